From an optimization exercise on the open Yosys and OpenROAD flow, aimed at small area and a short achievable clock period; shortcuts taken in it are not production practice. Where RTL was checked, it was by simulation tests only, not by an equivalence proof against the original. The runs stand in the order in which they began. Some may have run side by side, so a run need not build on the results above it, and the first need not be the original design. The series may have gaps, and a smaller design here may also do less where the tests do not look. The RTL of run 1 was laid out without a check of its function.

==> design/flow/design.v <==
`timescale 1ns / 1ps
module mips(
	input clk,                     
    input reset,                   
    input interrupt,               
    output [31:0] macroscopic_pc,  
    output [31:0] i_inst_addr,     
    input  [31:0] i_inst_rdata,    
    output [31:0] m_data_addr,     
    input  [31:0] m_data_rdata,    
    output [31:0] m_data_wdata,    
    output [3 :0] m_data_byteen,   
    output [31:0] m_int_addr,      
    output [3 :0] m_int_byteen,    
    output [31:0] m_inst_addr,     
    output w_grf_we,               
    output [4 :0] w_grf_addr,      
    output [31:0] w_grf_wdata,     
    output [31:0] w_inst_addr      
    );
wire IRQ0, IRQ1, DM_Wr, Timer0_Wr, Timer1_Wr;
wire [5:0] HWInt = {{3{1'b0}},interrupt,IRQ1,IRQ0};
wire [31:0] DIV_RD,DIV_WD, timer1_RD, timer0_RD, CPU_WD;
wire [3:0] DIV_Byteen, CPU_Byteen;
assign m_data_wdata = CPU_WD;
assign m_int_addr = m_data_addr;
assign m_int_byteen = CPU_Byteen;
CPU cpu(
	.clk (clk),
	.reset (reset),
    .i_inst_rdata (i_inst_rdata),
    .m_data_rdata (m_data_rdata),
	.HWInt (HWInt),
    .i_inst_addr (i_inst_addr),
    .m_data_addr (m_data_addr),
    .m_data_wdata (CPU_WD),
    .m_data_byteen (CPU_Byteen),
    .m_inst_addr (m_inst_addr),
    .w_grf_we (w_grf_we),
    .w_grf_addr (w_grf_addr),
    .w_grf_wdata (w_grf_wdata),
    .w_inst_addr (w_inst_addr),
	.macroscopic_pc (macroscopic_pc)
	);
wire DIV_Wr = |CPU_Byteen;
BRIDGE bridge(
	.DM_RD (m_data_rdata),
	.timer0_RD (timer0_RD),
	.timer1_RD (timer1_RD),
	.CPU_WD (CPU_WD),
	.DIV_Wr (DIV_Wr),
	.addr (m_data_addr),
	.CPU_Byteen (CPU_Byteen),
	.DM_Wr (DM_Wr),
	.DM_Byteen (m_data_byteen),
	.Timer0_Wr (Timer0_Wr),
	.Timer1_Wr (Timer1_Wr),
	.DIV_RD (DIV_RD),
	.DIV_WD (DIV_WD)
	);
TC timer0(
	.clk(clk), 
    .reset(reset), 
    .Addr(m_data_addr[31:2]), 
    .WE(Timer0_Wr), 
    .Din(DIV_WD), 
    .Dout(timer0_RD), 
    .IRQ(IRQ0)
	);
TC timer1(
	.clk(clk), 
    .reset(reset), 
    .Addr(m_data_addr[31:2]), 
    .WE(Timer1_Wr), 
    .Din(DIV_WD), 
    .Dout(timer1_RD), 
    .IRQ(IRQ1)
	);
endmodule
`timescale 1ns / 1ps
 `timescale 1ns / 1ps
module CPU(
    input clk,
    input reset,
	input [5:0] HWInt,
    input [31:0] i_inst_rdata,
    input [31:0] m_data_rdata,
    output [31:0] i_inst_addr,
    output [31:0] m_data_addr,
    output [31:0] m_data_wdata,
    output [3 :0] m_data_byteen,
    output [31:0] m_inst_addr,
    output w_grf_we,
    output [4:0] w_grf_addr,
    output [31:0] w_grf_wdata,
    output [31:0] w_inst_addr,
	output [31:0] macroscopic_pc  
    );
assign i_inst_addr = PC ; 
assign m_data_addr = AO_M;
assign m_data_wdata = DM_WD;
assign m_inst_addr = PC_M;
assign w_grf_we = RF_Wr;
assign w_grf_addr = A3_W;
assign w_grf_wdata = (A3_W == 0) 		   ? 0:
					 (RF_WD_Sel == 0) ? AO_W :
					 (RF_WD_Sel == 1) ? DR_W :
					 (RF_WD_Sel == 2) ? RA_W :
					 (RF_WD_Sel == 3) ? MD_W : 
					 (RF_WD_Sel == 4) ? CP0_W : AO_W;
assign w_inst_addr = PC_W;
assign macroscopic_pc = PC_M;
wire EXT_Sel,DM_Wr,RF_Wr,Stall;
wire [31:0] Instr,PC,RA,RD1,RD2,EXT_Ext,DM_D,ALU_C,HI,LO,Dout,Din;
wire [31:0] RA_D, PC_D,
			V1_E, V2_E, EXT_E, RA_E, PC_E,
			V2_M, AO_M, RA_M, PC_M, MD_M,DM_WD,
			DR_W, AO_W, RA_W, PC_W, MD_W,
			CP0_M, CP0_W, epc;
wire [4:0] RS_D,RT_D,RD_D,A3_E,A3_M,A3_W,RD,RD_E,RD_M;
wire [4:0] excCode_D,excCode_toD,excCode_E,excCode_toE,excCode_M,excCode_toM,excCode_toCP0;
wire [1:0] RF_A3_Sel,storeType,loadType,bType,detectType;
wire [2:0] RF_WD_Sel,ALU_Op,NPC_Op;
wire [3:0] MD_Op,CPU_Byteen;
wire [25:0] IMM_D; 
wire AO_M_For_ALU_A,AO_M_For_ALU_B,DR_W_For_ALU_A,DR_W_For_ALU_B,AO_M_For_V2_M,
	 AO_M_For_rs,AO_M_For_rt,DR_W_For_rs,DR_W_For_rt,AO_W_For_rs,AO_W_For_rt;
wire [5:0] opCode_D;
wire ALU_B_Sel, CP0_W_For_ALU_A, CP0_W_For_ALU_B, CP0_W_For_DM_WD, CP0_W_For_V2_M, CP0_W_For_rs, CP0_W_For_rt, CP0_Wr, DR_W_For_DM_WD, DR_W_For_V2_M, DStall, DisExc, EisExc, MD_M_For_ALU_A, MD_M_For_ALU_B, MD_M_For_V2_M, MD_M_For_rs, MD_M_For_rt, MD_W_For_rs, MD_W_For_rt, MisExc, RA_E_For_rs, RA_E_For_rt, RA_M_For_rs, RA_M_For_rt, RA_W_For_rs, RA_W_For_rt, busy, isBD, isERET, isExc_toCP0, isExc_toD, isExc_toE, isExc_toM, isJump, isOverflow_M, isOverflow_toM, req;
assign Instr = i_inst_rdata;
NPC npc(
	.clk (clk),  
	.reset (reset),
	.En (!DStall),
	.req (req),
	.PC (PC),
	.RF_RD1 ((RA_E_For_rs == 1) ? RA_E :
			 (AO_M_For_rs == 1) ? AO_M :
			 (MD_M_For_rs == 1) ? MD_M :
			 (RA_M_For_rs == 1) ? RA_M :
			 (DR_W_For_rs == 1) ? DR_W :
			 (CP0_W_For_rs == 1) ? CP0_W :
			 (AO_W_For_rs == 1) ? AO_W :
			 (MD_W_For_rs == 1) ? MD_W :
			 (RA_W_For_rs == 1) ? RA_W : RD1),
	.EPC (epc),
	.isJump (isJump),
	.Imm (IMM_D),
	.NPC_Op (NPC_Op),
	.NPC (PC),
	.RA (RA)
	);
IF_ExcDetect IF_Exc(
	.PC (PC),
	.isExc (isExc_toD),
	.excCode (excCode_toD)
	);
CONTROLLER controller(
	.clk (clk),
	.reset (reset),
	.instr (NPC_Op == 5 ? 0 : Instr),
	.flush (req),
	.busy (busy),
	.AO_M_For_ALU_A (AO_M_For_ALU_A),
	.AO_M_For_ALU_B (AO_M_For_ALU_B),
	.AO_M_For_V2_M (AO_M_For_V2_M),
	.AO_M_For_rs (AO_M_For_rs),
	.AO_M_For_rt (AO_M_For_rt),
	.MD_M_For_ALU_A (MD_M_For_ALU_A),
	.MD_M_For_ALU_B (MD_M_For_ALU_B),
	.MD_M_For_V2_M (MD_M_For_V2_M),
	.MD_M_For_rs (MD_M_For_rs),
	.MD_M_For_rt (MD_M_For_rt),
	.DR_W_For_rs (DR_W_For_rs),
	.DR_W_For_rt (DR_W_For_rt),
	.CP0_W_For_rs (CP0_W_For_rs),
	.CP0_W_For_rt (CP0_W_For_rt),
	.AO_W_For_rs (AO_W_For_rs), 
	.AO_W_For_rt (AO_W_For_rt),
	.MD_W_For_rs (MD_W_For_rs), 
	.MD_W_For_rt (MD_W_For_rt),
	.DR_W_For_ALU_A (DR_W_For_ALU_A),
	.DR_W_For_ALU_B (DR_W_For_ALU_B),
	.DR_W_For_DM_WD (DR_W_For_DM_WD),
	.DR_W_For_V2_M  (DR_W_For_V2_M),
	.CP0_W_For_ALU_A (CP0_W_For_ALU_A),
	.CP0_W_For_ALU_B (CP0_W_For_ALU_B),
	.CP0_W_For_DM_WD (CP0_W_For_DM_WD),
	.CP0_W_For_V2_M  (CP0_W_For_V2_M),
	.RA_E_For_rs (RA_E_For_rs),
	.RA_E_For_rt (RA_E_For_rt),
	.RA_M_For_rs (RA_M_For_rs),
	.RA_M_For_rt (RA_M_For_rt),
	.RA_W_For_rs (RA_W_For_rs),
	.RA_W_For_rt (RA_W_For_rt),
	.Dstop (DStall),
	.RF_A3_Sel (RF_A3_Sel),
	.RF_WD_Sel (RF_WD_Sel),
	.ALU_B_Sel (ALU_B_Sel),
	.EXT_Sel (EXT_Sel),
	.DM_Wr (DM_Wr),
	.CP0_Wr (CP0_Wr),
	.NPC_Op (NPC_Op),
	.RF_Wr (RF_Wr),
	.ALU_Op (ALU_Op),
	.MD_Op (MD_Op),
	.loadType (loadType),
	.storeType (storeType),
	.bType (bType),
	.detectType (detectType),
	.isBD (isBD),
	.isERET (isERET)
	);
regD D(
	.clk (clk),
	.reset (reset || req),
	.En (!DStall),
	.PC_Start (PC),
	.IM25_21 (Instr[25:21]),
	.IM20_16 (Instr[20:16]),
	.IM15_11 (Instr[15:11]),
	.IM25_0 (Instr[25:0]),
	.opCode (Instr[31:26]),
	.ADD4 (PC+8),
	.IFisExc (isExc_toD),
	.excCode_IF (excCode_toD),
	.rs (RS_D),
	.rt (RT_D),
	.rd (RD_D),
	.imm (IMM_D),
	.RA (RA_D),
	.PC (PC_D),
	.isExc (DisExc),
	.excCode (excCode_D),
	.opCode_D (opCode_D)
	);
D_ExcDetect D_Exc(
	.isD_Exc (DisExc),
	.D_ExcCode (excCode_D),
	.opCode (opCode_D),
	.isExc (isExc_toE),
	.excCode (excCode_toE)
	);
CMP cmp(
	.A ((RA_E_For_rs == 1) ? RA_E :
		(AO_M_For_rs == 1) ? AO_M :
		(MD_M_For_rs == 1) ? MD_M :
		(RA_M_For_rs == 1) ? RA_M :
		(DR_W_For_rs == 1) ? DR_W :
		(CP0_W_For_rs == 1) ? CP0_W :
		(AO_W_For_rs == 1) ? AO_W :
		(MD_W_For_rs == 1) ? MD_W :
		(RA_W_For_rs == 1) ? RA_W : RD1),
	.B ((RA_E_For_rt == 1) ? RA_E :
		(MD_M_For_rt == 1) ? MD_M :
		(RA_M_For_rt == 1) ? RA_M :
		(AO_M_For_rt == 1) ? AO_M :
		(DR_W_For_rt == 1) ? DR_W :
		(CP0_W_For_rt == 1) ? CP0_W :
		(AO_W_For_rt == 1) ? AO_W :
		(MD_W_For_rt == 1) ? MD_W :
		(RA_W_For_rt == 1) ? RA_W :RD2),
	.bType (bType),
	.isJump (isJump)
	);
GRF grf(
	.clk (clk),
	.reset (reset),
	.WE (RF_Wr),
	.WD ((A3_W == 0) ? 0 :
		 (RF_WD_Sel == 0) ? AO_W :
		 (RF_WD_Sel == 1) ? DR_W :
		 (RF_WD_Sel == 2) ? RA_W :
		 (RF_WD_Sel == 3) ? MD_W :
		 (RF_WD_Sel == 4) ? CP0_W : AO_W),		 
	.A1 (RS_D),
	.A2 (RT_D),
	.A3 (A3_W),
	.WPC (PC_W),
	.RD1 (RD1),
	.RD2 (RD2)	
	);
EXT ext(
	.IM_D (IMM_D[15:0]),
	.EXT_Sel (EXT_Sel),
	.EXT_Ext (EXT_Ext)
	);
regE E(
	.clk (clk),
	.En (!DStall),
	.reset (reset),
	.clear (DStall || req),
	.RD1 ((RA_E_For_rs == 1) ? RA_E :
		  (AO_M_For_rs == 1) ? AO_M :
		  (MD_M_For_rs == 1) ? MD_M :
		  (RA_M_For_rs == 1) ? RA_M :
		  (DR_W_For_rs == 1) ? DR_W :
		  (AO_W_For_rs == 1) ? AO_W :
		  (MD_W_For_rs == 1) ? MD_W :
		  (RA_W_For_rs == 1) ? RA_W : RD1),
	.RD2 ((RA_E_For_rt == 1) ? RA_E :
		  (MD_M_For_rt == 1) ? MD_M :
		  (RA_M_For_rt == 1) ? RA_M :
		  (AO_M_For_rt == 1) ? AO_M :
		  (DR_W_For_rt == 1) ? DR_W :
		  (AO_W_For_rt == 1) ? AO_W :
		  (MD_W_For_rt == 1) ? MD_W :
		  (RA_W_For_rt == 1) ? RA_W :RD2),
	.A3_D ((RF_A3_Sel == 0) ? RT_D:
		   (RF_A3_Sel == 1) ? RD_D:
		   (RF_A3_Sel == 2   ) ? 5'b11111 : RD_D), 
	.RD_D (RD_D),
	.EXT (EXT_Ext),
	.RA_D (RA_D),
	.PC_D (PC_D), 
	.DisExc (isExc_toE),
	.DExcCode (excCode_toE),
	.V1 (V1_E),
	.V2 (V2_E),
	.A3 (A3_E),
	.RD (RD_E),
	.ext (EXT_E),
	.RA (RA_E),
	.PC (PC_E),
	.EisExc (EisExc),
	.EExcCode (excCode_E)
	);	
ALU alu(
	.ALU_A ((AO_M_For_ALU_A == 1) ? AO_M : 
			(MD_M_For_ALU_A == 1) ? MD_M :
			(DR_W_For_ALU_A == 1) ? DR_W :
			(CP0_W_For_ALU_A == 1) ? CP0_W: V1_E),
	.ALU_B ((ALU_B_Sel == 0) ? EXT_E : 
			(AO_M_For_ALU_B == 1) ? AO_M :
			(MD_M_For_ALU_B == 1) ? MD_M :
			(DR_W_For_ALU_B == 1) ? DR_W :
			(CP0_W_For_ALU_B == 1) ? CP0_W : V2_E),
	.ALUOp (ALU_Op),
	.ALU_C (ALU_C)
	);
MULTDIV md(
	.clk (clk),
	.reset (reset),
	.A ((AO_M_For_ALU_A == 1) ? AO_M : 
		(MD_M_For_ALU_A == 1) ? MD_M :
		(DR_W_For_ALU_A == 1) ? DR_W :
		(CP0_W_For_ALU_A == 1) ? CP0_W: V1_E),
	.B ((ALU_B_Sel == 0) ? EXT_E : 
		(AO_M_For_ALU_B == 1) ? AO_M :
		(MD_M_For_ALU_B == 1) ? MD_M :
		(DR_W_For_ALU_B == 1) ? DR_W :
		(CP0_W_For_ALU_B == 1) ? CP0_W : V2_E),
	.MD_Op (MD_Op),
	.busy (busy),
	.HI (HI),
	.LO (LO)
	);
E_ExcDetect E_Exc(
	.isE_Exc (EisExc),
	.E_ExcCode (excCode_E),
	.ALU_A ((AO_M_For_ALU_A == 1) ? AO_M : 
			(MD_M_For_ALU_A == 1) ? MD_M :
			(DR_W_For_ALU_A == 1) ? DR_W :
			(CP0_W_For_ALU_A == 1) ? CP0_W :V1_E),
	.ALU_B ((ALU_B_Sel == 0) ? EXT_E : 
			(AO_M_For_ALU_B == 1) ? AO_M :
			(MD_M_For_ALU_B == 1) ? MD_M :
			(DR_W_For_ALU_B == 1) ? DR_W :
			(CP0_W_For_ALU_B == 1) ? CP0_W :V2_E),
	.detectType (detectType),
	.isOverflow (isOverflow_toM),
	.isExc (isExc_toM),
	.excCode (excCode_toM)
);	
regM M(
	.clk (clk),
	.reset (reset || req),
	.V2_E ((AO_M_For_V2_M == 1) ? AO_M :
		   (MD_M_For_V2_M == 1) ? MD_M :
		   (DR_W_For_V2_M == 1) ? DR_W :
		   (CP0_W_For_V2_M == 1) ? CP0_W : V2_E),
	.ALU_C (ALU_C),
	.A3_E (A3_E),
	.RD_E (RD_E),
	.RA_E (RA_E),
	.PC_E (PC_E),
	.MD ((MD_Op == 6) ? HI :
		 (MD_Op == 7) ? LO : 0),
	.EisExc (isExc_toM),
	.excCode_E (excCode_toM),
	.isOverflow_E (isOverflow_toM),
	.V2 (V2_M),
	.AO (AO_M),
	.A3 (A3_M),
	.RD (RD_M),
	.RA (RA_M),
	.PC (PC_M), 
	.MD_O (MD_M),
	.isExc (MisExc),
	.excCode (excCode_M),
	.isOverflow (isOverflow_M)
	);
M_ExcDetect M_Exc(
	.isOverflow (isOverflow_M),
	.isE_Exc (MisExc),
	.AO_M (AO_M),
	.E_ExcCode (excCode_M),
    .loadType (loadType),
    .storeType (storeType),
	.isExc (isExc_toCP0),
	.excCode (excCode_toCP0)
	);
CP0 cp0(
	.clk (clk),
	.reset (reset),
	.CP0_Wr (CP0_Wr),
	.readReg (RD_M),  
	.writeReg (RD_M),  
	.V2_M (V2_M),  
	.PC (PC_M),  
	.isBD (isBD),  
	.isExc (isExc_toCP0), 
	.excCode (excCode_toCP0),
	.HWInt (HWInt),  
	.EXLclear (isERET),
	.epc (epc),
	.req (req), 
	.CP0out (CP0_M)  
	);
assign m_data_byteen = (req) ? 0 : CPU_Byteen;	
DATA_BYTE data_byte(
	.sType (storeType),
	.DM_RD (m_data_rdata),
	.tempWD ((DR_W_For_DM_WD) ? DR_W : V2_M),
	.lowAddr (AO_M[1:0]),
    .m_data_byteen (CPU_Byteen),
	.DM_WD (DM_WD)
	);
DATA_EXTEND data_extend(
	.A (AO_M[1:0]),
	.Din (m_data_rdata),
	.loadType (loadType),
	.Dout (Dout)
	);
regW W(
	.clk (clk),
	.reset (reset || req),
	.D (Dout),
	.AO_M (AO_M),
	.A3_M (A3_M),
	.RA_M (RA_M),
	.PC_M (PC_M),
	.MD_M (MD_M),
	.CP0_M (CP0_M),
	.DR (DR_W),
	.AO (AO_W),
	.A3 (A3_W),
	.RA (RA_W),
	.PC (PC_W),
	.MD (MD_W),
	.CP0 (CP0_W)
	);
endmodule
`timescale 1ns / 1ps
module BRIDGE(
	input [31:0] DM_RD,
	input [31:0] timer0_RD,
	input [31:0] timer1_RD,
	input [31:0] CPU_WD,
	input DIV_Wr,
	input [31:0] addr,
	input [3:0] CPU_Byteen,
	output DM_Wr,
	output [3:0] DM_Byteen,
	output Timer0_Wr,
	output Timer1_Wr,
	output [31:0] DIV_RD,
	output [31:0] DIV_WD
    );
wire hitDM = (32'h0 <= addr && addr <= 32'h0000_2fff) ? 1 : 0;
wire hitTimer0 = (32'h0000_7f00 <= addr && addr <= 32'h0000_7f0b) ? 1 : 0;
wire hitTimer1 = (32'h0000_7f01 <= addr && addr <= 32'h0000_7f1b) ? 1 : 0;
assign DM_Wr = DIV_Wr && hitDM;
assign Timer0_Wr = DIV_Wr && hitTimer0;
assign Timer1_Wr = DIV_Wr && hitTimer1;
assign DM_Byteen = (DM_Wr) ? CPU_Byteen : 4'b0;
assign DIV_RD = (hitDM) ? DM_RD :
				(hitTimer0) ? timer0_RD :
				(hitTimer1) ? timer1_RD : 0 ;
assign DIV_WD = CPU_WD;
endmodule
`timescale 1ns / 1ps
module TC(
    input clk,
    input reset,
    input [31:2] Addr,
    input WE,
    input [31:0] Din,
    output [31:0] Dout,
    output IRQ
    );
	reg [1:0] state;
	reg [31:0] mem [2:0];
	reg _IRQ;
	assign IRQ = mem[0][3] & _IRQ;
	assign Dout = mem[Addr[3:2]];
	wire [31:0] load = Addr[3:2] == 0 ? {28'h0, Din[3:0]} : Din;
	integer i;
	always @(posedge clk) begin
		if(reset) begin
			state <= 0; 
			for(i = 0; i < 3; i = i+1) mem[i] <= 0;
			_IRQ <= 0;
		end
		else if(WE) begin
			mem[Addr[3:2]] <= load;
		end
		else begin
			case(state)
				2'b00 : if(mem[0][0]) begin
					state <= 2'b01;
					_IRQ <= 1'b0;
				end
				2'b01 : begin
					mem[2] <= mem[1];
					state <= 2'b10;
				end
				2'b10  : 
					if(mem[0][0]) begin
						if(mem[2] > 1) mem[2] <= mem[2]-1;
						else begin
							mem[2] <= 0;
							state <= 2'b11;
							_IRQ <= 1'b1;
						end
					end
					else state <= 2'b00;
				default : begin
					if(mem[0][2:1] == 2'b00) mem[0][0] <= 1'b0;
					else _IRQ <= 1'b0;
					state <= 2'b00;
				end
			endcase
		end
	end
endmodule
`timescale 1ns / 1ps
 `timescale 1ns / 1ps
module CONTROLLER(
	input clk,
	input reset,
	input flush,
    input [31:0] instr,
	input busy,
	output AO_M_For_ALU_A,
	output AO_M_For_ALU_B,
	output AO_M_For_V2_M,
	output MD_M_For_ALU_A,
	output MD_M_For_ALU_B,
	output MD_M_For_V2_M,
	output reg AO_M_For_rs,
	output reg AO_M_For_rt,
	output reg MD_M_For_rs,
	output reg MD_M_For_rt, 
	output reg DR_W_For_rs, 
	output reg DR_W_For_rt,
	output reg CP0_W_For_rs,
	output reg CP0_W_For_rt,
	output reg AO_W_For_rs, 
	output reg AO_W_For_rt,
	output reg MD_W_For_rs,
	output reg MD_W_For_rt,
	output reg DR_W_For_ALU_A, 
	output reg DR_W_For_ALU_B,
	output reg DR_W_For_DM_WD,
	output reg DR_W_For_V2_M,
	output reg CP0_W_For_ALU_A, 
	output reg CP0_W_For_ALU_B,
	output reg CP0_W_For_DM_WD,
	output reg CP0_W_For_V2_M,
	output reg RA_E_For_rs,
	output reg RA_E_For_rt,
	output reg RA_M_For_rs,
	output reg RA_M_For_rt,
	output reg RA_W_For_rs,
	output reg RA_W_For_rt,
	output reg Dstop,
	output [1:0] RF_A3_Sel,  
    output [2:0] RF_WD_Sel,  
    output ALU_B_Sel,  
    output EXT_Sel,  
    output DM_Wr,
	output CP0_Wr,
    output [2:0] NPC_Op,  
	output [1:0] bType,
    output RF_Wr,
	output [2:0] ALU_Op,
	output [3:0] MD_Op,
	output [1:0] loadType,
	output [1:0] storeType,
	output [1:0] detectType,
	output isBD,
	output isERET
    );
reg [31:0] Dinstr, Einstr, Minstr, Winstr;
reg [2:0] Dread,Dwrite,Eread,Ewrite,Mread,Mwrite,Wread,Wwrite;
reg [4:0] Drs, Drt, Drd, Ers, Ert, Erd, Mrs, Mrt, Mrd, Wrs, Wrt, Wrd;
reg DisLW,EisLW,MisLW,WisLW,DisJ,EisJ,MisJ,WisJ,
	DisCP0,EisCP0,MisCP0,WisCP0,DisMTC0,WisMTC0,DisERET,EisERET,MisERET,WisERET,
	DisPreBD,DisBD,EisBD,MisBD;
reg [1:0] DrsUse,DrtUse,Dnew,Enew,Mnew;
wire EisMTC0 = 1'b0;
wire MisMTC0 = 1'b0;
reg rsStopByE,rtStopByE,rsStopByM,rtStopByM,eretStopByMTC0;
reg [1:0] DRF_A3_Sel,
		  DdetectType,EdetectType,
		  DloadType,EloadType,MloadType,
		  DstoreType,EstoreType,MstoreType;
reg [2:0] DNPC_Op,
		  DRF_WD_Sel,ERF_WD_Sel,MRF_WD_Sel,WRF_WD_Sel,
		  DALU_Op,EALU_Op;
reg [3:0]		  DMD_Op,EMD_Op,MMD_Op,WMD_Op;
reg DRF_Wr,ERF_Wr,MRF_Wr,WRF_Wr,
	DALU_B_Sel,EALU_B_Sel,
	DEXT_Sel,
	DbType,
	DDM_Wr,EDM_Wr,MDM_Wr,WDM_Wr,
	DCP0_Wr,ECP0_Wr,MCP0_Wr,WCP0_Wr,
	DAO_M_For_ALU_A,DAO_M_For_ALU_B,EAO_M_For_ALU_A,EAO_M_For_ALU_B,
	DMD_M_For_ALU_A,DMD_M_For_ALU_B,EMD_M_For_ALU_A,EMD_M_For_ALU_B,
	DAO_M_For_V2_M,EAO_M_For_V2_M,
	DMD_M_For_V2_M,EMD_M_For_V2_M;
assign RF_A3_Sel = DRF_A3_Sel;
assign RF_WD_Sel = WRF_WD_Sel;
assign ALU_B_Sel = EALU_B_Sel;
assign EXT_Sel = DEXT_Sel;
assign DM_Wr = MDM_Wr;
assign CP0_Wr = MCP0_Wr;
assign NPC_Op = DNPC_Op;
assign bType = DbType;
assign RF_Wr = WRF_Wr;
assign ALU_Op = EALU_Op;
assign MD_Op = EMD_Op;
assign loadType = MloadType;
assign storeType = MstoreType;
assign detectType = EdetectType;
assign isBD = MisBD;
assign isERET = MisERET;
assign AO_M_For_ALU_A = EAO_M_For_ALU_A;
assign AO_M_For_ALU_B = EAO_M_For_ALU_B;
assign AO_M_For_V2_M = EAO_M_For_V2_M;
assign MD_M_For_ALU_A = EMD_M_For_ALU_A;
assign MD_M_For_ALU_B = EMD_M_For_ALU_B;
assign MD_M_For_V2_M = EMD_M_For_V2_M;
always @(posedge clk) begin
	if (reset) begin
		Dinstr <= 0;
		Einstr <= 0;
		Minstr <= 0;
		Winstr <= 0;
		Ewrite <= 5;
		Mwrite <= 5;
		Wwrite <= 5;
		Eread <= 5;
		Mread <= 5;
		Wread <= 5;
		DisBD <= 0; EisBD <= 0; MisBD <= 0;
		Ers <= 0; Ert <= 0; Erd <= 0;
		Mrs <= 0; Mrt <= 0; Mrd <= 0;
		Wrs <= 0; Wrt <= 0; Wrd <= 0;
		EisLW <= 0; MisLW <= 0; WisLW <= 0;
		EisCP0 <= 0; MisCP0 <= 0; WisCP0 <= 0;
		EisERET <= 0; MisERET <= 0; WisERET <= 0;
		EisJ <= 0; MisJ <= 0; WisJ <= 0;
		Enew <= 0; Mnew <= 0;
		ERF_WD_Sel <= 0; MRF_WD_Sel <= 0; WRF_WD_Sel <= 0;
		EALU_B_Sel <= 0;
		EDM_Wr <= 0; MDM_Wr <= 0;
		ECP0_Wr <= 0; MCP0_Wr <= 0;
		ERF_Wr <= 0; MRF_Wr <= 0; WRF_Wr <= 0;
		EMD_Op <= 8; MMD_Op <= 8; WMD_Op <= 8;
		EALU_Op <= 0;
		EloadType <= 3; MloadType <= 3;
		EstoreType <= 3; MstoreType <= 3;
		EdetectType <= 2;
		EAO_M_For_ALU_A <= 0;
		EAO_M_For_ALU_B <= 0;
		EAO_M_For_V2_M <= 0;
		EMD_M_For_ALU_A <= 0;
		EMD_M_For_ALU_B <= 0;
		EMD_M_For_V2_M <= 0;
		end
	else if (flush) begin
		Dinstr <= 0;
		Einstr <= 0;
		Minstr <= 0;
		Winstr <= 0;
		Ewrite <= 5;
		Mwrite <= 5;
		Wwrite <= 5;
		Eread <= 5;
		Mread <= 5;
		Wread <= 5;
		EDM_Wr <= 0;
		MDM_Wr <= 0;
		ECP0_Wr <= 0;
		MCP0_Wr <= 0;
		ERF_Wr <= 0;
		MRF_Wr <= 0;
		WRF_Wr <= 0;
		EloadType <= 3;
		EstoreType <= 3;
		MloadType <= 3;
		MstoreType <= 3;
	end
	else begin 
		if (Dstop == 0) begin
			Dinstr <= instr;
			DisBD <= (DisPreBD) ? 1 : 0;
			Einstr <= Dinstr;
			Ers <= Drs;
			Ert <= Drt;
			Erd <= Drd;
			Eread <= Dread;
			Ewrite <= Dwrite;
			EisLW <= DisLW;
			EisCP0 <= DisCP0;
			EisBD <= DisBD;
			EisERET <= DisERET;
			EisJ <= DisJ;
			Enew <= (Dnew == 0) ? 0 : Dnew - 1;
			ERF_WD_Sel <= DRF_WD_Sel;
			EALU_B_Sel <= DALU_B_Sel;
			EDM_Wr <= DDM_Wr;
			ECP0_Wr <= DCP0_Wr;
			ERF_Wr <= DRF_Wr;
			EMD_Op <= DMD_Op;
			EALU_Op <= DALU_Op;
			EstoreType <= DstoreType;
			EloadType <= DloadType;
			EdetectType <= DdetectType;
			EAO_M_For_ALU_A <= DAO_M_For_ALU_A;
			EAO_M_For_ALU_B <= DAO_M_For_ALU_B;
			EAO_M_For_V2_M  <= DAO_M_For_V2_M;
			EMD_M_For_ALU_A <= DMD_M_For_ALU_A;
			EMD_M_For_ALU_B <= DMD_M_For_ALU_B;
			EMD_M_For_V2_M  <= DMD_M_For_V2_M;
			end
		else if (Dstop == 1) begin
			Dinstr <= Dinstr;
			Einstr <= 0;
			Ers <= 0;
			Ert <= 0;
			Eread <= 5;
			Ewrite <= 5;
			EisLW <= 0;
			EisJ <= 0;
			EisCP0 <= 0;
			EisBD <= 0;
			EisERET <= 0;
			Enew <= 0;
			EALU_B_Sel <= 0;
			EDM_Wr <= 0;
			ECP0_Wr <= 0;
			ERF_Wr <= 0;
			EMD_Op <= 8;
			EALU_Op <= 0;
			EloadType <= 3;
			EstoreType <= 3;
			EdetectType <= 2;
			EAO_M_For_ALU_A <= 0;
			EAO_M_For_ALU_B <= 0;
			EAO_M_For_V2_M <= 0;
			EMD_M_For_ALU_A <= 0;
			EMD_M_For_ALU_B <= 0;
			EMD_M_For_V2_M <= 0;
			end
		Mread <= Eread;
		Minstr <= Einstr;
		Mrs <= Ers;
		Mrt <= Ert;	
		Mrd <= Erd;						
		Mwrite <= Ewrite;		
		MisLW <= EisLW;		
		MisJ <= EisJ;
		MisBD <= EisBD;
		MisERET <= EisERET;
		MisCP0 <= EisCP0;
		MMD_Op <= EMD_Op;			
		Mnew <= (Enew == 0) ? 0 : Enew - 1;
		MRF_WD_Sel <= ERF_WD_Sel;							
		MDM_Wr <= EDM_Wr;	
		MCP0_Wr <= ECP0_Wr;
		MRF_Wr <= ERF_Wr;					
		MloadType <= EloadType;
		MstoreType <= EstoreType;
		Wread <= Mread;
		Winstr <= Minstr;
		Wrs <= Mrs;
		Wrt <= Mrt;
		Wrd <= Mrd;
		Wwrite <= Mwrite;
		WisLW <= MisLW;
		WisJ <= MisJ;
		WisCP0 <= MisCP0;
		WisERET <= MisERET;
		WMD_Op <= MMD_Op;
		WRF_WD_Sel <= MRF_WD_Sel;
		WRF_Wr <= MRF_Wr;
end
end
always @(*) begin
	decode(Dinstr, Drs, Drt, Drd, Dread, Dwrite, DisLW, DisJ, DisCP0, DisMTC0, DisERET, DrsUse, DrtUse, Dnew,
		   DRF_A3_Sel, DRF_WD_Sel, DALU_B_Sel, DEXT_Sel, DDM_Wr,DCP0_Wr, DNPC_Op, DRF_Wr, 
		   DALU_Op, DMD_Op, DloadType, DstoreType, DbType, DdetectType, DisPreBD);
	DAO_M_For_ALU_A = (!EisJ) && (EMD_Op == 8) && ((DrsUse == Enew) && (Enew == 1))
				  && (Dread == 2 || Dread == 0)
				  && ((Ewrite == 3 && Erd == Drs && Erd != 0) || (Ewrite == 1 && Ert == Drs && Ert!= 0));
	DAO_M_For_ALU_B = (!EisJ) && (EMD_Op == 8) && ((DrtUse == Enew) && (Enew == 1))
				  && ((Dread == 2) || (Dread == 1))
				  && ((Ewrite == 3 && Erd == Drt && Erd != 0) || (Ewrite == 1 && Ert == Drt && Ert != 0));
	DMD_M_For_ALU_A = (EMD_Op == 6 || EMD_Op == 7)
				  && (Dread == 2 || Dread == 0)
				  && (Ewrite == 3 && Erd == Drs && Erd != 0);
	DMD_M_For_ALU_B = (EMD_Op == 6 || EMD_Op == 7)
				  && ((Dread == 2) || (Dread == 1))
				  && (Ewrite == 3 && Erd == Drt && Erd != 0);
	RA_E_For_rs = (EisJ)
				  && (Dread == 2 || Dread == 0)
				  && (Ewrite == 1 && Ert == Drs);
	RA_E_For_rt = (EisJ)
				  && ((Dread == 2) || (Dread == 1))
				  && (Ewrite == 1 && Ert == Drt);
	RA_M_For_rs = (MisJ)
				  && (Dread == 2 || Dread == 0)
				  && (Mwrite == 1 && Mrt == Drs)
				  && ((Ewrite == 3 && Erd != Drs) || (Ewrite == 1 && Ert != Drs) || (Ewrite == 5) || (Ewrite == 4) ||(Ewrite == 6) || (Mwrite == 7));
	RA_M_For_rt = (MisJ)
				  && ((Dread == 2) || (Dread == 1))
				  && (Mwrite == 1 && Mrt == Drt)
				  && ((Ewrite == 3 && Erd != Drt) || (Ewrite == 1 && Ert != Drt) || (Ewrite == 5) ||(Ewrite == 4)||(Ewrite == 6)  || (Mwrite == 7));
	RA_W_For_rs = (WisJ)
				  && (Dread == 2 || Dread == 0)
				  && (Wwrite == 1 && Wrt == Drs);
	RA_W_For_rt = (WisJ)
				  && ((Dread == 2) || (Dread == 1))
				  && (Wwrite == 1 && Wrt == Drt);
	DR_W_For_ALU_A = (WisLW)
				  && (Eread == 2 || Eread == 0)
				  && (Wrt == Ers && Wrt != 0)
				  && (((Mwrite == 3) && (Mrd != Ers)) || ((Mwrite == 1) && (Mrt != Ers)) || Mwrite == 5 || Mwrite == 4 || Mwrite == 6 || Mwrite == 7);
	DR_W_For_ALU_B = (WisLW)
				  && ((Eread == 2) || (Eread == 1)) 
				  && (Wrt == Ert && Wrt != 0)
				  && (((Mwrite == 3) && (Mrd != Ert)) || ((Mwrite == 1) && (Mrt != Ert)) || Mwrite == 5 || Mwrite == 4 || Mwrite == 6 || Mwrite == 7);
	DR_W_For_V2_M = (WisLW)
				  && ((Eread == 2) || (Eread == 1))
				  && (Wrt == Ert && Wrt != 0)
				  && (((Mwrite == 3) && (Mrd != Ert)) || ((Mwrite == 1) && (Mrt != Ert)) || Mwrite == 5 || Mwrite == 4 || Mwrite == 6 || Mwrite == 7);
	DR_W_For_DM_WD = (WisLW)
				  && ((Mread ==2) || (Mread == 1))
				  && (Wrt == Mrt  && Wrt != 0);
	CP0_W_For_ALU_A = (WisCP0)
				  && (Eread == 2 || Eread == 0)
				  && (Wrt == Ers && Wrt != 0)
				  && (((Mwrite == 3) && (Mrd != Ers)) || ((Mwrite == 1) && (Mrt != Ers)) || Mwrite == 5 || Mwrite == 4 || Mwrite == 6 || Mwrite == 7);
	CP0_W_For_ALU_B = (WisCP0)
				  && ((Eread == 2) || (Eread == 1))
				  && (Wrt == Ert && Wrt != 0)
				  && (((Mwrite == 3) && (Mrd != Ert)) || ((Mwrite == 1) && (Mrt != Ert)) || Mwrite == 5 || Mwrite == 4 || Mwrite == 6 || Mwrite == 7);
	CP0_W_For_V2_M = (WisCP0)
				  && ((Eread == 2) || (Eread == 1))
				  && (Wrt == Ert && Wrt != 0)
				  && (((Mwrite == 3) && (Mrd != Ert)) || ((Mwrite == 1) && (Mrt != Ert)) || Mwrite == 5 || Mwrite == 4 || Mwrite == 6 || Mwrite == 7);
	CP0_W_For_DM_WD = (WisCP0)
				  && ((Mread ==2) || (Mread == 1))
				  && (Wrt == Mrt  && Wrt != 0);
	DAO_M_For_V2_M =  (!EisJ) && (!EisLW) && (EMD_Op == 8)
				  && (DrtUse >= Enew)
				  && ((Dread == 2) || (Dread == 1))
				  && ((Ewrite == 3 && Erd == Drt && Erd != 0) || (Ewrite == 1 && Ert == Drt && Ert != 0));
	DMD_M_For_V2_M = (EMD_Op == 6 || EMD_Op == 7)
				  && (DrtUse >= Enew)
				  && (Dread == 2 || Dread == 1)
				  && (Ewrite == 3 && Erd == Drt && Erd != 0);
	AO_M_For_rs = (!MisJ) && (Mnew == 0) && (MMD_Op == 8)
	           && (Dread == 2 || Dread == 0)
			   && ((Mwrite == 3 && Mrd == Drs && Mrd != 0) || (Mwrite == 1 && Mrt == Drs && Mrt != 0))			
			   && ((Ewrite == 3 && Erd != Drs) || (Ewrite == 1 && Ert != Drs) || Ewrite == 5 || Ewrite == 4 || Ewrite == 6);
	MD_M_For_rs = (MMD_Op == 6 || MMD_Op == 7)
			   && (Dread == 2 || Dread == 0)
			   && (Mwrite == 3 && Mrd == Drs && Mrd != 0)			
			   && ((Ewrite == 3 && Erd != Drs) || (Ewrite == 1 && Ert != Drs) || Ewrite == 5 || Ewrite == 4 || Ewrite == 6);
	AO_M_For_rt = (!MisJ) && (Mnew == 0) && (MMD_Op == 8) && (!MisLW)
			   && ((Dread == 2) || (Dread == 1))
			   && ((Mwrite == 3 && Mrd == Drt && Mrd != 0) || (Mwrite == 1 && Mrt == Drt && Mrt != 0))
			   && ((Ewrite == 3 && Erd != Drt) || (Ewrite == 1 && Ert != Drt) || Ewrite == 5 || Ewrite == 4 || Ewrite == 6);
	MD_M_For_rt = (MMD_Op == 6 || MMD_Op == 7)
			   && ((Dread == 2) || (Dread == 1))
			   && (Mwrite == 3 && Mrd == Drt && Mrd != 0)		
			   && ((Ewrite == 3 && Erd != Drt) || (Ewrite == 1 && Ert != Drt) || Ewrite == 5 || Ewrite == 4 || Ewrite == 6);
	DR_W_For_rs = (WisLW)
			   && (Dread == 2 || Dread == 0)
			   && (Wrt == Drs && Wrt != 0);
	DR_W_For_rt = (WisLW)
			   && ((Dread == 2) || (Dread == 1))
			   && (Wrt == Drt && Wrt != 0);
	CP0_W_For_rs = (WisCP0)
			   && (Dread == 2 || Dread == 0)
			   && (Wrt == Drs && Wrt != 0);
	CP0_W_For_rt = (WisCP0)
			   && ((Dread == 2) || (Dread == 1))
			   && (Wrt == Drt && Wrt != 0);
	AO_W_For_rs = (!WisLW && !WisJ && WMD_Op == 8)
			   && (Dread == 2 || Dread == 0)
			   && ((Wwrite == 3 && Wrd == Drs && Wrd !=0 ) || (Wwrite == 1 && Wrt == Drs && Wrt != 0));
	MD_W_For_rs = (WMD_Op == 6 || WMD_Op == 7)
			   && (Dread == 2 || Dread == 0)
			   && (Wwrite == 3 && Wrd == Drs && Wrd !=0 );
	AO_W_For_rt = (!WisLW && !WisJ && WMD_Op == 8)
			   && ((Dread == 2) || (Dread == 1))
			   && ((Wwrite == 3 && Wrd == Drt && Wrd != 0) || (Wwrite == 1 && Wrt == Drt && Wrt != 0));
	MD_W_For_rt = (WMD_Op == 6 || WMD_Op == 7)
			   && ((Dread == 2) || (Dread == 1))
			   && (Wwrite == 3 && Wrd == Drt && Wrd !=0 );
	rsStopByE = (Dread == 2 || Dread == 0) 
			 && (Enew > DrsUse) 
			 && ((Ewrite == 3 && Erd == Drs && Erd != 0 ) || (Ewrite == 1 && Ert == Drs && Ert != 0));
	rsStopByM = (Dread == 2 || Dread == 0) 
			 && (Mnew > DrsUse)
			 && ((Mwrite == 3 && Mrd == Drs && Mrd != 0 ) || (Mwrite == 1 && Mrt == Drs && Mrt != 0));
	rtStopByE = (Dread == 2)
			 && (Enew > DrtUse)
			 && ((Ewrite == 3 && Erd == Drt && Erd != 0) || (Ewrite == 1 && Ert == Drt && Ert != 0));
	rtStopByM = (Dread == 2)
			 && (Mnew > DrtUse)
			 && ((Mwrite == 3 && Mrd == Drt && Mrd != 0) || (Mwrite == 1 && Mrt == Drt & Mrt != 0));
	eretStopByMTC0 = (DisERET) 
			 && ((EisMTC0 && Erd == 14) || (MisMTC0 && Mrd == 14));
	Dstop = (rsStopByE || rsStopByM || rtStopByE || rtStopByM)
		  ||(busy && (DMD_Op == 6 || DMD_Op == 7 || DMD_Op == 4 || DMD_Op == 5))
		  ||((EMD_Op == 0 || EMD_Op == 2 || EMD_Op == 1 || EMD_Op == 3) && (DMD_Op == 6 || DMD_Op == 7 || DMD_Op == 4 || DMD_Op == 5))
		  || eretStopByMTC0;
end
task decode;
	input [31:0] Instr;
	output [4:0] rs;
	output [4:0] rt;
	output [4:0] rd;
	output [2:0] read;
	output [2:0] write;
	output isLW;
	output isJ;
	output isCP0;
	output isMTC0;
	output isERET;
	output [1:0] rsUse;
	output [1:0] rtUse;
	output [1:0] new_c;
	output [1:0] RF_A3_Sel;  
    output [2:0] RF_WD_Sel;  
    output ALU_B_Sel;  
    output EXT_Sel;  
    output DM_Wr;
	output CP0_Wr;
    output [2:0] NPC_Op;  
    output RF_Wr;
	output [2:0] ALU_Op;
	output [3:0] MD_Op;
	output [1:0] loadType;
	output [1:0] storeType;
	output [1:0] bType;
	output [1:0] detectType;
	output isPreBD;
reg add, sub, And, Or, slt, sltu, lui, addi, andi, ori, addu, subu,
	lb, lh, lw, sb, sh, sw,
	mult, multu, div, divu, mfhi, mflo, mthi, mtlo,
	beq, bne, jal, jr,j,nop,
	mtc0, mfc0, eret, syscall;
reg [5:0] op,func;
reg [4:0] CP0;
begin
	rsUse = 0;
	rtUse = 0;
	new_c = 0;	
	op = Instr[31:26];
	func = Instr[5:0];
	CP0 = Instr[25:21];
	add = (op == 6'b000000) && (func == 6'b100000);
	addu = (op == 6'b000000) && (func == 6'b100001);
	addi = (op == 6'b001000);
	And = (op == 6'b000000) && (func == 6'b100100);
	andi = (op == 6'b001100);
	sub = (op == 6'b000000) && (func == 6'b100010);
	subu = (op == 6'b000000) && (func == 6'b100011);
	Or = (op == 6'b000000) && (func == 6'b100101);
	ori = (op == 6'b001101);
	lui = (op == 6'b001111);
	slt = (op == 6'b000000) && (func == 6'b101010);
	sltu = (op == 6'b000000) && (func == 6'b101011);
	mult = (op == 6'b000000) && (func == 6'b011000);
	multu = (op == 6'b000000) && (func == 6'b011001);
	div = (op == 6'b000000) && (func == 6'b011010);
	divu = (op == 6'b000000) && (func == 6'b011011);
	mfhi = (op == 6'b000000) && (func == 6'b010000);
	mflo = (op == 6'b000000) && (func == 6'b010010);
	mthi = (op == 6'b000000) && (func == 6'b010001);
	mtlo = (op == 6'b000000) && (func == 6'b010011);
	beq = (op == 6'b 000100);
	bne = (op == 6'b 000101);
	lb = (op == 6'b100000);
	lh = (op == 6'b100001);
	lw = (op == 6'b100011);
	sb = (op == 6'b101000);
	sh = (op == 6'b101001);
	sw = (op == 6'b101011);
	jal = (op == 6'b000011);
	jr = (op == 6'b000000) && (func == 6'b001000);
	j = (op == 6'b000010);
	nop = (Instr == 0);
	mtc0 = (op == 6'b010000) && (CP0 == 5'b00100);
	mfc0 = (op == 6'b010000) && (CP0 == 5'b00000);
	eret = (op == 6'b010000) && (func == 6'b011000);
	syscall = (op == 6'b000000) && (func == 6'b001100);
	rs = Instr[25:21];
	rt = (jal) ? 31 : Instr[20:16];
	rd = Instr[15:11];
	isLW = lw || lh || lb;
	isJ = jal || j;
	isPreBD = beq || bne ;
	RF_A3_Sel =    					  (ori || lui || lw || addi || andi || mfc0) ? 0 :
				(add || addu || sub || subu	|| And || Or || slt || sltu || mfhi || mflo) ? 1 :
																		(jal) ? 2 : 0;
	RF_WD_Sel = (add || addu || sub || subu || ori || lui || addi || And || andi || Or || slt || sltu) ? 0 :
																					  (lw || lh || lb) ? 1 :
																								 (jal) ? 2 : 
																						(mfhi || mflo) ? 3 : 
																								(mfc0) ? 4 : 0;
	ALU_B_Sel = (add || sub || addu || subu || beq || Or || And || slt || sltu || mult || multu || div || divu) ? 1 : 0;
	EXT_Sel = (lw || lh || lb || sw || sh || sb || addi) ? 1 : 0;
	DM_Wr = sw || sh || sb; 
	NPC_Op = (beq || bne) ? 1 :
			 (jal) ? 2 :
			 (jr)  ? 3  :
			 (j)   ? 4 : 
			 (eret)? 5 : 0;
	bType = (beq) ? 0 : 
			(bne) ? 1 : 2;
	RF_Wr = add ||addi || And || andi || slt || sltu || sub || addu|| subu || Or || ori 
			|| lw || lb || lh || lui || jal || addi || mfhi || mflo || mfc0;
	MD_Op = (mult ) ? 0 :
			(div )  ? 1  : 
			(multu) ? 2 :
			(divu) 	? 3 :
			(mthi)	? 4		:
			(mtlo)	? 5		: 
			(mfhi)	? 6		:
			(mflo)	? 7		: 8;
	isCP0 = mfc0;
	isMTC0 = mtc0;
	isERET = eret;
	CP0_Wr = mtc0;
	ALU_Op = (add || addu || lw ||lh || lb || sw || sh || sb || addi) ? 0 :
						  (sub || subu || beq) ? 1 :
								   (ori || Or) ? 2 : 
										 (lui) ? 3 : 
								 (And || andi) ? 4:
										  (slt)? 5: 
										 (sltu)? 6 :0;
	storeType = (sw) ? 0:
				(sh) ? 1:
				(sb) ? 2: 3;
	loadType = (lw) ? 0:
			   (lh) ? 1:
			   (lb) ? 2 : 3;
	detectType = (add || addi) ? 0 :
				 (sub)		   ? 1 : 2;
	if (add || sub || addu || subu || Or || And || slt || sltu) begin
		read = 2;
		write = 3;
		rsUse = 1;
		rtUse = 1;
		new_c = 2;
		end
	else if (ori || addi || andi) begin
		read = 0;
		write = 1;
		rsUse = 1;
		new_c = 2;
		end
	else if (lw || lh || lb) begin
		read = 0;
		write = 1;
		rsUse = 1;
		new_c = 3;
		end
	else if (sw || sh || sb) begin
		read = 2;
		write = 4;
		rsUse = 1;
		rtUse = 2;
		end
	else if (beq || bne) begin
		read = 2;
		write = 5;
		rsUse = 0;
		rtUse = 0;
		end
	else if (lui) begin
		read = 5;
		write = 1;
		rsUse = 1;
		new_c = 2;
		end
	else if (jal) begin
		read = 5;
		write = 1;
		new_c = 0;
		end
	else if (jr) begin
		read = 0;
		write = 5;
		rsUse = 0;
		end
	else if (mthi || mtlo) begin
		read = 0;
		write = 6;
		rsUse = 1;
		end
	else if (mult || multu || div || divu) begin
		read = 2;
		write = 6;
		rsUse = 1;
		rtUse = 1;
		end
	else if (mfhi || mflo) begin
		read = 6;
		write = 3;
		new_c = 2;
		end
	else if (mtc0) begin
		read = 1;
		write = 7;
		rtUse = 3;
		new_c = 3;
	end
	else if (mfc0) begin
		read = 7;
		write = 1;
		new_c = 3;
	end 
	else if (eret) begin
		read = 7;
		write = 5;
	end
	else begin
		read = 5;
		write = 5;
	end	
	end
endtask
endmodule 
`timescale 1ns / 1ps
 `timescale 1ns / 1ps
module NPC(
	input clk,
	input reset,
	input req,
	input En,
    input [31:0] PC,
	input [31:0] RF_RD1,
	input [31:0] EPC,
    input isJump,
	input [25:0] Imm,  
    input [2:0] NPC_Op,
    output reg [31:0] NPC,
	output reg [31:0] RA
    );
wire [2:0] option = NPC_Op;
wire [31:0] branch = {{14{Imm[15]}} , {Imm[15:0] , {2{1'b0}}}};  
wire [31:0] jal = {PC[31:28] , Imm , {2{1'b0}}};  
wire [31:0] j = {PC[31:28] , Imm , {2{1'b0}}};
always @(posedge clk) begin 
	if (reset) begin
		NPC <= 32'h00003000;
		RA <= 0;
	end
	else begin
		if (req) begin
			NPC <= 32'h0000_4180;
		end
	else if (En) begin
			case (NPC_Op)
				0 : NPC <= PC + 4;
				1 : if(isJump) NPC <= PC + branch  ;
					   else NPC <= PC + 4;
				2: begin
					NPC <= jal;
					RA <= PC + 4;
					end
				3 : NPC <= RF_RD1;
				4 : NPC <= j;
				5: NPC <= EPC;
				default : NPC <= PC + 4;
				endcase
				end
	end
end	
endmodule
`timescale 1ns / 1ps
module GRF(
	input clk,
	input reset,
	input WE,
	input [31:0] WD,
	input [4:0] A1,
	input [4:0] A2,
	input [4:0] A3,
	input [31:0] WPC,
	output [31:0] RD1,
	output [31:0] RD2
    );
reg [31:0] register [31:0];
assign RD1 = register[A1];
assign RD2 = register[A2];
integer i;
wire zero = 0;
always @(posedge clk) begin
	if (reset) begin
		for (i = 0; i < 32; i = i + 1) begin
		register[i] = 0;
		end
	end
	else begin 
		if(WE) begin
				register[A3] <= WD;
		end
	end
end
endmodule
`timescale 1ns / 1ps
 `timescale 1ns / 1ps
module CMP(
    input [31:0] A,
    input [31:0] B,
	input [1:0] bType,
	output reg isJump
    );
always @(*) begin
	case (bType)
		0 : isJump = (A == B) ? 1 : 0;
		1 : isJump = (A != B) ? 1 : 0;
		default : isJump = 0;
		endcase
end
endmodule
`timescale 1ns / 1ps
 `timescale 1ns / 1ps
module EXT(
    input [15:0] IM_D,
    input EXT_Sel,
    output [31:0] EXT_Ext
    );
assign EXT_Ext = (EXT_Sel == 0) ? {{16{2'b0}},IM_D} : {{16{IM_D[15]}},IM_D};
endmodule
`timescale 1ns / 1ps
 `timescale 1ns / 1ps
module ALU(
	input [31:0] ALU_A,
	input [31:0] ALU_B,
	input [2:0] ALUOp,
	output reg [31:0] ALU_C
    );
reg [32:0] temp;
always @(*) begin
	ALU_C = ALU_A + ALU_B;
	case (ALUOp)
		0:
			ALU_C = ALU_A + ALU_B;
		1:
			ALU_C = ALU_A - ALU_B;
		2:
			ALU_C = ALU_A | ALU_B;
		3:
			ALU_C = ALU_B << 16;
		4:
			ALU_C = ALU_A & ALU_B;
		5: begin
			ALU_C = (((ALU_A[31] == 1'd1) && (ALU_B[31] == 1'd0)) ||((ALU_A[31] == ALU_B[31]) &&(ALU_A[30:0] < ALU_B[30:0]))) ? 32'd1 : 32'd0;
			end
		6:
			ALU_C = ({1'b0,ALU_A} < {1'b0,ALU_B}) ? 1 : 0;
		endcase
end
function [31:0] opposite;
	input [31:0] temp;
	integer i;
	begin
		for (i = 0; i < 32; i = i + 1) begin
			opposite[i] = !temp[i];
		end
		opposite = opposite + 1'b1; 
	end
endfunction
endmodule
`timescale 1ns / 1ps
 `timescale 1ns / 1ps
module CP0(
	input clk,
	input reset,
	input CP0_Wr,
	input [4:0] readReg,  
	input [4:0] writeReg,  
	input [31:0] V2_M,  
	input [31:0] PC,  
	input isBD,  
	input isExc,
	input [4:0] excCode,
	input [5:0] HWInt,  
	input EXLclear,
	output [31:0] epc,
	output req, 
	output [31:0] CP0out  
    );
reg [31:0]SR, Cause, EPC, Prid;
reg[5:0] IM,IP;
reg [4:0] Cau_excCode;
reg IE, EXL;
wire CPU_Exc;
wire Int_Req;
wire [31:0] returnPC = (isBD) ? PC - 4 : PC;
assign Int_Req = |(HWInt[5:0] & IM[5:0]) & IE & !EXL ;
assign CPU_Exc = (isExc) && (excCode != 0) && (!EXL);
assign req = Int_Req || CPU_Exc;	
assign epc = EPC;
assign CP0out = (readReg == 12) ? SR :
				(readReg == 13) ? Cause :
				(readReg == 14) ? EPC :
				(readReg == 15) ? Prid : 0;
always @(*) begin
	IM = SR[15:10];
	EXL = SR[1];
	IE = SR[0];
	IP = Cause[15:10];
	Cau_excCode = Cause[6:2];
end
always @(posedge clk) begin
	if (reset) begin
		SR <= 0;
		Cause <= 0;
		EPC <= 0;
		Prid <= 0;
	end
	else begin
		Cause[15:10] <= HWInt;
		if (EXLclear) begin
			SR[1] <= 0;
		end
		else begin
			if (req) begin
				Cause[6:2] <= (Int_Req) ? 0 : excCode;
				SR[1] <= 1;
				EPC <= PC;
				Cause[31] <= isBD;
			end
			else if (CP0_Wr) begin
				if (writeReg == 12) SR <= V2_M;
				else if (writeReg == 14) EPC <= V2_M;
			end
		end
	end
end	
endmodule
`timescale 1ns / 1ps
 `timescale 1ns / 1ps
module MULTDIV(
    input clk,
    input reset,
	input [3:0] MD_Op,
    input [31:0] A,
    input [31:0] B,
	output reg busy,
    output reg [31:0] HI,
    output reg [31:0] LO
    );
reg [63:0] temp;
reg [3:0] cnt;
reg [31:0] hi,lo,tempA,tempB;
reg [31:0] res_hi,res_lo;
always @(posedge clk) begin
	if (reset) begin
		hi <= 0;
		lo <= 0;
	end
	else if (MD_Op == 0 || MD_Op == 2 || MD_Op == 1 || MD_Op == 3) begin
		hi <= res_hi;
		lo <= res_lo;
	end
end
always @(posedge clk) begin
	if (reset) begin
		busy <= 0;
		cnt <= 0;
		HI <= 0;
		LO <= 0;
	end
	else if (cnt == 0) begin
		case (MD_Op) 
			0: begin
				busy <= 1;
				cnt <= 5;
				end
			2: begin
				busy <= 1;
				cnt <= 5;
				end	
			1: begin
				busy <= 1;
				cnt <= 10;
				end
			3: begin
				busy <= 1;
				cnt <= 10;
				end
			4: HI <= A;
			5: LO <= A;
			default: begin
				busy <= 0;
				cnt <= 0;
			end
		endcase
	end
	else begin  
		case (MD_Op) 
			0: begin
				busy <= 1;
				cnt <= 5;
				end	
			2: begin
				busy <= 1;
				cnt <= 5;
				end	
			1: begin
				busy <= 1;
				cnt <= 5;
				end
			3: begin
				busy <= 1;
				cnt <= 5;
				end
			default:begin
				if (cnt == 1) begin
					busy <= 0;
					cnt <= 0;
					HI <= hi;
					LO <= lo;
					end
				else begin
					cnt <= (cnt == 0) ? 0 : cnt - 1;
					end
				end
		endcase
	end
end
always @(*) begin
	tempA = 0;
	tempB = 0;
	temp = 0;
	res_hi = hi;
	res_lo = lo;
	case (MD_Op)
		0: begin
			tempA = (A[31] == 1) ? opposite(A) : A;
			tempB = (B[31] == 1) ? opposite(B) : B;
			temp = tempA * tempB;
			temp = (A[31] == B[31]) ? temp : ~temp + 1;
			res_hi = temp[63:32];
			res_lo = temp[31:0];
			end
		2: begin
			temp = {{1'b0},A} * {{1'b0},B};
			res_hi = temp[63:32];
			res_lo = temp[31:0];
			end
		1: begin
			res_hi = $signed(A) % $signed(B);
			res_lo = $signed(A) / $signed(B);
			if (A == 32'h80000000 && B == 32'hffffffff) begin
				res_hi = 0;
				res_lo = 32'h80000000;
				end
			if (B == 0) begin
				res_hi = 0;
				res_lo = 0;
				end
			end
		3: begin
			res_hi = {{1'b0},A} % {{1'b0},B};
			res_lo = {{1'b0},A} / {{1'b0},B};
			if (B == 0) begin
				res_hi = 0;
				res_lo = 0;
				end
			end
		default: ;
	endcase
end
function [31:0] opposite;
	input [31:0] temp;
	begin
		opposite = ~temp + 1;
	end
endfunction
endmodule
`timescale 1ns / 1ps
 `timescale 1ns / 1ps
module regD(
	input clk,
	input reset,
	input En,
	input [31:0] PC_Start,
	input [5:0] opCode,
	input [4:0] IM25_21,
	input [4:0] IM20_16,
	input [4:0] IM15_11,
	input [25:0] IM25_0,
	input [31:0] ADD4,
	input IFisExc,
	input [4:0] excCode_IF,
	output reg isExc,
	output reg [4:0] rs,
	output reg [4:0] rt,
	output reg [4:0] rd,
	output reg [25:0] imm,
	output reg [31:0] RA,
	output reg [31:0] PC,
	output reg [5:0] opCode_D,
	output reg [4:0] excCode
    );
always @(posedge clk) begin
	if (reset) begin
		rs <= 0;
		rt <= 0;
		rd <= 0;
		imm <= 0;
		RA <= 0;
		PC <= 0;
		isExc <= 0;
		excCode <= 0;
		opCode_D <= 0;
	end
	else if (En) begin
		rs <= IM25_21;
		rt <= IM20_16;
		rd <= IM15_11;
		imm <= IM25_0;
		RA <= ADD4;
		PC <= PC_Start;
		isExc <= IFisExc;
		excCode <= 10;
		opCode_D <= opCode;
	end
end
endmodule
`timescale 1ns / 1ps
module regE(
	input clk,
	input reset,
	input clear,
	input En,
	input [31:0] PC_D,
	input [31:0] RD1,
	input [31:0] RD2,
	input [4:0] A3_D,
	input [31:0] EXT,
	input [31:0] RA_D,
	input [4:0] RD_D,
	input DisExc,
	input [4:0] DExcCode,
	output reg [31:0] V1,
	output reg [31:0] V2,
	output reg [4:0] A3,
	output reg [4:0] RD,
	output reg [31:0] ext,
	output reg [31:0] RA,
	output reg [31:0] PC,
	output reg EisExc,
	output reg [4:0] EExcCode
    );
always @(posedge clk) begin
	if (reset) begin
		V1 <= 0;
		V2 <= 0;
		A3 <= 0;
		ext <= 0;
		RA <= 0;
		PC <= 32'h00003000;
		EisExc <= 0;
		RD <= 0;
		EExcCode <= 0;
		end
	else begin
		if(clear) begin
			V1 <= 0;
			V2 <= 0;
			A3 <= 0;
			ext <= 0;
			RA <= 0;
			PC <= 32'h00003000;
			EisExc <= 0;
			RD <= 0;
		end
		else begin
			V1 <= RD1;
			V2 <= RD2;
			A3 <= A3_D;
			RD <= RD_D;
			ext <= EXT;
			RA <= RA_D;
			PC <= PC_D;
			EisExc <= DisExc;
			EExcCode <= DExcCode;
		end
	end
end
endmodule
`timescale 1ns / 1ps
 `timescale 1ns / 1ps
module regM(
	input clk,
	input reset,
	input [31:0] PC_E,
    input [31:0] V2_E,
    input [31:0] ALU_C,
    input [4:0] A3_E,
	input [4:0] RD_E,
    input [31:0] RA_E,
	input [31:0] MD,
	input EisExc,
	input [4:0] excCode_E,
	input isOverflow_E,
    output reg [31:0] V2,
    output reg [31:0] AO,
    output reg [4:0] A3,
	output reg [4:0] RD,
    output reg [31:0] RA,
	output reg [31:0] PC,
	output reg [31:0] MD_O,
	output reg isExc,
	output reg [4:0] excCode,
	output reg isOverflow
    );
always @(posedge clk) begin
	if (reset) begin
		V2 <= 0;
		AO <= 0;
		A3 <= 0;
		RA <= 0;
		PC <= 32'h00003000;
		MD_O <= 0;
		RD <= 0;
		isExc <= 0;
		isOverflow <= 0;
		excCode <= 0;
	end
	else begin
			V2 <= V2_E;
			AO <= ALU_C;
			A3 <= A3_E;
			RA <= RA_E;
			PC <= PC_E;
			MD_O <= MD;
			RD <= RD_E;
			isExc <= EisExc;
			excCode <= excCode_E;
			isOverflow <= isOverflow_E;
	end
end
endmodule
`timescale 1ns / 1ps
module regW(
	input clk,
	input reset,
	input [31:0] PC_M,
    input [31:0] D,
    input [31:0] AO_M,
    input [4:0] A3_M,
    input [31:0] RA_M,
	input [31:0] MD_M,
	input [31:0] CP0_M,
    output reg [31:0] DR,
    output reg [31:0] AO,
    output reg [4:0] A3,
    output reg [31:0] RA,
	output reg [31:0] PC,
	output reg [31:0] MD,
	output reg [31:0] CP0
    );
always @(posedge clk) begin
	if (reset) begin
		DR <= 0;
		AO <= 0;
		A3 <= 0;
		RA <= 0;
		PC <= 32'h3000;
		MD <= 0;
		CP0 <= 0;
	end
	else begin
		DR <= D;
		AO <= AO_M;
		A3 <= A3_M;
		RA <= RA_M;
		PC <= PC_M;
		MD <= MD_M;
		CP0 <= CP0_M;
	end
end
endmodule
`timescale 1ns / 1ps
module IF_ExcDetect(
	input [31:0] PC,
	output reg isExc,
	output reg [4:0] excCode
    );
always @(*) begin
	excCode = 4;
	if ((32'h00003000 > PC || PC > 32'h00006ffc) || (PC[1:0] != 0)) begin
		isExc = 1;
		excCode = 4;
	end
	else begin
		isExc = 0;
	end
end
endmodule
`timescale 1ns / 1ps
 `timescale 1ns / 1ps
module D_ExcDetect(
	input isD_Exc,
	input [4:0] D_ExcCode,
	input [5:0] opCode,
	output reg isExc,
	output reg [4:0] excCode
    );
wire legal = (opCode == 6'b000000 
		   || opCode == 6'b001000 
		   || opCode == 6'b001100
		   || opCode == 6'b 000100
		   || opCode == 6'b 000101
		   || opCode == 6'b000010
		   || opCode == 6'b000011
		   || opCode == 6'b100000
		   || opCode == 6'b100001
		   || opCode == 6'b100011
		   || opCode == 6'b001111
		   || opCode == 6'b001101
		   || opCode == 6'b010000
		   || opCode == 6'b010010
		   || opCode == 6'b010001
		   || opCode == 6'b010011
		   || opCode == 6'b101000
		   || opCode == 6'b101001
		   || opCode == 6'b101011);
always @(*) begin
	excCode = D_ExcCode;
	if (isD_Exc) begin
		isExc = 1;
		excCode = D_ExcCode;
	end
	else begin
		if (!legal) begin
			isExc = 1;
			excCode = 10;
		end	
		else begin
			isExc = 0;
		end
	end
end
endmodule
`timescale 1ns / 1ps
 `timescale 1ns / 1ps
module E_ExcDetect(
	input isE_Exc,
	input [4:0] E_ExcCode,
    input [31:0] ALU_A,
    input [31:0] ALU_B,
    input [1:0] detectType,
	output reg isOverflow,
	output reg isExc,
	output reg [4:0] excCode
    );
wire [32:0] temp_add = {ALU_A[31],ALU_A} + {ALU_B[31],ALU_B};
wire [32:0] temp_sub = {ALU_A[31],ALU_A} - {ALU_B[31],ALU_B};
always @(*) begin
	isOverflow = 0;
	isExc = 0;
	excCode = E_ExcCode;
	if (isE_Exc) begin
		isExc = 1;
		excCode = E_ExcCode;
	end
	else begin
		case (detectType)
			0: begin
				if (temp_add[32] != temp_add[31]) begin
					isOverflow = 1;
					isExc = 1;
					excCode = 12;
					end
				end
			1: begin
				if (temp_sub[32] != temp_sub[31]) begin
					isOverflow = 0;
					isExc = 1;
					excCode = 12;
					end
				end
			default : ;
		endcase
	end
end
endmodule
`timescale 1ns / 1ps
 `timescale 1ns / 1ps
module M_ExcDetect(
    input isOverflow,
	input isE_Exc,
	input [31:0] AO_M,
	input [4:0] E_ExcCode,
    input [1:0] loadType,
    input [1:0] storeType,
	output reg isExc,
	output reg [4:0] excCode
    );
wire isBeyond = !((32'h0000_7f20 <= AO_M && AO_M <= 32'h0000_7f23) 
			  ||(32'h0000_7f10 <= AO_M && AO_M <= 32'h0000_7f1b)
			  ||(32'h0000_7f00 <= AO_M && AO_M <= 32'h0000_7f0b)
			  ||(32'h0000_0000 <= AO_M && AO_M <= 32'h0000_2fff));
wire getTimer = (32'h0000_7f10 <= AO_M && AO_M <= 32'h0000_7f1b)
			  ||(32'h0000_7f00 <= AO_M && AO_M <= 32'h0000_7f0b);
always @(*) begin
	isExc = 0;
	excCode = E_ExcCode;
	if (isE_Exc) begin
		isExc = isE_Exc;
		excCode = E_ExcCode;
		end
	else if (loadType == 3 || storeType == 3) begin
		isExc = 0;
		end
	else begin
		case(loadType) 
			0 : begin
				if (AO_M[1:0] != 0 || isOverflow || isBeyond) begin
					isExc = 1;
					excCode = 4;
					end
				else begin
					isExc = 0;
					end
				end
			1 : begin
				if (AO_M[0] != 0 || isOverflow || isBeyond || getTimer) begin
					isExc = 1;
					excCode = 4;
				end
				else begin
					isExc = 0;
					end
				end
			2 : begin
				if (isOverflow || isBeyond || getTimer) begin
					isExc = 1;
					excCode = 4;
				end
				else begin
					isExc = 0;
					end
				end
		endcase
		case (storeType) 
			0 : begin
				if ((AO_M[1:0] != 0 || isOverflow || isBeyond || getTimer) && AO_M[3:2] == 2'd2) begin
					isExc = 1;
					excCode = 4;
					end
				else begin
					isExc = 0;
					end
				end
			1 : begin
				if (AO_M[0] != 0 || isOverflow || isBeyond || getTimer) begin
					isExc = 1;
					excCode = 4;
					end
				else begin
					isExc = 0;
					end
				end
			2 : begin
				if (isOverflow || isBeyond || getTimer) begin
					isExc = 1;
					excCode = 4;
				end
				else begin
					isExc = 0;
					end	
				end
		endcase
	end
end
endmodule
`timescale 1ns / 1ps
 `timescale 1ns / 1ps
module DATA_BYTE(
	input [1:0] sType,
	input [31:0] DM_RD,
	input [31:0] tempWD, 
	input [1:0] lowAddr,
    output reg [3:0] m_data_byteen,
	output reg [31:0] DM_WD
    );
always @(*) begin
	DM_WD = DM_RD;
	case (sType)
		0 : begin
				m_data_byteen = 4'b1111;
				DM_WD = tempWD;
				end
		1 : begin
			   if (lowAddr[1] == 0) begin
				m_data_byteen = 4'b0011;
				DM_WD[15:0] = tempWD[15:0];
				end
			   else begin
				m_data_byteen = 4'b1100;
				DM_WD[31:16] = tempWD[15:0];
				end
			    end
		2 : begin
			case(lowAddr)
				0 : begin
					m_data_byteen = 4'b0001;
					DM_WD[7:0] = tempWD[7:0];
					end
				1 : begin
					m_data_byteen = 4'b0010;
					DM_WD[15:8] = tempWD[7:0];
					end
				2 : begin
					m_data_byteen = 4'b0100;
					DM_WD[23:16] = tempWD[7:0];
					end
				3 : begin
					m_data_byteen = 4'b1000;
					DM_WD[31:24] = tempWD[7:0];
					end
			endcase
			end
		default : m_data_byteen = 0;
	endcase
end
endmodule
`timescale 1ns / 1ps
 `timescale 1ns / 1ps
module DATA_EXTEND(
    input [1:0] A,
    input [31:0] Din, 
    input [1:0] loadType,
    output reg [31:0] Dout
    );
wire byteLh = A[1];
wire [1:0] byteLb = A;
always @(*) begin
	case (loadType)
		0 : Dout = Din;
		1 : if (byteLh == 1) Dout = {{16{Din[31]}},Din[31:16]};
			  else Dout = {{16{Din[15]}}, Din[15:0]};
		2 : begin
			case(byteLb)
				0: Dout = {{24{Din[7]}},Din[7:0]};
				1: Dout = {{24{Din[15]}},Din[15:8]};
				2: Dout = {{24{Din[23]}},Din[23:16]};
				3: Dout = {{24{Din[31]}},Din[31:24]};
				endcase
			end
		default: Dout = Din;
		endcase
end
endmodule
`timescale 1ns / 1ps
==> design/flow/run.sh <==
#!/bin/bash
# synth_recipe.tcl (not shown) runs the flow's synth.tcl, then flattens the netlist and writes it again
# the make line also repeats each setting of config.mk as NAME=value (left out here)
make -C /OpenROAD-flow-scripts/flow DESIGN_CONFIG=/design/flow/config.mk WORK_HOME=/design/flow/orfs CLKGATE_MAP_FILE= SYNTH_SCRIPT=/design/flow/synth_recipe.tcl finish
==> design/flow/config.mk <==
export PLATFORM = sky130hd
export DESIGN_NAME = mips
export DESIGN_NICKNAME = mips
export VERILOG_FILES = /design/flow/design.v
export SDC_FILE = /design/flow/constraint.sdc
export NUM_CORES = 4
export LEC_CHECK = 0
export CAP_MARGIN = 40
export CELL_PAD_IN_SITES_DETAIL_PLACEMENT = 1
export CELL_PAD_IN_SITES_GLOBAL_PLACEMENT = 2
export CORE_MARGIN = 2
export CORE_UTILIZATION = 30
export PLACE_DENSITY = 0.5
export SLEW_MARGIN = 40
==> design/flow/constraint.sdc <==
create_clock -name core_clock -period 125.0 [get_ports {clk}]
set_input_delay 25.0000 -clock core_clock [delete_from_list [all_inputs] [get_ports {clk}]]
set_output_delay 25.0000 -clock core_clock [all_outputs]
set_load 0.01 [all_outputs]
==> results of run 1 <==
==> synth_stat cells, drive strengths merged, types with 333 or more instances <==
cell	n	area, um2
xor2	414	3630
ha	1801	22500
o21ai	1437	7210
mux4	673	15200
a21oi	1552	7770
buf	441	2120
nand2	3665	13800
nand3	404	2020
a21o	333	2500
clkbuf	1388	5210
o21a	427	3210
fa	1797	36000
xnor2	752	6600
inv	2475	9290
dfxtp	1003	20100
mux2i	555	5560
nor2	3463	13000
edfxtp	1160	34800
nor3	660	3370
==> layout by cell type (no fill, tap or decap), types with 335 or more instances in the layout <==
cell	count
inv_1	2424
nand3_1	399
o21a_1	425
xor2_1	406
xnor2_1	678
ha_1	1798
nor3_1	621
buf_4	2269
fa_1	1797
mux2i_1	524
nor2_1	3422
edfxtp_1	1160
a21oi_1	1525
o21ai_0	1311
nand2_1	3586
mux4_2	673
clkdlybuf4s50_1	335
dfxtp_1	958
==> kinds of logic (layout without fill, tap and decap cells) <==
kind of cell | after synthesis | count (layout) | share of synthesized area, %
adders and majority gates | 3598 | 3598 | 24.0
and+or+nand+nor | 9849 | 9849 | 17.6
AOI/OAI and AO/OA | 5848 | 5848 | 15.5
xor gates and xnor gates | 1166 | 1166 | 4.20
muxes | 1383 | 1383 | 9.22
buffers and inverters | 4345 | 5704 | 6.89
DFF | 2163 | 2163 | 22.6
other | 1 | 135 | 0.00154
==> worst min-delay path by stage <==
stage / slack, ns / to / cells after the start
after detailed placement: 0.40 / cpu.M.PC[12] / 1
after global placement: 0.39 / cpu.M.PC[12] / 1
after floorplan: 0.39 / cpu.M.PC[12] / 1
==> layout make-up <==
cell class	count	share of cell area, %
multi-input combinational	21900	61.7
sequential	2163	19.3
timing repair buffer	2702	7.76
tap	10800	4.74
inverter	2516	3.33
clock buffer	350	2.57
clock inverter	136	0.504
antenna	103	0.0905
==> per-stage QoR <==
stage | hold slack, ns | instance area (um2) | util, % | worst slack, ns
finish | 0.407 | 285000 | 35.2 | 6.30
floorplan | 0.393 | 244000 | - | 22.43
detailed placement | 0.404 | 275000 | 34.1 | 5.96
CTS | 0.412 | 284000 | 35.2 | 5.37
global placement | 0.395 | 274000 | 33.9 | 3.63
global route | 0.419 | 285000 | 35.2 | 0.00189
==> repair_timing <==
item,4_1_cts,5_1_grt
endpoints found under the setup margin,0,59
resized for setup,0,32
setup buffers,0,1
==> layer usage <==
layer	vias up	GRT usage [%]	part of all wire (%)
met4	96	14.6	4.9
met5	-	0.133	0.047
li1	100000	-	-
met3	2025	7.05	7.9
met1	124000	50.9	44
met2	9837	55.2	43
==> flow_metrics.tcl, run 1 <==
set metrics [dict create \
    crit_path_frequent_cell "o21a_1" \
    synthArstFlopShare_pct 0 \
    ctsHoldBuffers 0 \
    die_w_um 905 \
    tightest_slew_ns 1.01 \
    cts_made_buffers 270 \
    largest_reg_flops 1024 \
    hold_viol_final 0 \
    grt_pass1_vias 238000 \
    synth_area_um2 243000 \
    skew_ns 0.132 \
    finalWirelength_um 1540000 \
    slew_violations 0 \
    reg2regPathDepth 510 \
    slowest_delay_ns 0.76 \
    rsz0062_at_grt "no" \
    cp.depth 510 \
    yosysSeqAreaShare_pct 22.6 \
    relSlewSlack_pct 32.0 \
    drt_iter0_drc 25300 \
    layout.nets 33200 \
    crit_buf_inv 73 \
    avgRoutedWirePerCell_um 37.9 \
    cts.sinks 2163 \
    ys_ff_latch 2163 \
    fill_cells 93800 \
    io_buffers 336 \
    finalSetupViolations 0 \
    grt_pass1_wl_um 2080000 \
    place_inst 40000 \
    cts.htree.levels 5 \
    status "no timing/DRC/antenna violations" \
    drv_cap 0 \
    synth_edf_count 1160 \
    initial_core_util_pct 30.1 \
    cp.required_ns 125.82 \
    critPathSlowestCell "or4b_2" \
    hold_path_class "flip-flop to flip-flop" \
    synthFlopType "edfxtp_1" \
    drive_gt1_share_pct 15.0 \
    clockRootBuffer "clkbuf_16" \
    io_pins 337 \
    r2r_start "cpu.controller.Ert[1]" \
    cts_tree "yes" \
    holdPathStages 1 \
    multi_input_area_um2 176000 \
    cts_buffer_depth 4 \
    ant_nets 0 \
    fin_crit_ns 118.70 \
    fin_crit_sh_pct 95.0 \
    dr.pass1.iters 9 \
    viasPerCell 5.83 \
    drc 0 \
    synth_cell_types 122 \
    crit_family "compound AO/OA/AOI/OAI gates" \
    rows 330 \
    dp_hpwl_um 1170000 \
    core_area_um2 808000 \
    grt_max_degree 142 \
    min_from "cpu.E.PC[12]" \
    max_freq_mhz 8.42 \
    endpoint "cpu.md.lo[25]" \
    fin_cells 40600 \
    grt_usage_pct 36.4 \
    largest-register "cpu.grf.register" \
    antenna_found_initial 231 \
    globalplace.congestion 0.978 \
    path_class "flip-flop to flip-flop" \
    avgSynthCellArea_um2 8.59 \
    top_regs "cpu.grf.register x1024, timer0.mem x68, timer1.mem x68" \
    rrSetupSlack_ns 6.30 \
    fin_tns_setup_ns 0 \
    die_area_um2 819000 \
    via_count 237000 \
    syn-instance-count 28400 \
    arrival_ns 119.52 \
    yosys_warnings 18 \
    crit_path_start "cpu.controller.Ert[1]" \
    crit_fanout 30 \
    clkLatencyLatePin_ns 1.03 \
    startpoint_type "flip-flop" \
    regArea_um2 55000 \
    synthToLayoutAreaGrowth_pct 17.0 \
    grt_overflow 0 \
    worstReg2RegEnd "cpu.md.lo[25]" \
    cts.clk_slew.worst_paths_ns 0.06 \
    dieHeight_um 905 \
    worstSetupEndpointType "flip-flop" \
    hold_path_end "cpu.M.PC[12]" \
]
Power of run 1 is not shown: the default activity estimate is doubtful for this run.
==> inputs of run 2 (changes only) <==
--- a/design/flow/design.v
+++ b/design/flow/design.v
@@ -1383,18 +1383,62 @@
     output reg [31:0] HI,
     output reg [31:0] LO
     );
-reg [63:0] temp;
 reg [3:0] cnt;
-reg [31:0] hi,lo,tempA,tempB;
-reg [31:0] res_hi,res_lo;
-always @(posedge clk) begin
-	if (reset) begin
-		hi <= 0;
-		lo <= 0;
+wire isMult = (MD_Op == 0) || (MD_Op == 2);
+wire isDiv = (MD_Op == 1) || (MD_Op == 3);
+wire isSigned = (MD_Op == 0) || (MD_Op == 1);
+wire issue = isMult || isDiv;
+reg mode_div;           
+reg neg_q, neg_r, dz;   
+reg [32:0] ph;          
+reg [34:0] pl;          
+reg [32:0] md;          
+wire aNeg = isSigned & A[31];
+wire bNeg = isSigned & B[31];
+wire negA = isDiv ? aNeg : bNeg;
+wire [32:0] A33 = {aNeg, A};
+wire [32:0] nA = negA ? (~A33 + 33'd1) : A33;
+wire [31:0] absB = bNeg ? (~B + 32'd1) : B;
+reg [32:0] h;
+reg [34:0] l;
+reg [32:0] t;
+reg [33:0] s;
+integer k;
+always @(*) begin
+	h = ph;
+	l = pl;
+	for (k = 0; k < 7; k = k + 1) begin
+		if (mode_div) begin
+			t = {h[31:0], l[34]};
+			s = {1'b0, t} - {1'b0, md};
+			l = {l[33:0], ~s[33]};
+			h = s[33] ? t : s[32:0];
+		end
+		else begin
+			s = {h[32], h} + (l[0] ? {md[32], md} : 34'd0);
+			h = s[33:1];
+			l = {s[0], l[34:1]};
+		end
 	end
-	else if (MD_Op == 0 || MD_Op == 2 || MD_Op == 1 || MD_Op == 3) begin
-		hi <= res_hi;
-		lo <= res_lo;
+end
+wire [31:0] q = l[31:0];
+wire [31:0] r = h[31:0];
+wire [31:0] resLo = mode_div ? (dz ? 32'd0 : (neg_q ? (~q + 32'd1) : q)) : l[31:0];
+wire [31:0] resHi = mode_div ? (dz ? 32'd0 : (neg_r ? (~r + 32'd1) : r)) : {h[28:0], l[34:32]};
+wire iterate = (cnt != 0) && (cnt <= 5);
+always @(posedge clk) begin
+	if (issue) begin
+		mode_div <= isDiv;
+		neg_q <= aNeg ^ bNeg;
+		neg_r <= aNeg;
+		dz <= (B == 0);
+		ph <= 0;
+		pl <= {3'b000, isDiv ? nA[31:0] : absB};
+		md <= isDiv ? {1'b0, absB} : nA;
+	end
+	else if (iterate) begin
+		ph <= h;
+		pl <= l;
 	end
 end
 always @(posedge clk) begin
@@ -1406,19 +1450,11 @@
 	end
 	else if (cnt == 0) begin
 		case (MD_Op) 
-			0: begin
+			0, 2: begin
 				busy <= 1;
 				cnt <= 5;
 				end
-			2: begin
-				busy <= 1;
-				cnt <= 5;
-				end	
-			1: begin
-				busy <= 1;
-				cnt <= 10;
-				end
-			3: begin
+			1, 3: begin
 				busy <= 1;
 				cnt <= 10;
 				end
@@ -1431,86 +1467,21 @@
 		endcase
 	end
 	else begin  
-		case (MD_Op) 
-			0: begin
-				busy <= 1;
-				cnt <= 5;
-				end	
-			2: begin
-				busy <= 1;
-				cnt <= 5;
-				end	
-			1: begin
-				busy <= 1;
-				cnt <= 5;
-				end
-			3: begin
-				busy <= 1;
-				cnt <= 5;
-				end
-			default:begin
-				if (cnt == 1) begin
-					busy <= 0;
-					cnt <= 0;
-					HI <= hi;
-					LO <= lo;
-					end
-				else begin
-					cnt <= (cnt == 0) ? 0 : cnt - 1;
-					end
-				end
-		endcase
+		if (issue) begin
+			busy <= 1;
+			cnt <= 5;
+		end
+		else if (cnt == 1) begin
+			busy <= 0;
+			cnt <= 0;
+			HI <= resHi;
+			LO <= resLo;
+		end
+		else begin
+			cnt <= cnt - 1;
+		end
 	end
 end
-always @(*) begin
-	tempA = 0;
-	tempB = 0;
-	temp = 0;
-	res_hi = hi;
-	res_lo = lo;
-	case (MD_Op)
-		0: begin
-			tempA = (A[31] == 1) ? opposite(A) : A;
-			tempB = (B[31] == 1) ? opposite(B) : B;
-			temp = tempA * tempB;
-			temp = (A[31] == B[31]) ? temp : ~temp + 1;
-			res_hi = temp[63:32];
-			res_lo = temp[31:0];
-			end
-		2: begin
-			temp = {{1'b0},A} * {{1'b0},B};
-			res_hi = temp[63:32];
-			res_lo = temp[31:0];
-			end
-		1: begin
-			res_hi = $signed(A) % $signed(B);
-			res_lo = $signed(A) / $signed(B);
-			if (A == 32'h80000000 && B == 32'hffffffff) begin
-				res_hi = 0;
-				res_lo = 32'h80000000;
-				end
-			if (B == 0) begin
-				res_hi = 0;
-				res_lo = 0;
-				end
-			end
-		3: begin
-			res_hi = {{1'b0},A} % {{1'b0},B};
-			res_lo = {{1'b0},A} / {{1'b0},B};
-			if (B == 0) begin
-				res_hi = 0;
-				res_lo = 0;
-				end
-			end
-		default: ;
-	endcase
-end
-function [31:0] opposite;
-	input [31:0] temp;
-	begin
-		opposite = ~temp + 1;
-	end
-endfunction
 endmodule
 `timescale 1ns / 1ps
  `timescale 1ns / 1ps
@@ -1923,7 +1894,7 @@
 	output reg [31:0] DM_WD
     );
 always @(*) begin
-	DM_WD = DM_RD;
+	DM_WD = tempWD;
 	case (sType)
 		0 : begin
 				m_data_byteen = 4'b1111;
@@ -1932,30 +1903,30 @@
 		1 : begin
 			   if (lowAddr[1] == 0) begin
 				m_data_byteen = 4'b0011;
-				DM_WD[15:0] = tempWD[15:0];
+				DM_WD = {2{tempWD[15:0]}};
 				end
 			   else begin
 				m_data_byteen = 4'b1100;
-				DM_WD[31:16] = tempWD[15:0];
+				DM_WD = {2{tempWD[15:0]}};
 				end
 			    end
 		2 : begin
 			case(lowAddr)
 				0 : begin
 					m_data_byteen = 4'b0001;
-					DM_WD[7:0] = tempWD[7:0];
+					DM_WD = {4{tempWD[7:0]}};
 					end
 				1 : begin
 					m_data_byteen = 4'b0010;
-					DM_WD[15:8] = tempWD[7:0];
+					DM_WD = {4{tempWD[7:0]}};
 					end
 				2 : begin
 					m_data_byteen = 4'b0100;
-					DM_WD[23:16] = tempWD[7:0];
+					DM_WD = {4{tempWD[7:0]}};
 					end
 				3 : begin
 					m_data_byteen = 4'b1000;
-					DM_WD[31:24] = tempWD[7:0];
+					DM_WD = {4{tempWD[7:0]}};
 					end
 			endcase
 			end
==> design/flow/config.mk (replaced) <==
export PLATFORM = sky130hd
export DESIGN_NAME = mips
export DESIGN_NICKNAME = mips
export VERILOG_FILES = /design/flow/design.v
export SDC_FILE = /design/flow/constraint.sdc
export NUM_CORES = 4
export LEC_CHECK = 0
export ABC_AREA = 1
export ABC_CLOCK_PERIOD_IN_PS = 50000
export CAP_MARGIN = 40
export CELL_PAD_IN_SITES_DETAIL_PLACEMENT = 1
export CELL_PAD_IN_SITES_GLOBAL_PLACEMENT = 2
export CORE_MARGIN = 2
export CORE_UTILIZATION = 50
export PLACE_DENSITY = 0.65
export SLEW_MARGIN = 40
==> run 2 against run 1 <==
Compared with the run above:
- the run now fails in global placement without I/O (3_1_place_gp_skip_io)
- area after synthesis down 36%
- synthesized cell count down 18%
==> flow_metrics.tcl, run 2 <==
set metrics [dict create \
    synth-compound-area-share_pct 17.8 \
    synthXorXnorAreaFrac_pct 2.80 \
    synth.area.top_cells "edfxtp_1, nand2_1, dfxtp_1" \
    post-synth-top-area-fraction_pct 23.5 \
    post-synth-top-count-cell "nand2_1" \
    yosysTopAreaCell "edfxtp_1" \
    die_w_um 564 \
    synthFlopType "edfxtp_1" \
    yosys_warnings 18 \
    dieHeight_um 564 \
    avgSynthCellArea_um2 6.78 \
    syn-instance-count 23200 \
    rows 205 \
    synth_common_cells "nand2_1, nor2_1, inv_1" \
    ys_ff_latch 2204 \
    initial_core_util_pct 50.3 \
    synth-simple-area-share_pct 28.5 \
    synth_area_um2 157000 \
    synth_edf_count 1229 \
    yosysSeqAreaShare_pct 35.9 \
    synth_fa_ha_area_share_pct 5.36 \
    stop_stage "global placement without I/O (3_1_place_gp_skip_io)" \
    synth_cell_types 75 \
    synthArstFlopShare_pct 0 \
    synth_top_family_by_area "simple AND/OR/NAND/NOR gates" \
    status "aborted with a tool error" \
    firstError "[ERROR GPL-0301] Utilization 102.045 % exceeds 100%." \
    muxShareOfSynthArea_pct 0.0510 \
]
[run 2: cell families after synthesis]
family | Yosys count
multiplexers | 8
XOR/XNOR | 502
other | 1
adder cells (fa/ha/maj) | 662
AND/OR/NAND/NOR | 10900
buffers and inverters | 3839
AO/OA/AOI/OAI | 5021
flip-flops | 2204
==> inputs of run 3 (changes only) <==
==> design/flow/config.mk (replaced) <==
export PLATFORM = sky130hd
export DESIGN_NAME = mips
export DESIGN_NICKNAME = mips
export VERILOG_FILES = /design/flow/design.v
export SDC_FILE = /design/flow/constraint.sdc
export NUM_CORES = 4
export LEC_CHECK = 0
export ABC_AREA = 1
export ABC_CLOCK_PERIOD_IN_PS = 50000
export CAP_MARGIN = 40
export CELL_PAD_IN_SITES_DETAIL_PLACEMENT = 0
export CELL_PAD_IN_SITES_GLOBAL_PLACEMENT = 1
export CORE_MARGIN = 2
export CORE_UTILIZATION = 40
export PLACE_DENSITY = 0.6
export SLEW_MARGIN = 40
==> run 3 against run 2 <==
Compared with the run above:
- the run now finishes clean
- area after synthesis unchanged
- synthesized cell count unchanged
==> flow_metrics.tcl, run 3 <==
set metrics [dict create \
    cts.sinks 2204 \
    tightest_slew_ns 1.04 \
    dr.pass1.iters 7 \
    cts_buffer_depth 4 \
    cts_tree "yes" \
    drc 0 \
    grt_max_degree 135 \
    fin_tns_setup_ns 0 \
    avgRoutedWirePerCell_um 28.7 \
    die_w_um 630 \
    ctsResizeCount 0 \
    reg2regPathDepth 124 \
    io_pins 337 \
    r2r_start "cpu.md.pl[0]" \
    ctsHoldBuffers 0 \
    regArea_um2 56500 \
    synthXorXnorAreaFrac_pct 2.80 \
    hold_path_class "flip-flop to flip-flop" \
    drive_gt1_share_pct 5.15 \
    rrSetupSlack_ns 97.74 \
    core_area_um2 392000 \
    rows 230 \
    crit_fanout 7 \
    die_area_um2 397000 \
    drv_cap 0 \
    startpoint_type "primary input" \
    skew_ns 0.0642 \
    yosysTopAreaCell "edfxtp_1" \
    cts_made_buffers 278 \
    synth_area_um2 157000 \
    yosys_warnings 18 \
    largest-register "cpu.grf.register" \
    fin_crit_ns 52.28 \
    fin_crit_sh_pct 41.8 \
    crit_path_start "interrupt" \
    cp.required_ns 100.00 \
    grt_usage_pct 39.2 \
    relSlewSlack_pct 30.2 \
    endpoint "m_data_byteen[3]" \
    synth.area.top_cells "edfxtp_1, nand2_1, dfxtp_1" \
    rsz0062_at_grt "no" \
    finalSetupViolations 0 \
    yosysSeqAreaShare_pct 35.9 \
    via_count 164000 \
    status "no timing/DRC/antenna violations" \
    fill_cells 41200 \
    cts.htree.levels 5 \
    synth_fa_ha_area_share_pct 5.36 \
    clockRootBuffer "clkbuf_16" \
    final_common_cell "nand2_1" \
    ys_ff_latch 2204 \
    ant_nets 0 \
    worstSetupEndpointType "output port" \
    finalWirelength_um 810000 \
    muxShareOfSynthArea_pct 0.0510 \
    synth_edf_count 1229 \
    antenna_found_initial 35 \
    synth_common_cells "nand2_1, nor2_1, inv_1" \
    layout.nets 23500 \
    arrival_ns 27.28 \
    worstReg2RegEnd "cpu.md.LO[30]" \
    globalplace.congestion 1.00 \
    post-synth-top-count-cell "nand2_1" \
    top_regs "cpu.grf.register x1024, timer0.mem x68, timer1.mem x68" \
    synthToLayoutAreaGrowth_pct 11.3 \
    grt_overflow 0 \
    dp_hpwl_um 570000 \
    io_buffers 336 \
    synth-simple-area-share_pct 28.5 \
    synth_top_family_by_area "simple AND/OR/NAND/NOR gates" \
    slew_violations 0 \
    dieHeight_um 630 \
    multi_input_area_um2 86500 \
    postCtsSetupBuffers 0 \
    synthArstFlopShare_pct 0 \
    path_class "primary input to output port" \
    avgSynthCellArea_um2 6.78 \
    syn-instance-count 23200 \
    cts.clk_slew.worst_paths_ns 0.06 \
    initial_core_util_pct 40.1 \
    grt_pass1_wl_um 1130000 \
    synth_cell_types 75 \
    synthFlopType "edfxtp_1" \
    hold_viol_final 0 \
    mostFrequentLayoutCells "nand2_1, nor2_1, inv_1" \
    max_freq_mhz 19.1 \
    largest_reg_flops 1024 \
    synth-compound-area-share_pct 17.8 \
    viasPerCell 5.82 \
    grt_pass1_vias 151000 \
    post-synth-top-area-fraction_pct 23.5 \
    clkLatencyLatePin_ns 0.97 \
    drt_iter0_drc 19900 \
]
-- run 3: cell counts after synthesis --
No cell type changed its count.
-- run 3: logic make-up (layout without fill, tap and decap cells) --
family	Yosys count	count (layout)
buf+inv	3839	3646
fa+ha+maj	662	662
simple gates	10900	10900
xor+xnor	502	502
other cells	1	53
compound gates	5021	5021
mux	8	8
flops	2204	2204
-- run 3: cell type report --
type                    count  area share (%)
multi-input cells       17100            49.5
flip-flops and latches   2204            32.3
inverters                2389            5.18
clock buffers             368            4.44
repair buffers            775            3.97
well taps                5220            3.74
clock inverters           114           0.762
diodes                     21          0.0301
-- run 3: stage by stage --
step | instances | utilization [%] | setup WS, ns | hold slack (ns) | cell area [um2]
floorplan | 23200 | - | 74.00 | 0.393 | 157000
global placement | 27700 | 42.1 | 72.68 | 0.395 | 165000
detailed placement | 27700 | 42.2 | 72.78 | 0.397 | 165000
CTS | 28200 | 44.5 | 72.76 | 0.409 | 174000
global route | 28200 | 44.6 | 72.61 | 0.423 | 175000
finish | 28200 | 44.6 | 72.72 | 0.403 | 175000
-- run 3: worst min-delay path by stage --
stage | cells after the start | endpoint | start
after floorplan | 1 | cpu.M.PC[12] | cpu.E.PC[12]
after global placement | 2 | cpu.M.A3[3] | cpu.E.A3[3]
after detailed placement | 2 | cpu.M.PC[4] | cpu.E.PC[4]
after CTS | 2 | cpu.M.PC[29] | cpu.E.PC[29]
after global routing | 2 | cpu.M.PC[29] | cpu.E.PC[29]
final | 2 | cpu.M.PC[29] | cpu.E.PC[29]
-- run 3: worst max-delay path: stages --
cell and delay, ns:
clkdlybuf4s50_1 0.39, inv_1 0.11, o211ai_1 0.09, nand2_1 0.17
nand2_4 0.10, inv_2 0.14, o21ai_0 0.15, nand2_2 0.18
nand4_1 0.20, nor2_1 0.17, clkdlybuf4s50_1 0.56
-- run 3: metal layers --
layer	GRT usage [%]	vias to the layer above	routed length (um)	part of all wire, %
li1	-	76300	-	-
met1	52.7	78100	338000	42
met2	59.1	8298	343000	42
met3	6.58	1647	72000	8.9
met4	23.2	20	55900	6.9
met5	0	-	134	0.017
Power of run 3 is not shown: default switching activity piles up to over one toggle a cycle in this logic, so the estimate is an artifact.
==> run 4: too many edits to list; what changed since run 3 <==
design/flow/design.v: 1964 -> 1872 lines; modules unchanged: 6
  mips: edited, 78 -> 78 lines
  CPU: edited, 382 -> 323 lines
  TC: edited, 54 -> 71 lines
  CONTROLLER: edited, 614 -> 619 lines
  NPC: edited, 45 -> 46 lines
  GRF: edited, 30 -> 31 lines
  ALU: edited, 38 -> 39 lines
  CP0: edited, 66 -> 66 lines
  MULTDIV: edited, 110 -> 166 lines
  cneg: new, 17 lines
  regD: edited, 48 -> 27 lines
  regE: edited, 61 -> 58 lines
  regM: edited, 51 -> 39 lines
  regW: edited, 39 -> 27 lines
  E_ExcDetect: edited, 41 -> 38 lines
  M_ExcDetect: edited, 88 -> 9 lines
  DATA_BYTE: edited, 49 -> 48 lines
==> module mips, changes in run 4 <==
@@ -1,7 +1,7 @@
 module mips(
-	input clk,                     
-    input reset,                   
-    input interrupt,               
+	input clk,                    
+    input reset,                  
+    input interrupt,              
     output [31:0] macroscopic_pc,  
     output [31:0] i_inst_addr,     
     input  [31:0] i_inst_rdata,    
@@ -9,8 +9,8 @@
     input  [31:0] m_data_rdata,    
     output [31:0] m_data_wdata,    
     output [3 :0] m_data_byteen,   
-    output [31:0] m_int_addr,      
-    output [3 :0] m_int_byteen,    
+    output [31:0] m_int_addr,     
+    output [3 :0] m_int_byteen,   
     output [31:0] m_inst_addr,     
     output w_grf_we,               
     output [4 :0] w_grf_addr,      
==> module CPU as of run 4 <==
module CPU(
    input clk,
    input reset,
	input [5:0] HWInt,
    input [31:0] i_inst_rdata,
    input [31:0] m_data_rdata,
    output [31:0] i_inst_addr,
    output [31:0] m_data_addr,
    output [31:0] m_data_wdata,
    output [3 :0] m_data_byteen,
    output [31:0] m_inst_addr,
    output w_grf_we,
    output [4:0] w_grf_addr,
    output [31:0] w_grf_wdata,
    output [31:0] w_inst_addr,
	output [31:0] macroscopic_pc  
    );
assign i_inst_addr = PC ; 
assign m_data_addr = AO_M;
assign m_data_wdata = DM_WD;
assign m_inst_addr = PC_M;
assign w_grf_we = RF_Wr;
assign w_grf_addr = A3_W;
assign w_inst_addr = PC_W;
assign macroscopic_pc = PC_M;
wire EXT_Sel,DM_Wr,RF_Wr,Stall;
wire alu_ovf;
wire [31:0] Instr,PC,RD1,RD2,EXT_Ext,Dout,instr_D;
wire [31:0] PC_D,
			V1_E, V2_E, EXT_E, PC_E,
			V2_M, AO_M, PC_M, DM_WD,
			AO_W, PC_W,
			CP0_M, CP0_W, epc, HI, LO, ALU_C;
wire [4:0] A3_E,A3_M,A3_W,RD_E,RD_M;
wire [4:0] excCode_D,excCode_toD,excCode_E,excCode_toE,excCode_M,excCode_toM,excCode_toCP0;
wire [1:0] RF_A3_Sel,storeType,loadType,bType,detectType;
wire [2:0] RF_WD_Sel,ALU_Op,NPC_Op;
wire [3:0] MD_Op,CPU_Byteen;
wire AO_M_For_ALU_A,AO_M_For_ALU_B,DR_W_For_ALU_A,DR_W_For_ALU_B,AO_M_For_V2_M,
	 AO_M_For_rs,AO_M_For_rt,DR_W_For_rs,DR_W_For_rt,AO_W_For_rs,AO_W_For_rt;
wire ALU_B_Sel, CP0_W_For_ALU_A, CP0_W_For_ALU_B, CP0_W_For_DM_WD, CP0_W_For_V2_M, CP0_W_For_rs, CP0_W_For_rt, CP0_Wr, DR_W_For_DM_WD, DR_W_For_V2_M, DStall, DisExc, EisExc, MD_M_For_ALU_A, MD_M_For_ALU_B, MD_M_For_V2_M, MD_M_For_rs, MD_M_For_rt, MD_W_For_rs, MD_W_For_rt, MisExc, RA_E_For_rs, RA_E_For_rt, RA_M_For_rs, RA_M_For_rt, RA_W_For_rs, RA_W_For_rt, busy, isBD, isERET, isExc_toCP0, isExc_toD, isExc_toE, isExc_toM, isJump, req, isJ_E, isLW_M;
assign Instr = i_inst_rdata;
wire [4:0] RS_D = instr_D[25:21];
wire [4:0] RT_D = instr_D[20:16];
wire [4:0] RD_D = instr_D[15:11];
wire [25:0] IMM_D = instr_D[25:0];
wire [5:0] opCode_D = instr_D[31:26];
reg [31:0] RA_E;
reg rc;
integer ri;
always @(*) begin
	rc = 1'b1;
	RA_E[2:0] = PC_E[2:0];
	for (ri = 3; ri < 32; ri = ri + 1) begin
		RA_E[ri] = PC_E[ri] ^ rc;
		rc = PC_E[ri] & rc;
	end
end
wire M_rs = AO_M_For_rs | MD_M_For_rs | RA_M_For_rs;
wire M_rt = AO_M_For_rt | MD_M_For_rt | RA_M_For_rt;
wire W_rs = AO_W_For_rs | MD_W_For_rs | RA_W_For_rs;
wire W_rt = AO_W_For_rt | MD_W_For_rt | RA_W_For_rt;
wire [31:0] fwdE_rs = RA_E_For_rs ? RA_E :
					  M_rs ? AO_M :
					  (DR_W_For_rs | W_rs) ? AO_W : RD1;
wire [31:0] fwdE_rt = RA_E_For_rt ? RA_E :
					  M_rt ? AO_M :
					  (DR_W_For_rt | W_rt) ? AO_W : RD2;
wire cp0_rs = !RA_E_For_rs && !M_rs && !DR_W_For_rs && CP0_W_For_rs;
wire cp0_rt = !RA_E_For_rt && !M_rt && !DR_W_For_rt && CP0_W_For_rt;
wire [31:0] fwdD_rs = cp0_rs ? CP0_W : fwdE_rs;
wire [31:0] fwdD_rt = cp0_rt ? CP0_W : fwdE_rt;
NPC npc(
	.clk (clk),  
	.reset (reset),
	.En (!DStall),
	.req (req),
	.PC (PC),
	.RF_RD1 (fwdD_rs),
	.EPC (epc),
	.isJump (isJump),
	.Imm (IMM_D),
	.NPC_Op (NPC_Op),
	.NPC (PC)
	);
IF_ExcDetect IF_Exc(
	.PC (PC),
	.isExc (isExc_toD),
	.excCode (excCode_toD)
	);
CONTROLLER controller(
	.clk (clk),
	.reset (reset),
	.instr (instr_D),
	.flush (req),
	.busy (busy),
	.AO_M_For_ALU_A (AO_M_For_ALU_A),
	.AO_M_For_ALU_B (AO_M_For_ALU_B),
	.AO_M_For_V2_M (AO_M_For_V2_M),
	.AO_M_For_rs (AO_M_For_rs),
	.AO_M_For_rt (AO_M_For_rt),
	.MD_M_For_ALU_A (MD_M_For_ALU_A),
	.MD_M_For_ALU_B (MD_M_For_ALU_B),
	.MD_M_For_V2_M (MD_M_For_V2_M),
	.MD_M_For_rs (MD_M_For_rs),
	.MD_M_For_rt (MD_M_For_rt),
	.DR_W_For_rs (DR_W_For_rs),
	.DR_W_For_rt (DR_W_For_rt),
	.CP0_W_For_rs (CP0_W_For_rs),
	.CP0_W_For_rt (CP0_W_For_rt),
	.AO_W_For_rs (AO_W_For_rs), 
	.AO_W_For_rt (AO_W_For_rt),
	.MD_W_For_rs (MD_W_For_rs), 
	.MD_W_For_rt (MD_W_For_rt),
	.DR_W_For_ALU_A (DR_W_For_ALU_A),
	.DR_W_For_ALU_B (DR_W_For_ALU_B),
	.DR_W_For_DM_WD (DR_W_For_DM_WD),
	.DR_W_For_V2_M  (DR_W_For_V2_M),
	.CP0_W_For_ALU_A (CP0_W_For_ALU_A),
	.CP0_W_For_ALU_B (CP0_W_For_ALU_B),
	.CP0_W_For_DM_WD (CP0_W_For_DM_WD),
	.CP0_W_For_V2_M  (CP0_W_For_V2_M),
	.RA_E_For_rs (RA_E_For_rs),
	.RA_E_For_rt (RA_E_For_rt),
	.RA_M_For_rs (RA_M_For_rs),
	.RA_M_For_rt (RA_M_For_rt),
	.RA_W_For_rs (RA_W_For_rs),
	.RA_W_For_rt (RA_W_For_rt),
	.Dstop (DStall),
	.RF_A3_Sel (RF_A3_Sel),
	.RF_WD_Sel (RF_WD_Sel),
	.ALU_B_Sel (ALU_B_Sel),
	.EXT_Sel (EXT_Sel),
	.DM_Wr (DM_Wr),
	.CP0_Wr (CP0_Wr),
	.NPC_Op (NPC_Op),
	.RF_Wr (RF_Wr),
	.ALU_Op (ALU_Op),
	.MD_Op (MD_Op),
	.loadType (loadType),
	.storeType (storeType),
	.bType (bType),
	.detectType (detectType),
	.isBD (isBD),
	.isERET (isERET),
	.isJ_E (isJ_E),
	.isLW_M (isLW_M)
	);
regD D(
	.clk (clk),
	.reset (reset || req),
	.En (!DStall),
	.PC_Start (PC),
	.Instr (Instr),
	.IFisExc (isExc_toD),
	.isExc (DisExc),
	.instr (instr_D),
	.PC (PC_D),
	.excCode (excCode_D)
	);
D_ExcDetect D_Exc(
	.isD_Exc (DisExc),
	.D_ExcCode (excCode_D),
	.opCode (opCode_D),
	.isExc (isExc_toE),
	.excCode (excCode_toE)
	);
CMP cmp(
	.A (fwdD_rs),
	.B (fwdD_rt),
	.bType (bType),
	.isJump (isJump)
	);
wire [31:0] WD_W = (A3_W == 0) ? 32'd0 :
				   (RF_WD_Sel == 4) ? CP0_W : AO_W;
assign w_grf_wdata = WD_W;
GRF grf(
	.clk (clk),
	.reset (reset),
	.WE (RF_Wr),
	.WD (WD_W),
	.A1 (RS_D),
	.A2 (RT_D),
	.A3 (A3_W),
	.WPC (PC_W),
	.RD1 (RD1),
	.RD2 (RD2)	
	);
EXT ext(
	.IM_D (IMM_D[15:0]),
	.EXT_Sel (EXT_Sel),
	.EXT_Ext (EXT_Ext)
	);
regE E(
	.clk (clk),
	.En (!DStall),
	.reset (reset),
	.clear (DStall || req),
	.RD1 (fwdE_rs),
	.RD2 (fwdE_rt),
	.A3_D ((RF_A3_Sel == 0) ? RT_D:
		   (RF_A3_Sel == 1) ? RD_D:
		   (RF_A3_Sel == 2   ) ? 5'b11111 : RD_D),
	.RD_D (RD_D),
	.EXT (EXT_Ext),
	.PC_D (PC_D), 
	.DisExc (isExc_toE),
	.DExcCode (excCode_toE),
	.V1 (V1_E),
	.V2 (V2_E),
	.A3 (A3_E),
	.RD (RD_E),
	.ext (EXT_E),
	.PC (PC_E),
	.EisExc (EisExc),
	.EExcCode (excCode_E)
	);	
wire [31:0] opA = (AO_M_For_ALU_A | MD_M_For_ALU_A) ? AO_M :
				  DR_W_For_ALU_A ? AO_W :
				  CP0_W_For_ALU_A ? CP0_W : V1_E;
wire [31:0] opB = (ALU_B_Sel == 0) ? EXT_E :
				  (AO_M_For_ALU_B | MD_M_For_ALU_B) ? AO_M :
				  DR_W_For_ALU_B ? AO_W :
				  CP0_W_For_ALU_B ? CP0_W : V2_E;
ALU alu(
	.ALU_A (opA),
	.ALU_B (opB),
	.ALUOp (ALU_Op),
	.ALU_C (ALU_C),
	.ovf (alu_ovf)
	);
MULTDIV md(
	.clk (clk),
	.reset (reset),
	.A (opA),
	.B (opB),
	.MD_Op (MD_Op),
	.busy (busy),
	.HI (HI),
	.LO (LO)
	);
E_ExcDetect E_Exc(
	.isE_Exc (EisExc),
	.E_ExcCode (excCode_E),
	.ovf (alu_ovf),
	.detectType (detectType),
	.isOverflow (),
	.isExc (isExc_toM),
	.excCode (excCode_toM)
);	
wire [31:0] AO_E = isJ_E ? RA_E :
				   (MD_Op == 6) ? HI :
				   (MD_Op == 7) ? LO : ALU_C;
regM M(
	.clk (clk),
	.reset (reset || req),
	.V2_E ((AO_M_For_V2_M | MD_M_For_V2_M) ? AO_M :
		   DR_W_For_V2_M ? AO_W :
		   CP0_W_For_V2_M ? CP0_W : V2_E),
	.AO_E (AO_E),
	.A3_E (A3_E),
	.RD_E (RD_E),
	.PC_E (PC_E),
	.EisExc (isExc_toM),
	.excCode_E (excCode_toM),
	.V2 (V2_M),
	.AO (AO_M),
	.A3 (A3_M),
	.RD (RD_M),
	.PC (PC_M), 
	.isExc (MisExc),
	.excCode (excCode_M)
	);
M_ExcDetect M_Exc(
	.isE_Exc (MisExc),
	.E_ExcCode (excCode_M),
	.isExc (isExc_toCP0),
	.excCode (excCode_toCP0)
	);
CP0 cp0(
	.clk (clk),
	.reset (reset),
	.CP0_Wr (CP0_Wr),
	.readReg (RD_M),  
	.writeReg (RD_M),  
	.V2_M (V2_M),  
	.PC (PC_M),  
	.isBD (isBD), 
	.isExc (isExc_toCP0),
	.excCode (excCode_toCP0),
	.HWInt (HWInt),  
	.EXLclear (isERET),
	.epc (epc),
	.req (req), 
	.CP0out (CP0_M)  
	);
assign m_data_byteen = (req) ? 0 : CPU_Byteen;	
DATA_BYTE data_byte(
	.sType (storeType),
	.tempWD ((DR_W_For_DM_WD) ? AO_W : V2_M),
	.lowAddr (AO_M[1:0]),
    .m_data_byteen (CPU_Byteen),
	.DM_WD (DM_WD)
	);
DATA_EXTEND data_extend(
	.A (AO_M[1:0]),
	.Din (m_data_rdata),
	.loadType (loadType),
	.Dout (Dout)
	);
regW W(
	.clk (clk),
	.reset (reset || req),
	.AO_M (isLW_M ? Dout : AO_M),
	.A3_M (A3_M),
	.PC_M (PC_M),
	.CP0_M (CP0_M),
	.AO (AO_W),
	.A3 (A3_W),
	.PC (PC_W),
	.CP0 (CP0_W)
	);
endmodule
==> module TC as of run 4 <==
module TC(
    input clk,
    input reset,
    input [31:2] Addr,
    input WE,
    input [31:0] Din,
    output [31:0] Dout,
    output IRQ
    );
	reg [1:0] state;
	reg [3:0] ctrl;
	reg [31:0] preset, count;
	reg _IRQ;
	assign IRQ = ctrl[3] & _IRQ;
	assign Dout = 32'd0;
	reg [31:0] dec;
	reg bw;
	integer j;
	always @(*) begin
		bw = 1'b1;
		for (j = 0; j < 32; j = j + 1) begin
			dec[j] = count[j] ^ bw;
			bw = bw & ~count[j];
		end
	end
	wire gt1 = |count[31:1];
	always @(posedge clk) begin
		if(reset) begin
			state <= 0;
			ctrl <= 0;
			preset <= 0;
			count <= 0;
			_IRQ <= 0;
		end
		else if(WE) begin
			case (Addr[3:2])
				2'd0: ctrl <= Din[3:0];
				2'd1: preset <= Din;
				2'd2: count <= Din;
				default: ;
			endcase
		end
		else begin
			case(state)
				2'b00 : if(ctrl[0]) begin
					state <= 2'b01;
					_IRQ <= 1'b0;
				end
				2'b01 : begin
					count <= preset;
					state <= 2'b10;
				end
				2'b10  :
					if(ctrl[0]) begin
						if(gt1) count <= dec;
						else begin
							count <= 0;
							state <= 2'b11;
							_IRQ <= 1'b1;
						end
					end
					else state <= 2'b00;
				default : begin
					if(ctrl[2:1] == 2'b00) ctrl[0] <= 1'b0;
					else _IRQ <= 1'b0;
					state <= 2'b00;
				end
			endcase
		end
	end
endmodule
==> module CONTROLLER, changes in run 4 <==
@@ -2,7 +2,7 @@
 	input clk,
 	input reset,
 	input flush,
-    input [31:0] instr,
+    input [31:0] instr,       
 	input busy,
 	output AO_M_For_ALU_A,
 	output AO_M_For_ALU_B,
@@ -52,9 +52,13 @@
 	output [1:0] storeType,
 	output [1:0] detectType,
 	output isBD,
-	output isERET
+	output isERET,
+	output isJ_E,
+	output isLW_M
     );
-reg [31:0] Dinstr, Einstr, Minstr, Winstr;
+reg [31:0] Einstr, Minstr, Winstr;
+reg Dkill;
+wire [31:0] Dinstr = Dkill ? 32'd0 : instr;
 reg [2:0] Dread,Dwrite,Eread,Ewrite,Mread,Mwrite,Wread,Wwrite;
 reg [4:0] Drs, Drt, Drd, Ers, Ert, Erd, Mrs, Mrt, Mrd, Wrs, Wrt, Wrd;
 reg DisLW,EisLW,MisLW,WisLW,DisJ,EisJ,MisJ,WisJ,
@@ -98,6 +102,8 @@
 assign detectType = EdetectType;
 assign isBD = MisBD;
 assign isERET = MisERET;
+assign isJ_E = EisJ;
+assign isLW_M = MisLW;
 assign AO_M_For_ALU_A = EAO_M_For_ALU_A;
 assign AO_M_For_ALU_B = EAO_M_For_ALU_B;
 assign AO_M_For_V2_M = EAO_M_For_V2_M;
@@ -106,7 +112,7 @@
 assign MD_M_For_V2_M = EMD_M_For_V2_M;
 always @(posedge clk) begin
 	if (reset) begin
-		Dinstr <= 0;
+		Dkill <= 0;
 		Einstr <= 0;
 		Minstr <= 0;
 		Winstr <= 0;
@@ -143,7 +149,7 @@
 		EMD_M_For_V2_M <= 0;
 		end
 	else if (flush) begin
-		Dinstr <= 0;
+		Dkill <= 0;
 		Einstr <= 0;
 		Minstr <= 0;
 		Winstr <= 0;
@@ -167,7 +173,7 @@
 	end
 	else begin 
 		if (Dstop == 0) begin
-			Dinstr <= instr;
+			Dkill <= (DNPC_Op == 5);
 			DisBD <= (DisPreBD) ? 1 : 0;
 			Einstr <= Dinstr;
 			Ers <= Drs;
@@ -199,7 +205,6 @@
 			EMD_M_For_V2_M  <= DMD_M_For_V2_M;
 			end
 		else if (Dstop == 1) begin
-			Dinstr <= Dinstr;
 			Einstr <= 0;
 			Ers <= 0;
 			Ert <= 0;
==> module NPC as of run 4 <==
module NPC(
	input clk,
	input reset,
	input req,
	input En,
    input [31:0] PC,
	input [31:0] RF_RD1,
	input [31:0] EPC,
    input isJump,
	input [25:0] Imm,  
    input [2:0] NPC_Op,
    output reg [31:0] NPC
    );
wire [31:0] branch = {{14{Imm[15]}} , {Imm[15:0] , {2{1'b0}}}};  
wire [31:0] jal = {PC[31:28] , Imm , {2{1'b0}}};  
wire take = (NPC_Op == 1) && isJump;
wire [31:0] addend = take ? branch : 32'd4;
reg [31:0] sum;
reg c;
integer i;
always @(*) begin
	c = 1'b0;
	for (i = 0; i < 32; i = i + 1) begin
		sum[i] = PC[i] ^ addend[i] ^ c;
		c = (PC[i] & addend[i]) | (PC[i] & c) | (addend[i] & c);
	end
end
always @(posedge clk) begin 
	if (reset) begin
		NPC <= 32'h00003000;
	end
	else begin
		if (req) begin
			NPC <= 32'h0000_4180;
		end
	else if (En) begin
			case (NPC_Op)
				2, 4 : NPC <= jal;
				3 : NPC <= RF_RD1;
				5: NPC <= EPC;
				default : NPC <= sum;
				endcase
				end
	end
end	
endmodule
==> module GRF as of run 4 <==
module GRF(
	input clk,
	input reset,
	input WE,
	input [31:0] WD,
	input [4:0] A1,
	input [4:0] A2,
	input [4:0] A3,
	input [31:0] WPC,
	output reg [31:0] RD1,
	output reg [31:0] RD2
    );
reg [31:0] r [31:1];
wire [31:0] wd = WD & {32{~reset}};
genvar g;
generate for (g = 1; g < 32; g = g + 1) begin: gr
	wire en = reset | (WE && A3 == g);
	always @(posedge clk) if (en) r[g] <= wd;
end endgenerate
wire [31:0] s1 = 32'd1 << A1;
wire [31:0] s2 = 32'd1 << A2;
integer i;
always @(*) begin
	RD1 = 32'd0;
	RD2 = 32'd0;
	for (i = 1; i < 32; i = i + 1) begin
		RD1 = RD1 | (r[i] & {32{s1[i]}});
		RD2 = RD2 | (r[i] & {32{s2[i]}});
	end
end
endmodule
==> module ALU as of run 4 <==
module ALU(
	input [31:0] ALU_A,
	input [31:0] ALU_B,
	input [2:0] ALUOp,
	output reg [31:0] ALU_C,
	output ovf
    );
wire sub = (ALUOp == 1) || (ALUOp == 5) || (ALUOp == 6);
wire [31:0] y = sub ? ~ALU_B : ALU_B;
reg [31:0] s;
reg c;
integer j;
always @(*) begin
	c = sub;
	for (j = 0; j < 32; j = j + 1) begin
		s[j] = ALU_A[j] ^ y[j] ^ c;
		c = (ALU_A[j] & y[j]) | (ALU_A[j] & c) | (y[j] & c);
	end
end
assign ovf = (ALU_A[31] == y[31]) && (s[31] != ALU_A[31]);
wire lt = (ALU_A[31] != ALU_B[31]) ? ALU_A[31] : s[31];
wire ltu = ~c;
always @(*) begin
	case (ALUOp)
		2:
			ALU_C = ALU_A | ALU_B;
		3:
			ALU_C = ALU_B << 16;
		4:
			ALU_C = ALU_A & ALU_B;
		5:
			ALU_C = {31'd0, lt};
		6:
			ALU_C = {31'd0, ltu};
		default:
			ALU_C = s;
	endcase
end
endmodule
==> module CP0, changes in run 4 <==
@@ -6,7 +6,7 @@
 	input [4:0] writeReg,  
 	input [31:0] V2_M,  
 	input [31:0] PC,  
-	input isBD,  
+	input isBD, 
 	input isExc,
 	input [4:0] excCode,
 	input [5:0] HWInt,  
==> module MULTDIV as of run 4 <==
module MULTDIV(
    input clk,
    input reset,
	input [3:0] MD_Op,
    input [31:0] A,
    input [31:0] B,
	output reg busy,
    output reg [31:0] HI,
    output reg [31:0] LO
    );
reg [3:0] cnt;
wire isMult = (MD_Op == 0) || (MD_Op == 2);
wire isDiv = (MD_Op == 1) || (MD_Op == 3);
wire isSigned = (MD_Op == 0) || (MD_Op == 1);
wire issue = isMult || isDiv;
reg mode_div;           
reg neg_q, neg_r, dz;   
reg [2:0] phx;
reg [7:0] plx;
wire [34:0] ph = {phx, HI};  
wire [39:0] pl = {plx, LO};  
reg pv;                 
reg [32:0] md;          
wire aNeg = isSigned & A[31];
wire bNeg = isSigned & B[31];
wire negA = isDiv ? aNeg : bNeg;
wire [32:0] A33 = {aNeg, A};
wire [32:0] nA;
wire [31:0] absB;
cneg #(33) negA_u (.x(A33), .n(negA), .y(nA));
cneg #(32) negB_u (.x(B), .n(bNeg), .y(absB));
reg [32:0] h, t, y;
reg [34:0] l, hm, ym, M1, M2;
reg [39:0] lm;
reg [33:0] s;
reg [35:0] sm;
reg pvm, bneg, bone, btwo;
reg [32:0] s0, s1;
reg c, c0, c1, cm;
integer k, j, b;
always @(*) begin
	h = ph[32:0];
	l = pl[34:0];
	s = 0; s0 = 0; s1 = 0; t = 0; y = 0; c = 0; c0 = 0; c1 = 0;
	for (k = 0; k < 7; k = k + 1) begin
		t = {h[31:0], l[34]};
		y = ~md;
		c = 1'b1;
		for (b = 0; b < 3; b = b + 1) begin
			c0 = 1'b0;
			c1 = 1'b1;
			for (j = 11 * b; j < 11 * b + 11; j = j + 1) begin
				s0[j] = t[j] ^ y[j] ^ c0;
				c0 = (t[j] & y[j]) | (t[j] & c0) | (y[j] & c0);
				s1[j] = t[j] ^ y[j] ^ c1;
				c1 = (t[j] & y[j]) | (t[j] & c1) | (y[j] & c1);
				s[j] = c ? s1[j] : s0[j];
			end
			c = c ? c1 : c0;
		end
		l = {l[33:0], c};
		h = c ? s[32:0] : t;
	end
end
always @(*) begin
	hm = ph;
	lm = pl;
	pvm = pv;
	M1 = {{2{md[32]}}, md};
	M2 = {md[32], md, 1'b0};
	sm = 0; ym = 0; cm = 0; bneg = 0; bone = 0; btwo = 0;
	for (k = 0; k < 4; k = k + 1) begin
		bneg = lm[1] & ~(lm[0] & pvm);
		bone = lm[0] ^ pvm;
		btwo = (lm[1] & ~lm[0] & ~pvm) | (~lm[1] & lm[0] & pvm);
		ym = ((M1 & {35{bone}}) | (M2 & {35{btwo}})) ^ {35{bneg}};
		cm = bneg;
		for (j = 0; j < 35; j = j + 1) begin
			sm[j] = hm[j] ^ ym[j] ^ cm;
			cm = (hm[j] & ym[j]) | (hm[j] & cm) | (ym[j] & cm);
		end
		sm[35] = hm[34] ^ ym[34] ^ cm;
		pvm = lm[1];
		hm = {sm[35], sm[35:2]};
		lm = {sm[1:0], lm[39:2]};
	end
end
wire [31:0] q = l[31:0];
wire [31:0] r = h[31:0];
wire [31:0] resLo = mode_div ? (dz ? 32'd0 : q) : lm[31:0];
wire [31:0] resHi = mode_div ? (dz ? 32'd0 : r) : {hm[23:0], lm[39:32]};
reg fix_q, fix_r;
wire [31:0] fixLo, fixHi;
cneg #(32) negQ_u (.x(LO), .n(fix_q), .y(fixLo));
cneg #(32) negR_u (.x(HI), .n(fix_r), .y(fixHi));
wire iterate = (cnt != 0) && (cnt <= 5);
wire [34:0] nh = mode_div ? {2'b00, h} : hm;
wire [39:0] nl = mode_div ? {5'd0, l} : lm;
wire [31:0] initL = isDiv ? nA[31:0] : absB;
always @(posedge clk) begin
	if (issue) begin
		mode_div <= isDiv;
		neg_q <= aNeg ^ bNeg;
		neg_r <= aNeg;
		dz <= (B == 0);
		pv <= 1'b0;
		md <= isDiv ? {1'b0, absB} : nA;
		phx <= 3'd0;
		plx <= 8'd0;
	end
	else if (iterate) begin
		pv <= pvm;
		phx <= nh[34:32];
		plx <= nl[39:32];
	end
end
always @(posedge clk) begin
	if (reset) begin
		fix_q <= 0;
		fix_r <= 0;
	end
	else begin
		fix_q <= (cnt == 1) && !issue && mode_div && !dz && neg_q;
		fix_r <= (cnt == 1) && !issue && mode_div && !dz && neg_r;
	end
end
always @(posedge clk) begin
	if (reset) begin
		busy <= 0;
		cnt <= 0;
		HI <= 0;
		LO <= 0;
	end
	else if (issue) begin
		busy <= 1;
		cnt <= (cnt == 0 && isDiv) ? 4'd10 : 4'd5;
		HI <= 32'd0;
		LO <= initL;
	end
	else if (cnt == 0) begin
		if (fix_q) LO <= fixLo;
		if (fix_r) HI <= fixHi;
		case (MD_Op) 
			4: HI <= A;
			5: LO <= A;
			default: begin
				busy <= 0;
				cnt <= 0;
			end
		endcase
	end
	else if (cnt == 1) begin
		busy <= 0;
		cnt <= 0;
		HI <= resHi;
		LO <= resLo;
	end
	else begin
		cnt <= cnt - 1;
		if (iterate) begin
			HI <= nh[31:0];
			LO <= nl[31:0];
		end
	end
end
endmodule
==> module cneg as of run 4 <==
module cneg #(parameter W = 32) (
	input [W-1:0] x,
	input n,
	output reg [W-1:0] y
	);
reg c;
reg [W-1:0] v;
integer i;
always @(*) begin
	v = x ^ {W{n}};
	c = n;
	for (i = 0; i < W; i = i + 1) begin
		y[i] = v[i] ^ c;
		c = v[i] & c;
	end
end
endmodule
==> module regD as of run 4 <==
module regD(
	input clk,
	input reset,
	input En,
	input [31:0] PC_Start,
	input [31:0] Instr,
	input IFisExc,
	output reg isExc,
	output reg [31:0] instr,
	output reg [31:0] PC,
	output reg [4:0] excCode
    );
always @(posedge clk) begin
	if (reset) begin
		instr <= 0;
		PC <= 0;
		isExc <= 0;
		excCode <= 0;
	end
	else if (En) begin
		instr <= Instr;
		PC <= PC_Start;
		isExc <= IFisExc;
		excCode <= 10;
	end
end
endmodule
==> module regE as of run 4 <==
module regE(
	input clk,
	input reset,
	input clear,
	input En,
	input [31:0] PC_D,
	input [31:0] RD1,
	input [31:0] RD2,
	input [4:0] A3_D,
	input [31:0] EXT,
	input [4:0] RD_D,
	input DisExc,
	input [4:0] DExcCode,
	output reg [31:0] V1,
	output reg [31:0] V2,
	output reg [4:0] A3,
	output reg [4:0] RD,
	output [31:0] ext,
	output reg [31:0] PC,
	output reg EisExc,
	output reg [4:0] EExcCode
    );
reg [16:0] ext17;
assign ext = {{15{ext17[16]}}, ext17};
always @(posedge clk) begin
	if (reset) begin
		V1 <= 0;
		V2 <= 0;
		A3 <= 0;
		ext17 <= 0;
		PC <= 32'h00003000;
		EisExc <= 0;
		RD <= 0;
		EExcCode <= 0;
		end
	else begin
		if(clear) begin
			V1 <= 0;
			V2 <= 0;
			A3 <= 0;
			ext17 <= 0;
			PC <= 32'h00003000;
			EisExc <= 0;
			RD <= 0;
		end
		else begin
			V1 <= RD1;
			V2 <= RD2;
			A3 <= A3_D;
			RD <= RD_D;
			ext17 <= EXT[16:0];
			PC <= PC_D;
			EisExc <= DisExc;
			EExcCode <= DExcCode;
		end
	end
end
endmodule
==> module regM as of run 4 <==
module regM(
	input clk,
	input reset,
	input [31:0] PC_E,
    input [31:0] V2_E,
    input [31:0] AO_E,
    input [4:0] A3_E,
	input [4:0] RD_E,
	input EisExc,
	input [4:0] excCode_E,
    output reg [31:0] V2,
    output reg [31:0] AO,
    output reg [4:0] A3,
	output reg [4:0] RD,
	output reg [31:0] PC,
	output reg isExc,
	output reg [4:0] excCode
    );
always @(posedge clk) begin
	if (reset) begin
		V2 <= 0;
		AO <= 0;
		A3 <= 0;
		PC <= 32'h00003000;
		RD <= 0;
		isExc <= 0;
		excCode <= 0;
	end
	else begin
			V2 <= V2_E;
			AO <= AO_E;
			A3 <= A3_E;
			PC <= PC_E;
			RD <= RD_E;
			isExc <= EisExc;
			excCode <= excCode_E;
	end
end
endmodule
==> module regW as of run 4 <==
module regW(
	input clk,
	input reset,
	input [31:0] PC_M,
    input [31:0] AO_M,
    input [4:0] A3_M,
	input [31:0] CP0_M,
    output reg [31:0] AO,
    output reg [4:0] A3,
	output reg [31:0] PC,
	output reg [31:0] CP0
    );
always @(posedge clk) begin
	if (reset) begin
		AO <= 0;
		A3 <= 0;
		PC <= 32'h3000;
		CP0 <= 0;
	end
	else begin
		AO <= AO_M;
		A3 <= A3_M;
		PC <= PC_M;
		CP0 <= CP0_M;
	end
end
endmodule
==> module E_ExcDetect as of run 4 <==
module E_ExcDetect(
	input isE_Exc,
	input [4:0] E_ExcCode,
	input ovf,
    input [1:0] detectType,
	output reg isOverflow,
	output reg isExc,
	output reg [4:0] excCode
    );
always @(*) begin
	isOverflow = 0;
	isExc = 0;
	excCode = E_ExcCode;
	if (isE_Exc) begin
		isExc = 1;
		excCode = E_ExcCode;
	end
	else begin
		case (detectType)
			0: begin
				if (ovf) begin
					isOverflow = 1;
					isExc = 1;
					excCode = 12;
					end
				end
			1: begin
				if (ovf) begin
					isOverflow = 0;
					isExc = 1;
					excCode = 12;
					end
				end
			default : ;
		endcase
	end
end
endmodule
==> module M_ExcDetect as of run 4 <==
module M_ExcDetect(
	input isE_Exc,
	input [4:0] E_ExcCode,
	output isExc,
	output [4:0] excCode
    );
assign isExc = isE_Exc;
assign excCode = E_ExcCode;
endmodule
==> module DATA_BYTE, changes in run 4 <==
@@ -1,6 +1,5 @@
 module DATA_BYTE(
 	input [1:0] sType,
-	input [31:0] DM_RD,
 	input [31:0] tempWD, 
 	input [1:0] lowAddr,
     output reg [3:0] m_data_byteen,
--- a/design/flow/config.mk
+++ b/design/flow/config.mk
@@ -7,10 +7,12 @@
 export LEC_CHECK = 0
 export ABC_AREA = 1
 export ABC_CLOCK_PERIOD_IN_PS = 50000
-export CAP_MARGIN = 40
+export CAP_MARGIN = 15
 export CELL_PAD_IN_SITES_DETAIL_PLACEMENT = 0
 export CELL_PAD_IN_SITES_GLOBAL_PLACEMENT = 1
 export CORE_MARGIN = 2
-export CORE_UTILIZATION = 40
-export PLACE_DENSITY = 0.6
-export SLEW_MARGIN = 40
+export CORE_UTILIZATION = 50
+export CTS_CLUSTER_DIAMETER = 60
+export CTS_CLUSTER_SIZE = 30
+export PLACE_DENSITY = 0.66
+export SLEW_MARGIN = 15
==> run 4 against run 3 <==
Compared with the run above:
- critical path depth is 2 higher
- final area down 29%
- sequential share of layout area rose by 5.9 points
- largest cell class unchanged
==> flow_metrics.tcl, run 4 <==
set metrics [dict create \
    clkLatencyLatePin_ns 0.89 \
    synth.area.top_cells "edfxtp_1, dfxtp_1, nand2_1" \
    min_from "cpu.E.A3[4]" \
    worstReg2RegEnd "cpu.md.phx[0]" \
    startpoint_type "primary input" \
    post-synth-top-count-cell "nand2_1" \
    final_common_cell "nand2_1" \
    avgSynthCellArea_um2 8.32 \
    grt_pass1_wl_um 713000 \
    r2r_start "cpu.md.md[1]" \
    initial_core_util_pct 50.3 \
    grt_usage_pct 42.9 \
    fin_crit_sh_pct 42.1 \
    relSlewSlack_pct 7.13 \
    dp_hpwl_um 363000 \
    synthXorXnorAreaFrac_pct 3.75 \
    avgRoutedWirePerCell_um 30.4 \
    cp.required_ns 100.00 \
    largest_reg_flops 992 \
    yosysTopAreaCell "edfxtp_1" \
    io_buffers 336 \
    dieHeight_um 477 \
    mostFrequentLayoutCells "nand2_1, inv_1, o21ai_0" \
    max_freq_mhz 19.0 \
    fin_crit_ns 52.63 \
    cts.htree.levels 4 \
    synth-compound-area-share_pct 18.4 \
    path_class "primary input to output port" \
    yosysSeqAreaShare_pct 42.7 \
    synth_fa_ha_area_share_pct 9.20 \
    synth_edf_count 1029 \
    viasPerCell 6.45 \
    synthArstFlopShare_pct 0 \
    postCtsSetupBuffers 0 \
    drv_cap 0 \
    syn-instance-count 13400 \
    reg2regPathDepth 142 \
    grt_pass1_vias 99100 \
    largest-register "cpu.grf.r" \
    core_area_um2 222000 \
    drt_iter0_drc 16000 \
    die_area_um2 227000 \
    slew_violations 0 \
    cts_buffer_depth 3 \
    clockRootBuffer "clkbuf_16" \
    dr.pass1.iters 9 \
    cts_tree "yes" \
    fin_util_pct 56.1 \
    yosys_warnings 21 \
    synth-simple-area-share_pct 17.7 \
    tightest_slew_ns 1.38 \
    globalplace.congestion 1.02 \
    crit_fanout 4 \
    grt_max_degree 138 \
    ant_nets 0 \
    synth_top_family_by_area "compound AO/OA/AOI/OAI gates" \
    fin_tns_setup_ns 0 \
    worstSetupEndpointType "output port" \
    synth_cell_types 70 \
    rsz0062_at_grt "no" \
    hold_slack_ns 0.414 \
    layout.nets 14200 \
    fin_cells 16600 \
    synthToLayoutAreaGrowth_pct 11.6 \
    synth_area_um2 112000 \
    synthFlopType "edfxtp_1" \
    cts.sinks 1867 \
    finalSetupViolations 0 \
    cts.clk_slew.worst_paths_ns 0.07 \
    drive_gt1_share_pct 6.87 \
    post-synth-top-area-fraction_pct 27.7 \
    hold_viol_final 0 \
    holdPathStages 2 \
    ctsResizeCount 0 \
    via_count 107000 \
    die_w_um 477 \
    antenna_found_initial 35 \
    synth_common_cells "nand2_1, inv_1, o21ai_0" \
    cts_made_buffers 155 \
    rows 173 \
    ctsHoldBuffers 0 \
    drc 0 \
    grt_overflow 0 \
    top_regs "cpu.grf.r x992, cpu.md.md x33" \
    rrSetupSlack_ns 77.05 \
    skew_ns 0.0956 \
    place_inst 16300 \
    muxShareOfSynthArea_pct 0.116 \
    arrival_ns 27.63 \
    hold_path_end "cpu.M.A3[4]" \
    io_pins 337 \
    hold_path_class "flip-flop to flip-flop" \
    status "no timing/DRC/antenna violations" \
    ys_ff_latch 1867 \
    finalWirelength_um 504000 \
]
run 4: layout make-up:
cell class / count / area, um2
Tap cell: 2975 / 3720
Antenna cell: 20 / 50.0
Clock buffer: 169 / 3960
Inverter: 1437 / 5420
Fill cell: 20200 / 97400
Multi-Input combinational cell: 9300 / 56000
Sequential cell: 1867 / 47700
Clock inverter: 120 / 1670
Timing Repair Buffer: 707 / 6170
run 4: cell families after synthesis:
family,after synthesis
AOI/OAI and AO/OA,3342
and+or+nand+nor,4806
adders and majority gates,661
buffers and inverters,2261
DFF,1867
xor gates and xnor gates,478
muxes,13
run 4: metal layers:
layer  track usage [%]  up-vias  routed length, um
met1              57.0    51500             192000
met5                 0        -                229
met3              13.3     1333              69000
met4              23.1       28              32700
met2              62.3     7573             210000
li1                  -    46600                  -
run 4: worst max-delay path, stage by stage:
cell and delay (ns):
clkdlybuf4s50_1 0.40, inv_1 0.08, o211ai_1 0.10, nand3_1 0.22, nand2_2 0.20, nor2_1 0.24, inv_1 0.11, nor2_1 0.15
nor4_1 0.07, inv_1 0.11, nand4_1 0.17, nor3_1 0.21, clkdlybuf4s50_1 0.57
run 4: stage by stage:
| stage | setup slack [ns] | cell area, um2 |
|---|---|---|
| 2_1_floorplan | 73.59 | 112000 |
| 3_3_place_gp | 72.36 | 119000 |
| 3_5_place_dp | 72.46 | 119000 |
| 4_1_cts | 72.45 | 125000 |
| 5_1_grt | 72.15 | 125000 |
| 6_report | 72.37 | 125000 |
run 4: worst max-delay path by stage:
stage                     startpoint                to  slack, ns  depth (start not counted)
after floorplan            interrupt  m_data_byteen[0]      73.59                         11
after global placement     interrupt  m_data_byteen[0]      72.36                         13
after detailed placement   interrupt  m_data_byteen[1]      72.46                         13
after CTS                  interrupt  m_data_byteen[1]      72.45                         13
after global routing       interrupt  m_data_byteen[0]      72.15                         13
final                      interrupt  m_data_byteen[1]      72.37                         13
Power of run 4 is left out for the same reason.
==> inputs of run 5 (changes only) <==
==> design/flow/flow/run.sh (new file) <==
#!/bin/bash
# Layout flow: the standard flow (standard.sh) with two changes after synthesis:
#  - the ports are buffered with sky130_fd_sc_hd__buf_1 (buffer_ports -buffer_cell)
#    instead of the delay buffer buffer_ports picks by default;
#  - the setup repair margin of ORFS's repair_timing is raised, so that the resizer
#    also works on the paths from the interrupt input to the byte-enable outputs
#    (their slack is about 73 ns at the 125 ns clock, so a margin above that makes
#    them repair targets).
# Synthesis is the standard one, unchanged. Each make run's full output goes to its
# own log file here.
set -euo pipefail
MARGIN=${MARGIN:-75.5}
sed "s/CLKGATE_MAP_FILE= /CLKGATE_MAP_FILE= SETUP_SLACK_MARGIN=$MARGIN 'BUFFER_PORTS_ARGS=-buffer_cell sky130_fd_sc_hd__buf_1' /" standard.sh > standard_mod.sh
bash standard.sh synth > synth.log 2>&1
bash standard_mod.sh floorplan > floorplan.log 2>&1
bash standard_mod.sh place > place.log 2>&1
bash standard_mod.sh cts > cts.log 2>&1
bash standard_mod.sh grt > grt.log 2>&1
bash standard_mod.sh finish > finish.log 2>&1
test -f out/final.def
==> design/flow/standard.sh (new file) <==
#!/bin/bash
# synth_recipe.tcl (not shown) runs the flow's synth.tcl, then flattens the netlist and writes it again
# the make line also repeats each setting of config.mk as NAME=value (left out here)
make -C /OpenROAD-flow-scripts/flow DESIGN_CONFIG=/design/flow/config.mk WORK_HOME=/design/flow/orfs CLKGATE_MAP_FILE= SYNTH_SCRIPT=/design/flow/synth_recipe.tcl "${@:-finish}"
removed: design/flow/run.sh
==> run 5 against run 4 <==
Compared with the run above:
- area after synthesis unchanged
- flip-flop and latch count unchanged
- final area down 1.5%
- clock skew up 0.014 ns
- largest cell class unchanged
==> flow_metrics.tcl, run 5 <==
set metrics [dict create \
    status "no timing/DRC/antenna violations" \
    syn-instance-count 13400 \
    drt_iter0_drc 16200 \
    finalWirelength_um 506000 \
    drc 0 \
    cts_made_buffers 154 \
    io_pins 337 \
    hold_viol_final 0 \
    grt_pass1_wl_um 716000 \
    hold_path_class "flip-flop to flip-flop" \
    slew_violations 0 \
    cts.htree.levels 4 \
    ant_nets 0 \
    synth_edf_count 1029 \
    die_w_um 477 \
    top_regs "cpu.grf.r x992, cpu.md.md x33" \
    crit_fanout 3 \
    dr.pass1.iters 7 \
    largest_reg_flops 992 \
    fin_tns_setup_ns 0 \
    relSlewSlack_pct 5.16 \
    clkLatencyLatePin_ns 0.88 \
    yosysTopAreaCell "edfxtp_1" \
    synth_common_cells "nand2_1, inv_1, o21ai_0" \
    grt_pass1_vias 99200 \
    tightest_slew_ns 1.41 \
    final_cell_area_um2 123000 \
    synthArstFlopShare_pct 0 \
    fin_util_pct 55.3 \
    ys_ff_latch 1867 \
    synth_cell_types 70 \
    dp_hpwl_um 365000 \
    drive_gt1_share_pct 7.16 \
    holdPathStages 2 \
    rsz0062_at_grt "yes" \
    path_class "primary input to output port" \
    synth.area.top_cells "edfxtp_1, dfxtp_1, nand2_1" \
    cp.depth 14 \
    slowest_delay_ns 0.27 \
    die_area_um2 227000 \
    post-synth-top-area-fraction_pct 27.7 \
    skew_ns 0.109 \
    cts_tree "yes" \
    arrival_ns 26.77 \
    synth_area_um2 112000 \
    cp.required_ns 100.00 \
    dieHeight_um 477 \
    worstSetupEndpointType "output port" \
    post-synth-top-count-cell "nand2_1" \
    grt_usage_pct 43.1 \
    reg2regPathDepth 143 \
    io_buffers 336 \
    avgSynthCellArea_um2 8.32 \
    core_area_um2 222000 \
    yosysSeqAreaShare_pct 42.7 \
    synthFlopType "edfxtp_1" \
    hold_slack_ns 0.418 \
    yosys_warnings 21 \
    initial_core_util_pct 50.3 \
    layout.nets 14200 \
    clockRootBuffer "clkbuf_16" \
    crit_family "simple AND/OR/NAND/NOR gates" \
    final_common_cell "nand2_1" \
    globalplace.congestion 1.03 \
    startpoint_type "primary input" \
    antenna_found_initial 43 \
    grt_overflow 0 \
    cts.clk_slew.worst_paths_ns 0.10 \
    synthToLayoutAreaGrowth_pct 9.96 \
    dpl-instance-area_um2 117000 \
    largest-register "cpu.grf.r" \
    fin_crit_ns 51.77 \
    critPathSlowestCell "nor4_2" \
    grt_max_degree 142 \
    max_freq_mhz 19.3 \
    cts.sinks 1867 \
    via_count 107000 \
    finalSetupViolations 0 \
    fin_crit_sh_pct 41.4 \
    viasPerCell 6.45 \
    avgRoutedWirePerCell_um 30.5 \
    crit_buf_inv 6 \
    drv_cap 0 \
    cp_cell_sequence "buf_8 > inv_8 > o211ai_1 > nand3_2 > nand2_4 > nor2_4 > nand2_2 > inv_2 > nor4_2 > inv_1 > nand4_1 > buf_4 > nor2_2 > buf_2" \
    rows 173 \
    cts_buffer_depth 3 \
    mostFrequentLayoutCells "nand2_1, inv_1, o21ai_0" \
]
run 5: cell counts after synthesis:
No cell type changed its count.
run 5: layout make-up:
class,instances,area (um2)
flip-flops and latches,1867,47700
repair buffers,713,4140
well taps,2975,3720
fillers,20600,99200
inverters,1437,5440
diodes,27,67.6
multi-input cells,9300,56100
clock buffers,163,3960
clock inverters,125,1710
run 5: worst reg2reg max path: cells and delay by family, from the launching register on:
kind / cells / cell delay (ns)
DFF: 1 / 0.63
adders and majority gates: 70 / 32.18
buffers and inverters: 17 / 5.02
AOI/OAI and AO/OA: 8 / 1.37
and+or+nand+nor: 48 / 7.78
run 5: layer usage:
metal  global-route usage, %  wire [um]  part of all wire (%)
met2                    62.6     211000                    42
met3                    14.5      70100                    14
met5                       0        316                 0.062
met1                    56.6     192000                    38
met4                    22.9      32100                   6.3
run 5: what timing repair did:
action	in CTS	in global routing
gates resized for setup	15	14
hold buffers	0	0
pin swaps	5	6
setup buffers	10	2
endpoints found under the hold margin	0	0
endpoints found under the setup margin	8	42
run 5: logic make-up after synthesis:
kind of cell	count (synthesis)	synth area share [%]
flip-flops	1867	42.7
multiplexers	13	0.116
XOR/XNOR	478	3.75
AO/OA/AOI/OAI	3342	18.4
adder cells (fa/ha/maj)	661	9.20
AND/OR/NAND/NOR	4806	17.7
buffers and inverters	2261	8.08
run 5: worst paths after layout:
path	from	endpoint	slack, ns
max	interrupt	m_data_byteen[3]	73.23
min reg2reg	cpu.M.A3[3]	cpu.W.A3[3]	0.42
max reg2reg	cpu.md.md[1]	cpu.md.HI[15]	77.85
min	cpu.M.A3[3]	cpu.W.A3[3]	0.42
run 5: metrics by stage:
| step | worst slack [ns] | std cells |
|---|---|---|
| floorplan | 73.67 | 13400 |
| global placement | 72.90 | 16300 |
| detailed placement | 72.94 | 16300 |
| CTS | 73.32 | 16600 |
| global route | 73.21 | 16600 |
| finish | 73.23 | 16600 |
Power of run 5 is left out for the same reason.
==> inputs of run 6 (changes only) <==
==> design/flow/run.sh (new file) <==
#!/bin/bash
# synth_recipe.tcl (not shown) runs the flow's synth.tcl, then flattens the netlist and writes it again
# the make line also repeats each setting of config.mk as NAME=value (left out here)
make -C /OpenROAD-flow-scripts/flow DESIGN_CONFIG=/design/flow/config.mk WORK_HOME=/design/flow/orfs CLKGATE_MAP_FILE= SYNTH_SCRIPT=/design/flow/synth_recipe.tcl finish
--- a/design/flow/config.mk
+++ b/design/flow/config.mk
@@ -11,8 +11,8 @@
 export CELL_PAD_IN_SITES_DETAIL_PLACEMENT = 0
 export CELL_PAD_IN_SITES_GLOBAL_PLACEMENT = 1
 export CORE_MARGIN = 2
-export CORE_UTILIZATION = 50
+export CORE_UTILIZATION = 58
 export CTS_CLUSTER_DIAMETER = 60
 export CTS_CLUSTER_SIZE = 30
-export PLACE_DENSITY = 0.66
+export PLACE_DENSITY = 0.72
 export SLEW_MARGIN = 15
removed: design/flow/flow/run.sh
removed: design/flow/standard.sh
==> run 6 against run 5 <==
Compared with the run above:
- wire length decreased by 5.1%
- critical path type unchanged
- worst setup slack got worse by 1.2 ns
- core utilization increased by 9.0 points
- clock-buffer cell count decreased by 7
- final cell count decreased by 3.1%
- clock skew decreased by 0.0065 ns
==> flow_metrics.tcl, run 6 <==
set metrics [dict create \
    dpl-instance-area_um2 118000 \
    yosysTopAreaCell "edfxtp_1" \
    grt_max_degree 88 \
    yosysSeqAreaShare_pct 42.7 \
    cts_tree "yes" \
    arrival_ns 27.97 \
    top_regs "cpu.grf.r x992, cpu.md.md x33" \
    synth.area.top_cells "edfxtp_1, dfxtp_1, nand2_1" \
    synth_common_cells "nand2_1, inv_1, o21ai_0" \
    cts_made_buffers 143 \
    drive_gt1_share_pct 6.51 \
    max_freq_mhz 18.9 \
    synthToLayoutAreaGrowth_pct 10.5 \
    relSlewSlack_pct 7.13 \
    synthArstFlopShare_pct 0 \
    cts.clk_slew.worst_paths_ns 0.09 \
    endpoint "m_data_byteen[1]" \
    finalWirelength_um 480000 \
    antenna_found_initial 30 \
    clkLatencyLatePin_ns 0.87 \
    die_area_um2 196000 \
    drv_cap 0 \
    final_cell_area_um2 123000 \
    dr.pass1.iters 9 \
    final_common_cell "nand2_1" \
    ctsHoldBuffers 0 \
    post-synth-top-area-fraction_pct 27.7 \
    yosys_warnings 21 \
    post-synth-top-count-cell "nand2_1" \
    worstReg2RegEnd "cpu.md.HI[19]" \
    avgRoutedWirePerCell_um 29.8 \
    startpoint_type "primary input" \
    rrSetupSlack_ns 76.89 \
    ctsResizeCount 0 \
    largest-register "cpu.grf.r" \
    fin_cells 16100 \
    io_pins 337 \
    io_buffers 336 \
    viasPerCell 6.73 \
    die_w_um 443 \
    grt_overflow 0 \
    synthFlopType "edfxtp_1" \
    avgSynthCellArea_um2 8.32 \
    grt_usage_pct 47.5 \
    drc 0 \
    hold_path_class "flip-flop to flip-flop" \
    tightest_slew_ns 1.39 \
    fin_crit_ns 52.97 \
    ant_nets 0 \
    core_area_um2 192000 \
    fin_crit_sh_pct 42.4 \
    path_class "primary input to output port" \
    initial_core_util_pct 58.2 \
    drt_iter0_drc 18300 \
    skew_ns 0.103 \
    layout.nets 14200 \
    synth_area_um2 112000 \
    synth_cell_types 70 \
    r2r_start "cpu.md.md[1]" \
    crit_path_start "interrupt" \
    crit_fanout 4 \
    cp.required_ns 100.00 \
    cts.sinks 1867 \
    grt_pass1_wl_um 687000 \
    reg2regPathDepth 137 \
    dp_hpwl_um 343000 \
    dieHeight_um 443 \
    fin_tns_setup_ns 0 \
    worstSetupEndpointType "output port" \
    syn-instance-count 13400 \
    via_count 108000 \
    grt_pass1_vias 101000 \
    hold_viol_final 0 \
    ys_ff_latch 1867 \
    place_inst 15800 \
    cts_buffer_depth 3 \
    status "no timing/DRC/antenna violations" \
    largest_reg_flops 992 \
    finalSetupViolations 0 \
    cts.htree.levels 4 \
    rows 161 \
    slew_violations 0 \
    postCtsSetupBuffers 0 \
    synth_edf_count 1029 \
    rsz0062_at_grt "no" \
    clockRootBuffer "clkbuf_16" \
    globalplace.congestion 1.08 \
    mostFrequentLayoutCells "nand2_1, inv_1, o21ai_0" \
]
run 6: worst min-delay path by stage:
stage | from | endpoint | slack, ns | depth (start not counted)
detailed placement | cpu.controller.ERF_Wr | cpu.controller.MRF_Wr | 0.40 | 2
floorplan | cpu.controller.EloadType[0] | cpu.controller.MloadType[0] | 0.39 | 1
global placement | cpu.controller.MRF_Wr | cpu.controller.WRF_Wr | 0.40 | 2
CTS | cpu.controller.ERF_Wr | cpu.controller.MRF_Wr | 0.41 | 2
finish | cpu.controller.ERF_Wr | cpu.controller.MRF_Wr | 0.41 | 2
global route | cpu.controller.MRF_Wr | cpu.controller.WRF_Wr | 0.43 | 2
run 6: layer usage:
metal,vias up,share of wire (%),track usage [%]
li1,46400,-,-
met1,51300,36,60.6
met2,8556,41,67.9
met3,1993,15,17.2
met4,30,8.1,30.8
met5,-,0.049,0
run 6: cells by family after synthesis:
logic type / synth area share (%)
multiplexers: 0.116
AND/OR/NAND/NOR: 17.7
adder cells (fa/ha/maj): 9.20
flip-flops: 42.7
buffers and inverters: 8.08
XOR/XNOR: 3.75
AO/OA/AOI/OAI: 18.4
run 6: per-stage QoR:
| step | setup WS [ns] | util [%] | hold slack (ns) |
|---|---|---|---|
| final | 72.03 | 64.3 | 0.411 |
| after global routing | 71.86 | 64.3 | 0.426 |
| after CTS | 72.17 | 64.3 | 0.412 |
| after detailed placement | 72.16 | 61.5 | 0.398 |
| after global placement | 72.14 | 61.5 | 0.401 |
| after floorplan | 73.59 | - | 0.393 |
run 6: critical path: stages:
cell and delay (ns):
clkdlybuf4s50_1 0.41, inv_1 0.09, o211ai_1 0.09, nand3_1 0.20
nand2_2 0.09, nor2_1 0.58, inv_1 0.20, nor2_1 0.18
nor4_1 0.07, inv_1 0.13, nand4_1 0.18, nor3_1 0.19
clkdlybuf4s50_1 0.57
run 6: area by class of cell:
type / instances / area [um2]
Clock inverter: 111 / 1490
Timing Repair Buffer: 675 / 5930
Multi-Input combinational cell: 9300 / 56000
Sequential cell: 1867 / 47700
Fill cell: 16100 / 68500
Inverter: 1437 / 5420
Antenna cell: 22 / 55.1
Clock buffer: 156 / 3720
Tap cell: 2526 / 3160
Power of run 6 is left out for the same reason.
==> inputs of run 7 (changes only) <==
==> design/flow/flow/run.sh (new file) <==
#!/bin/bash
# Layout flow: the standard flow (standard.sh) with two changes after synthesis:
#  - the ports are buffered with sky130_fd_sc_hd__buf_1 (buffer_ports -buffer_cell)
#    instead of the delay buffer buffer_ports picks by default;
#  - the setup repair margin of ORFS's repair_timing is raised, so that the resizer
#    also works on the paths from the interrupt input to the byte-enable outputs
#    (their slack is about 73 ns at the 125 ns clock, so a margin above that makes
#    them repair targets).
# Synthesis is the standard one, unchanged. Each make run's full output goes to its
# own log file here.
set -euo pipefail
MARGIN=${MARGIN:-75.5}
sed "s/CLKGATE_MAP_FILE= /CLKGATE_MAP_FILE= SETUP_SLACK_MARGIN=$MARGIN 'BUFFER_PORTS_ARGS=-buffer_cell sky130_fd_sc_hd__buf_1' /" standard.sh > standard_mod.sh
bash standard.sh synth > synth.log 2>&1
bash standard_mod.sh floorplan > floorplan.log 2>&1
bash standard_mod.sh place > place.log 2>&1
bash standard_mod.sh cts > cts.log 2>&1
bash standard_mod.sh grt > grt.log 2>&1
bash standard_mod.sh finish > finish.log 2>&1
test -f out/final.def
==> design/flow/standard.sh (new file) <==
#!/bin/bash
# synth_recipe.tcl (not shown) runs the flow's synth.tcl, then flattens the netlist and writes it again
# the make line also repeats each setting of config.mk as NAME=value (left out here)
make -C /OpenROAD-flow-scripts/flow DESIGN_CONFIG=/design/flow/config.mk WORK_HOME=/design/flow/orfs CLKGATE_MAP_FILE= SYNTH_SCRIPT=/design/flow/synth_recipe.tcl "${@:-finish}"
--- a/design/flow/config.mk
+++ b/design/flow/config.mk
@@ -11,8 +11,8 @@
 export CELL_PAD_IN_SITES_DETAIL_PLACEMENT = 0
 export CELL_PAD_IN_SITES_GLOBAL_PLACEMENT = 1
 export CORE_MARGIN = 2
-export CORE_UTILIZATION = 58
+export CORE_UTILIZATION = 55
 export CTS_CLUSTER_DIAMETER = 60
 export CTS_CLUSTER_SIZE = 30
-export PLACE_DENSITY = 0.72
+export PLACE_DENSITY = 0.7
 export SLEW_MARGIN = 15
removed: design/flow/run.sh
==> run 7 against run 6 <==
Compared with the run above:
- still clean on timing, DRC and antenna
- clock skew shrank 0.029 ns
- register-to-register slack gained 0.75 ns
- final cell count rose by 1.0%
- wire length increased by 2.6%
- area after synthesis is the same
- critical path depth up 1
- hold slack worse by 0.0012 ns
- first-iteration DRC count fell by 6.5%
- flip-flop and latch count stayed put
- global-route usage shrank 1.2 points
- critical path type unchanged
- critical endpoint unchanged
- largest cell class unchanged
==> flow_metrics.tcl, run 7 <==
set metrics [dict create \
    avgSynthCellArea_um2 8.32 \
    yosys_warnings 21 \
    mostFrequentLayoutCells "nand2_1, inv_1, o21ai_0" \
    startpoint_type "primary input" \
    grt_max_degree 145 \
    largest_reg_flops 992 \
    grt_overflow 0 \
    slew_violations 0 \
    hold_path_class "flip-flop to flip-flop" \
    synth_cell_types 70 \
    post-synth-top-area-fraction_pct 27.7 \
    io_buffers 336 \
    core_area_um2 202000 \
    worstSetupEndpointType "output port" \
    globalplace.congestion 1.08 \
    synth_common_cells "nand2_1, inv_1, o21ai_0" \
    layout.nets 14200 \
    io_pins 337 \
    path_class "primary input to output port" \
    ys_ff_latch 1867 \
    fin_crit_ns 51.71 \
    tightest_slew_ns 1.34 \
    cp.required_ns 100.00 \
    yosysTopAreaCell "edfxtp_1" \
    synthArstFlopShare_pct 0 \
    antenna_found_initial 31 \
    drc 0 \
    cts_tree "yes" \
    ctsHoldBuffers 0 \
    drive_gt1_share_pct 6.99 \
    cts.sinks 1867 \
    post-synth-top-count-cell "nand2_1" \
    relSlewSlack_pct 9.71 \
    finalWirelength_um 493000 \
    clockRootBuffer "clkbuf_16" \
    drv_cap 0 \
    critPathSlowestCell "nor3_2" \
    cts_buffer_depth 3 \
    ant_nets 0 \
    cts.clk_slew.worst_paths_ns 0.09 \
    synthFlopType "edfxtp_1" \
    synthToLayoutAreaGrowth_pct 9.50 \
    dr.pass1.iters 7 \
    cp_cell_sequence "buf_8 > inv_8 > o211ai_1 > nand3_2 > nand2_2 > nor2_4 > buf_12 > inv_8 > nor2_4 > nor4_4 > inv_1 > nand4_1 > nor3_2 > buf_2" \
    die_w_um 455 \
    crit_fanout 4 \
    fin_tns_setup_ns 0 \
    via_count 108000 \
    viasPerCell 6.64 \
    max_freq_mhz 19.3 \
    cts.htree.levels 4 \
    syn-instance-count 13400 \
    drt_iter0_drc 17100 \
    finalSetupViolations 0 \
    synth.area.top_cells "edfxtp_1, dfxtp_1, nand2_1" \
    yosysSeqAreaShare_pct 42.7 \
    rows 165 \
    synth_edf_count 1029 \
    top_regs "cpu.grf.r x992, cpu.md.md x33" \
    avgRoutedWirePerCell_um 30.3 \
    rsz0062_at_grt "yes" \
    status "no timing/DRC/antenna violations" \
    slowest_delay_ns 0.27 \
    die_area_um2 207000 \
    grt_usage_pct 46.3 \
    fin_crit_sh_pct 41.4 \
    clkLatencyLatePin_ns 0.91 \
    hold_viol_final 0 \
    grt_pass1_vias 101000 \
    largest-register "cpu.grf.r" \
    arrival_ns 26.71 \
    cts_made_buffers 150 \
    initial_core_util_pct 55.3 \
    synth_area_um2 112000 \
    dieHeight_um 455 \
    final_common_cell "nand2_1" \
    skew_ns 0.0740 \
    dp_hpwl_um 352000 \
    grt_pass1_wl_um 699000 \
]
run 7: critical path: cells and delay by family:
kind            cells  cell delay (ns)
buf+inv             6             0.56
compound gates      1             0.09
simple gates        7             1.04
run 7: final timing paths:
kind,startpoint,endpoint,slack (ns),depth (start not counted)
max,interrupt,m_data_byteen[1],73.29,14
min,cpu.D.PC[20],cpu.E.PC[20],0.41,2
max reg2reg,cpu.md.md[1],cpu.md.HI[12],77.64,141
min reg2reg,cpu.D.PC[20],cpu.E.PC[20],0.41,2
run 7: per-stage QoR:
| stage | area (um2) | cells | setup slack [ns] | utilization [%] | hold WS [ns] |
|---|---|---|---|---|---|
| 6_report | 122000 | 16300 | 73.29 | 60.5 | 0.410 |
| 3_3_place_gp | 116000 | 16000 | 73.04 | 57.6 | 0.397 |
| 5_1_grt | 122000 | 16300 | 73.20 | 60.5 | 0.441 |
| 4_1_cts | 122000 | 16200 | 73.40 | 60.5 | 0.408 |
| 2_1_floorplan | 112000 | 13400 | 73.67 | - | 0.393 |
| 3_5_place_dp | 116000 | 16000 | 73.04 | 57.6 | 0.402 |
run 7: routing by layer:
| metal | wire, um | global-route usage [%] | up-vias |
|---|---|---|---|
| met5 | 273 | 1.10 | - |
| met4 | 36500 | 27.5 | 30 |
| met3 | 71400 | 15.0 | 1813 |
| met2 | 206000 | 67.6 | 8338 |
| met1 | 178000 | 59.9 | 51300 |
| li1 | - | - | 46500 |
run 7: logic make-up (layout without fill, tap and decap cells):
family | after synthesis | in the layout | synth area share, %
AO/OA/AOI/OAI | 3342 | 3342 | 18.4
XOR/XNOR | 478 | 478 | 3.75
AND/OR/NAND/NOR | 4806 | 4806 | 17.7
buffers and inverters | 2261 | 2412 | 8.08
adder cells (fa/ha/maj) | 661 | 661 | 9.20
other | 0 | 11 | 0
multiplexers | 13 | 13 | 0.116
flip-flops | 1867 | 1867 | 42.7
run 7: cell type report:
| class | instances | area [um2] |
|---|---|---|
| Sequential cell | 1867 | 47700 |
| Multi-Input combinational cell | 9300 | 56100 |
| Clock buffer | 164 | 3920 |
| Timing Repair Buffer | 695 | 4060 |
| Antenna cell | 11 | 27.5 |
| Fill cell | 17600 | 79800 |
| Inverter | 1437 | 5450 |
| Clock inverter | 116 | 1760 |
| Tap cell | 2672 | 3340 |
run 7: what timing repair did:
item	CTS	global route
setup buffers	10	5
endpoints found under the hold margin	0	0
resized for setup	21	18
endpoints found under the setup margin	8	42
pin swaps	6	5
Power of run 7 is left out for the same reason.
==> inputs of run 8 (changes only) <==
--- a/design/flow/flow/run.sh
+++ b/design/flow/flow/run.sh
@@ -9,7 +9,7 @@
 # Synthesis is the standard one, unchanged. Each make run's full output goes to its
 # own log file here.
 set -euo pipefail
-MARGIN=${MARGIN:-75.5}
+MARGIN=${MARGIN:-78}
 sed "s/CLKGATE_MAP_FILE= /CLKGATE_MAP_FILE= SETUP_SLACK_MARGIN=$MARGIN 'BUFFER_PORTS_ARGS=-buffer_cell sky130_fd_sc_hd__buf_1' /" standard.sh > standard_mod.sh
 bash standard.sh synth > synth.log 2>&1
 bash standard_mod.sh floorplan > floorplan.log 2>&1
--- a/design/flow/config.mk
+++ b/design/flow/config.mk
@@ -11,8 +11,8 @@
 export CELL_PAD_IN_SITES_DETAIL_PLACEMENT = 0
 export CELL_PAD_IN_SITES_GLOBAL_PLACEMENT = 1
 export CORE_MARGIN = 2
-export CORE_UTILIZATION = 55
+export CORE_UTILIZATION = 50
 export CTS_CLUSTER_DIAMETER = 60
 export CTS_CLUSTER_SIZE = 30
-export PLACE_DENSITY = 0.7
+export PLACE_DENSITY = 0.66
 export SLEW_MARGIN = 15
==> run 8 against run 7 <==
Compared with the run above:
- global-route usage is 3.3 points lower
- wire length is 3.0% higher
- final area is 0.53% higher
- area after synthesis stayed put
- worst setup slack worse by 0.056 ns
- core utilization is 5.2 points lower
- sequential share of layout area is 0.21 points lower
- first-iteration DRC count is 5.8% lower
- clock-buffer cell count is 1 lower
- largest cell class unchanged
==> flow_metrics.tcl, run 8 <==
set metrics [dict create \
    avgSynthCellArea_um2 8.32 \
    grt_max_degree 142 \
    cts_tree "yes" \
    dieHeight_um 477 \
    rrSetupSlack_ns 80.05 \
    globalplace.congestion 1.03 \
    final_common_cell "nand2_1" \
    drv_cap 0 \
    mostFrequentLayoutCells "nand2_1, inv_1, o21ai_0" \
    antenna_found_initial 43 \
    place_ws_ns 72.94 \
    synthArstFlopShare_pct 0 \
    core_area_um2 222000 \
    rsz0062_at_grt "yes" \
    grt_overflow 0 \
    fin_ws_ns 73.24 \
    yosysSeqAreaShare_pct 42.7 \
    fin_crit_sh_pct 41.4 \
    synthToLayoutAreaGrowth_pct 10.1 \
    yosys_warnings 21 \
    synth_common_cells "nand2_1, inv_1, o21ai_0" \
    fill_cells 20600 \
    skew_ns 0.106 \
    clkLatencyLatePin_ns 0.88 \
    synthFlopType "edfxtp_1" \
    io_pins 337 \
    grt_pass1_vias 99100 \
    tightest_slew_ns 1.37 \
    max_freq_mhz 19.3 \
    avgRoutedWirePerCell_um 30.5 \
    largest_reg_flops 992 \
    die_area_um2 227000 \
    largest-register "cpu.grf.r" \
    fin_crit_ns 51.76 \
    arrival_ns 26.76 \
    dp_hpwl_um 365000 \
    min_from "cpu.controller.ERF_Wr" \
    initial_core_util_pct 50.3 \
    ys_ff_latch 1867 \
    relSlewSlack_pct 7.99 \
    grt_pass1_wl_um 716000 \
    cts.htree.levels 4 \
    hold_viol_final 0 \
    drc 0 \
    synth_edf_count 1029 \
    synth.area.top_cells "edfxtp_1, dfxtp_1, nand2_1" \
    synth_area_um2 112000 \
    fin_tns_setup_ns 0 \
    crit_fanout 3 \
    synth_cell_types 70 \
    io_buffers 336 \
    cts.clk_slew.worst_paths_ns 0.10 \
    r2r_start "cpu.md.md[0]" \
    reg2regPathDepth 148 \
    post-synth-top-area-fraction_pct 27.7 \
    hold_path_end "cpu.controller.MRF_Wr" \
    dr.pass1.iters 7 \
    hold_slack_ns 0.421 \
    cts.sinks 1867 \
    ant_nets 0 \
    worstSetupEndpointType "output port" \
    drt_iter0_drc 16100 \
    finalWirelength_um 507000 \
    cts_buffer_depth 3 \
    post-synth-top-count-cell "nand2_1" \
    yosysTopAreaCell "edfxtp_1" \
    status "no timing/DRC/antenna violations" \
    cp.required_ns 100.00 \
    grt_usage_pct 43.1 \
    rows 173 \
    viasPerCell 6.45 \
    die_w_um 477 \
    worstReg2RegEnd "cpu.md.HI[12]" \
    hold_path_class "flip-flop to flip-flop" \
    slew_violations 0 \
    cts_made_buffers 154 \
    path_class "primary input to output port" \
    top_regs "cpu.grf.r x992, cpu.md.md x33" \
    startpoint_type "primary input" \
    layout.nets 14200 \
    holdPathStages 2 \
    syn-instance-count 13400 \
    clockRootBuffer "clkbuf_16" \
    via_count 107000 \
    drive_gt1_share_pct 7.29 \
    finalSetupViolations 0 \
]
-- run 8: cell counts after synthesis --
Identical to the previous run, type by type.
-- run 8: worst max path at each step --
| stage | start | end | slack, ns | cells past startpoint |
|---|---|---|---|---|
| after floorplan | interrupt | m_data_byteen[0] | 73.67 | 11 |
| after global placement | interrupt | m_data_byteen[1] | 72.90 | 13 |
| final | interrupt | m_data_byteen[3] | 73.24 | 14 |
| after CTS | interrupt | m_data_byteen[3] | 73.32 | 14 |
| after global routing | interrupt | m_data_byteen[3] | 73.21 | 14 |
| after detailed placement | interrupt | m_data_byteen[1] | 72.94 | 13 |
-- run 8: cell families (layout without fill, tap and decap cells) --
logic type,Yosys count,count (layout),share of synthesized area (%)
DFF,1867,1867,42.7
xor gates and xnor gates,478,478,3.75
AOI/OAI and AO/OA,3342,3342,18.4
adders and majority gates,661,661,9.20
muxes,13,13,0.116
other,0,23,0
and+or+nand+nor,4806,4810,17.7
buffers and inverters,2261,2446,8.08
-- run 8: critical path: stages --
cell and delay, ns:
buf_8 0.09, inv_8 0.02, o211ai_1 0.24, nand3_2 0.16
nand2_4 0.18, nor2_4 0.08, nand2_2 0.08, inv_2 0.05
nor4_2 0.27, inv_1 0.10, nand4_1 0.16, buf_4 0.16
nor2_2 0.03, buf_2 0.13
-- run 8: final cells by class --
class	count	area (um2)	share of cell area (%)
multi-input cells	9304	56200	45.7
flip-flops and latches	1867	47700	38.8
inverters	1437	5480	4.45
repair buffers	721	4210	3.42
clock buffers	163	3960	3.22
well taps	2975	3720	3.03
clock inverters	125	1710	1.39
diodes	23	57.6	0.0468
-- run 8: per-layer routing --
layer	track usage (%)	vias to the layer above	share of wire, %
li1	-	46600	-
met2	62.5	7347	42
met1	56.6	51800	38
met3	14.5	1379	14
met4	23.1	22	6.5
met5	0	-	0.031
-- run 8: metrics by stage --
step | utilization, % | cells | area [um2]
6_report | 55.4 | 16600 | 123000
4_1_cts | 55.3 | 16600 | 123000
3_3_place_gp | 52.6 | 16300 | 117000
5_1_grt | 55.4 | 16600 | 123000
3_5_place_dp | 52.6 | 16300 | 117000
2_1_floorplan | - | 13400 | 112000
-- run 8: what timing repair did --
item | CTS | global route
pin swaps | 5 | 7
hold buffers | 0 | 0
gates resized for setup | 25 | 17
hold endpoints to repair | 0 | 0
setup buffers | 10 | 10
cloned | 0 | 4
endpoints found under the setup margin | 42 | 42
Power of run 8 is left out for the same reason.

[what the ideal ports hide]
Ports are ideal in the flow. The routed layouts listed here were re-timed in OpenROAD. Step 1 sets driving cells, clkbuf_16 on the clock port and buf_2 on the other inputs (assumed; they add their load-dependent delay and slew). Step 2 adds t to the input delays and takes it off the output delays; t is the mean of the earliest and latest rising clock arrival at the registers after step 1. Input paths then give back, and output paths get back, about the clock's delay inside the block. Three values: ideal ports, drivers, drivers and shift; two values: the first two.
run	t (ns)	slack for setup (ns)	worst setup path at the end
run 1	1.092	6.298 / 6.298 / 6.298	register to register
run 3	1.062	72.723 / 72.696 / 72.696	input to output
run 4	0.941	72.374 / 72.343 / 72.343	input to output
run 5	0.934	73.233 / 73.169 / 73.169	input to output
run 6	0.921	72.025 / 71.998 / 71.998	input to output
run 7	0.968	73.294 / 73.250 / 73.250	input to output
run 8	0.937	73.239 / 73.175 / 73.175	input to output
After both steps setup and hold are still met in every run listed.
